From an optimization exercise on the open Yosys and OpenROAD flow, aimed at small area; shortcuts taken in it are not production practice. RTL that was checked went through simulation tests only; none was proved equivalent to the original. Order is by start time. A run may have started before the one above it ended, and the first run may already hold edits. Some runs may be left out. An edit can pass the tests and still lose a function that they never use. The RTL of runs 3 and 4 was laid out without a check of its function. Power and IR drop assume default switching activity.

<file path="flow/design.v">
module DS18B20Z
(
	input				clk_in,			 
	input				rst_n_in,		 
	input				ow_i,			 
	output	reg			ow_o,			 
	output	reg			ow_oe,			 
	output	reg	[15:0]	data_out		 
);	
	wire				one_wire;
	assign one_wire = ow_i;
	localparam	IDLE	=	3'd0;
	localparam	MAIN	=	3'd1;
	localparam	INIT	=	3'd2;
	localparam	WRITE	=	3'd3;
	localparam	READ	=	3'd4;
	localparam	DELAY	=	3'd5;
	reg					clk_1mhz;
	reg		[2:0]		cnt_1mhz;
	always@(posedge clk_in or negedge rst_n_in) begin
		if(!rst_n_in) begin
			cnt_1mhz <= 3'd0;
			clk_1mhz <= 1'b0;
		end else if(cnt_1mhz >= 3'd5) begin
			cnt_1mhz <= 3'd0;
			clk_1mhz <= ~clk_1mhz;
		end else begin
			cnt_1mhz <= cnt_1mhz + 1'b1;
		end
	end
	wire				tick_1mhz;
	assign tick_1mhz = (cnt_1mhz >= 3'd5) && !clk_1mhz;
	reg		[3:0]		cnt_main;
	reg		[7:0]		data_wr;
	reg		[7:0]		data_wr_buffer;
	reg		[2:0]		cnt_init;
	reg		[19:0]		cnt_delay;
	reg		[19:0]		num_delay;
	reg		[5:0]		cnt_write;
	reg		[5:0]		cnt_read;
	reg		[15:0]		temperature;
	reg		[7:0]		temperature_buffer;
	reg		[2:0] 		state;
	reg		[2:0] 		state_back;
	always@(posedge clk_in or negedge rst_n_in) begin
		if(!rst_n_in) begin
			state <= IDLE;
			state_back <= IDLE;
			cnt_main <= 4'd0;
			cnt_init <= 3'd0;
			cnt_write <= 6'd0;
			cnt_read <= 6'd0;
			cnt_delay <= 20'd0;
			ow_oe <= 1'b0;
			ow_o <= 1'b0;
			temperature <= 16'h0;
			data_out <= 16'h0;
		end else if(tick_1mhz) begin
			case(state)
				IDLE:begin
						state <= MAIN;
						state_back <= MAIN;
						cnt_main <= 4'd0;
						cnt_init <= 3'd0;
						cnt_write <= 6'd0;
						cnt_read <= 6'd0;
						cnt_delay <= 20'd0;
						ow_oe <= 1'b0;
					end
				MAIN:begin
						if(cnt_main >= 4'd11) cnt_main <= 1'b0;
						else cnt_main <= cnt_main + 1'b1;
						case(cnt_main)
							4'd0: begin state <= INIT; end
							4'd1: begin data_wr <= 8'hcc;state <= WRITE; end
							4'd2: begin data_wr <= 8'h44;state <= WRITE; end
							4'd3: begin num_delay <= 20'd750000;state <= DELAY;state_back <= MAIN; end
							4'd4: begin state <= INIT; end
							4'd5: begin data_wr <= 8'hcc;state <= WRITE; end
							4'd6: begin data_wr <= 8'hbe;state <= WRITE; end
							4'd7: begin state <= READ; end
							4'd8: begin temperature[7:0] <= temperature_buffer; end
							4'd9: begin state <= READ; end
							4'd10: begin temperature[15:8] <= temperature_buffer; end
							4'd11: begin state <= IDLE;data_out <= temperature; end
							default: state <= IDLE;
						endcase
					end
				INIT:begin
						if(cnt_init >= 3'd6) cnt_init <= 1'b0;
						else cnt_init <= cnt_init + 1'b1;
						case(cnt_init)
							3'd0: begin ow_oe <= 1'b1; ow_o <= 1'b0; end
							3'd1: begin num_delay <= 20'd500;state <= DELAY;state_back <= INIT; end
							3'd2: begin ow_oe <= 1'b0; end
							3'd3: begin num_delay <= 20'd100;state <= DELAY;state_back <= INIT; end
							3'd4: begin if(one_wire) state <= IDLE; else state <= INIT; end
							3'd5: begin num_delay <= 20'd400;state <= DELAY;state_back <= INIT; end
							3'd6: begin state <= MAIN; end
							default: state <= IDLE;
						endcase
					end
				WRITE:begin
						if(cnt_write >= 6'd50) cnt_write <= 1'b0;
						else cnt_write <= cnt_write + 1'b1;
						case(cnt_write)
							6'd0: begin data_wr_buffer <= data_wr; end
							6'd1: begin ow_oe <= 1'b1; ow_o <= 1'b0; end
							6'd2: begin num_delay <= 20'd2;state <= DELAY;state_back <= WRITE; end
							6'd3: begin ow_oe <= 1'b1; ow_o <= data_wr_buffer[0]; end
							6'd4: begin num_delay <= 20'd80;state <= DELAY;state_back <= WRITE; end
							6'd5: begin ow_oe <= 1'b0; end
							6'd6: begin num_delay <= 20'd2;state <= DELAY;state_back <= WRITE; end
							6'd7: begin ow_oe <= 1'b1; ow_o <= 1'b0; end
							6'd8: begin num_delay <= 20'd2;state <= DELAY;state_back <= WRITE; end
							6'd9: begin ow_oe <= 1'b1; ow_o <= data_wr_buffer[1]; end
							6'd10: begin num_delay <= 20'd80;state <= DELAY;state_back <= WRITE; end
							6'd11: begin ow_oe <= 1'b0; end
							6'd12: begin num_delay <= 20'd2;state <= DELAY;state_back <= WRITE; end
							6'd13: begin ow_oe <= 1'b1; ow_o <= 1'b0; end
							6'd14: begin num_delay <= 20'd2;state <= DELAY;state_back <= WRITE; end
							6'd15: begin ow_oe <= 1'b1; ow_o <= data_wr_buffer[2]; end
							6'd16: begin num_delay <= 20'd80;state <= DELAY;state_back <= WRITE; end
							6'd17: begin ow_oe <= 1'b0; end
							6'd18: begin num_delay <= 20'd2;state <= DELAY;state_back <= WRITE; end
							6'd19: begin ow_oe <= 1'b1; ow_o <= 1'b0; end
							6'd20: begin num_delay <= 20'd2;state <= DELAY;state_back <= WRITE; end
							6'd21: begin ow_oe <= 1'b1; ow_o <= data_wr_buffer[3]; end
							6'd22: begin num_delay <= 20'd80;state <= DELAY;state_back <= WRITE; end
							6'd23: begin ow_oe <= 1'b0; end
							6'd24: begin num_delay <= 20'd2;state <= DELAY;state_back <= WRITE; end
							6'd25: begin ow_oe <= 1'b1; ow_o <= 1'b0; end
							6'd26: begin num_delay <= 20'd2;state <= DELAY;state_back <= WRITE; end
							6'd27: begin ow_oe <= 1'b1; ow_o <= data_wr_buffer[4]; end
							6'd28: begin num_delay <= 20'd80;state <= DELAY;state_back <= WRITE; end
							6'd29: begin ow_oe <= 1'b0; end
							6'd30: begin num_delay <= 20'd2;state <= DELAY;state_back <= WRITE; end
							6'd31: begin ow_oe <= 1'b1; ow_o <= 1'b0; end
							6'd32: begin num_delay <= 20'd2;state <= DELAY;state_back <= WRITE; end
							6'd33: begin ow_oe <= 1'b1; ow_o <= data_wr_buffer[5]; end
							6'd34: begin num_delay <= 20'd80;state <= DELAY;state_back <= WRITE; end
							6'd35: begin ow_oe <= 1'b0; end
							6'd36: begin num_delay <= 20'd2;state <= DELAY;state_back <= WRITE; end
							6'd37: begin ow_oe <= 1'b1; ow_o <= 1'b0; end
							6'd38: begin num_delay <= 20'd2;state <= DELAY;state_back <= WRITE; end
							6'd39: begin ow_oe <= 1'b1; ow_o <= data_wr_buffer[6]; end
							6'd40: begin num_delay <= 20'd80;state <= DELAY;state_back <= WRITE; end
							6'd41: begin ow_oe <= 1'b0; end
							6'd42: begin num_delay <= 20'd2;state <= DELAY;state_back <= WRITE; end
							6'd43: begin ow_oe <= 1'b1; ow_o <= 1'b0; end
							6'd44: begin num_delay <= 20'd2;state <= DELAY;state_back <= WRITE; end
							6'd45: begin ow_oe <= 1'b1; ow_o <= data_wr_buffer[7]; end
							6'd46: begin num_delay <= 20'd80;state <= DELAY;state_back <= WRITE; end
							6'd47: begin ow_oe <= 1'b0; end
							6'd48: begin num_delay <= 20'd2;state <= DELAY;state_back <= WRITE; end
							6'd49: begin num_delay <= 20'd80;state <= DELAY;state_back <= WRITE; end
							6'd50: begin state <= MAIN; end
							default: state <= IDLE;
						endcase
					end
				READ:begin
						if(cnt_read >= 6'd48) cnt_read <= 1'b0;
						else cnt_read <= cnt_read + 1'b1;
						case(cnt_read)
							6'd0: begin ow_oe <= 1'b1; ow_o <= 1'b0; end
							6'd1: begin num_delay <= 20'd2;state <= DELAY;state_back <= READ; end
							6'd2: begin ow_oe <= 1'b0; end
							6'd3: begin num_delay <= 20'd10;state <= DELAY;state_back <= READ; end
							6'd4: begin temperature_buffer[0] <= one_wire; end
							6'd5: begin num_delay <= 20'd55;state <= DELAY;state_back <= READ; end
							6'd6: begin ow_oe <= 1'b1; ow_o <= 1'b0; end
							6'd7: begin num_delay <= 20'd2;state <= DELAY;state_back <= READ; end
							6'd8: begin ow_oe <= 1'b0; end
							6'd9: begin num_delay <= 20'd10;state <= DELAY;state_back <= READ; end
							6'd10: begin temperature_buffer[1] <= one_wire; end
							6'd11: begin num_delay <= 20'd55;state <= DELAY;state_back <= READ; end
							6'd12: begin ow_oe <= 1'b1; ow_o <= 1'b0; end
							6'd13: begin num_delay <= 20'd2;state <= DELAY;state_back <= READ; end
							6'd14: begin ow_oe <= 1'b0; end
							6'd15: begin num_delay <= 20'd10;state <= DELAY;state_back <= READ; end
							6'd16: begin temperature_buffer[2] <= one_wire; end
							6'd17: begin num_delay <= 20'd55;state <= DELAY;state_back <= READ; end
							6'd18: begin ow_oe <= 1'b1; ow_o <= 1'b0; end
							6'd19: begin num_delay <= 20'd2;state <= DELAY;state_back <= READ; end
							6'd20: begin ow_oe <= 1'b0; end
							6'd21: begin num_delay <= 20'd10;state <= DELAY;state_back <= READ; end
							6'd22: begin temperature_buffer[3] <= one_wire; end
							6'd23: begin num_delay <= 20'd55;state <= DELAY;state_back <= READ; end
							6'd24: begin ow_oe <= 1'b1; ow_o <= 1'b0; end
							6'd25: begin num_delay <= 20'd2;state <= DELAY;state_back <= READ; end
							6'd26: begin ow_oe <= 1'b0; end
							6'd27: begin num_delay <= 20'd10;state <= DELAY;state_back <= READ; end
							6'd28: begin temperature_buffer[4] <= one_wire; end
							6'd29: begin num_delay <= 20'd55;state <= DELAY;state_back <= READ; end
							6'd30: begin ow_oe <= 1'b1; ow_o <= 1'b0; end
							6'd31: begin num_delay <= 20'd2;state <= DELAY;state_back <= READ; end
							6'd32: begin ow_oe <= 1'b0; end
							6'd33: begin num_delay <= 20'd10;state <= DELAY;state_back <= READ; end
							6'd34: begin temperature_buffer[5] <= one_wire; end
							6'd35: begin num_delay <= 20'd55;state <= DELAY;state_back <= READ; end
							6'd36: begin ow_oe <= 1'b1; ow_o <= 1'b0; end
							6'd37: begin num_delay <= 20'd2;state <= DELAY;state_back <= READ; end
							6'd38: begin ow_oe <= 1'b0; end
							6'd39: begin num_delay <= 20'd10;state <= DELAY;state_back <= READ; end
							6'd40: begin temperature_buffer[6] <= one_wire; end
							6'd41: begin num_delay <= 20'd55;state <= DELAY;state_back <= READ; end
							6'd42: begin ow_oe <= 1'b1; ow_o <= 1'b0; end
							6'd43: begin num_delay <= 20'd2;state <= DELAY;state_back <= READ; end
							6'd44: begin ow_oe <= 1'b0; end
							6'd45: begin num_delay <= 20'd10;state <= DELAY;state_back <= READ; end
							6'd46: begin temperature_buffer[7] <= one_wire; end
							6'd47: begin num_delay <= 20'd55;state <= DELAY;state_back <= READ; end
							6'd48: begin state <= MAIN; end
							default: state <= IDLE;
						endcase
					end
				DELAY:begin
						if(cnt_delay >= num_delay) begin
							cnt_delay <= 1'b0;
							state <= state_back; 
						end else cnt_delay <= cnt_delay + 1'b1;
					end
			endcase
		end
	end
endmodule
</file>
<file path="flow/run.sh">
#!/bin/bash
# synth_recipe.tcl (not shown) runs the flow's synth.tcl, then flattens the netlist and writes it again
# the make line also repeats each setting of config.mk as NAME=value (left out here)
make -C /OpenROAD-flow-scripts/flow DESIGN_CONFIG=/design/flow/config.mk WORK_HOME=/design/flow/orfs CLKGATE_MAP_FILE= SYNTH_SCRIPT=/design/flow/synth_recipe.tcl finish
</file>
<file path="flow/config.mk">
export PLATFORM = sky130hd
export DESIGN_NAME = DS18B20Z
export DESIGN_NICKNAME = DS18B20Z
export VERILOG_FILES = /design/flow/design.v
export SDC_FILE = /design/flow/constraint.sdc
export NUM_CORES = 4
export LEC_CHECK = 0
export CAP_MARGIN = 20
export CORE_MARGIN = 2
export CORE_UTILIZATION = 40
export SLEW_MARGIN = 20
</file>
<file path="flow/constraint.sdc">
create_clock -name core_clock -period 10.0 [get_ports {clk_in}]
set_input_delay 2.0000 -clock core_clock [delete_from_list [all_inputs] [get_ports {clk_in}]]
set_output_delay 2.0000 -clock core_clock [all_outputs]
set_load 0.01 [all_outputs]
</file>
==> results of run 1 <==
cell type report:
cell class | count | area, µm² | share of cell area (%)
Sequential cell | 106 | 2768 | 39.80
Inverter | 30 | 112.6 | 1.619
Clock buffer | 9 | 225.2 | 3.239
Timing Repair Buffer | 21 | 205.2 | 2.951
Tap cell | 216 | 270.3 | 3.886
Clock inverter | 7 | 67.56 | 0.9716
Multi-Input combinational cell | 480 | 3306 | 47.54
worst max path at each step:
stage	startpoint	end	slack, ns	cells after the start
2_1_floorplan	ow_i	state[1]	7.07	5
3_3_place_gp	rst_n_in	num_delay[17]	5.74	4
3_5_place_dp	rst_n_in	num_delay[17]	5.59	4
4_1_cts	rst_n_in	num_delay[0]	5.97	4
5_1_grt	rst_n_in	num_delay[17]	5.77	4
6_report	rst_n_in	num_delay[1]	6.06	4
critical path, cell delays in order:
cell      delay, ns
buf_4          0.47
buf_4          0.58
o311ai_0       0.24
nor2_1         0.60
sequential cells by signal, indices dropped and copies added, names as in the netlist, 3 cells and up:
name                cells
num_delay               9
cnt_read                6
cnt_main                4
cnt_write               6
data_out               16
cnt_delay              20
state_back              3
data_wr_buffer          3
cnt_1mhz                3
data_wr                 3
cnt_init                3
temperature_buffer      8
state                   3
temperature            16
cell families (layout without fill, tap and decap cells):
logic type	count (synthesis)	in the layout
AO/OA/AOI/OAI	136	136
XOR/XNOR	24	24
adder cells (fa/ha/maj)	39	39
buffers and inverters	66	67
flip-flops	106	106
multiplexers	40	40
AND/OR/NAND/NOR	241	241
stage by stage:
| stage | hold slack (ns) | std cells | utilization (%) | setup slack (ns) | instance area [µm²] |
|---|---|---|---|---|---|
| 2_1_floorplan | 0.4003 | 652 | - | 7.070 | 6360 |
| 3_3_place_gp | 0.4107 | 853 | 42.40 | 5.738 | 6661 |
| 3_5_place_dp | 0.4045 | 853 | 42.40 | 5.593 | 6661 |
| 4_1_cts | 0.4218 | 869 | 44.26 | 5.974 | 6954 |
| 5_1_grt | 0.4341 | 869 | 44.26 | 5.775 | 6954 |
| 6_report | 0.4206 | 869 | 44.26 | 6.064 | 6954 |
routing by layer:
| metal | part of all wire [%] | vias up |
|---|---|---|
| met3 | 3.8 | 20 |
| met1 | 48 | 2333 |
| met4 | 1.3 | 0 |
| li1 | - | 2345 |
| met2 | 47 | 119 |
| met5 | 0 | - |
cell usage in the layout (no fill, tap or decap), types with 5 or more instances in the layout:
cell type,n
ha_1,39
edfxtp_1,23
clkbuf_16,9
xor2_1,17
nand3b_1,5
mux2_2,34
nor4_1,8
nand3_1,29
inv_1,30
nor2_2,10
a21oi_1,26
xnor2_1,7
nand4_1,11
o21ai_0,45
o21ai_1,6
and3_1,10
nand2b_1,10
nand2_1,54
or3_1,5
nor3_1,19
nor2b_1,13
nor2_1,43
clkdlybuf4s50_1,19
dfrtp_1,83
o41ai_1,5
==> results.json, run 1 <==
{
  "grt.busiest_layer": "met2",
  "antenna_found_initial": 0,
  "min_period_ns": 3.936,
  "grt_max_degree": 48,
  "synth.top_cells.by_area": "dfrtp_1 (33%), edfxtp_1 (11%), ha_1 (7.7%)",
  "grt_usage_pct": 17.26,
  "async_flop_share_pct": 78.30,
  "clkTransAtPathRegs_ns": 0.07,
  "dieArea_um2": 16920,
  "ys_ff_latch": 106,
  "insertion_delay_ns": 0.35,
  "yosys.area_share.simple_pct": 20.01,
  "period_share_pct": 39.36,
  "grt.met2_usage_pct": 27.75,
  "vias": 4817,
  "final.setup.tns_ns": 0,
  "status": "complete, no violations",
  "hold_depth": 0,
  "cts_tree": "built",
  "synth_compound_area_share_pct": 13.99,
  "grt_pass1_vias": 4702,
  "yosys-top-cells-count": "dfrtp_1 (83), nand2_1 (54), o21ai_0 (45)",
  "critPathKind": "input port to flip-flop",
  "yosysTopAreaCell": "dfrtp_1",
  "cts.path.max_buffers": 2,
  "hold_viol_final": 0,
  "hold_path.class": "flip-flop to flip-flop",
  "start_util_pct": 40.48,
  "overflow": 0,
  "synth_most_common_cell": "dfrtp_1",
  "ios": 21,
  "synth_flop_cell": "dfrtp_1",
  "drt_iter0_drc": 436,
  "required_ns": 9.99,
  "n_antenna_cell": 0,
  "coreArea_um2": 15710,
  "grtUsageMet1_pct": 23.46,
  "reg2regPathDepth": 7,
  "hp-start": "data_wr[5]",
  "io_buffers": 20,
  "ant_nets": 0,
  "htreeDepth": 3,
  "synth_top_family_by_area": "simple AND/OR/NAND/NOR gates",
  "post_cts_buffers": 0,
  "fmax_mhz": 254.1,
  "ys_types": 73,
  "seq_area_frac_synth_pct": 43.52,
  "die_y_um": 130.1,
  "vias_per_cell": 5.543,
  "maxSlewViolCount": 0,
  "drc": 0,
  "grt_pass1_wl_um": 23250,
  "start_kind": "input port",
  "timing.rr.start": "cnt_1mhz[1]",
  "grt_setup_unrepaired": "false",
  "relSlewSlack_pct": 33.31,
  "worst_pin_slew_ns": 0.9927,
  "gp_congestion": 0.8863,
  "final_nets": 690,
  "synthMuxAreaShare_pct": 7.004,
  "firstDrtPassIters": 5,
  "std_cell_rows": 46,
  "yosys_warnings": 1,
  "cp-end-kind": "flip-flop",
  "wl_um": 13850,
  "grtUsageMet3_pct": 4.264,
  "crit_path_max_fanout": 47,
  "final_layout_size_suffix_gt1_share_pct": 11.18,
  "clock_sinks": 106,
  "synthAdderAreaFrac_pct": 7.673,
  "cap_violations": 0,
  "netlist_instances": 652,
  "syn_area_per_cell_um2": 9.754,
  "synthesis.nets": 694,
  "finClkSkew_ns": 0.007557,
  "synth_xor_area_share_pct": 3.305,
  "syn_area_um2": 6360,
  "cts_hold_buf": 0,
  "hpwl_um": 9822,
  "r2r_setup_slack_ns": 7.08,
  "area_growth_pct": 9.345,
  "finalSetupViolCount": 0,
  "whs_endpoint": "data_wr_buffer[5]",
  "cts_resized": 0,
  "rr_endpoint": "num_delay[1]",
  "fp.dieW_um": 130.1,
  "synth_edf_count": 23,
  "cts-root-buf": "clkbuf_16",
  "crit_arrival_ns": 3.92,
  "fill_cells": 1523,
  "cts_inserted_buffers": 9,
  "yosysTopAreaCellShare_pct": 32.66,
  "drt-wirelength-per-cell_um": 15.94
}
Power of run 1 is not shown: the default activity estimate is doubtful for this run.
==> run 2: changes to the inputs <==
==> flow/design.v (replaced) <==
module DS18B20Z
(
	input				clk_in,
	input				rst_n_in,
	input				ow_i,
	output	reg			ow_o,
	output	reg			ow_oe,
	output	reg	[15:0]	data_out
);
	reg		[2:0]	jc;
	reg				half;
	wire			j5 = jc[2] & ~jc[1];
	wire			tick = j5 & ~half;
	always @(posedge clk_in or negedge rst_n_in) begin
		if (!rst_n_in) begin
			jc <= 3'd0;
			half <= 1'b0;
		end else begin
			jc <= {jc[1:0], ~jc[2]};
			if (j5) half <= ~half;
		end
	end
	localparam PRE = 3'd0, INITA = 3'd1, INITB = 3'd2, WRITE = 3'd3, CONV = 3'd4, READ = 3'd5;
	reg		[15:0]	cnt;
	reg		[2:0]	ph;
	reg				grp;
	reg		[3:0]	bitn;
	reg		[15:0]	sr;
	function has;
		input [19:0] v;
		input [19:0] k;
		has = (v & k) == k;
	endfunction
	wire	[7:0]	wbyte = bitn[3] ? (grp ? 8'hbe : 8'h44) : 8'hcc;
	wire			wbit = wbyte[bitn[2:0]];
	wire			b7 = bitn[2:0] == 3'd7;
	wire			b15 = bitn == 4'd15;
	wire			sample = ph == READ && cnt[6:0] == 7'd17;
	always @(posedge clk_in) begin
		if (tick && sample) sr <= {ow_i, sr[15:1]};
	end
	reg				done;
	always @(*) begin
		case (ph)
			PRE:	done = has(cnt, 2);
			INITA:	done = has(cnt, 605);
			INITB:	done = has(cnt, 405);
			WRITE:	done = b15 ? has(cnt, 176) : b7 ? has(cnt, 177) : has(cnt, 92);
			CONV:	done = b15 ? has(cnt, 16'h31a2) : has(cnt, 16'hc000);
			default: done = b15 ? has(cnt, 77) : b7 ? has(cnt, 78) : has(cnt, 75);
		endcase
	end
	always @(posedge clk_in or negedge rst_n_in) begin
		if (!rst_n_in) begin
			cnt <= 16'd0;
			ph <= PRE;
			grp <= 1'b0;
			bitn <= 4'd0;
			ow_oe <= 1'b0;
			ow_o <= 1'b0;
			data_out <= 16'h0;
		end else if (tick) begin
			if (done) cnt <= 16'd0;
			else cnt <= cnt + 1'b1;
			if (ph == INITA && has(cnt, 502)) ow_oe <= 1'b0;
			if (ph == WRITE && has(cnt, 87)) ow_oe <= 1'b0;
			if (ph == READ && has(cnt, 4)) ow_oe <= 1'b0;
			if (ph == WRITE && has(cnt, 4)) ow_o <= wbit;
			if (done) begin
				case (ph)
					PRE: begin ph <= INITA; ow_oe <= 1'b1; ow_o <= 1'b0; end
					INITA: begin
						if (ow_i) begin ph <= PRE; grp <= 1'b0; end
						else ph <= INITB;
					end
					INITB: begin ph <= WRITE; ow_oe <= 1'b1; ow_o <= 1'b0; end
					WRITE: begin
						bitn <= bitn + 1'b1;
						if (b15 && !grp) ph <= CONV;
						else begin
							ow_oe <= 1'b1; ow_o <= 1'b0;
							if (b15) ph <= READ;
						end
					end
					CONV: begin
						bitn <= bitn + 1'b1;
						if (b15) begin ph <= INITA; grp <= 1'b1; ow_oe <= 1'b1; ow_o <= 1'b0; end
					end
					default: begin
						bitn <= bitn + 1'b1;
						if (b15) begin ph <= PRE; grp <= 1'b0; data_out <= sr; end
						else begin ow_oe <= 1'b1; ow_o <= 1'b0; end
					end
				endcase
			end
		end
	end
endmodule
==> run 2 against run 1 <==
  * Design area fell by 52%
  * Global-route usage fell by 1.7 points
  * First-iteration DRC count fell by 83%
  * Sequential cell count fell by 44
  * Via count fell by 60%
==> results.json, run 2 <==
{
  "final.setup.tns_ns": 0,
  "fp.dieW_um": 88.84,
  "gp_congestion": 0.8329,
  "ant_nets": 0,
  "layout_common_cells": "dfrtp_1 (46), nor2_1 (20), clkdlybuf4s50_1 (19)",
  "start_kind": "flip-flop",
  "syn_area_per_cell_um2": 11.80,
  "yosysTopAreaCell": "dfrtp_1",
  "worstPathBufferInverterCount": 1,
  "critPathSlowestCell": "clkdlybuf4s50_1",
  "final_nets": 272,
  "grt_pass1_vias": 1885,
  "crit_path_max_fanout": 2,
  "grt_max_degree": 47,
  "synthesis.nets": 252,
  "ys_types": 49,
  "cap_violations": 0,
  "drt-wirelength-per-cell_um": 14.61,
  "required_ns": 8.00,
  "cp_num_cells": 1,
  "status": "complete, no violations",
  "post_cts_buffers": 0,
  "endpoint": "data_out[15]",
  "io_buffers": 20,
  "grt_pass1_wl_um": 9252,
  "yosysTopAreaCellShare_pct": 39.98,
  "cp_cell_sequence": "clkdlybuf4s50_1",
  "async_flop_share_pct": 74.19,
  "hold_path.class": "flip-flop to flip-flop",
  "drc": 0,
  "timing.rr.start": "bitn[0]",
  "coreArea_um2": 6869,
  "synth_edf_count": 16,
  "netlist_instances": 244,
  "finClkSkew_ns": 0.007172,
  "clkTransAtPathRegs_ns": 0.08,
  "start_util_pct": 41.91,
  "yosys-top-cells-count": "dfrtp_1 (46), nor2_1 (20), edfxtp_1 (16), o21ai_0 (16), nand2_1 (15)",
  "finalSetupViolCount": 0,
  "r2r_setup_slack_ns": 7.23,
  "vias_per_cell": 5.227,
  "antenna_found_initial": 0,
  "final_layout_size_suffix_gt1_share_pct": 17.10,
  "hpwl_um": 3470,
  "reg_top3": "cnt x16, data_out x16, sr x16",
  "grt_setup_unrepaired": "false",
  "maxSlewViolCount": 0,
  "insertion_delay_ns": 0.34,
  "n_antenna_cell": 0,
  "cts_tree": "built",
  "firstDrtPassIters": 4,
  "vias": 1908,
  "yosys_warnings": 1,
  "critPathLaunch": "data_out[15]",
  "critPathKind": "flip-flop to output pin",
  "overflow": 0,
  "crit_arrival_ns": 1.25,
  "synth.top_cells.by_area": "dfrtp_1 (40%), edfxtp_1 (17%), mux2_4 (5.2%)",
  "period_share_pct": 32.49,
  "ys_ff_latch": 62,
  "critical-path-top-delay-family": "buffers and inverters",
  "synth_flop_cell": "dfrtp_1",
  "drt_iter0_drc": 76,
  "reg2regPathDepth": 8,
  "fmax_mhz": 307.8,
  "die_y_um": 88.84,
  "worst_pin_slew_ns": 0.7074,
  "hold_viol_final": 0,
  "fill_cells": 649,
  "min_period_ns": 3.249,
  "cts_resized": 0,
  "cp-end-kind": "output pin",
  "cts_inserted_buffers": 9,
  "cpPeakStageDelay_ns": 0.54,
  "seq_area_frac_synth_pct": 56.67,
  "mostFrequentLayoutCell": "dfrtp_1",
  "std_cell_rows": 30,
  "htreeDepth": 3,
  "syn_area_um2": 2879,
  "synth_most_common_cell": "dfrtp_1",
  "wl_um": 5331,
  "area_growth_pct": 16.25,
  "clock_sinks": 62,
  "cts_hold_buf": 0,
  "ios": 21,
  "cts-root-buf": "clkbuf_8",
  "rr_endpoint": "data_out[11]",
  "grt_usage_pct": 15.60,
  "cts.path.max_buffers": 2,
  "dieArea_um2": 7893,
  "relSlewSlack_pct": 52.48
}
## run 2: changes by cell type after synthesis, sizes merged, moves of 16 or more
| cell | previous run | this run |
|---|---|---|
| ha | 39 | 5 |
| dfrtp | 83 | 46 |
| mux2 | 36 | 19 |
| nor2 | 53 | 20 |
| o21ai | 51 | 16 |
| nand3 | 29 | 12 |
| a21oi | 26 | 10 |
| inv | 30 | 5 |
| nand2 | 55 | 15 |
## run 2: layout make-up
cell class                 instances  area, µm²  share of cell area, %
sequential                        62       1632                  48.75
multi-input combinational        165       1169                  34.92
timing repair buffer              21      205.2                  6.131
clock buffer                      11      162.7                  4.860
tap                               96      120.1                  3.589
clock inverter                     5      40.04                  1.196
inverter                           5      18.77                 0.5607
## run 2: cells by family after synthesis
| family | Yosys count | synth area share [%] |
|---|---|---|
| and+or+nand+nor | 85 | 15.99 |
| DFF | 62 | 56.67 |
| AOI/OAI and AO/OA | 45 | 10.08 |
| muxes | 20 | 9.083 |
| buffers and inverters | 17 | 2.955 |
| xor gates and xnor gates | 10 | 3.042 |
| adders and majority gates | 5 | 2.173 |
## run 2: metal layers
layer	part of all wire (%)	GRT usage, %	up-vias
met5	0	0	-
met4	2.1	6.887	0
met1	50	21.47	937
li1	-	-	924
met3	3.7	4.571	13
met2	44	22.86	34
## run 2: worst reg2reg max path, delay by kind of cell, from the launching register on
family,cells,cell delay (ns)
AOI/OAI and AO/OA,3,0.87
muxes,1,0.39
DFF,1,0.43
adders and majority gates,2,0.50
and+or+nand+nor,2,0.46
## run 2: through the flow
step | util [%] | cell area [µm²] | hold slack, ns | instances | worst slack (ns)
2_1_floorplan | - | 2879 | 0.3312 | 244 | 6.761
3_3_place_gp | 45.74 | 3142 | 0.3347 | 349 | 6.612
6_report | 48.73 | 3347 | 0.3456 | 365 | 6.751
3_5_place_dp | 45.74 | 3142 | 0.3418 | 349 | 6.578
4_1_cts | 48.69 | 3344 | 0.3487 | 365 | 6.735
5_1_grt | 48.73 | 3347 | 0.3501 | 365 | 6.702
## run 2: worst min path at each step
stage	start	end	slack [ns]	depth (start not counted)
floorplan	jc[0]	jc[1]	0.33	0
global route	jc[0]	jc[1]	0.35	0
detailed placement	jc[0]	jc[1]	0.34	0
CTS	jc[0]	jc[1]	0.35	0
global placement	jc[0]	jc[1]	0.33	0
finish	jc[0]	jc[1]	0.35	0
Power of run 2 is not shown: the default activity estimate is doubtful for this run.
==> run 3: changes to the inputs <==
--- a/flow/design.v
+++ b/flow/design.v
@@ -4,5 +4,5 @@
 	input				rst_n_in,
 	input				ow_i,
-	output	reg			ow_o,
+	output	wire		ow_o,
 	output	reg			ow_oe,
 	output	reg	[15:0]	data_out
@@ -40,4 +40,5 @@
 		if (tick && sample) sr <= {ow_i, sr[15:1]};
 	end
+	assign ow_o = wbit && cnt[6:0] > 7'd4;
 	reg				done;
 	always @(*) begin
@@ -58,5 +59,4 @@
 			bitn <= 4'd0;
 			ow_oe <= 1'b0;
-			ow_o <= 1'b0;
 			data_out <= 16'h0;
 		end else if (tick) begin
@@ -66,18 +66,17 @@
 			if (ph == WRITE && has(cnt, 87)) ow_oe <= 1'b0;
 			if (ph == READ && has(cnt, 4)) ow_oe <= 1'b0;
-			if (ph == WRITE && has(cnt, 4)) ow_o <= wbit;
 			if (done) begin
 				case (ph)
-					PRE: begin ph <= INITA; ow_oe <= 1'b1; ow_o <= 1'b0; end
+					PRE: begin ph <= INITA; ow_oe <= 1'b1; end
 					INITA: begin
 						if (ow_i) begin ph <= PRE; grp <= 1'b0; end
 						else ph <= INITB;
 					end
-					INITB: begin ph <= WRITE; ow_oe <= 1'b1; ow_o <= 1'b0; end
+					INITB: begin ph <= WRITE; ow_oe <= 1'b1; end
 					WRITE: begin
 						bitn <= bitn + 1'b1;
 						if (b15 && !grp) ph <= CONV;
 						else begin
-							ow_oe <= 1'b1; ow_o <= 1'b0;
+							ow_oe <= 1'b1;
 							if (b15) ph <= READ;
 						end
@@ -85,10 +84,10 @@
 					CONV: begin
 						bitn <= bitn + 1'b1;
-						if (b15) begin ph <= INITA; grp <= 1'b1; ow_oe <= 1'b1; ow_o <= 1'b0; end
+						if (b15) begin ph <= INITA; grp <= 1'b1; ow_oe <= 1'b1; end
 					end
 					default: begin
 						bitn <= bitn + 1'b1;
 						if (b15) begin ph <= PRE; grp <= 1'b0; data_out <= sr; end
-						else begin ow_oe <= 1'b1; ow_o <= 1'b0; end
+						else begin ow_oe <= 1'b1; end
 					end
 				endcase
==> run 3 against run 2 <==
  * Non-clock buffer count up 1
  * Register-to-register slack worse by 0.37 ns
  * Setup slack worse by 0.72 ns
  * Worst hold slack better by 0.015 ns
  * Synthesized cell count down 0.82%
  * Global-route usage up 0.44 points
  * Largest cell class unchanged
  * Critical path depth up 5
  * Still clean on timing, DRC and antenna
==> results.json, run 3 <==
{
  "htreeDepth": 3,
  "maxSlewViolCount": 0,
  "period_share_pct": 39.66,
  "final.setup.tns_ns": 0,
  "syn_area_um2": 2894,
  "drt_iter0_drc": 135,
  "cts_tree": "built",
  "start_util_pct": 40.55,
  "pre_cts_ws_ns": 6.405,
  "start_kind": "flip-flop",
  "fill_cells": 687,
  "vias_per_cell": 5.240,
  "synth_flop_cell": "dfrtp_1",
  "grt.busiest_layer": "met2",
  "worst_pin_slew_ns": 0.9691,
  "seqCellArea_um2": 1607,
  "yosysTopAreaCell": "dfrtp_1",
  "grtUsageMet1_pct": 21.02,
  "synth_edf_count": 16,
  "multi_input_area_um2": 1185,
  "wl_um": 5487,
  "finalSetupViolCount": 0,
  "crit_arrival_ns": 1.97,
  "dieArea_um2": 7932,
  "fin_ws_ns": 6.034,
  "gp_congestion": 0.8952,
  "r2r_setup_slack_ns": 6.86,
  "clock_sinks": 61,
  "yosysTopAreaCellShare_pct": 38.91,
  "async_flop_share_pct": 73.77,
  "synth_most_common_cell": "dfrtp_1",
  "grt_max_degree": 46,
  "min_period_ns": 3.966,
  "final_layout_size_suffix_gt1_share_pct": 14.23,
  "hold_path.class": "flip-flop to flip-flop",
  "grtUsageMet3_pct": 4.432,
  "cts-root-buf": "clkbuf_8",
  "synthesis.nets": 251,
  "required_ns": 8.00,
  "cap_violations": 0,
  "ant_nets": 0,
  "cts_inserted_buffers": 9,
  "clkTransAtPathRegs_ns": 0.07,
  "finClkSkew_ns": 0.01220,
  "mostFrequentLayoutCell": "dfrtp_1",
  "fmax_mhz": 252.2,
  "yosys_warnings": 1,
  "cts_hold_buf": 0,
  "firstDrtPassIters": 4,
  "hold_viol_final": 0,
  "grt_setup_unrepaired": "false",
  "netlist_instances": 242,
  "cts_resized": 0,
  "std_cell_rows": 31,
  "vias": 1918,
  "area_growth_pct": 16.21,
  "overflow": 0,
  "utilization_pct": 47.12,
  "status": "complete, no violations",
  "ys_ff_latch": 61,
  "grt_pass1_wl_um": 9328,
  "seq_area_frac_synth_pct": 55.51,
  "drc": 0,
  "grt_pass1_vias": 1897,
  "fp.dieW_um": 89.06,
  "n_antenna_cell": 0,
  "relSlewSlack_pct": 35.16,
  "syn_area_per_cell_um2": 11.96,
  "antenna_found_initial": 0,
  "final_nets": 271,
  "yosys-top-cells-count": "dfrtp_1 (45), nor2_1 (24), edfxtp_1 (16)",
  "hpwl_um": 3514,
  "drt-wirelength-per-cell_um": 14.99,
  "layout_common_cells": "dfrtp_1 (45), nor2_1 (24), clkdlybuf4s50_1 (19)",
  "synth.top_cells.by_area": "dfrtp_1 (39%), edfxtp_1 (17%), mux2_4 (5.2%)",
  "insertion_delay_ns": 0.35,
  "grt.met2_usage_pct": 23.61,
  "coreArea_um2": 7137,
  "cp-end-kind": "output pin",
  "ios": 21,
  "post_cts_buffers": 0,
  "cts.path.max_buffers": 2,
  "die_y_um": 89.06,
  "crit_path_max_fanout": 6,
  "ys_types": 48,
  "io_buffers": 20,
  "reg_top3": "cnt x16, data_out x16, sr x16",
  "grt_usage_pct": 16.04,
  "critPathKind": "flip-flop to output pin"
}
==> run 3: cell types whose count changed in the layout (fill, tap and decap cells not counted), sizes merged, moves of 3 or more <==
| cell | previous run | this run |
|---|---|---|
| nor2 | 20 | 24 |
| clkinvlp | 3 | 0 |
| nand2 | 15 | 10 |
| xor2 | 7 | 3 |
| inv | 6 | 11 |
| o21ai | 16 | 11 |
| xnor2 | 3 | 10 |
| nor3 | 11 | 7 |
==> run 3: critical path, cell delays in order (launching register included) <==
cell	delay, ns
dfrtp_1	0.44
inv_1	0.12
ha_1	0.22
inv_1	0.05
a21oi_1	0.06
a21oi_1	0.17
clkdlybuf4s50_1	0.55
==> run 3: cells by family after synthesis <==
logic type                 after synthesis  share of synthesized area, %
xor gates and xnor gates                13                         3.934
muxes                                   20                         9.079
DFF                                     61                         55.51
and+or+nand+nor                         86                         17.12
buffers and inverters                   21                         3.761
AOI/OAI and AO/OA                       35                         7.999
adders and majority gates                6                         2.594
==> run 3: cell type report <==
type	instances	area share, %
sequential	61	47.77
multi-input combinational	160	35.23
timing repair buffer	22	6.324
clock buffer	9	3.683
tap	99	3.683
clock inverter	7	2.418
inverter	8	0.8929
==> run 3: per-stage QoR <==
| step | instances | instance area (µm²) | hold slack (ns) |
|---|---|---|---|
| finish | 366 | 3363 | 0.3602 |
| CTS | 365 | 3353 | 0.3636 |
| global route | 366 | 3363 | 0.3671 |
| detailed placement | 349 | 3148 | 0.3435 |
| global placement | 349 | 3148 | 0.3429 |
| floorplan | 242 | 2894 | 0.3312 |
==> run 3: worst paths after layout <==
path	start	to	cells past startpoint
max reg2reg	bitn[0]	data_out[1]	8
max	cnt[0]	ow_o	6
min in group asynchronous	rst_n_in	data_out[12]	1
min reg2reg	jc[0]	jc[1]	0
min	jc[0]	jc[1]	0
max in group asynchronous	rst_n_in	cnt[14]	1
==> run 3: layer usage <==
layer | vias up | part of all wire, %
met5 | - | 0
met4 | 0 | 3.0
met3 | 18 | 3.4
met2 | 37 | 45
met1 | 943 | 48
li1 | 920 | -
Power of run 3 is not shown: the default activity estimate is doubtful for this run.
==> run 4: changes to the inputs <==
--- a/flow/design.v
+++ b/flow/design.v
@@ -22,5 +22,5 @@
 	end
 	localparam PRE = 3'd0, INITA = 3'd1, INITB = 3'd2, WRITE = 3'd3, CONV = 3'd4, READ = 3'd5;
-	reg		[15:0]	cnt;
+	reg		[10:0]	cnt;
 	reg		[2:0]	ph;
 	reg				grp;
@@ -37,9 +37,11 @@
 	wire			b15 = bitn == 4'd15;
 	wire			sample = ph == READ && cnt[6:0] == 7'd17;
+	reg				done;
+	wire			jend = ~sr[7] & sr[6];
 	always @(posedge clk_in) begin
-		if (tick && sample) sr <= {ow_i, sr[15:1]};
+		if (tick && (sample || done && (ph == WRITE || ph == CONV && b15)))
+			sr <= {ph == READ ? ow_i : ph == CONV ? ~sr[0] : 1'b0, sr[15:1]};
 	end
 	assign ow_o = wbit && cnt[6:0] > 7'd4;
-	reg				done;
 	always @(*) begin
 		case (ph)
@@ -48,5 +50,5 @@
 			INITB:	done = has(cnt, 405);
 			WRITE:	done = b15 ? has(cnt, 176) : b7 ? has(cnt, 177) : has(cnt, 92);
-			CONV:	done = b15 ? has(cnt, 16'h31a2) : has(cnt, 16'hc000);
+			CONV:	done = b15 && jend ? has(cnt, 96) : has(cnt, 1806);
 			default: done = b15 ? has(cnt, 77) : b7 ? has(cnt, 78) : has(cnt, 75);
 		endcase
@@ -54,5 +56,5 @@
 	always @(posedge clk_in or negedge rst_n_in) begin
 		if (!rst_n_in) begin
-			cnt <= 16'd0;
+			cnt <= 11'd0;
 			ph <= PRE;
 			grp <= 1'b0;
@@ -61,5 +63,5 @@
 			data_out <= 16'h0;
 		end else if (tick) begin
-			if (done) cnt <= 16'd0;
+			if (done) cnt <= 11'd0;
 			else cnt <= cnt + 1'b1;
 			if (ph == INITA && has(cnt, 502)) ow_oe <= 1'b0;
@@ -84,5 +86,5 @@
 					CONV: begin
 						bitn <= bitn + 1'b1;
-						if (b15) begin ph <= INITA; grp <= 1'b1; ow_oe <= 1'b1; end
+						if (b15 && jend) begin ph <= INITA; grp <= 1'b1; ow_oe <= 1'b1; end
 					end
 					default: begin
--- a/flow/config.mk
+++ b/flow/config.mk
@@ -9,3 +9,6 @@
 export CORE_MARGIN = 2
 export CORE_UTILIZATION = 40
+export CTS_BUF_LIST = sky130_fd_sc_hd__clkbuf_8
+export CTS_CLUSTER_DIAMETER = 200
+export CTS_CLUSTER_SIZE = 64
 export SLEW_MARGIN = 20
==> run 4 against run 3 <==
  * Still clean
  * Global-route usage shrank 0.48 points
  * Clock-buffer cell count down 4
  * First-iteration DRC count fell by 16%
  * Sequential share of layout area grew 0.25 points
  * Critical path type unchanged
  * Critical endpoint unchanged
  * Largest cell class unchanged
==> results.json, run 4 <==
{
  "cts-root-buf": "clkbuf_8",
  "start_kind": "flip-flop",
  "cts_resized": 0,
  "reg_top3": "data_out x16, sr x16, cnt x11",
  "drt-wirelength-per-cell_um": 16.21,
  "grt_usage_pct": 15.56,
  "std_cell_rows": 30,
  "ys_ff_latch": 56,
  "fill_cells": 615,
  "cts.path.max_buffers": 2,
  "ant_nets": 0,
  "critPathSlowestCell": "dfrtp_1",
  "ios": 21,
  "worstPathBufferInverterCount": 1,
  "post_cts_buffers": 0,
  "area_growth_pct": 11.74,
  "syn_area_per_cell_um2": 12.11,
  "final_layout_size_suffix_gt1_share_pct": 13.41,
  "endpoint": "ow_o",
  "seqCellArea_um2": 1481,
  "start_util_pct": 41.10,
  "grt_max_degree": 41,
  "cp_num_cells": 4,
  "synth_flop_cell": "dfrtp_1",
  "wl_um": 5283,
  "grt_pass1_vias": 1755,
  "clkTransAtPathRegs_ns": 0.10,
  "final_nets": 254,
  "synthesis.nets": 237,
  "final.setup.tns_ns": 0,
  "overflow": 0,
  "grt_setup_unrepaired": "false",
  "critPathKind": "flip-flop to output pin",
  "netlist_instances": 228,
  "yosys-top-cells-count": "dfrtp_1 (40), edfxtp_1 (16), a21oi_1 (14)",
  "mostFrequentLayoutCell": "dfrtp_1",
  "layout_common_cells": "dfrtp_1 (40), clkdlybuf4s50_1 (19), edfxtp_1 (16)",
  "fin_ws_ns": 5.977,
  "rr_endpoint": "data_out[4]",
  "cp-end-kind": "output pin",
  "hold_path.class": "flip-flop to flip-flop",
  "dieArea_um2": 7584,
  "maxSlewViolCount": 0,
  "status": "complete, no violations",
  "drc": 0,
  "coreArea_um2": 6719,
  "vias": 1820,
  "drt_iter0_drc": 113,
  "seq_area_frac_synth_pct": 53.65,
  "pre_cts_ws_ns": 6.322,
  "synth_edf_count": 16,
  "vias_per_cell": 5.583,
  "required_ns": 8.00,
  "relSlewSlack_pct": 39.18,
  "gp_congestion": 0.7913,
  "cts_hold_buf": 0,
  "hold_viol_final": 0,
  "clock_sinks": 56,
  "syn_area_um2": 2761,
  "die_y_um": 87.09,
  "worst_pin_slew_ns": 0.9123,
  "yosys_warnings": 1,
  "firstDrtPassIters": 4,
  "yosysTopAreaCellShare_pct": 36.25,
  "io_buffers": 20,
  "finClkSkew_ns": 0.004538,
  "cpPeakStageDelay_ns": 0.51,
  "synth_most_common_cell": "dfrtp_1",
  "cap_violations": 0,
  "antenna_found_initial": 0,
  "fmax_mhz": 248.6,
  "htreeDepth": 2,
  "async_flop_share_pct": 71.43,
  "reg2regPathDepth": 7,
  "r2r_setup_slack_ns": 6.93,
  "cts_tree": "built",
  "grt_pass1_wl_um": 9080,
  "crit_path_max_fanout": 12,
  "n_antenna_cell": 0,
  "critPathLaunch": "cnt[3]",
  "hpwl_um": 3512,
  "insertion_delay_ns": 0.31,
  "cp_cell_sequence": "or3_1 -> nor3_1 -> a21oi_1 -> clkdlybuf4s50_1",
  "ys_types": 52,
  "timing.rr.start": "bitn[0]",
  "critical-path-top-delay-family": "simple AND/OR/NAND/NOR gates",
  "fp.dieW_um": 87.09,
  "crit_arrival_ns": 2.02,
  "finalSetupViolCount": 0,
  "cts_inserted_buffers": 5,
  "min_period_ns": 4.023,
  "multi_input_area_um2": 1182,
  "synth.top_cells.by_area": "dfrtp_1 (36%), edfxtp_1 (17%), mux2_4 (5.4%)",
  "yosysTopAreaCell": "dfrtp_1",
  "period_share_pct": 40.23
}
[run 4: area by class of cell]
cell class / instances / share of cell area (%)
inverter: 8 / 0.9732
timing repair buffer: 21 / 6.569
sequential: 56 / 48.01
multi-input combinational: 153 / 38.32
tap: 80 / 3.244
clock inverter: 3 / 0.6488
clock buffer: 5 / 2.230
[run 4: how the worst min path moves through the flow]
stage               startpoint  slack (ns)  depth (start not counted)     to
finish                   jc[0]        0.36                          0  jc[1]
global route             jc[0]        0.38                          0  jc[1]
CTS                      jc[0]        0.36                          0  jc[1]
detailed placement       jc[0]        0.34                          0  jc[1]
global placement         jc[0]        0.33                          0  jc[1]
floorplan                jc[0]        0.33                          0  jc[1]
[run 4: logic make-up (layout without fill, tap and decap cells)]
group / after synthesis / after routing / synth area share [%]
buf+inv: 19 / 37 / 3.716
simple gates: 72 / 72 / 16.22
mux: 19 / 19 / 9.062
xor+xnor: 10 / 10 / 3.172
flops: 56 / 56 / 53.65
fa+ha+maj: 6 / 6 / 2.719
compound gates: 46 / 46 / 11.46
[run 4: per-stage QoR]
stage               hold slack [ns]  std cells  util, %  instance area, µm²
floorplan                    0.3312        228        -                2761
global placement             0.3339        318    44.60                2997
detailed placement           0.3372        318    44.60                2997
CTS                          0.3623        326    45.92                3085
global route                 0.3821        326    45.92                3085
finish                       0.3577        326    45.92                3085
[run 4: per-layer routing]
metal,vias to the layer above,share of wire (%),track usage [%]
met3,6,4.1,3.223
met2,47,46,22.83
met5,-,0,0
li1,871,-,-
met4,0,1.2,6.534
met1,896,49,22.34
Power of run 4 is not shown: the default activity estimate is doubtful for this run.
==> run 5: changes to the inputs <==
--- a/flow/design.v
+++ b/flow/design.v
@@ -21,5 +21,5 @@
 		end
 	end
-	localparam PRE = 3'd0, INITA = 3'd1, INITB = 3'd2, WRITE = 3'd3, CONV = 3'd4, READ = 3'd5;
+	localparam PRE = 3'd0, INITA = 3'd5, INITB = 3'd6, WRITE = 3'd2, CONV = 3'd7, READ = 3'd4;
 	reg		[10:0]	cnt;
 	reg		[2:0]	ph;
==> run 5 against run 4 <==
  * Highest routed layer unchanged
  * Critical path depth is 2 higher
  * Fmax about the same
  * Setup slack lost 0.0035 ns
  * Via count increased by 2.3%
  * Clock skew rose by 0.0099 ns
  * Core utilization fell by 0.30 points
  * First-iteration DRC count is 36% higher
  * Die area is 0.52% lower
  * Sequential share of layout area up 0.31 points
  * Worst hold slack got worse by 0.0016 ns
  * Global-route usage hardly changed
==> results.json, run 5 <==
{
  "layout_common_cells": "dfrtp_1 (40), nand2_1 (19), clkdlybuf4s50_1 (19)",
  "firstDrtPassIters": 5,
  "hold_viol_final": 0,
  "synth_most_common_cell": "dfrtp_1",
  "critPathKind": "flip-flop to output pin",
  "antenna_found_initial": 0,
  "synth_edf_count": 16,
  "min_period_ns": 4.027,
  "worst_pin_slew_ns": 0.9855,
  "yosysTopAreaCell": "dfrtp_1",
  "cts_resized": 0,
  "cap_violations": 0,
  "whs_endpoint": "jc[1]",
  "crit_arrival_ns": 2.03,
  "wl_um": 5400,
  "hpwl_um": 3612,
  "synth_flop_cell": "dfrtp_1",
  "drc": 0,
  "vias": 1861,
  "final.setup.tns_ns": 0,
  "clkTransAtPathRegs_ns": 0.10,
  "yosysTopAreaCellShare_pct": 36.45,
  "synthesis.nets": 247,
  "rr_endpoint": "sr[2]",
  "hold_depth": 0,
  "n_antenna_cell": 0,
  "std_cell_rows": 30,
  "fp.dieW_um": 86.86,
  "reg2regPathDepth": 7,
  "overflow": 0,
  "cts_tree": "built",
  "ys_ff_latch": 56,
  "async_flop_share_pct": 71.43,
  "finalSetupViolCount": 0,
  "die_y_um": 86.86,
  "htreeDepth": 2,
  "drt-wirelength-per-cell_um": 16.27,
  "syn_area_um2": 2746,
  "status": "complete, no violations",
  "fill_cells": 615,
  "grt_usage_pct": 15.55,
  "grt_pass1_vias": 1749,
  "ant_nets": 0,
  "finClkSkew_ns": 0.01443,
  "io_buffers": 20,
  "area_growth_pct": 11.62,
  "seq_area_frac_synth_pct": 53.94,
  "start_kind": "flip-flop",
  "hp-start": "jc[0]",
  "pre_cts_ws_ns": 6.341,
  "drt_iter0_drc": 154,
  "clock_sinks": 56,
  "utilization_pct": 45.62,
  "reg_top3": "data_out x16, sr x16, cnt x11",
  "ios": 21,
  "start_util_pct": 40.88,
  "post_cts_buffers": 0,
  "yosys_warnings": 1,
  "final_nets": 259,
  "timing.rr.start": "bitn[0]",
  "required_ns": 8.00,
  "dieArea_um2": 7545,
  "fin_ws_ns": 5.973,
  "ys_types": 50,
  "cts.path.max_buffers": 2,
  "fmax_mhz": 248.3,
  "timing.hold.ws_ns": 0.3561,
  "grt_max_degree": 41,
  "relSlewSlack_pct": 34.09,
  "mostFrequentLayoutCell": "dfrtp_1",
  "yosys-top-cells-count": "dfrtp_1 (40), nand2_1 (19), edfxtp_1 (16)",
  "hold_path.class": "flip-flop to flip-flop",
  "cts-root-buf": "clkbuf_8",
  "crit_path_max_fanout": 10,
  "cp-end-kind": "output pin",
  "maxSlewViolCount": 0,
  "final_layout_size_suffix_gt1_share_pct": 13.49,
  "insertion_delay_ns": 0.32,
  "coreArea_um2": 6719,
  "synth.top_cells.by_area": "dfrtp_1 (36%), edfxtp_1 (17%), mux2_4 (5.5%)",
  "r2r_setup_slack_ns": 6.62,
  "cts_hold_buf": 0,
  "syn_area_per_cell_um2": 11.49,
  "period_share_pct": 40.27,
  "gp_congestion": 0.8889,
  "netlist_instances": 239,
  "grt_setup_unrepaired": "false",
  "vias_per_cell": 5.605,
  "grt_pass1_wl_um": 9232,
  "cts_inserted_buffers": 5
}
==> run 5: changes by cell type after synthesis, moves of 4 or more <==
cell | before | now
o21ai_0 | 5 | 9
mux2_2 | 0 | 9
nand3_1 | 13 | 9
mux2_1 | 8 | 0
nand2_1 | 9 | 19
inv_1 | 6 | 10
==> run 5: per-stage QoR <==
step	std cells	area [µm²]
finish	332	3065
global route	332	3065
CTS	332	3065
detailed placement	324	2949
global placement	324	2949
floorplan	239	2746
==> run 5: cell families (layout without fill, tap and decap cells) <==
family / count (synthesis) / in the layout / synth area share (%)
compound gates: 51 / 51 / 12.30
xor+xnor: 7 / 7 / 2.232
fa+ha+maj: 5 / 5 / 2.278
buf+inv: 25 / 38 / 4.738
flops: 56 / 56 / 53.94
mux: 20 / 20 / 9.522
simple gates: 75 / 75 / 14.99
==> run 5: final cells by class <==
cell class	count	area (µm²)	area share [%]
Inverter	10	37.54	1.224
Clock buffer	5	68.82	2.245
Multi-Input combinational cell	158	1135	37.02
Sequential cell	56	1481	48.33
Tap cell	80	100.1	3.265
Clock inverter	3	47.55	1.551
Timing Repair Buffer	20	195.2	6.367
==> run 5: routing by layer <==
layer	up-vias	GRT usage (%)	part of all wire (%)
li1	894	-	-
met4	0	3.977	0.94
met3	6	3.223	6.1
met5	-	0	0
met2	62	23.18	45
met1	899	23.14	48
==> run 5: how the worst max path moves through the flow <==
stage | from | to | slack (ns) | cells past startpoint
after detailed placement | cnt[0] | ow_o | 6.34 | 6
after global routing | cnt[0] | ow_o | 5.80 | 6
after CTS | cnt[0] | ow_o | 5.96 | 6
final | cnt[0] | ow_o | 5.97 | 6
after global placement | cnt[0] | ow_o | 6.39 | 6
after floorplan | cnt[0] | ow_o | 6.88 | 6
==> run 5: critical path, stage by stage (launching register included) <==
cell and delay [ns]:
dfrtp_1 0.53, inv_1 0.11, ha_1 0.20, inv_1 0.05
a21oi_1 0.06, a22oi_1 0.19, clkdlybuf4s50_1 0.57
Power of run 5 is not shown: the default activity estimate is doubtful for this run.
==> run 6: changes to the inputs <==
--- a/flow/design.v
+++ b/flow/design.v
@@ -21,5 +21,5 @@
 		end
 	end
-	localparam PRE = 3'd0, INITA = 3'd5, INITB = 3'd6, WRITE = 3'd2, CONV = 3'd7, READ = 3'd4;
+	localparam PRE = 3'd0, INITA = 3'd4, INITB = 3'd7, WRITE = 3'd6, CONV = 3'd5, READ = 3'd2;
 	reg		[10:0]	cnt;
 	reg		[2:0]	ph;
==> flow/flow/run.sh (new file) <==
#!/bin/bash
# The standard layout, with single-drive buffers on the ports and a clock tree
# of clkbuf_8 without dummy loads.
set -euo pipefail
export BUFFER_PORTS_ARGS="-buffer_cell sky130_fd_sc_hd__buf_1"
export CTS_ARGS="-sink_clustering_enable -repair_clock_nets -dont_use_dummy_load -buf_list sky130_fd_sc_hd__clkbuf_8 -sink_clustering_size 64 -sink_clustering_max_diameter 200"
bash standard.sh > standard.log 2>&1
==> flow/standard.sh (new file) <==
#!/bin/bash
# synth_recipe.tcl (not shown) runs the flow's synth.tcl, then flattens the netlist and writes it again
# the make line also repeats each setting of config.mk as NAME=value (left out here)
make -C /OpenROAD-flow-scripts/flow DESIGN_CONFIG=/design/flow/config.mk WORK_HOME=/design/flow/orfs CLKGATE_MAP_FILE= SYNTH_SCRIPT=/design/flow/synth_recipe.tcl "${@:-finish}"
removed: flow/run.sh
==> run 6 against run 5 <==
  * Still clean on timing, DRC and antenna
  * Routed wire length shrank 7.4%
  * Final cell count shrank 3.6%
  * Register-to-register slack gained 0.34 ns
  * Sequential cell count is the same
  * Via count shrank 6.8%
  * Non-clock buffer count grew 1
  * Global-route usage shrank 0.43 points
  * First-iteration DRC count shrank 59%
  * Setup slack gained 0.52 ns
  * Worst hold slack gained 0.0015 ns
  * Design area shrank 7.6%
  * Area after synthesis shrank 3.8%
  * Critical endpoint unchanged
==> results.json, run 6 <==
{
  "drt_iter0_drc": 63,
  "finalSetupViolCount": 0,
  "ant_nets": 0,
  "async_flop_share_pct": 71.43,
  "yosysTopAreaCell": "dfrtp_1",
  "htreeDepth": 2,
  "start_util_pct": 41.38,
  "cap_violations": 0,
  "min_period_ns": 3.505,
  "grt_max_degree": 41,
  "syn_area_um2": 2643,
  "std_cell_rows": 29,
  "final_nets": 253,
  "antenna_found_initial": 0,
  "multi_input_area_um2": 1071,
  "hold_viol_final": 0,
  "grt_setup_unrepaired": "false",
  "vias": 1735,
  "netlist_instances": 229,
  "insertion_delay_ns": 0.31,
  "final_layout_size_suffix_gt1_share_pct": 12.35,
  "ys_ff_latch": 56,
  "fp.dieW_um": 85.28,
  "yosys-top-cells-count": "dfrtp_1 (40), nor2_1 (17), edfxtp_1 (16), mux2_2 (16), nand2_1 (16)",
  "seq_area_frac_synth_pct": 56.06,
  "cp-end-kind": "output pin",
  "coreArea_um2": 6386,
  "worst_pin_slew_ns": 0.9118,
  "cts-root-buf": "clkbuf_8",
  "fmax_mhz": 285.3,
  "cp_cell_sequence": "inv_1 -> ha_1 -> inv_1 -> a21oi_1 -> a21oi_1 -> buf_1",
  "synth_most_common_cell": "dfrtp_1",
  "cpPeakStageDelay_ns": 0.52,
  "finClkSkew_ns": 0.01977,
  "overflow": 0,
  "clkTransAtPathRegs_ns": 0.08,
  "firstDrtPassIters": 4,
  "grt_usage_pct": 15.11,
  "status": "complete, no violations",
  "crit_arrival_ns": 1.51,
  "ios": 21,
  "cts.path.max_buffers": 2,
  "mostFrequentLayoutCell": "dfrtp_1",
  "synth_flop_cell": "dfrtp_1",
  "post_cts_buffers": 0,
  "critPathKind": "flip-flop to output pin",
  "fill_cells": 609,
  "hold_path.class": "flip-flop to flip-flop",
  "ys_types": 46,
  "critPathSlowestCell": "dfrtp_1",
  "area_growth_pct": 7.150,
  "crit_path_max_fanout": 10,
  "drt-wirelength-per-cell_um": 15.63,
  "yosysTopAreaCellShare_pct": 37.88,
  "cts_inserted_buffers": 5,
  "worstPathBufferInverterCount": 3,
  "grt_pass1_vias": 1706,
  "final.setup.tns_ns": 0,
  "layout_common_cells": "dfrtp_1 (40), buf_1 (19), nor2_1 (17)",
  "yosys_warnings": 1,
  "maxSlewViolCount": 0,
  "relSlewSlack_pct": 39.21,
  "seqCellArea_um2": 1481,
  "io_buffers": 20,
  "reg_top3": "data_out x16, sr x16, cnt x11",
  "dieArea_um2": 7273,
  "drc": 0,
  "required_ns": 8.00,
  "grt_pass1_wl_um": 8666,
  "synth.top_cells.by_area": "dfrtp_1 (38%), edfxtp_1 (18%), mux2_2 (6.8%)",
  "cts_tree": "built",
  "synth_edf_count": 16,
  "clock_sinks": 56,
  "cts_resized": 0,
  "start_kind": "flip-flop",
  "n_antenna_cell": 0,
  "die_y_um": 85.28,
  "critical-path-top-delay-family": "flip-flops",
  "synthesis.nets": 237,
  "cts_hold_buf": 0,
  "period_share_pct": 35.05,
  "gp_congestion": 0.8471,
  "vias_per_cell": 5.422,
  "hpwl_um": 3266,
  "wl_um": 5003,
  "syn_area_per_cell_um2": 11.54
}
## run 6: cell types whose count changed after synthesis, moves of 3 or more
| cell | change |
|---|---|
| nor3_1 | -3 |
| a21oi_1 | -5 |
| a31oi_1 | +5 |
| mux2_2 | +7 |
| nand4_1 | -3 |
| mux2_4 | -9 |
| nand2_1 | -3 |
| nand3_1 | +3 |
| nor2_1 | +8 |
| o31ai_1 | -3 |
## run 6: cell families after synthesis
family / synth area share (%)
AOI/OAI and AO/OA: 10.56
xor gates and xnor gates: 2.983
adders and majority gates: 2.367
buffers and inverters: 3.409
DFF: 56.06
muxes: 8.996
and+or+nand+nor: 15.63
## run 6: worst paths after layout
path	from	endpoint	slack [ns]	cells after the start
max	cnt[0]	ow_o	6.49	6
min	jc[0]	jc[1]	0.36	0
max reg2reg	ph[0]	sr[8]	6.96	7
min reg2reg	jc[0]	jc[1]	0.36	0
max in group asynchronous	rst_n_in	data_out[3]	7.61	1
min in group asynchronous	rst_n_in	cnt[10]	1.82	1
## run 6: through the flow
| stage | cell area, µm² | hold slack, ns | std cells | worst slack [ns] | utilization (%) |
|---|---|---|---|---|---|
| 2_1_floorplan | 2643 | 0.3312 | 229 | 6.975 | - |
| 3_5_place_dp | 2763 | 0.3412 | 315 | 6.834 | 43.26 |
| 5_1_grt | 2831 | 0.3751 | 320 | 6.370 | 44.34 |
| 3_3_place_gp | 2763 | 0.3314 | 315 | 6.857 | 43.26 |
| 4_1_cts | 2831 | 0.3606 | 320 | 6.489 | 44.34 |
| 6_report | 2831 | 0.3576 | 320 | 6.495 | 44.34 |
## run 6: worst register-to-register path, delay by kind of cell, from the launching register on
| family | cells | cell delay (ns) |
|---|---|---|
| and+or+nand+nor | 2 | 0.55 |
| buffers and inverters | 1 | 0.26 |
| DFF | 1 | 0.75 |
| AOI/OAI and AO/OA | 4 | 1.18 |
## run 6: layout make-up
cell class,instances,share of cell area (%)
repair buffers,21,2.961
multi-input cells,153,37.83
clock buffers,5,2.430
flip-flops and latches,56,52.32
inverters,8,1.061
well taps,77,3.403
## run 6: per-layer routing
metal | GRT usage, % | vias up | part of all wire (%)
li1 | - | 853 | -
met1 | 22.28 | 837 | 50
met2 | 22.16 | 39 | 44
met3 | 3.210 | 6 | 3.9
met4 | 5.051 | 0 | 1.3
met5 | 0 | - | 0
Power of run 6 is not shown: the default activity estimate is doubtful for this run.
==> run 7: changes to the inputs <==
==> flow/run.sh (new file) <==
#!/bin/bash
# synth_recipe.tcl (not shown) runs the flow's synth.tcl, then flattens the netlist and writes it again
# the make line also repeats each setting of config.mk as NAME=value (left out here)
make -C /OpenROAD-flow-scripts/flow DESIGN_CONFIG=/design/flow/config.mk WORK_HOME=/design/flow/orfs CLKGATE_MAP_FILE= SYNTH_SCRIPT=/design/flow/synth_recipe.tcl finish
removed: flow/flow/run.sh
removed: flow/standard.sh
==> run 7 against run 6 <==
  * Still clean
  * Design area is 5.2% higher
  * Critical path depth unchanged
  * Sequential cell count did not move
  * Worst hold slack better by 0.018 ns
  * Sequential share of layout area down 2.6 points
  * Routed wire length is 0.56% lower
  * Setup slack got worse by 0.43 ns
  * Clock skew fell by 0.0047 ns
  * Register-to-register slack got worse by 0.07 ns
==> results.json, run 7 <==
{
  "synth_edf_count": 16,
  "vias": 1742,
  "cts_tree": "built",
  "hold_viol_final": 0,
  "yosysTopAreaCellShare_pct": 37.88,
  "io_buffers": 20,
  "yosysTopAreaCell": "dfrtp_1",
  "cts_inserted_buffers": 5,
  "drt_iter0_drc": 158,
  "critPathKind": "flip-flop to output pin",
  "antenna_found_initial": 0,
  "cts.path.max_buffers": 2,
  "netlist_instances": 229,
  "finClkSkew_ns": 0.01502,
  "timing.hold.ws_ns": 0.3755,
  "synth_most_common_cell": "dfrtp_1",
  "start_kind": "flip-flop",
  "dieArea_um2": 7273,
  "cts_resized": 0,
  "finalSetupViolCount": 0,
  "ios": 21,
  "firstDrtPassIters": 4,
  "cp-end-kind": "output pin",
  "cp_cell_sequence": "inv_1 -> ha_1 -> inv_1 -> a21oi_1 -> a21oi_1 -> clkdlybuf4s50_1",
  "drt-wirelength-per-cell_um": 15.40,
  "fp.dieW_um": 85.28,
  "fmax_mhz": 254.3,
  "hold_path.class": "flip-flop to flip-flop",
  "crit_path_max_fanout": 10,
  "async_flop_share_pct": 71.43,
  "n_antenna_cell": 0,
  "clock_sinks": 56,
  "cts-root-buf": "clkbuf_8",
  "die_y_um": 85.28,
  "insertion_delay_ns": 0.32,
  "hpwl_um": 3275,
  "min_period_ns": 3.932,
  "grt_usage_pct": 14.63,
  "area_growth_pct": 12.69,
  "syn_area_um2": 2643,
  "period_share_pct": 39.32,
  "grt_pass1_vias": 1656,
  "htreeDepth": 2,
  "yosys_warnings": 1,
  "fill_cells": 585,
  "clkTransAtPathRegs_ns": 0.11,
  "drc": 0,
  "post_cts_buffers": 0,
  "fin_ws_ns": 6.068,
  "mostFrequentLayoutCell": "dfrtp_1",
  "start_util_pct": 41.38,
  "vias_per_cell": 5.393,
  "seq_area_frac_synth_pct": 56.06,
  "ys_types": 46,
  "grt_max_degree": 41,
  "synth_flop_cell": "dfrtp_1",
  "fin_cells": 323,
  "cts_hold_buf": 0,
  "relSlewSlack_pct": 40.72,
  "critPathSlowestCell": "clkdlybuf4s50_1",
  "layout_common_cells": "dfrtp_1 (40), clkdlybuf4s50_1 (19), nor2_1 (17)",
  "ys_ff_latch": 56,
  "maxSlewViolCount": 0,
  "overflow": 0,
  "cpPeakStageDelay_ns": 0.55,
  "reg_top3": "data_out x16, sr x16, cnt x11",
  "place_inst": 315,
  "grt_pass1_wl_um": 8355,
  "synthesis.nets": 237,
  "yosys-top-cells-count": "dfrtp_1 (40), nor2_1 (17), edfxtp_1 (16), mux2_2 (16), nand2_1 (16)",
  "grt_setup_unrepaired": "false",
  "worst_pin_slew_ns": 0.8892,
  "ant_nets": 0,
  "final_layout_size_suffix_gt1_share_pct": 13.41,
  "gp_congestion": 0.8335,
  "final_nets": 253,
  "std_cell_rows": 29,
  "pre_cts_ws_ns": 6.440,
  "cap_violations": 0,
  "synth.top_cells.by_area": "dfrtp_1 (38%), edfxtp_1 (18%), mux2_2 (6.8%)",
  "coreArea_um2": 6386,
  "syn_area_per_cell_um2": 11.54,
  "required_ns": 8.00,
  "crit_arrival_ns": 1.93,
  "final.setup.tns_ns": 0,
  "wl_um": 4975,
  "status": "complete, no violations"
}
## run 7: cell counts after synthesis
Identical to the previous run, type by type.
## run 7: area by class of cell
cell class                 count  area (µm²)  share of cell area, %
tap                           77       96.34                  3.235
timing repair buffer          21       202.7                  6.807
inverter                       8       30.03                  1.008
sequential                    56        1481                  49.75
clock buffer                   5       68.82                  2.311
clock inverter                 3       27.53                 0.9244
multi-input combinational    153        1071                  35.97
## run 7: metrics by stage
stage / util [%] / cell area [µm²]
finish: 46.63 / 2978
global route: 46.63 / 2978
CTS: 46.63 / 2978
detailed placement: 45.12 / 2882
global placement: 45.12 / 2882
floorplan: - / 2643
## run 7: logic make-up (layout without fill, tap and decap cells)
group / after synthesis / count (layout) / synth area share (%)
buf+inv: 20 / 37 / 3.409
fa+ha+maj: 5 / 5 / 2.367
mux: 21 / 21 / 8.996
compound gates: 42 / 42 / 10.56
xor+xnor: 9 / 9 / 2.983
flops: 56 / 56 / 56.06
simple gates: 76 / 76 / 15.63
## run 7: final timing paths
path / start / endpoint / slack [ns] / cells past startpoint
worst max-delay path: cnt[0] / ow_o / 6.07 / 6
min in group asynchronous: rst_n_in / bitn[0] / 1.79 / 1
worst min-delay path: jc[0] / jc[1] / 0.38 / 0
max in group asynchronous: rst_n_in / data_out[4] / 7.65 / 1
worst min register to register: jc[0] / jc[1] / 0.38 / 0
worst max register to register: ph[0] / sr[6] / 6.89 / 7
## run 7: per-layer routing
| metal | global-route usage (%) | part of all wire, % | routed length [µm] |
|---|---|---|---|
| met5 | 0 | 0 | 0 |
| met4 | 5.628 | 1.1 | 56 |
| met3 | 2.432 | 3.4 | 171 |
| met2 | 21.66 | 46 | 2287 |
| met1 | 21.55 | 49 | 2459 |
## run 7: critical path, delay by kind of cell (launching register included)
family | cells | cell delay [ns]
adder cells (fa/ha/maj) | 1 | 0.20
buffers and inverters | 3 | 0.68
flip-flops | 1 | 0.52
AO/OA/AOI/OAI | 2 | 0.21
Power of run 7 is not shown: the default activity estimate is doubtful for this run.
==> run 8: changes to the inputs <==
==> flow/flow/run.sh (new file) <==
#!/bin/bash
# Own layout flow: the standard synthesis; its combinational logic mapped
# again by ABC for area, with every register instance kept as it is and the
# result proven equivalent (else the standard netlist is kept); then the
# standard layout, with buf_1 port buffers and a clkbuf_8 clock tree without
# dummy loads. Each tool's output goes to a log file in this folder.
set -euo pipefail
W=$(pwd)
R=$W/orfs/results/$FLOW_PLATFORM/DS18B20Z/base
LIB=$FLOW_HOME/platforms/$FLOW_PLATFORM/lib/sky130_fd_sc_hd__tt_025C_1v80.lib
export BUFFER_PORTS_ARGS="-buffer_cell sky130_fd_sc_hd__buf_1"
export CTS_ARGS="-sink_clustering_enable -repair_clock_nets -dont_use_dummy_load -buf_list sky130_fd_sc_hd__clkbuf_8 -sink_clustering_size 64 -sink_clustering_max_diameter 200"

bash standard.sh synth > synth.log 2>&1
cp "$R/1_2_yosys.v" "$W/std.v"

# cells the platform keeps out of use (low-power and probe cells)
DU=$(grep -o 'cell *( *"\?sky130_fd_sc_hd__\(lpflow\|probe\)[a-z0-9_]*' "$LIB" \
	| sed 's/.*(\s*"\?//; s/^/-dont_use /' | tr '\n' ' ')
sed "s|@LIB@|$LIB|g; s|@DU@|$DU|" flow/remap.ys > remap.ys
sed "s|@LIB@|$LIB|g" flow/equiv.ys > equiv.ys
if yosys -l remap.log -s remap.ys > /dev/null 2>&1 &&
	yosys -l equiv.log -s equiv.ys > /dev/null 2>&1; then
	cp "$W/remapped.v" "$R/1_2_yosys.v"
	rm -f "$R/1_synth.odb" "$R/1_synth.sdc"
	echo "remapped netlist used" > remap_result.txt
else
	echo "standard netlist kept" > remap_result.txt
fi

bash standard.sh > layout.log 2>&1
==> flow/flow/equiv.ys (new file) <==
read_liberty -ignore_miss_func @LIB@
read_verilog std.v
rename DS18B20Z gold
read_verilog remapped.v
rename DS18B20Z gate
flatten gold gate
opt_clean
async2sync
equiv_make gold gate equiv
equiv_simple
equiv_induct
equiv_status -assert equiv
==> flow/flow/remap.ys (new file) <==
read_liberty -ignore_miss_func @LIB@
blackbox sky130_fd_sc_hd__df* sky130_fd_sc_hd__edf* sky130_fd_sc_hd__sdf* sky130_fd_sc_hd__dl* sky130_fd_sc_hd__sed*
read_verilog std.v
hierarchy -top DS18B20Z
flatten
opt_clean
abc -liberty @LIB@ @DU@ -script +strash;dc2;dch,-f;amap;strash;dc2;dch,-f;amap
opt_clean -purge
tee -o remap_stat.txt stat -liberty @LIB@
write_verilog -noattr -nohex -nodec remapped.v
==> flow/standard.sh (new file) <==
#!/bin/bash
# synth_recipe.tcl (not shown) runs the flow's synth.tcl, then flattens the netlist and writes it again
# the make line also repeats each setting of config.mk as NAME=value (left out here)
make -C /OpenROAD-flow-scripts/flow DESIGN_CONFIG=/design/flow/config.mk WORK_HOME=/design/flow/orfs CLKGATE_MAP_FILE= SYNTH_SCRIPT=/design/flow/synth_recipe.tcl "${@:-finish}"
removed: flow/run.sh
==> run 8 against run 7 <==
  * Critical path type unchanged
  * Largest cell class unchanged
  * Register-to-register slack gained 0.07 ns
  * Design area shrank 4.9%
  * Synthesized cell count is the same
==> results.json, run 8 <==
{
  "yosys-top-cells-count": "dfrtp_1 (40), nor2_1 (17), edfxtp_1 (16), mux2_2 (16), nand2_1 (16)",
  "cts_hold_buf": 0,
  "synth_flop_cell": "dfrtp_1",
  "clkTransAtPathRegs_ns": 0.08,
  "fmax_mhz": 285.3,
  "drt-wirelength-per-cell_um": 15.63,
  "overflow": 0,
  "coreArea_um2": 6386,
  "insertion_delay_ns": 0.31,
  "synth.top_cells.by_area": "dfrtp_1 (38%), edfxtp_1 (18%), mux2_2 (6.8%)",
  "post_cts_buffers": 0,
  "worst_pin_slew_ns": 0.9118,
  "layout_common_cells": "dfrtp_1 (40), buf_1 (19), nor2_1 (17)",
  "grt.met2_usage_pct": 22.16,
  "gp_congestion": 0.8471,
  "start_kind": "flip-flop",
  "io_buffers": 20,
  "std_cell_rows": 29,
  "ios": 21,
  "critical-path-top-delay-family": "flip-flops",
  "clock_sinks": 56,
  "final_layout_size_suffix_gt1_share_pct": 12.35,
  "cpPeakStageDelay_ns": 0.52,
  "grtUsageMet3_pct": 3.210,
  "netlist_instances": 229,
  "final.setup.tns_ns": 0,
  "required_ns": 8.00,
  "vias": 1735,
  "firstDrtPassIters": 4,
  "grt_max_degree": 41,
  "fill_cells": 609,
  "grtUsageMet1_pct": 22.28,
  "crit_path_max_fanout": 10,
  "die_y_um": 85.28,
  "syn_area_per_cell_um2": 11.54,
  "hold_path.class": "flip-flop to flip-flop",
  "ys_types": 46,
  "dieArea_um2": 7273,
  "critPathSlowestCell": "dfrtp_1",
  "cts_resized": 0,
  "async_flop_share_pct": 71.43,
  "yosysTopAreaCellShare_pct": 37.88,
  "cp_cell_sequence": "inv_1 -> ha_1 -> inv_1 -> a21oi_1 -> a21oi_1 -> buf_1",
  "cts_tree": "built",
  "n_antenna_cell": 0,
  "cap_violations": 0,
  "cp-end-kind": "output pin",
  "hpwl_um": 3266,
  "grt_setup_unrepaired": "false",
  "mostFrequentLayoutCell": "dfrtp_1",
  "r2r_setup_slack_ns": 6.96,
  "ys_ff_latch": 56,
  "finClkSkew_ns": 0.01977,
  "area_growth_pct": 7.150,
  "vias_per_cell": 5.422,
  "synth_edf_count": 16,
  "synth_most_common_cell": "dfrtp_1",
  "hold_viol_final": 0,
  "antenna_found_initial": 0,
  "finalSetupViolCount": 0,
  "ant_nets": 0,
  "critPathKind": "flip-flop to output pin",
  "status": "complete, no violations",
  "cts.path.max_buffers": 2,
  "seqCellArea_um2": 1481,
  "min_period_ns": 3.505,
  "start_util_pct": 41.38,
  "grt_pass1_wl_um": 8666,
  "reg_top3": "data_out x16, sr x16, cnt x11",
  "cts-root-buf": "clkbuf_8",
  "grt.busiest_layer": "met1",
  "htreeDepth": 2,
  "relSlewSlack_pct": 39.21,
  "grt_usage_pct": 15.11,
  "drc": 0,
  "worstPathBufferInverterCount": 3,
  "period_share_pct": 35.05,
  "maxSlewViolCount": 0,
  "final_nets": 253,
  "seq_area_frac_synth_pct": 56.06,
  "grt_pass1_vias": 1706,
  "syn_area_um2": 2643,
  "wl_um": 5003,
  "crit_arrival_ns": 1.51,
  "fp.dieW_um": 85.28,
  "multi_input_area_um2": 1071,
  "cts_inserted_buffers": 5,
  "drt_iter0_drc": 63,
  "yosys_warnings": 1,
  "synthesis.nets": 237,
  "yosysTopAreaCell": "dfrtp_1"
}
==> run 8: cell types whose count changed in the layout (fill, tap and decap cells not counted) <==
cell,previous run,this run
clkinv_4,1,0
buf_1,0,19
clkinvlp_4,1,0
clkdlybuf4s50_1,19,0
inv_8,1,0
==> run 8: path summary, 6_finish.rpt <==
kind / startpoint / endpoint / depth (start not counted)
worst max-delay path: cnt[0] / ow_o / 6
worst min-delay path: jc[0] / jc[1] / 0
worst max register to register: ph[0] / sr[8] / 7
worst min register to register: jc[0] / jc[1] / 0
max in group asynchronous: rst_n_in / data_out[3] / 1
min in group asynchronous: rst_n_in / cnt[10] / 1
==> run 8: cell families (layout without fill, tap and decap cells) <==
logic type | after synthesis | count (layout) | share of synthesized area [%]
AND/OR/NAND/NOR | 76 | 76 | 15.63
AO/OA/AOI/OAI | 42 | 42 | 10.56
multiplexers | 21 | 21 | 8.996
XOR/XNOR | 9 | 9 | 2.983
flip-flops | 56 | 56 | 56.06
adder cells (fa/ha/maj) | 5 | 5 | 2.367
buffers and inverters | 20 | 34 | 3.409
==> run 8: area by class of cell <==
cell class | count | area share [%]
tap | 77 | 3.403
inverter | 8 | 1.061
timing repair buffer | 21 | 2.961
multi-input combinational | 153 | 37.83
clock buffer | 5 | 2.430
sequential | 56 | 52.32
==> run 8: through the flow <==
step	util [%]	worst slack, ns	area, µm²	hold slack (ns)	instances
floorplan	-	6.975	2643	0.3312	229
global placement	43.26	6.857	2763	0.3314	315
detailed placement	43.26	6.834	2763	0.3412	315
CTS	44.34	6.489	2831	0.3606	320
global route	44.34	6.370	2831	0.3751	320
finish	44.34	6.495	2831	0.3576	320
==> run 8: routing by layer <==
metal | routed length (µm) | vias up
li1 | - | 853
met1 | 2526 | 837
met2 | 2216 | 39
met3 | 194 | 6
met4 | 66 | 0
met5 | 0 | -
Power of run 8 is not shown: the default activity estimate is doubtful for this run.
==> run 9: changes to the inputs <==
--- a/flow/flow/equiv.ys
+++ b/flow/flow/equiv.ys
@@ -4,4 +4,5 @@
 read_verilog remapped.v
 rename DS18B20Z gate
+rename -hide gold/c:_*_ gold/w:_*_ gate/c:_*_ gate/w:_*_
 flatten gold gate
 opt_clean
==> run 9 against run 8 <==
  * Fmax is 3.6% lower
  * Clock-buffer cell count is the same
  * Global-route usage increased by 2.1 points
  * Highest routed layer unchanged
  * Final cell count up 0.63%
  * Setup slack lost 0.13 ns
  * Via count increased by 1.7%
==> results.json, run 9 <==
{
  "fmax_mhz": 275.1,
  "insertion_delay_ns": 0.31,
  "fin_cells": 322,
  "grtUsageMet1_pct": 25.17,
  "cts_tree": "built",
  "drc": 0,
  "mostFrequentLayoutCell": "nor2_1",
  "dieArea_um2": 6480,
  "coreArea_um2": 5574,
  "critPathSlowestCell": "or3_1",
  "grt.met2_usage_pct": 24.83,
  "die_y_um": 80.50,
  "min_period_ns": 3.635,
  "drt-wirelength-per-cell_um": 15.29,
  "required_ns": 8.00,
  "crit_path_max_fanout": 6,
  "ios": 21,
  "grt_setup_unrepaired": "false",
  "pre_cts_ws_ns": 6.629,
  "hold_path.class": "flip-flop to flip-flop",
  "vias": 1764,
  "reg_top3": "data_out x16, sr x16, cnt x11",
  "multi_input_area_um2": 765.7,
  "cts_hold_buf": 0,
  "vias_per_cell": 5.478,
  "seqCellArea_um2": 1481,
  "crit_arrival_ns": 1.64,
  "grtUsageMet3_pct": 3.820,
  "fill_cells": 517,
  "grt_max_degree": 41,
  "grt_pass1_wl_um": 8328,
  "cts-root-buf": "clkbuf_8",
  "htreeDepth": 2,
  "period_share_pct": 36.35,
  "cts_inserted_buffers": 5,
  "critPathKind": "flip-flop to output pin",
  "std_cell_rows": 27,
  "antenna_found_initial": 0,
  "status": "complete, no violations",
  "post_cts_buffers": 0,
  "start_util_pct": 42.00,
  "final_layout_size_suffix_gt1_share_pct": 3.600,
  "drt_iter0_drc": 223,
  "finalSetupViolCount": 0,
  "grt_usage_pct": 17.17,
  "ant_nets": 0,
  "wl_um": 4924,
  "fp.dieW_um": 80.50,
  "cp-end-kind": "output pin",
  "synthesis.nets": 226,
  "clkTransAtPathRegs_ns": 0.08,
  "io_buffers": 20,
  "layout_common_cells": "nor2_1 (42), dfrtp_1 (40), clkinv_1 (30)",
  "cp_cell_sequence": "or3_1 -> nor3_1 -> a21oi_1 -> buf_1",
  "start_kind": "flip-flop",
  "netlist_instances": 223,
  "final.setup.tns_ns": 0,
  "n_antenna_cell": 0,
  "finClkSkew_ns": 0.01820,
  "hold_viol_final": 0,
  "cap_violations": 0,
  "syn_area_um2": 2341,
  "grt_pass1_vias": 1673,
  "firstDrtPassIters": 5,
  "relSlewSlack_pct": 40.17,
  "cpPeakStageDelay_ns": 0.47,
  "clock_sinks": 56,
  "final_nets": 255,
  "maxSlewViolCount": 0,
  "cts_resized": 0,
  "gp_congestion": 0.9203,
  "place_inst": 317,
  "fin_ws_ns": 6.365,
  "cts.path.max_buffers": 2,
  "yosys_warnings": 1,
  "grt.busiest_layer": "met1",
  "overflow": 0,
  "worst_pin_slew_ns": 0.8974,
  "area_growth_pct": 11.49,
  "syn_area_per_cell_um2": 10.50,
  "hpwl_um": 3448
}
==> run 9: cell types whose count changed in the layout (fill, tap and decap cells not counted), sizes merged, moves of 6 or more <==
cell	before	now
xor2	6	0
mux2	19	0
a22o	1	15
inv	8	0
nand3	13	1
clkinv	0	30
a21oi	8	15
nor2	17	42
==> run 9: layout make-up <==
class                      count  area share (%)
timing repair buffer          22           3.500
clock buffer                   5           2.637
inverter                      30           4.314
multi-input combinational    137           29.34
sequential                    56           56.76
tap                           72           3.452
==> run 9: worst paths after layout <==
path                       startpoint           end  slack, ns  cells past startpoint
setup / recovery               cnt[3]          ow_o       6.36                      4
hold / removal                  jc[0]         jc[1]       0.36                      0
setup reg to reg              bitn[2]       bitn[2]       6.59                     17
hold reg to reg                 jc[0]         jc[1]       0.36                      0
max in group asynchronous    rst_n_in       bitn[3]       7.62                      1
min in group asynchronous    rst_n_in  data_out[13]       1.79                      1
==> run 9: critical path, delay by kind of cell, from the launching register on <==
kind	cells	cell delay, ns
AO/OA/AOI/OAI	1	0.10
buffers and inverters	1	0.13
flip-flops	1	0.46
AND/OR/NAND/NOR	2	0.64
==> run 9: per-stage QoR <==
stage | hold WS (ns) | utilization (%) | cell area, µm²
after floorplan | 0.3312 | - | 2341
after global placement | 0.3374 | 45.39 | 2530
after detailed placement | 0.3443 | 45.59 | 2541
after CTS | 0.3624 | 46.82 | 2610
after global routing | 0.3752 | 46.82 | 2610
final | 0.3594 | 46.82 | 2610
==> run 9: routing by layer <==
layer	vias to the layer above	part of all wire, %
li1	858	-
met1	835	47
met2	58	45
met3	13	5.2
met4	0	2.2
met5	-	0
Power of run 9 is not shown: the default activity estimate is doubtful for this run.
==> run 10: changes to the inputs <==
--- a/flow/flow/run.sh
+++ b/flow/flow/run.sh
@@ -10,5 +10,5 @@
 LIB=$FLOW_HOME/platforms/$FLOW_PLATFORM/lib/sky130_fd_sc_hd__tt_025C_1v80.lib
 export BUFFER_PORTS_ARGS="-buffer_cell sky130_fd_sc_hd__buf_1"
-export CTS_ARGS="-sink_clustering_enable -repair_clock_nets -dont_use_dummy_load -buf_list sky130_fd_sc_hd__clkbuf_8 -sink_clustering_size 64 -sink_clustering_max_diameter 200"
+export CTS_ARGS="-sink_clustering_enable -repair_clock_nets -dont_use_dummy_load -buf_list sky130_fd_sc_hd__clkbuf_8 -sink_clustering_size 30 -sink_clustering_max_diameter 500 -sink_clustering_levels 1"
 
 bash standard.sh synth > synth.log 2>&1
==> run 10 against run 9 <==
  * Core utilization is the same
  * First-iteration DRC count stayed put
  * Fmax did not move
  * Sequential share of layout area unchanged
  * Final cell count unchanged
  * Register-to-register slack barely moved
  * Critical path depth stayed put
  * Critical endpoint unchanged
==> results.json, run 10 <==
{
  "status": "complete, no violations",
  "final.setup.tns_ns": 0,
  "overflow": 0,
  "grt_setup_unrepaired": "false",
  "io_buffers": 20,
  "cap_violations": 0,
  "wl_met1_um": 2330,
  "period_share_pct": 36.35,
  "critPathKind": "flip-flop to output pin",
  "drt_iter0_drc": 223,
  "wl_met2_um": 2226,
  "grt_max_degree": 41,
  "finalSetupViolCount": 0,
  "cts-root-buf": "clkbuf_8",
  "die_y_um": 80.50,
  "ant_nets": 0,
  "cts_tree": "built",
  "final_nets": 255,
  "grt_pass1_vias": 1673,
  "crit_arrival_ns": 1.64,
  "grt_pass1_wl_um": 8328,
  "netlist_instances": 223,
  "n_antenna_cell": 0,
  "top_layer": "met4",
  "utilization_pct": 46.82,
  "coreArea_um2": 5574,
  "hold_viol_final": 0,
  "post_cts_buffers": 0,
  "vias_per_cell": 5.478,
  "dieArea_um2": 6480,
  "cts_resized": 0,
  "wl_um": 4924,
  "rr_endpoint": "bitn[2]",
  "min_period_ns": 3.635,
  "cpPeakStageDelay_ns": 0.47,
  "fmax_mhz": 275.1,
  "firstDrtPassIters": 5,
  "hpwl_um": 3448,
  "std_cell_rows": 27,
  "crit_path_max_fanout": 6,
  "area_growth_pct": 11.49,
  "hold_path.class": "flip-flop to flip-flop",
  "hp-start": "jc[0]",
  "gp_congestion": 0.9203,
  "grt_usage_pct": 17.17,
  "reg_top3": "data_out x16, sr x16, cnt x11",
  "hold_depth": 0,
  "reg2regPathDepth": 17,
  "htreeDepth": 2,
  "worst_pin_slew_ns": 0.8974,
  "clkTransAtPathRegs_ns": 0.08,
  "cp-end-kind": "output pin",
  "synthesis.nets": 226,
  "mostFrequentLayoutCell": "nor2_1",
  "cts.path.max_buffers": 2,
  "finClkSkew_ns": 0.01820,
  "required_ns": 8.00,
  "maxSlewViolCount": 0,
  "clock_sinks": 56,
  "r2r_setup_slack_ns": 6.59,
  "whs_endpoint": "jc[1]",
  "layout_common_cells": "nor2_1 (42), dfrtp_1 (40), clkinv_1 (30)",
  "relSlewSlack_pct": 40.17,
  "final_layout_size_suffix_gt1_share_pct": 3.600,
  "drt-wirelength-per-cell_um": 15.29,
  "timing.hold.ws_ns": 0.3594,
  "vias": 1764,
  "fp.dieW_um": 80.50,
  "cts_hold_buf": 0,
  "timing.rr.start": "bitn[2]",
  "antenna_found_initial": 0,
  "ios": 21,
  "wl_met3_um": 258,
  "worstPathBufferInverterCount": 1,
  "start_kind": "flip-flop",
  "drc": 0,
  "syn_area_per_cell_um2": 10.50,
  "critPathSlowestCell": "or3_1",
  "cp_num_cells": 4,
  "start_util_pct": 42.00,
  "cts_inserted_buffers": 5,
  "critical-path-top-delay-family": "simple AND/OR/NAND/NOR gates",
  "cp_cell_sequence": "or3_1 -> nor3_1 -> a21oi_1 -> buf_1",
  "syn_area_um2": 2341,
  "yosys_warnings": 1,
  "insertion_delay_ns": 0.31
}
[run 10: routing by layer]
| metal | global-route usage (%) | vias up |
|---|---|---|
| met5 | 0 | - |
| met4 | 6.441 | 0 |
| met3 | 3.820 | 13 |
| met2 | 24.83 | 58 |
| met1 | 25.17 | 835 |
| li1 | - | 858 |
[run 10: final cells by class]
| class | instances | area [µm²] |
|---|---|---|
| tap | 72 | 90.09 |
| inverter | 30 | 112.6 |
| sequential | 56 | 1481 |
| multi-input combinational | 137 | 765.7 |
| fill | 517 | 2964 |
| timing repair buffer | 22 | 91.34 |
| clock buffer | 5 | 68.82 |
[run 10: stage by stage]
stage | instance area [µm²] | std cells | worst slack (ns)
6_report | 2610 | 322 | 6.365
3_5_place_dp | 2541 | 317 | 6.629
3_3_place_gp | 2530 | 317 | 6.565
2_1_floorplan | 2341 | 223 | 6.011
4_1_cts | 2610 | 322 | 6.367
5_1_grt | 2610 | 322 | 6.135
[run 10: worst max-delay path by stage]
stage / from / endpoint
detailed placement: bitn[2] / sr[0]
global placement: bitn[2] / sr[0]
floorplan: bitn[0] / sr[0]
global route: bitn[1] / bitn[2]
CTS: cnt[3] / ow_o
finish: cnt[3] / ow_o
Power of run 10 is not shown: the default activity estimate is doubtful for this run.
==> run 11: changes to the inputs <==
--- a/flow/flow/run.sh
+++ b/flow/flow/run.sh
@@ -10,5 +10,5 @@
 LIB=$FLOW_HOME/platforms/$FLOW_PLATFORM/lib/sky130_fd_sc_hd__tt_025C_1v80.lib
 export BUFFER_PORTS_ARGS="-buffer_cell sky130_fd_sc_hd__buf_1"
-export CTS_ARGS="-sink_clustering_enable -repair_clock_nets -dont_use_dummy_load -buf_list sky130_fd_sc_hd__clkbuf_8 -sink_clustering_size 30 -sink_clustering_max_diameter 500 -sink_clustering_levels 1"
+export CTS_ARGS="-sink_clustering_enable -repair_clock_nets -dont_use_dummy_load -buf_list sky130_fd_sc_hd__clkbuf_16 -sink_clustering_size 64 -sink_clustering_max_diameter 500"
 
 bash standard.sh synth > synth.log 2>&1
==> run 11 against run 10 <==
  * Critical endpoint unchanged
  * Worst hold slack got worse by 0.0059 ns
  * Critical path type unchanged
  * Non-clock buffer count unchanged
  * Core utilization increased by 1.0 points
  * Sequential cell count unchanged
==> results.json, run 11 <==
{
  "critPathKind": "flip-flop to output pin",
  "vias_per_cell": 5.615,
  "insertion_delay_ns": 0.29,
  "fill_cells": 509,
  "reg_top3": "data_out x16, sr x16, cnt x11",
  "drt-wirelength-per-cell_um": 15.39,
  "hpwl_um": 3448,
  "drt_iter0_drc": 224,
  "top_layer": "met4",
  "finalSetupViolCount": 0,
  "synthesis.nets": 226,
  "seqCellArea_um2": 1481,
  "crit_arrival_ns": 1.59,
  "grt_max_degree": 41,
  "finClkSkew_ns": 0.01165,
  "critPathSlowestCell": "or3_1",
  "grt_setup_unrepaired": "false",
  "dieArea_um2": 6480,
  "status": "complete, no violations",
  "n_antenna_cell": 0,
  "utilization_pct": 47.83,
  "cp-end-kind": "output pin",
  "critical-path-top-delay-family": "simple AND/OR/NAND/NOR gates",
  "overflow": 0,
  "wl_met2_um": 2265,
  "final_layout_size_suffix_gt1_share_pct": 3.600,
  "clkTransAtPathRegs_ns": 0.06,
  "final.setup.tns_ns": 0,
  "ios": 21,
  "cp_cell_sequence": "or3_1 -> nor3_1 -> a21oi_1 -> buf_1",
  "hold_path.class": "flip-flop to flip-flop",
  "firstDrtPassIters": 4,
  "wl_met1_um": 2347,
  "wl_met3_um": 228,
  "min_period_ns": 3.593,
  "gp_congestion": 0.9203,
  "multi_input_area_um2": 765.7,
  "worst_pin_slew_ns": 0.8914,
  "worstPathBufferInverterCount": 1,
  "grt_pass1_wl_um": 8383,
  "final_nets": 255,
  "cpPeakStageDelay_ns": 0.47,
  "coreArea_um2": 5574,
  "start_util_pct": 42.00,
  "cts.path.max_buffers": 2,
  "die_y_um": 80.50,
  "yosys_warnings": 1,
  "period_share_pct": 35.93,
  "mostFrequentLayoutCell": "nor2_1",
  "wl_um": 4956,
  "grt_usage_pct": 17.39,
  "htreeDepth": 2,
  "layout_common_cells": "nor2_1 (42), dfrtp_1 (40), clkinv_1 (30)",
  "cts_inserted_buffers": 5,
  "cts_hold_buf": 0,
  "std_cell_rows": 27,
  "start_kind": "flip-flop",
  "syn_area_um2": 2341,
  "clock_sinks": 56,
  "fp.dieW_um": 80.50,
  "fin_ws_ns": 6.407,
  "cap_violations": 0,
  "cts-root-buf": "clkbuf_16",
  "syn_area_per_cell_um2": 10.50,
  "cts_tree": "built",
  "area_growth_pct": 13.90,
  "io_buffers": 20,
  "ant_nets": 0,
  "maxSlewViolCount": 0,
  "vias": 1808,
  "crit_path_max_fanout": 6,
  "post_cts_buffers": 0,
  "cts_resized": 0,
  "grt_pass1_vias": 1657,
  "fmax_mhz": 278.3,
  "drc": 0,
  "antenna_found_initial": 0,
  "relSlewSlack_pct": 40.57,
  "timing.hold.ws_ns": 0.3535,
  "netlist_instances": 223,
  "pre_cts_ws_ns": 6.629,
  "required_ns": 8.00,
  "hold_viol_final": 0
}
==> run 11: changes by cell type in the layout (fill, tap and decap cells not counted) <==
cell       previous run  this run
clkbuf_16             0         5
clkbuf_8              5         0
==> run 11: layout make-up <==
| class | count | share of cell area [%] |
|---|---|---|
| clock buffers | 5 | 4.693 |
| multi-input cells | 137 | 28.72 |
| inverters | 30 | 4.223 |
| flip-flops and latches | 56 | 55.56 |
| well taps | 72 | 3.379 |
| repair buffers | 22 | 3.426 |
==> run 11: worst register-to-register path: stages, from the launching register on <==
cell	delay (ns)
dfrtp_1	0.38
clkinv_1	0.10
nor3_1	0.39
clkinv_1	0.19
nor2_1	0.24
clkinv_1	0.15
or3_1	0.44
nor3_1	0.17
a2111oi_0	0.10
a21oi_1	0.25
clkinv_1	0.21
o32ai_4	0.47
==> run 11: per-stage QoR <==
| stage | cells | cell area [µm²] |
|---|---|---|
| floorplan | 223 | 2341 |
| global placement | 317 | 2530 |
| detailed placement | 317 | 2541 |
| CTS | 322 | 2666 |
| global route | 322 | 2666 |
| finish | 322 | 2666 |
==> run 11: layer usage <==
metal,GRT usage (%),vias up
li1,-,859
met1,25.75,874
met2,24.92,61
met3,3.933,14
met4,6.271,0
met5,0,-
==> run 11: final timing paths <==
| kind | from | to | slack, ns | cells after the start |
|---|---|---|---|---|
| max in group asynchronous | rst_n_in | bitn[2] | 7.60 | 1 |
| min in group asynchronous | rst_n_in | data_out[13] | 1.83 | 1 |
| hold / removal | jc[0] | jc[1] | 0.35 | 0 |
| hold reg to reg | jc[0] | jc[1] | 0.35 | 0 |
| setup reg to reg | bitn[2] | sr[9] | 6.56 | 11 |
| setup / recovery | cnt[3] | ow_o | 6.41 | 4 |
Power of run 11 is not shown: the default activity estimate is doubtful for this run.
==> run 12: changes to the inputs <==
--- a/flow/flow/run.sh
+++ b/flow/flow/run.sh
@@ -10,5 +10,5 @@
 LIB=$FLOW_HOME/platforms/$FLOW_PLATFORM/lib/sky130_fd_sc_hd__tt_025C_1v80.lib
 export BUFFER_PORTS_ARGS="-buffer_cell sky130_fd_sc_hd__buf_1"
-export CTS_ARGS="-sink_clustering_enable -repair_clock_nets -dont_use_dummy_load -buf_list sky130_fd_sc_hd__clkbuf_16 -sink_clustering_size 64 -sink_clustering_max_diameter 500"
+export CTS_ARGS="-repair_clock_nets -dont_use_dummy_load -buf_list sky130_fd_sc_hd__clkbuf_16"
 
 bash standard.sh synth > synth.log 2>&1
==> run 12 against run 11 <==
  * Core utilization did not move
  * Still clean on timing, DRC and antenna
  * Setup slack did not move
  * Critical path type unchanged
  * Design area is the same
==> results.json, run 12 <==
{
  "status": "complete, no violations",
  "crit_path_max_fanout": 6,
  "overflow": 0,
  "std_cell_rows": 27,
  "cpPeakStageDelay_ns": 0.47,
  "cts.path.max_buffers": 2,
  "min_period_ns": 3.593,
  "cap_violations": 0,
  "hold_viol_final": 0,
  "clkTransAtPathRegs_ns": 0.06,
  "vias_per_cell": 5.615,
  "ant_nets": 0,
  "cts_inserted_buffers": 5,
  "io_buffers": 20,
  "required_ns": 8.00,
  "area_growth_pct": 13.90,
  "insertion_delay_ns": 0.29,
  "hp-start": "jc[0]",
  "final_nets": 255,
  "grt_setup_unrepaired": "false",
  "drc": 0,
  "critPathSlowestCell": "or3_1",
  "drt-wirelength-per-cell_um": 15.39,
  "fp.dieW_um": 80.50,
  "hold_depth": 0,
  "syn_area_per_cell_um2": 10.50,
  "crit_arrival_ns": 1.59,
  "maxSlewViolCount": 0,
  "reg_top3": "data_out x16, sr x16, cnt x11",
  "clock_sinks": 56,
  "htreeDepth": 2,
  "die_y_um": 80.50,
  "final.setup.tns_ns": 0,
  "grt_pass1_wl_um": 8383,
  "ios": 21,
  "dieArea_um2": 6480,
  "final_layout_size_suffix_gt1_share_pct": 3.600,
  "coreArea_um2": 5574,
  "grt_usage_pct": 17.39,
  "relSlewSlack_pct": 40.57,
  "grt_pass1_vias": 1657,
  "netlist_instances": 223,
  "yosys_warnings": 1,
  "n_antenna_cell": 0,
  "rr_endpoint": "sr[9]",
  "vias": 1808,
  "cp_cell_sequence": "or3_1 -> nor3_1 -> a21oi_1 -> buf_1",
  "worst_pin_slew_ns": 0.8914,
  "wl_um": 4956,
  "start_util_pct": 42.00,
  "mostFrequentLayoutCell": "nor2_1",
  "cts_tree": "built",
  "hold_path.class": "flip-flop to flip-flop",
  "critPathKind": "flip-flop to output pin",
  "grt_max_degree": 41,
  "whs_endpoint": "jc[1]",
  "finClkSkew_ns": 0.01165,
  "start_kind": "flip-flop",
  "layout_common_cells": "nor2_1 (42), dfrtp_1 (40), clkinv_1 (30)",
  "cp-end-kind": "output pin",
  "finalSetupViolCount": 0,
  "timing.rr.start": "bitn[2]",
  "post_cts_buffers": 0,
  "drt_iter0_drc": 224,
  "reg2regPathDepth": 11,
  "firstDrtPassIters": 4,
  "cts_hold_buf": 0,
  "fmax_mhz": 278.3,
  "period_share_pct": 35.93,
  "hpwl_um": 3448,
  "antenna_found_initial": 0,
  "r2r_setup_slack_ns": 6.56,
  "cts-root-buf": "clkbuf_16",
  "syn_area_um2": 2341,
  "synthesis.nets": 226,
  "cts_resized": 0,
  "gp_congestion": 0.9203
}
==> run 12: area by class of cell <==
type	instances	area (µm²)
Inverter	30	112.6
Sequential cell	56	1481
Multi-Input combinational cell	137	765.7
Clock buffer	5	125.1
Tap cell	72	90.09
Timing Repair Buffer	22	91.34
Fill cell	509	2908
==> run 12: worst max path at each step <==
stage               endpoint  startpoint  slack, ns  depth (start not counted)
global placement       sr[0]     bitn[2]       6.57                         11
finish                  ow_o      cnt[3]       6.41                          4
floorplan              sr[0]     bitn[0]       6.01                         11
CTS                     ow_o      cnt[3]       6.39                          4
global route         bitn[2]     bitn[1]       6.15                         17
detailed placement     sr[0]     bitn[2]       6.63                         11
==> run 12: through the flow <==
stage / area, µm² / instances / worst slack, ns / utilization (%) / hold slack, ns
finish: 2666 / 322 / 6.407 / 47.83 / 0.3535
global route: 2666 / 322 / 6.147 / 47.83 / 0.3685
CTS: 2666 / 322 / 6.392 / 47.83 / 0.3564
detailed placement: 2541 / 317 / 6.629 / 45.59 / 0.3443
global placement: 2530 / 317 / 6.565 / 45.39 / 0.3374
floorplan: 2341 / 223 / 6.011 / - / 0.3312
==> run 12: metal layers <==
metal | share of wire, % | track usage [%]
met3 | 4.6 | 3.933
met4 | 2.3 | 6.271
met5 | 0 | 0
met2 | 46 | 24.92
met1 | 47 | 25.75
==> run 12: critical path: cells and delay by family, from the launching register on <==
kind,cells,cell delay (ns)
and+or+nand+nor,2,0.64
DFF,1,0.44
buffers and inverters,1,0.13
AOI/OAI and AO/OA,1,0.09
Power of run 12 is not shown: the default activity estimate is doubtful for this run.
==> run 13: changes to the inputs <==
--- a/flow/design.v
+++ b/flow/design.v
@@ -5,5 +5,5 @@
 	input				ow_i,
 	output	wire		ow_o,
-	output	reg			ow_oe,
+	output	wire		ow_oe,
 	output	reg	[15:0]	data_out
 );
@@ -38,4 +38,6 @@
 	wire			sample = ph == READ && cnt[6:0] == 7'd17;
 	reg				done;
+	assign ow_oe = (ph == INITA && cnt < 11'd503) || (ph == WRITE && cnt < 11'd88) ||
+		(ph == READ && cnt < 11'd5);
 	wire			jend = ~sr[7] & sr[6];
 	always @(posedge clk_in) begin
@@ -60,25 +62,20 @@
 			grp <= 1'b0;
 			bitn <= 4'd0;
-			ow_oe <= 1'b0;
 			data_out <= 16'h0;
 		end else if (tick) begin
 			if (done) cnt <= 11'd0;
 			else cnt <= cnt + 1'b1;
-			if (ph == INITA && has(cnt, 502)) ow_oe <= 1'b0;
-			if (ph == WRITE && has(cnt, 87)) ow_oe <= 1'b0;
-			if (ph == READ && has(cnt, 4)) ow_oe <= 1'b0;
 			if (done) begin
 				case (ph)
-					PRE: begin ph <= INITA; ow_oe <= 1'b1; end
+					PRE: begin ph <= INITA; end
 					INITA: begin
 						if (ow_i) begin ph <= PRE; grp <= 1'b0; end
 						else ph <= INITB;
 					end
-					INITB: begin ph <= WRITE; ow_oe <= 1'b1; end
+					INITB: begin ph <= WRITE; end
 					WRITE: begin
 						bitn <= bitn + 1'b1;
 						if (b15 && !grp) ph <= CONV;
 						else begin
-							ow_oe <= 1'b1;
 							if (b15) ph <= READ;
 						end
@@ -86,10 +83,10 @@
 					CONV: begin
 						bitn <= bitn + 1'b1;
-						if (b15 && jend) begin ph <= INITA; grp <= 1'b1; ow_oe <= 1'b1; end
+						if (b15 && jend) begin ph <= INITA; grp <= 1'b1; end
 					end
 					default: begin
 						bitn <= bitn + 1'b1;
 						if (b15) begin ph <= PRE; grp <= 1'b0; data_out <= sr; end
-						else begin ow_oe <= 1'b1; end
+						else begin end
 					end
 				endcase
--- a/flow/flow/run.sh
+++ b/flow/flow/run.sh
@@ -10,5 +10,5 @@
 LIB=$FLOW_HOME/platforms/$FLOW_PLATFORM/lib/sky130_fd_sc_hd__tt_025C_1v80.lib
 export BUFFER_PORTS_ARGS="-buffer_cell sky130_fd_sc_hd__buf_1"
-export CTS_ARGS="-repair_clock_nets -dont_use_dummy_load -buf_list sky130_fd_sc_hd__clkbuf_16"
+export CTS_ARGS="-sink_clustering_enable -repair_clock_nets -dont_use_dummy_load -buf_list sky130_fd_sc_hd__clkbuf_8 -sink_clustering_size 64 -sink_clustering_max_diameter 200"
 
 bash standard.sh synth > synth.log 2>&1
==> run 13 against run 12 <==
  * Clock skew grew 0.023 ns
  * Sequential share of layout area is 1.3 points higher
  * Clock-buffer cell count unchanged
  * Largest cell class unchanged
==> results.json, run 13 <==
{
  "ant_nets": 0,
  "grt_setup_unrepaired": "false",
  "mostFrequentLayoutCell": "dfrtp_1",
  "critical-path-top-delay-family": "compound AO/OA/AOI/OAI gates",
  "syn_area_um2": 2297,
  "cts_tree": "built",
  "std_cell_rows": 27,
  "relSlewSlack_pct": 41.65,
  "fp.dieW_um": 79.78,
  "worst_pin_slew_ns": 0.8753,
  "overflow": 0,
  "grt_pass1_wl_um": 7776,
  "crit_top_cell": "clkinv_1",
  "vias": 1696,
  "drc": 0,
  "status": "complete, no violations",
  "cts_inserted_buffers": 5,
  "crit_path_max_fanout": 8,
  "syn_area_per_cell_um2": 10.68,
  "cts-root-buf": "clkbuf_8",
  "reg_top3": "data_out x16, sr x16, cnt x11",
  "start_kind": "flip-flop",
  "drt_iter0_drc": 168,
  "grt_pass1_vias": 1624,
  "antenna_found_initial": 0,
  "worstPathBufferInverterCount": 3,
  "crit_arrival_ns": 2.07,
  "cpPeakStageDelay_ns": 0.43,
  "min_period_ns": 4.067,
  "critPathKind": "flip-flop to output pin",
  "clkTransAtPathRegs_ns": 0.11,
  "period_share_pct": 40.67,
  "post_cts_buffers": 0,
  "gp_congestion": 0.9328,
  "wl_um": 4341,
  "firstDrtPassIters": 4,
  "r2r_setup_slack_ns": 6.06,
  "htreeDepth": 2,
  "netlist_instances": 215,
  "cp_cell_sequence": "clkinv_1 -> nor2_1 -> clkinv_1 -> a2111o_1 -> o22ai_1 -> o211a_1 -> buf_1",
  "grt_max_degree": 40,
  "dieArea_um2": 6365,
  "grt_usage_pct": 15.80,
  "critPathSlowestCell": "dfrtp_1",
  "layout_common_cells": "dfrtp_1 (39), nor2_1 (34), clkinv_1 (30)",
  "final.setup.tns_ns": 0,
  "coreArea_um2": 5540,
  "start_util_pct": 41.46,
  "n_antenna_cell": 0,
  "fin_area_um2": 2561,
  "hold_path.class": "flip-flop to flip-flop",
  "io_buffers": 20,
  "drt-wirelength-per-cell_um": 13.78,
  "maxSlewViolCount": 0,
  "cap_violations": 0,
  "hpwl_um": 3103,
  "required_ns": 8.00,
  "fmax_mhz": 245.9,
  "cp-end-kind": "output pin",
  "place_area_um2": 2492,
  "vias_per_cell": 5.384,
  "hold_viol_final": 0,
  "die_y_um": 79.78,
  "cts_hold_buf": 0,
  "clock_sinks": 55,
  "yosys_warnings": 1,
  "final_nets": 248,
  "finalSetupViolCount": 0,
  "area_growth_pct": 11.49,
  "synthesis.nets": 218,
  "finClkSkew_ns": 0.03500,
  "fill_cells": 534,
  "cts_resized": 0,
  "insertion_delay_ns": 0.32,
  "final_layout_size_suffix_gt1_share_pct": 4.115,
  "cts.path.max_buffers": 2,
  "ios": 21
}
==> run 13: layer usage <==
metal / track usage [%] / vias to the layer above / share of wire, %
li1: - / 833 / -
met1: 23.60 / 810 / 51
met2: 22.27 / 42 / 43
met3: 3.394 / 11 / 3.8
met4: 6.610 / 0 / 2.2
met5: 0 / - / 0
==> run 13: area by class of cell <==
class | count | area [µm²] | share of cell area (%)
flip-flops and latches | 55 | 1456 | 56.86
multi-input cells | 130 | 734.5 | 28.68
inverters | 30 | 112.6 | 4.397
repair buffers | 23 | 98.84 | 3.859
well taps | 72 | 90.09 | 3.517
clock buffers | 5 | 68.82 | 2.687
==> run 13: worst paths after layout <==
path,start,cells after the start,endpoint
max,ph[1],7,ow_oe
min,jc[0],0,jc[1]
min reg2reg,jc[0],0,jc[1]
max in group asynchronous,rst_n_in,1,bitn[1]
min in group asynchronous,rst_n_in,1,data_out[7]
max reg2reg,bitn[2],15,data_out[9]
==> run 13: through the flow <==
step                util [%]  hold slack [ns]  worst slack, ns  instances
finish                 46.23           0.3614            5.933        315
global route           46.23           0.3837            5.498        315
CTS                    46.23           0.3677            5.919        315
detailed placement     44.99           0.3372            6.071        310
global placement       44.99           0.3335            6.185        310
floorplan                  -           0.3312            4.746        215
Power of run 13 is not shown: the default activity estimate is doubtful for this run.
==> run 14: changes to the inputs <==
--- a/flow/config.mk
+++ b/flow/config.mk
@@ -6,9 +6,9 @@
 export NUM_CORES = 4
 export LEC_CHECK = 0
-export CAP_MARGIN = 20
+export CAP_MARGIN = 0
 export CORE_MARGIN = 2
-export CORE_UTILIZATION = 40
+export CORE_UTILIZATION = 60
 export CTS_BUF_LIST = sky130_fd_sc_hd__clkbuf_8
 export CTS_CLUSTER_DIAMETER = 200
 export CTS_CLUSTER_SIZE = 64
-export SLEW_MARGIN = 20
+export SLEW_MARGIN = 0
==> run 14 against run 13 <==
  * Clock skew decreased by 0.021 ns
  * Still clean
  * Critical path depth increased by 8
  * Critical endpoint is now data_out[7]
  * Via count grew 2.5%
  * Largest cell class unchanged
==> results.json, run 14 <==
{
  "insertion_delay_ns": 0.30,
  "die_y_um": 65.88,
  "crit_path_max_fanout": 18,
  "period_share_pct": 49.07,
  "netlist_instances": 215,
  "htreeDepth": 2,
  "crit_top_cell": "clkinv_1",
  "wl_um": 4485,
  "dieArea_um2": 4340,
  "min_period_ns": 4.907,
  "status": "complete, no violations",
  "cp-end-kind": "flip-flop",
  "hold_path.class": "flip-flop to flip-flop",
  "cts_hold_buf": 0,
  "fmax_mhz": 203.8,
  "ios": 21,
  "fin_ws_ns": 5.093,
  "ant_nets": 0,
  "area_growth_pct": 9.858,
  "maxSlewViolCount": 0,
  "final_nets": 247,
  "start_util_pct": 62.75,
  "hpwl_um": 3265,
  "antenna_found_initial": 0,
  "clock_sinks": 55,
  "syn_area_per_cell_um2": 10.68,
  "yosys_warnings": 1,
  "cp_cell_sequence": "clkinv_1 -> nor3_1 -> clkinv_1 -> nor2_1 -> clkinv_1 -> or3_1 -> a21oi_1 -> o21ai_0 -> a31o_1 -> a31oi_1 -> clkinv_1 -> nor4_2 -> buf_4 -> clkinv_1 -> a22o_1",
  "reg2regPathDepth": 15,
  "worst_pin_slew_ns": 1.091,
  "firstDrtPassIters": 4,
  "critical-path-top-delay-family": "compound AO/OA/AOI/OAI gates",
  "io_buffers": 20,
  "clkTransAtPathRegs_ns": 0.08,
  "reg_top3": "data_out x16, sr x16, cnt x11",
  "std_cell_rows": 22,
  "mostFrequentLayoutCell": "dfrtp_1",
  "finClkSkew_ns": 0.01389,
  "grt_setup_unrepaired": "false",
  "cts_inserted_buffers": 5,
  "synthesis.nets": 218,
  "finalSetupViolCount": 0,
  "grt_max_degree": 40,
  "hold_viol_final": 0,
  "cpPeakStageDelay_ns": 0.80,
  "drt-wirelength-per-cell_um": 15.47,
  "final.setup.tns_ns": 0,
  "final_layout_size_suffix_gt1_share_pct": 3.719,
  "coreArea_um2": 3661,
  "drc": 0,
  "worstPathBufferInverterCount": 6,
  "cap_violations": 0,
  "gp_congestion": 0.9559,
  "utilization_pct": 68.93,
  "vias": 1739,
  "fp.dieW_um": 65.88,
  "cp_num_cells": 15,
  "hold_depth": 0,
  "start_kind": "flip-flop",
  "cts-root-buf": "clkbuf_8",
  "crit_arrival_ns": 5.09,
  "cts.path.max_buffers": 2,
  "relSlewSlack_pct": 26.94,
  "overflow": 0,
  "cts_resized": 0,
  "vias_per_cell": 5.997,
  "grt_pass1_vias": 1656,
  "layout_common_cells": "dfrtp_1 (39), nor2_1 (34), clkinv_1 (30)",
  "fill_cells": 268,
  "pre_cts_ws_ns": 5.147,
  "n_antenna_cell": 0,
  "grt_usage_pct": 23.75,
  "timing.hold.ws_ns": 0.3579,
  "drt_iter0_drc": 202,
  "grt_pass1_wl_um": 7596,
  "critPathSlowestCell": "a31oi_1",
  "syn_area_um2": 2297,
  "post_cts_buffers": 0,
  "required_ns": 10.18,
  "cts_tree": "built",
  "critPathKind": "flip-flop to flip-flop"
}
-- run 14: worst paths after layout --
path | startpoint | to | slack, ns
max in group asynchronous | rst_n_in | ph[2] | 7.59
hold / removal | jc[0] | jc[1] | 0.36
setup / recovery | bitn[2] | data_out[7] | 5.09
min in group asynchronous | rst_n_in | data_out[12] | 1.82
hold reg to reg | jc[0] | jc[1] | 0.36
setup reg to reg | bitn[2] | data_out[7] | 5.09
-- run 14: cell type report --
| type | count | area (µm²) | area share [%] |
|---|---|---|---|
| clock buffer | 5 | 68.82 | 2.727 |
| tap | 48 | 60.06 | 2.380 |
| sequential | 55 | 1456 | 57.71 |
| multi-input combinational | 130 | 734.5 | 29.10 |
| timing repair buffer | 22 | 91.34 | 3.619 |
| inverter | 30 | 112.6 | 4.462 |
-- run 14: through the flow --
stage / std cells / area [µm²]
3_3_place_gp: 285 / 2455
2_1_floorplan: 215 / 2297
5_1_grt: 290 / 2524
3_5_place_dp: 285 / 2455
4_1_cts: 290 / 2524
6_report: 290 / 2524
-- run 14: routing by layer --
metal  GRT usage, %  wire length (µm)
met2          38.51              2224
met5              0                 0
met4          11.72               142
met1          29.19              1856
met3          6.644               261
Power of run 14 is not shown: the default activity estimate is doubtful for this run.
==> run 15: changes to the inputs <==
--- a/flow/config.mk
+++ b/flow/config.mk
@@ -8,7 +8,8 @@
 export CAP_MARGIN = 0
 export CORE_MARGIN = 2
-export CORE_UTILIZATION = 60
+export CORE_UTILIZATION = 40
 export CTS_BUF_LIST = sky130_fd_sc_hd__clkbuf_8
 export CTS_CLUSTER_DIAMETER = 200
 export CTS_CLUSTER_SIZE = 64
+export GPL_TIMING_DRIVEN = 0
 export SLEW_MARGIN = 0
==> run 15 against run 14 <==
  * Routed wire length up 2.4%
  * Setup slack worse by 0.28 ns
  * Die area up 47%
  * Core utilization down 23 points
  * Highest routed layer unchanged
==> results.json, run 15 <==
{
  "post_cts_buffers": 0,
  "grt_pass1_wl_um": 7755,
  "hold_path.class": "flip-flop to flip-flop",
  "cts_resized": 0,
  "cts.path.max_buffers": 2,
  "vias_per_cell": 5.318,
  "netlist_instances": 215,
  "fmax_mhz": 192.9,
  "status": "complete, no violations",
  "gp_congestion": 0.8601,
  "final_nets": 247,
  "start_kind": "flip-flop",
  "multi_input_area_um2": 734.5,
  "wl_um": 4591,
  "worstPathBufferInverterCount": 5,
  "r2r_setup_slack_ns": 4.82,
  "critPathKind": "flip-flop to flip-flop",
  "overflow": 0,
  "area_growth_pct": 11.33,
  "die_y_um": 79.78,
  "utilization_pct": 46.16,
  "cp_num_cells": 14,
  "fill_cells": 542,
  "pre_cts_ws_ns": 4.751,
  "insertion_delay_ns": 0.31,
  "grt_max_degree": 40,
  "io_buffers": 20,
  "grt_pass1_vias": 1587,
  "endpoint": "data_out[0]",
  "rr_endpoint": "data_out[0]",
  "period_share_pct": 51.84,
  "hpwl_um": 3231,
  "coreArea_um2": 5540,
  "cts_tree": "built",
  "reg2regPathDepth": 14,
  "cpPeakStageDelay_ns": 0.87,
  "cp_cell_sequence": "clkinv_1 -> nor3_1 -> clkinv_1 -> nor2_1 -> clkinv_1 -> or3_1 -> a21oi_1 -> o21ai_0 -> a31o_1 -> a31oi_1 -> clkinv_1 -> nor4_2 -> clkinv_1 -> a22o_1",
  "reg_top3": "data_out x16, sr x16, cnt x11",
  "n_antenna_cell": 0,
  "syn_area_per_cell_um2": 10.68,
  "cts_inserted_buffers": 5,
  "critical-path-top-delay-family": "compound AO/OA/AOI/OAI gates",
  "clkTransAtPathRegs_ns": 0.09,
  "hold_viol_final": 0,
  "worst_pin_slew_ns": 1.173,
  "layout_common_cells": "dfrtp_1 (39), nor2_1 (34), clkinv_1 (30)",
  "start_util_pct": 41.46,
  "min_period_ns": 5.184,
  "cts_hold_buf": 0,
  "timing.rr.start": "bitn[0]",
  "critPathSlowestCell": "a31oi_1",
  "drc": 0,
  "crit_arrival_ns": 5.38,
  "grt_usage_pct": 15.89,
  "ant_nets": 0,
  "finClkSkew_ns": 0.03149,
  "finalSetupViolCount": 0,
  "mostFrequentLayoutCell": "dfrtp_1",
  "cap_violations": 0,
  "crit_top_cell": "clkinv_1",
  "firstDrtPassIters": 4,
  "syn_area_um2": 2297,
  "final.setup.tns_ns": 0,
  "crit_path_max_fanout": 18,
  "timing.hold.ws_ns": 0.3521,
  "hp-start": "jc[0]",
  "drt_iter0_drc": 135,
  "cts-root-buf": "clkbuf_8",
  "synthesis.nets": 218,
  "dieArea_um2": 6365,
  "final_layout_size_suffix_gt1_share_pct": 3.719,
  "fin_ws_ns": 4.816,
  "required_ns": 10.20,
  "cp-end-kind": "flip-flop",
  "antenna_found_initial": 0,
  "grt_setup_unrepaired": "false",
  "maxSlewViolCount": 0,
  "relSlewSlack_pct": 21.42,
  "seqCellArea_um2": 1456,
  "drt-wirelength-per-cell_um": 14.62,
  "htreeDepth": 2,
  "ios": 21,
  "clock_sinks": 55,
  "fp.dieW_um": 79.78,
  "vias": 1670,
  "critPathLaunch": "bitn[0]",
  "std_cell_rows": 27,
  "yosys_warnings": 1
}
[run 15: cell types whose count changed in the layout (fill, tap and decap cells not counted), sizes merged]
cell / delta
clkbuf: -1
buf: +1
[run 15: worst min path at each step]
stage | end | slack (ns) | cells after the start
CTS | jc[1] | 0.36 | 0
finish | jc[1] | 0.35 | 0
global placement | jc[1] | 0.34 | 0
global route | jc[1] | 0.37 | 0
floorplan | jc[1] | 0.33 | 0
detailed placement | jc[1] | 0.35 | 0
[run 15: layer usage]
layer	up-vias	routed length, µm	global-route usage [%]
li1	838	-	-
met1	792	2295	23.19
met2	35	2096	23.19
met3	5	142	4.186
met4	0	56	5.085
met5	-	0	0
[run 15: cell type report]
cell class / instances / share of cell area, %
timing repair buffer: 22 / 3.718
sequential: 55 / 56.95
tap: 72 / 3.523
multi-input combinational: 130 / 28.72
inverter: 30 / 4.403
clock buffer: 5 / 2.691
[run 15: metrics by stage]
| step | instances | instance area, µm² |
|---|---|---|
| finish | 314 | 2557 |
| global route | 314 | 2557 |
| CTS | 314 | 2557 |
| detailed placement | 309 | 2489 |
| global placement | 307 | 2462 |
| floorplan | 215 | 2297 |
Power of run 15 is not shown: the default activity estimate is doubtful for this run.
==> run 16: changes to the inputs <==
--- a/flow/flow/run.sh
+++ b/flow/flow/run.sh
@@ -18,14 +18,27 @@
 DU=$(grep -o 'cell *( *"\?sky130_fd_sc_hd__\(lpflow\|probe\)[a-z0-9_]*' "$LIB" \
 	| sed 's/.*(\s*"\?//; s/^/-dont_use /' | tr '\n' ' ')
-sed "s|@LIB@|$LIB|g; s|@DU@|$DU|" flow/remap.ys > remap.ys
-sed "s|@LIB@|$LIB|g" flow/equiv.ys > equiv.ys
-if yosys -l remap.log -s remap.ys > /dev/null 2>&1 &&
-	yosys -l equiv.log -s equiv.ys > /dev/null 2>&1; then
-	cp "$W/remapped.v" "$R/1_2_yosys.v"
-	rm -f "$R/1_synth.odb" "$R/1_synth.sdc"
-	echo "remapped netlist used" > remap_result.txt
-else
-	echo "standard netlist kept" > remap_result.txt
-fi
+# a few ABC scripts; the smallest result that is proven equivalent is used
+SCRIPTS=(
+	"+strash;dc2;dch,-f;amap;strash;dc2;dch,-f;amap"
+	"+strash;balance;rewrite;refactor;resub;rewrite,-z;dc2;dch,-f;amap;strash;dc2;dch,-f;amap"
+	"+strash;dc2;dc2;dc2;dch,-f;amap;strash;dch,-f;amap;strash;dch,-f;amap"
+)
+echo "standard netlist kept" > remap_result.txt
+for N in 0 1 2; do
+	sed "s|@LIB@|$LIB|g; s|@DU@|$DU|; s|@SCRIPT@|${SCRIPTS[$N]}|; s|@N@|$N|g" flow/remap.ys > remap_$N.ys
+	yosys -l remap_$N.log -s remap_$N.ys > /dev/null 2>&1 || true
+done
+for N in $(for N in 0 1 2; do
+		[[ -f remap_stat_$N.txt ]] && echo "$(awk '/Chip area/ {print $NF}' remap_stat_$N.txt) $N"
+	done | sort -n | awk '{print $2}'); do
+	cp "remapped_$N.v" remapped.v
+	sed "s|@LIB@|$LIB|g" flow/equiv.ys > equiv.ys
+	if yosys -l equiv_$N.log -s equiv.ys > /dev/null 2>&1; then
+		cp "$W/remapped.v" "$R/1_2_yosys.v"
+		rm -f "$R/1_synth.odb" "$R/1_synth.sdc"
+		echo "remapped netlist $N used" > remap_result.txt
+		break
+	fi
+done
 
 bash standard.sh > layout.log 2>&1
==> flow/flow/remap.ys (replaced) <==
read_liberty -ignore_miss_func @LIB@
blackbox sky130_fd_sc_hd__df* sky130_fd_sc_hd__edf* sky130_fd_sc_hd__sdf* sky130_fd_sc_hd__dl* sky130_fd_sc_hd__sed*
read_verilog std.v
hierarchy -top DS18B20Z
flatten
opt_clean
abc -liberty @LIB@ @DU@ -script @SCRIPT@
opt_clean -purge
tee -o remap_stat_@N@.txt stat -liberty @LIB@
write_verilog -noattr -nohex -nodec remapped_@N@.v
--- a/flow/config.mk
+++ b/flow/config.mk
@@ -6,5 +6,5 @@
 export NUM_CORES = 4
 export LEC_CHECK = 0
-export CAP_MARGIN = 0
+export CAP_MARGIN = 20
 export CORE_MARGIN = 2
 export CORE_UTILIZATION = 40
@@ -12,4 +12,3 @@
 export CTS_CLUSTER_DIAMETER = 200
 export CTS_CLUSTER_SIZE = 64
-export GPL_TIMING_DRIVEN = 0
-export SLEW_MARGIN = 0
+export SLEW_MARGIN = 20
==> run 16 against run 15 <==
  * Final cell count stayed put
  * Highest routed layer unchanged
  * Non-clock buffer count stayed put
  * Critical path depth is 6 lower
  * Clock-buffer cell count stayed put
  * Design area is 0.98% lower
  * Area after synthesis is 0.65% lower
  * Global-route usage is 0.40 points higher
  * Register-to-register slack better by 1.6 ns
  * Still clean on timing, DRC and antenna
  * Worst hold slack worse by 0.011 ns
  * Sequential cell count stayed put
==> results.json, run 16 <==
{
  "status": "complete, no violations",
  "fmax_mhz": 249.0,
  "cts_hold_buf": 0,
  "reg_top3": "data_out x16, sr x16, cnt x11",
  "cts.path.max_buffers": 2,
  "vias_per_cell": 5.417,
  "period_share_pct": 40.16,
  "hold_path.class": "flip-flop to flip-flop",
  "fp.dieW_um": 79.54,
  "finClkSkew_ns": 0.03493,
  "required_ns": 8.00,
  "drt_iter0_drc": 105,
  "mostFrequentLayoutCell": "dfrtp_1",
  "worstPathBufferInverterCount": 2,
  "crit_path_max_fanout": 5,
  "hold_depth": 0,
  "hpwl_um": 3280,
  "worst_pin_slew_ns": 0.8827,
  "relSlewSlack_pct": 41.15,
  "ant_nets": 0,
  "insertion_delay_ns": 0.31,
  "grt_usage_pct": 16.29,
  "cp_cell_sequence": "clkinv_1 -> nand3_1 -> nor4_1 -> a31o_1 -> nand3_1 -> o32a_1 -> nor3_1 -> buf_1",
  "utilization_pct": 45.99,
  "wl_um": 4619,
  "critical-path-top-delay-family": "simple AND/OR/NAND/NOR gates",
  "finalSetupViolCount": 0,
  "cap_violations": 0,
  "gp_congestion": 0.8544,
  "critPathKind": "flip-flop to output pin",
  "fin_cells": 314,
  "crit_arrival_ns": 2.02,
  "firstDrtPassIters": 4,
  "ios": 21,
  "final_layout_size_suffix_gt1_share_pct": 3.306,
  "cpPeakStageDelay_ns": 0.43,
  "die_y_um": 79.54,
  "hold_viol_final": 0,
  "cts_inserted_buffers": 5,
  "fill_cells": 541,
  "final.setup.tns_ns": 0,
  "grt_pass1_wl_um": 7907,
  "post_cts_buffers": 0,
  "dieArea_um2": 6326,
  "io_buffers": 20,
  "place_inst": 309,
  "min_period_ns": 4.016,
  "clkTransAtPathRegs_ns": 0.11,
  "cp_num_cells": 8,
  "synthesis.nets": 218,
  "htreeDepth": 2,
  "start_util_pct": 41.45,
  "syn_area_per_cell_um2": 10.61,
  "grt_max_degree": 40,
  "coreArea_um2": 5507,
  "clock_sinks": 55,
  "drc": 0,
  "cts-root-buf": "clkbuf_8",
  "cts_resized": 0,
  "maxSlewViolCount": 0,
  "layout_common_cells": "dfrtp_1 (39), nor2_1 (37), clkinv_1 (29)",
  "grt_pass1_vias": 1633,
  "cp-end-kind": "output pin",
  "yosys_warnings": 1,
  "vias": 1701,
  "area_growth_pct": 10.96,
  "syn_area_um2": 2282,
  "std_cell_rows": 27,
  "start_kind": "flip-flop",
  "drt-wirelength-per-cell_um": 14.71,
  "antenna_found_initial": 0,
  "critPathSlowestCell": "dfrtp_1",
  "netlist_instances": 215,
  "crit_top_cell": "nand3_1",
  "reg2regPathDepth": 12,
  "overflow": 0,
  "cts_tree": "built",
  "n_antenna_cell": 0,
  "grt_setup_unrepaired": "false",
  "final_nets": 247
}
==> run 16: cell type report <==
class | instances | area, µm² | area share (%)
Sequential cell | 55 | 1456 | 57.51
Inverter | 29 | 108.9 | 4.298
Tap cell | 72 | 90.09 | 3.557
Timing Repair Buffer | 22 | 91.34 | 3.607
Multi-Input combinational cell | 131 | 716.9 | 28.31
Clock buffer | 5 | 68.82 | 2.717
==> run 16: stage by stage <==
| stage | cell area (µm²) | hold WS [ns] | worst slack, ns |
|---|---|---|---|
| 2_1_floorplan | 2282 | 0.3312 | 6.515 |
| 3_3_place_gp | 2464 | 0.3334 | 6.353 |
| 3_5_place_dp | 2464 | 0.3466 | 6.305 |
| 4_1_cts | 2532 | 0.3497 | 5.978 |
| 5_1_grt | 2532 | 0.3587 | 5.786 |
| 6_report | 2532 | 0.3414 | 5.984 |
==> run 16: routing by layer <==
metal	track usage (%)	share of wire, %
met1	24.31	50
met2	23.19	44
met3	3.394	4.5
met4	6.207	1.9
met5	0	0
==> run 16: final timing paths <==
check | startpoint | endpoint | slack (ns)
worst min-delay path | jc[1] | jc[2] | 0.34
worst max-delay path | cnt[6] | ow_oe | 5.98
min in group asynchronous | rst_n_in | data_out[8] | 1.79
max in group asynchronous | rst_n_in | bitn[3] | 7.61
worst min register to register | jc[1] | jc[2] | 0.34
worst max register to register | bitn[2] | data_out[15] | 6.40
==> run 16: worst reg2reg max path, delay by kind of cell, from the launching register on <==
| kind | cells | cell delay (ns) |
|---|---|---|
| buffers and inverters | 2 | 0.86 |
| AO/OA/AOI/OAI | 5 | 0.86 |
| flip-flops | 1 | 0.40 |
| AND/OR/NAND/NOR | 5 | 1.37 |
Power of run 16 is not shown: the default activity estimate is doubtful for this run.
==> run 17: changes to the inputs <==
--- a/flow/config.mk
+++ b/flow/config.mk
@@ -6,9 +6,9 @@
 export NUM_CORES = 4
 export LEC_CHECK = 0
-export CAP_MARGIN = 20
+export CAP_MARGIN = 0
 export CORE_MARGIN = 2
-export CORE_UTILIZATION = 40
+export CORE_UTILIZATION = 60
 export CTS_BUF_LIST = sky130_fd_sc_hd__clkbuf_8
 export CTS_CLUSTER_DIAMETER = 200
 export CTS_CLUSTER_SIZE = 64
-export SLEW_MARGIN = 20
+export SLEW_MARGIN = 0
==> run 17 against run 16 <==
  * Clock skew fell by 0.015 ns
  * Routed wire length down 2.1%
  * Critical path type unchanged
  * Synthesized cell count did not move
  * Critical path depth did not move
  * Global-route usage grew 7.6 points
  * Design area decreased by 1.2%
  * Clock-buffer cell count unchanged
  * Still clean on timing, DRC and antenna
  * Area after synthesis is the same
  * Worst hold slack improved by 0.032 ns
  * Fmax up 0.42%
==> results.json, run 17 <==
{
  "clock_sinks": 55,
  "final_nets": 247,
  "ios": 21,
  "vias": 1728,
  "fill_cells": 286,
  "period_share_pct": 39.99,
  "n_antenna_cell": 0,
  "cts_inserted_buffers": 5,
  "start_kind": "flip-flop",
  "crit_arrival_ns": 2.00,
  "cts_tree": "built",
  "relSlewSlack_pct": 35.99,
  "netlist_instances": 215,
  "post_cts_buffers": 0,
  "clkTransAtPathRegs_ns": 0.08,
  "drt_iter0_drc": 164,
  "synthesis.nets": 218,
  "timing.rr.start": "bitn[3]",
  "gp_congestion": 1.026,
  "cts.path.max_buffers": 2,
  "area_growth_pct": 9.649,
  "finClkSkew_ns": 0.02034,
  "place_inst": 285,
  "grt_pass1_vias": 1682,
  "vias_per_cell": 5.959,
  "reg_top3": "data_out x16, sr x16, cnt x11",
  "multi_input_area_um2": 716.9,
  "grt_usage_pct": 23.94,
  "hold_viol_final": 0,
  "antenna_found_initial": 0,
  "cap_violations": 0,
  "crit_path_max_fanout": 6,
  "grt_max_degree": 40,
  "insertion_delay_ns": 0.30,
  "coreArea_um2": 3661,
  "syn_area_um2": 2282,
  "min_period_ns": 3.999,
  "fp.dieW_um": 65.68,
  "io_buffers": 20,
  "fin_cells": 290,
  "hpwl_um": 3252,
  "hp-start": "jc[0]",
  "std_cell_rows": 22,
  "hold_depth": 0,
  "grt_setup_unrepaired": "false",
  "ant_nets": 0,
  "maxSlewViolCount": 0,
  "reg2regPathDepth": 12,
  "whs_endpoint": "jc[1]",
  "final.setup.tns_ns": 0,
  "syn_area_per_cell_um2": 10.61,
  "yosys_warnings": 1,
  "status": "complete, no violations",
  "firstDrtPassIters": 5,
  "fmax_mhz": 250.0,
  "hold_path.class": "flip-flop to flip-flop",
  "cts_hold_buf": 0,
  "drc": 0,
  "seqCellArea_um2": 1456,
  "rr_endpoint": "data_out[9]",
  "overflow": 0,
  "r2r_setup_slack_ns": 6.52,
  "finalSetupViolCount": 0,
  "final_layout_size_suffix_gt1_share_pct": 3.306,
  "cts-root-buf": "clkbuf_8",
  "grt_pass1_wl_um": 7707,
  "required_ns": 8.00,
  "worst_pin_slew_ns": 0.9602,
  "cp-end-kind": "output pin",
  "dieArea_um2": 4313,
  "wl_um": 4524,
  "cts_resized": 0,
  "htreeDepth": 2,
  "critPathKind": "flip-flop to output pin",
  "layout_common_cells": "dfrtp_1 (39), nor2_1 (37), clkinv_1 (29)",
  "drt-wirelength-per-cell_um": 15.60,
  "start_util_pct": 62.34,
  "mostFrequentLayoutCell": "dfrtp_1",
  "die_y_um": 65.68
}
-- run 17: changes by cell type in the layout (fill, tap and decap cells not counted), sizes merged --
cell    before  now
buf         22   21
clkbuf       5    6
-- run 17: cell type report --
class | instances | area share (%)
flip-flops and latches | 55 | 58.20
multi-input cells | 131 | 28.65
inverters | 29 | 4.350
repair buffers | 22 | 3.650
clock buffers | 5 | 2.750
well taps | 48 | 2.400
-- run 17: worst max path at each step --
stage               startpoint  endpoint
floorplan               cnt[6]     ow_oe
finish                  cnt[3]     ow_oe
CTS                     cnt[3]     ow_oe
global route            cnt[3]     ow_oe
detailed placement      cnt[3]     ow_oe
global placement        cnt[6]     ow_oe
-- run 17: stage by stage --
step                      setup slack (ns)  util (%)  hold WS, ns  area [µm²]
final                                6.001     68.35       0.3736        2502
after global routing                 5.838     68.35       0.3786        2502
after CTS                            5.988     68.35       0.3791        2502
after detailed placement             6.327     66.47       0.3483        2434
after global placement               6.361     66.47       0.3407        2434
after floorplan                      6.515         -       0.3312        2282
-- run 17: layer usage --
metal / vias to the layer above / wire [µm] / global-route usage, %
li1: 826 / - / -
met1: 837 / 2002 / 30.68
met2: 56 / 2219 / 39.27
met3: 9 / 220 / 5.822
met4: 0 / 82 / 9.375
met5: - / 0 / 0
-- run 17: critical path: stages, from the launching register on --
cell and delay (ns):
dfrtp_1 0.44, clkinv_1 0.09, nand3_1 0.09, nor4_1 0.37
a31o_1 0.15, nand3_1 0.07, o32a_1 0.18, nor3_1 0.17
buf_1 0.17
Power of run 17 is not shown: the default activity estimate is doubtful for this run.
==> run 18: changes to the inputs <==
--- a/flow/flow/run.sh
+++ b/flow/flow/run.sh
@@ -10,5 +10,5 @@
 LIB=$FLOW_HOME/platforms/$FLOW_PLATFORM/lib/sky130_fd_sc_hd__tt_025C_1v80.lib
 export BUFFER_PORTS_ARGS="-buffer_cell sky130_fd_sc_hd__buf_1"
-export CTS_ARGS="-sink_clustering_enable -repair_clock_nets -dont_use_dummy_load -buf_list sky130_fd_sc_hd__clkbuf_8 -sink_clustering_size 64 -sink_clustering_max_diameter 200"
+export CTS_ARGS="-sink_clustering_enable -repair_clock_nets -dont_use_dummy_load -root_buf sky130_fd_sc_hd__clkbuf_16 -buf_list sky130_fd_sc_hd__clkbuf_16 -sink_clustering_size 100 -sink_clustering_max_diameter 1000"
 
 bash standard.sh synth > synth.log 2>&1
--- a/flow/config.mk
+++ b/flow/config.mk
@@ -6,9 +6,9 @@
 export NUM_CORES = 4
 export LEC_CHECK = 0
-export CAP_MARGIN = 0
+export CAP_MARGIN = 20
 export CORE_MARGIN = 2
-export CORE_UTILIZATION = 60
+export CORE_UTILIZATION = 40
 export CTS_BUF_LIST = sky130_fd_sc_hd__clkbuf_8
 export CTS_CLUSTER_DIAMETER = 200
 export CTS_CLUSTER_SIZE = 64
-export SLEW_MARGIN = 0
+export SLEW_MARGIN = 20
==> run 18 against run 17 <==
  * Still clean
  * Area after synthesis did not move
  * Critical path depth stayed put
  * Non-clock buffer count did not move
  * Via count down 2.2%
  * Clock skew up 0.0033 ns
  * Global-route usage is 7.6 points lower
  * Register-to-register slack lost 0.12 ns
  * Sequential share of layout area shrank 1.9 points
  * Routed wire length grew 2.6%
  * Critical path type unchanged
  * Highest routed layer unchanged
==> results.json, run 18 <==
{
  "start_util_pct": 41.45,
  "htreeDepth": 2,
  "clkTransAtPathRegs_ns": 0.08,
  "grt_pass1_wl_um": 7935,
  "min_period_ns": 3.993,
  "drt-wirelength-per-cell_um": 14.78,
  "critPathKind": "flip-flop to output pin",
  "vias": 1690,
  "worst_pin_slew_ns": 0.8861,
  "n_antenna_cell": 0,
  "drt_iter0_drc": 115,
  "drc": 0,
  "cap_violations": 0,
  "status": "complete, no violations",
  "cts_tree": "built",
  "critical-path-top-delay-family": "simple AND/OR/NAND/NOR gates",
  "fin_area_um2": 2589,
  "required_ns": 8.00,
  "timing.hold.ws_ns": 0.3510,
  "crit_top_cell": "nand3_1",
  "mostFrequentLayoutCell": "dfrtp_1",
  "dieArea_um2": 6326,
  "hold_viol_final": 0,
  "fp.dieW_um": 79.54,
  "area_growth_pct": 13.43,
  "grt_pass1_vias": 1616,
  "cts-root-buf": "clkbuf_16",
  "crit_path_max_fanout": 5,
  "grt_setup_unrepaired": "false",
  "antenna_found_initial": 0,
  "firstDrtPassIters": 4,
  "cpPeakStageDelay_ns": 0.42,
  "layout_common_cells": "dfrtp_1 (39), nor2_1 (37), clkinv_1 (29)",
  "grt_max_degree": 40,
  "maxSlewViolCount": 0,
  "fmax_mhz": 250.5,
  "crit_arrival_ns": 1.99,
  "cp-end-kind": "output pin",
  "cts_hold_buf": 0,
  "hold_path.class": "flip-flop to flip-flop",
  "ant_nets": 0,
  "period_share_pct": 39.93,
  "finalSetupViolCount": 0,
  "post_cts_buffers": 0,
  "worstPathBufferInverterCount": 2,
  "vias_per_cell": 5.382,
  "netlist_instances": 215,
  "cts_inserted_buffers": 5,
  "final_nets": 247,
  "place_area_um2": 2464,
  "utilization_pct": 47.01,
  "coreArea_um2": 5507,
  "std_cell_rows": 27,
  "hpwl_um": 3280,
  "synthesis.nets": 218,
  "overflow": 0,
  "syn_area_um2": 2282,
  "yosys_warnings": 1,
  "final_layout_size_suffix_gt1_share_pct": 3.306,
  "insertion_delay_ns": 0.30,
  "gp_congestion": 0.8544,
  "die_y_um": 79.54,
  "ios": 21,
  "cts_resized": 0,
  "start_kind": "flip-flop",
  "grt_usage_pct": 16.36,
  "io_buffers": 20,
  "finClkSkew_ns": 0.02359,
  "reg_top3": "data_out x16, sr x16, cnt x11",
  "critPathSlowestCell": "dfrtp_1",
  "wl_um": 4641,
  "relSlewSlack_pct": 40.93,
  "cp_cell_sequence": "clkinv_1 -> nand3_1 -> nor4_1 -> a31o_1 -> nand3_1 -> o32a_1 -> nor3_1 -> buf_1",
  "final.setup.tns_ns": 0,
  "cts.path.max_buffers": 2,
  "clock_sinks": 55,
  "syn_area_per_cell_um2": 10.61
}
[run 18: cell types whose count changed in the layout (fill, tap and decap cells not counted)]
cell       before  now
clkbuf_8        5    0
clkbuf_16       0    5
buf_2           0    1
clkbuf_2        1    0
[run 18: worst register-to-register path, delay by kind of cell (launching register included)]
| kind | cells | cell delay [ns] |
|---|---|---|
| simple gates | 5 | 1.36 |
| buf+inv | 2 | 0.87 |
| compound gates | 5 | 0.87 |
| flops | 1 | 0.39 |
[run 18: final timing paths]
check / from / endpoint / slack, ns / depth (start not counted)
worst min-delay path: jc[1] / jc[2] / 0.35 / 0
worst min register to register: jc[1] / jc[2] / 0.35 / 0
min in group asynchronous: rst_n_in / data_out[8] / 1.82 / 1
max in group asynchronous: rst_n_in / bitn[3] / 7.59 / 1
worst max register to register: bitn[2] / data_out[15] / 6.40 / 12
worst max-delay path: cnt[6] / ow_oe / 6.01 / 8
[run 18: stage by stage]
stage               instances  setup slack (ns)
floorplan                 215             6.515
global placement          309             6.353
detailed placement        309             6.305
CTS                       314             5.995
global route              314             5.810
finish                    314             6.007
[run 18: layout make-up]
cell class | count | area, µm²
Timing Repair Buffer | 22 | 91.34
Sequential cell | 55 | 1456
Tap cell | 72 | 90.09
Inverter | 29 | 108.9
Fill cell | 536 | 2918
Multi-Input combinational cell | 131 | 716.9
Clock buffer | 5 | 125.1
[run 18: per-layer routing]
metal	routed length (µm)	part of all wire [%]	global-route usage [%]	vias up
li1	-	-	-	827
met1	2380	51	24.91	816
met3	211	4.5	3.733	4
met4	54	1.2	5.172	0
met2	1995	43	23.03	43
met5	0	0	0	-
Power of run 18 is not shown: the default activity estimate is doubtful for this run.
==> run 19: changes to the inputs <==
--- a/flow/flow/run.sh
+++ b/flow/flow/run.sh
@@ -10,5 +10,5 @@
 LIB=$FLOW_HOME/platforms/$FLOW_PLATFORM/lib/sky130_fd_sc_hd__tt_025C_1v80.lib
 export BUFFER_PORTS_ARGS="-buffer_cell sky130_fd_sc_hd__buf_1"
-export CTS_ARGS="-sink_clustering_enable -repair_clock_nets -dont_use_dummy_load -root_buf sky130_fd_sc_hd__clkbuf_16 -buf_list sky130_fd_sc_hd__clkbuf_16 -sink_clustering_size 100 -sink_clustering_max_diameter 1000"
+export CTS_ARGS="-sink_clustering_enable -repair_clock_nets -dont_use_dummy_load -buf_list sky130_fd_sc_hd__clkbuf_8 -sink_clustering_size 100 -sink_clustering_max_diameter 1000"
 
 bash standard.sh synth > synth.log 2>&1
==> run 19 against run 18 <==
  * Routed wire length decreased by 0.47%
  * Core utilization fell by 1.0 points
  * Clock skew is 0.011 ns higher
  * Area after synthesis stayed put
  * Critical path depth unchanged
  * Sequential share of layout area grew 1.3 points
  * Via count grew 0.65%
  * Die area is the same
  * Highest routed layer unchanged
  * Synthesized cell count did not move
  * Fmax shrank 0.59%
==> results.json, run 19 <==
{
  "syn_area_um2": 2282,
  "start_util_pct": 41.45,
  "vias_per_cell": 5.417,
  "start_kind": "flip-flop",
  "reg2regPathDepth": 12,
  "whs_endpoint": "jc[2]",
  "grt_usage_pct": 16.29,
  "cts_resized": 0,
  "final.setup.tns_ns": 0,
  "htreeDepth": 2,
  "status": "complete, no violations",
  "clock_sinks": 55,
  "finClkSkew_ns": 0.03493,
  "relSlewSlack_pct": 41.15,
  "syn_area_per_cell_um2": 10.61,
  "post_cts_buffers": 0,
  "clkTransAtPathRegs_ns": 0.11,
  "cts_tree": "built",
  "dieArea_um2": 6326,
  "coreArea_um2": 5507,
  "area_growth_pct": 10.96,
  "seqCellArea_um2": 1456,
  "hold_path.class": "flip-flop to flip-flop",
  "min_period_ns": 4.016,
  "fmax_mhz": 249.0,
  "reg_top3": "data_out x16, sr x16, cnt x11",
  "drt-wirelength-per-cell_um": 14.71,
  "ant_nets": 0,
  "synthesis.nets": 218,
  "maxSlewViolCount": 0,
  "grt_max_degree": 40,
  "period_share_pct": 40.16,
  "netlist_instances": 215,
  "layout_common_cells": "dfrtp_1 (39), nor2_1 (37), clkinv_1 (29)",
  "die_y_um": 79.54,
  "drt_iter0_drc": 105,
  "drc": 0,
  "io_buffers": 20,
  "yosys_warnings": 1,
  "worst_pin_slew_ns": 0.8827,
  "ios": 21,
  "crit_path_max_fanout": 5,
  "std_cell_rows": 27,
  "mostFrequentLayoutCell": "dfrtp_1",
  "hp-start": "jc[1]",
  "cts.path.max_buffers": 2,
  "cp-end-kind": "output pin",
  "grt_pass1_vias": 1633,
  "hpwl_um": 3280,
  "final_layout_size_suffix_gt1_share_pct": 3.306,
  "final_nets": 247,
  "crit_arrival_ns": 2.02,
  "cap_violations": 0,
  "firstDrtPassIters": 4,
  "required_ns": 8.00,
  "n_antenna_cell": 0,
  "rr_endpoint": "data_out[15]",
  "timing.rr.start": "bitn[2]",
  "gp_congestion": 0.8544,
  "vias": 1701,
  "wl_um": 4619,
  "hold_depth": 0,
  "multi_input_area_um2": 716.9,
  "grt_pass1_wl_um": 7907,
  "fill_cells": 541,
  "critPathKind": "flip-flop to output pin",
  "cts_hold_buf": 0,
  "hold_viol_final": 0,
  "insertion_delay_ns": 0.31,
  "cts-root-buf": "clkbuf_8",
  "antenna_found_initial": 0,
  "overflow": 0,
  "cts_inserted_buffers": 5,
  "finalSetupViolCount": 0,
  "r2r_setup_slack_ns": 6.40,
  "fp.dieW_um": 79.54,
  "grt_setup_unrepaired": "false"
}
[run 19: changes by cell type in the layout (fill, tap and decap cells not counted)]
cell,before,now
clkbuf_16,5,0
clkbuf_8,0,5
[run 19: worst max path at each step]
stage | cells past startpoint | end | startpoint | slack (ns)
4_1_cts | 8 | ow_oe | cnt[6] | 5.98
5_1_grt | 8 | ow_oe | cnt[6] | 5.79
6_report | 8 | ow_oe | cnt[6] | 5.98
2_1_floorplan | 7 | ow_oe | cnt[6] | 6.52
3_5_place_dp | 8 | ow_oe | cnt[6] | 6.30
3_3_place_gp | 12 | data_out[14] | bitn[2] | 6.35
[run 19: critical path, cell delays in order (launching register included)]
cell	delay [ns]
dfrtp_1	0.43
clkinv_1	0.09
nand3_1	0.10
nor4_1	0.37
a31o_1	0.15
nand3_1	0.07
o32a_1	0.18
nor3_1	0.17
buf_1	0.17
[run 19: per-layer routing]
layer | global-route usage, % | share of wire (%)
met1 | 24.31 | 50
met2 | 23.19 | 44
met3 | 3.394 | 4.5
met4 | 6.207 | 1.9
met5 | 0 | 0
[run 19: cell type report]
| type | count | area share [%] |
|---|---|---|
| tap | 72 | 3.557 |
| sequential | 55 | 57.51 |
| timing repair buffer | 22 | 3.607 |
| inverter | 29 | 4.298 |
| clock buffer | 5 | 2.717 |
| multi-input combinational | 131 | 28.31 |
[run 19: through the flow]
stage | instance area (µm²) | cells | util, % | setup slack [ns] | hold slack, ns
floorplan | 2282 | 215 | - | 6.515 | 0.3312
global placement | 2464 | 309 | 44.74 | 6.353 | 0.3334
detailed placement | 2464 | 309 | 44.74 | 6.305 | 0.3466
CTS | 2532 | 314 | 45.99 | 5.978 | 0.3497
global route | 2532 | 314 | 45.99 | 5.786 | 0.3587
finish | 2532 | 314 | 45.99 | 5.984 | 0.3414
Power of run 19 is not shown: the default activity estimate is doubtful for this run.
==> run 20: changes to the inputs <==
--- a/flow/design.v
+++ b/flow/design.v
@@ -22,5 +22,5 @@
 	end
 	localparam PRE = 3'd0, INITA = 3'd4, INITB = 3'd7, WRITE = 3'd6, CONV = 3'd5, READ = 3'd2;
-	reg		[10:0]	cnt;
+	reg		[9:0]	cnt;
 	reg		[2:0]	ph;
 	reg				grp;
@@ -38,7 +38,7 @@
 	wire			sample = ph == READ && cnt[6:0] == 7'd17;
 	reg				done;
-	assign ow_oe = (ph == INITA && cnt < 11'd503) || (ph == WRITE && cnt < 11'd88) ||
-		(ph == READ && cnt < 11'd5);
-	wire			jend = ~sr[7] & sr[6];
+	assign ow_oe = (ph == INITA && cnt < 10'd503) || (ph == WRITE && cnt < 10'd88) ||
+		(ph == READ && cnt < 10'd5);
+	wire			jend = ~sr[4] & sr[3];
 	always @(posedge clk_in) begin
 		if (tick && (sample || done && (ph == WRITE || ph == CONV && b15)))
@@ -52,5 +52,5 @@
 			INITB:	done = has(cnt, 405);
 			WRITE:	done = b15 ? has(cnt, 176) : b7 ? has(cnt, 177) : has(cnt, 92);
-			CONV:	done = b15 && jend ? has(cnt, 96) : has(cnt, 1806);
+			CONV:	done = b15 && jend && grp ? has(cnt, 226) : has(cnt, 768);
 			default: done = b15 ? has(cnt, 77) : b7 ? has(cnt, 78) : has(cnt, 75);
 		endcase
@@ -58,5 +58,5 @@
 	always @(posedge clk_in or negedge rst_n_in) begin
 		if (!rst_n_in) begin
-			cnt <= 11'd0;
+			cnt <= 10'd0;
 			ph <= PRE;
 			grp <= 1'b0;
@@ -64,5 +64,5 @@
 			data_out <= 16'h0;
 		end else if (tick) begin
-			if (done) cnt <= 11'd0;
+			if (done) cnt <= 10'd0;
 			else cnt <= cnt + 1'b1;
 			if (done) begin
@@ -83,5 +83,5 @@
 					CONV: begin
 						bitn <= bitn + 1'b1;
-						if (b15 && jend) begin ph <= INITA; grp <= 1'b1; end
+						if (b15 && jend) begin grp <= 1'b1; if (grp) ph <= INITA; end
 					end
 					default: begin
--- a/flow/flow/run.sh
+++ b/flow/flow/run.sh
@@ -10,5 +10,5 @@
 LIB=$FLOW_HOME/platforms/$FLOW_PLATFORM/lib/sky130_fd_sc_hd__tt_025C_1v80.lib
 export BUFFER_PORTS_ARGS="-buffer_cell sky130_fd_sc_hd__buf_1"
-export CTS_ARGS="-sink_clustering_enable -repair_clock_nets -dont_use_dummy_load -buf_list sky130_fd_sc_hd__clkbuf_8 -sink_clustering_size 100 -sink_clustering_max_diameter 1000"
+export CTS_ARGS="-sink_clustering_enable -repair_clock_nets -dont_use_dummy_load -buf_list sky130_fd_sc_hd__clkbuf_8 -sink_clustering_size 64 -sink_clustering_max_diameter 200"
 
 bash standard.sh synth > synth.log 2>&1
==> run 20 against run 19 <==
  * Core utilization down 0.22 points
  * Routed wire length is 0.48% higher
  * Sequential share of layout area down 0.37 points
  * Global-route usage shrank 0.44 points
  * Clock skew down 0.0073 ns
  * Design area is 1.1% lower
  * Largest cell class unchanged
  * Sequential cell count shrank 1
  * Clock-buffer cell count is the same
==> results.json, run 20 <==
{
  "status": "complete, no violations",
  "vias": 1686,
  "maxSlewViolCount": 0,
  "grt_pass1_wl_um": 7790,
  "vias_per_cell": 5.352,
  "post_cts_buffers": 0,
  "cts-root-buf": "clkbuf_8",
  "grt_setup_unrepaired": "false",
  "grt_max_degree": 39,
  "coreArea_um2": 5473,
  "final_nets": 248,
  "std_cell_rows": 27,
  "critPathLaunch": "ph[2]",
  "cts.path.max_buffers": 2,
  "cts_tree": "built",
  "timing.rr.start": "ph[2]",
  "drt_iter0_drc": 119,
  "clkTransAtPathRegs_ns": 0.09,
  "syn_area_per_cell_um2": 10.38,
  "start_util_pct": 41.15,
  "cts_resized": 0,
  "htreeDepth": 2,
  "r2r_setup_slack_ns": 5.27,
  "hold_path.class": "flip-flop to flip-flop",
  "crit_arrival_ns": 4.96,
  "mostFrequentLayoutCell": "nor2_1",
  "firstDrtPassIters": 4,
  "drt-wirelength-per-cell_um": 14.73,
  "dieArea_um2": 6247,
  "antenna_found_initial": 0,
  "cp-end-kind": "flip-flop",
  "required_ns": 10.23,
  "period_share_pct": 47.30,
  "final_layout_size_suffix_gt1_share_pct": 3.704,
  "clock_sinks": 54,
  "syn_area_um2": 2252,
  "wl_um": 4641,
  "overflow": 0,
  "ios": 21,
  "critPathKind": "flip-flop to flip-flop",
  "relSlewSlack_pct": 42.14,
  "ant_nets": 0,
  "fp.dieW_um": 79.04,
  "area_growth_pct": 11.22,
  "layout_common_cells": "nor2_1 (40), dfrtp_1 (38), clkinv_1 (32)",
  "cap_violations": 0,
  "hold_viol_final": 0,
  "synthesis.nets": 220,
  "final.setup.tns_ns": 0,
  "start_kind": "flip-flop",
  "min_period_ns": 4.730,
  "rr_endpoint": "grp",
  "finalSetupViolCount": 0,
  "netlist_instances": 217,
  "finClkSkew_ns": 0.02764,
  "insertion_delay_ns": 0.31,
  "die_y_um": 79.04,
  "n_antenna_cell": 0,
  "yosys_warnings": 1,
  "hpwl_um": 3329,
  "fmax_mhz": 211.4,
  "cts_inserted_buffers": 5,
  "crit_path_max_fanout": 18,
  "worst_pin_slew_ns": 0.8680,
  "grt_usage_pct": 15.85,
  "reg2regPathDepth": 19,
  "endpoint": "grp",
  "gp_congestion": 0.8864,
  "grt_pass1_vias": 1620,
  "drc": 0,
  "io_buffers": 20,
  "cts_hold_buf": 0,
  "reg_top3": "data_out x16, sr x16, cnt x10"
}
## run 20: worst min path at each step
stage | start | endpoint | slack, ns | cells after the start
finish | jc[0] | jc[1] | 0.35 | 0
global route | jc[0] | jc[1] | 0.36 | 0
CTS | jc[0] | jc[1] | 0.36 | 0
detailed placement | jc[0] | jc[1] | 0.34 | 0
global placement | jc[0] | jc[1] | 0.33 | 0
floorplan | jc[0] | jc[1] | 0.33 | 0
## run 20: per-stage QoR
step	setup WS [ns]	hold WS [ns]	cell area (µm²)	util, %	std cells
finish	5.270	0.3545	2505	45.77	315
detailed placement	4.827	0.3371	2434	44.47	310
CTS	4.813	0.3562	2502	45.72	315
global route	4.614	0.3636	2505	45.77	315
global placement	5.075	0.3345	2434	44.47	310
floorplan	6.106	0.3312	2252	-	217
## run 20: per-layer routing
| metal | part of all wire [%] | track usage [%] | up-vias |
|---|---|---|---|
| li1 | - | - | 821 |
| met1 | 49 | 21.45 | 818 |
| met2 | 46 | 25.85 | 40 |
| met3 | 3.9 | 3.636 | 7 |
| met4 | 1.0 | 4.138 | 0 |
| met5 | 0 | 0 | - |
## run 20: critical path, cell delays in order (launching register included)
cell and delay [ns]:
dfrtp_1 0.39, clkinv_1 0.20, nor2_1 0.20, clkinv_1 0.16, nor2_1 0.15, nand2_1 0.06, o21ai_0 0.15, a21oi_1 0.09
nor2_1 0.09, nor3_1 0.08, or2_0 0.26, nor2_1 0.60, clkinv_1 0.30, nor2_1 0.25, clkinv_1 0.13, nor2_2 0.54
clkinv_1 0.61, nand2_1 0.22, a21oi_1 0.06, a21oi_1 0.14
## run 20: area by class of cell
cell class / instances / area (µm²)
fillers: 535 / 2968
flip-flops and latches: 54 / 1431
multi-input cells: 131 / 710.7
inverters: 32 / 120.1
well taps: 72 / 90.09
repair buffers: 21 / 83.83
clock buffers: 5 / 68.82
Power of run 20 is not shown: the default activity estimate is doubtful for this run.
==> run 21: changes to the inputs <==
--- a/flow/design.v
+++ b/flow/design.v
@@ -21,6 +21,7 @@
 		end
 	end
-	localparam PRE = 3'd0, INITA = 3'd4, INITB = 3'd7, WRITE = 3'd6, CONV = 3'd5, READ = 3'd2;
-	reg		[9:0]	cnt;
+	localparam PRE = 3'd0, INITA = 3'd4, INITA2 = 3'd1, INITB = 3'd7, WRITE = 3'd6, CONV = 3'd5,
+		CONV2 = 3'd3, READ = 3'd2;
+	reg		[8:0]	cnt;
 	reg		[2:0]	ph;
 	reg				grp;
@@ -38,10 +39,9 @@
 	wire			sample = ph == READ && cnt[6:0] == 7'd17;
 	reg				done;
-	assign ow_oe = (ph == INITA && cnt < 10'd503) || (ph == WRITE && cnt < 10'd88) ||
-		(ph == READ && cnt < 10'd5);
-	wire			jend = ~sr[4] & sr[3];
+	assign ow_oe = ph == INITA || (ph == WRITE && cnt < 9'd88) || (ph == READ && cnt < 9'd5);
+	wire			jend = ~sr[3] & sr[2];
 	always @(posedge clk_in) begin
-		if (tick && (sample || done && (ph == WRITE || ph == CONV && b15)))
-			sr <= {ph == READ ? ow_i : ph == CONV ? ~sr[0] : 1'b0, sr[15:1]};
+		if (tick && (sample || done && (ph == WRITE || (ph == CONV || ph == CONV2) && b15)))
+			sr <= {ph == READ ? ow_i : ph == CONV || ph == CONV2 ? ~sr[0] : 1'b0, sr[15:1]};
 	end
 	assign ow_o = wbit && cnt[6:0] > 7'd4;
@@ -49,8 +49,10 @@
 		case (ph)
 			PRE:	done = has(cnt, 2);
-			INITA:	done = has(cnt, 605);
+			INITA:	done = has(cnt, 502);
+			INITA2:	done = has(cnt, 102);
 			INITB:	done = has(cnt, 405);
 			WRITE:	done = b15 ? has(cnt, 176) : b7 ? has(cnt, 177) : has(cnt, 92);
-			CONV:	done = b15 && jend && grp ? has(cnt, 226) : has(cnt, 768);
+			CONV:	done = has(cnt, 498);
+			CONV2:	done = b15 && jend ? has(cnt, 4) : has(cnt, 498);
 			default: done = b15 ? has(cnt, 77) : b7 ? has(cnt, 78) : has(cnt, 75);
 		endcase
@@ -58,5 +60,5 @@
 	always @(posedge clk_in or negedge rst_n_in) begin
 		if (!rst_n_in) begin
-			cnt <= 10'd0;
+			cnt <= 9'd0;
 			ph <= PRE;
 			grp <= 1'b0;
@@ -64,10 +66,11 @@
 			data_out <= 16'h0;
 		end else if (tick) begin
-			if (done) cnt <= 10'd0;
+			if (done) cnt <= 9'd0;
 			else cnt <= cnt + 1'b1;
 			if (done) begin
 				case (ph)
 					PRE: begin ph <= INITA; end
-					INITA: begin
+					INITA: begin ph <= INITA2; end
+					INITA2: begin
 						if (ow_i) begin ph <= PRE; grp <= 1'b0; end
 						else ph <= INITB;
@@ -83,5 +86,9 @@
 					CONV: begin
 						bitn <= bitn + 1'b1;
-						if (b15 && jend) begin grp <= 1'b1; if (grp) ph <= INITA; end
+						if (b15 && jend) begin grp <= 1'b1; if (grp) ph <= CONV2; end
+					end
+					CONV2: begin
+						bitn <= bitn + 1'b1;
+						if (b15 && jend) ph <= INITA;
 					end
 					default: begin
==> run 21 against run 20 <==
  * Die area down 1.6%
  * Register-to-register slack gained 0.47 ns
  * Via count fell by 2.9%
  * Global-route usage grew 0.28 points
  * Non-clock buffer count is 1 higher
  * Area after synthesis fell by 1.7%
==> results.json, run 21 <==
{
  "hold_viol_final": 0,
  "p_switching_uw": 66.84,
  "critical-path-top-delay-family": "simple AND/OR/NAND/NOR gates",
  "htreeDepth": 2,
  "netlist_instances": 207,
  "cts_tree": "built",
  "grt_pass1_wl_um": 7652,
  "reg2regPathDepth": 15,
  "clkTransAtPathRegs_ns": 0.08,
  "p_int_uw": 268.7,
  "mostFrequentLayoutCell": "dfrtp_1",
  "final_nets": 239,
  "worst_pin_slew_ns": 0.9229,
  "pwr_density_cell_nw_per_um2": 135.7,
  "insertion_delay_ns": 0.31,
  "yosys_warnings": 1,
  "cp_cell_sequence": "clkinv_1 -> nor3_1 -> clkinv_1 -> nor2_1 -> clkinv_1 -> nor3_1 -> a21oi_1 -> o32ai_1 -> o21ai_0 -> nor2_1 -> clkinv_1 -> nor2_1 -> buf_4 -> clkinv_1 -> a22o_1",
  "fmax_mhz": 234.8,
  "power.leakage_uw": 0.0009107,
  "firstDrtPassIters": 5,
  "post_cts_buffers": 0,
  "hold_path.class": "flip-flop to flip-flop",
  "rr_endpoint": "data_out[4]",
  "cap_violations": 0,
  "final_layout_size_suffix_gt1_share_pct": 3.846,
  "overflow": 0,
  "ir_drop_mv": 0.05705,
  "pwr-share-clk_pct": 31.8,
  "critPathSlowestCell": "nor2_1",
  "drc": 0,
  "cts.path.max_buffers": 2,
  "start_kind": "flip-flop",
  "std_cell_rows": 27,
  "whs_endpoint": "jc[1]",
  "maxSlewViolCount": 0,
  "r2r_setup_slack_ns": 5.74,
  "required_ns": 10.18,
  "finClkSkew_ns": 0.02959,
  "multi_input_area_um2": 703.2,
  "synthesis.nets": 210,
  "crit_top_cell": "clkinv_1",
  "status": "complete, no violations",
  "cts_hold_buf": 0,
  "cp-end-kind": "flip-flop",
  "crit_arrival_ns": 4.44,
  "hp-start": "jc[0]",
  "fp.dieW_um": 78.41,
  "syn_area_um2": 2215,
  "hold_depth": 0,
  "layout_common_cells": "dfrtp_1 (37), nor2_1 (31), clkinv_1 (30)",
  "hpwl_um": 3174,
  "syn_area_per_cell_um2": 10.70,
  "antenna_found_initial": 0,
  "ios": 21,
  "area_growth_pct": 11.64,
  "start_util_pct": 40.72,
  "clock_sinks": 53,
  "pre_cts_ws_ns": 5.715,
  "combPwrFrac_pct": 1.9,
  "finalSetupViolCount": 0,
  "timing.rr.start": "bitn[1]",
  "dieArea_um2": 6148,
  "cts_inserted_buffers": 5,
  "min_period_ns": 4.259,
  "grt_setup_unrepaired": "false",
  "grt_pass1_vias": 1597,
  "grt_max_degree": 38,
  "reg_top3": "data_out x16, sr x16, cnt x9",
  "cpPeakStageDelay_ns": 0.53,
  "fin_ws_ns": 5.741,
  "period_share_pct": 42.59,
  "cts-root-buf": "clkbuf_8",
  "swShare_pct": 19.92,
  "critPathKind": "flip-flop to flip-flop",
  "io_buffers": 20,
  "seqCellArea_um2": 1406,
  "ant_nets": 0,
  "drt-wirelength-per-cell_um": 14.40,
  "die_y_um": 78.41,
  "n_antenna_cell": 0,
  "vias": 1637,
  "worstPathBufferInverterCount": 6,
  "fill_cells": 541,
  "gp_congestion": 0.9757,
  "grt_usage_pct": 16.13,
  "power_frac_seq_pct": 66.3,
  "crit_path_max_fanout": 17,
  "final.setup.tns_ns": 0,
  "vias_per_cell": 5.350,
  "cts_resized": 0,
  "coreArea_um2": 5439,
  "wl_um": 4407,
  "relSlewSlack_pct": 38.47,
  "drt_iter0_drc": 117
}
run 21: cell count changes in the layout (fill, tap and decap cells not counted), sizes merged, moves of 3 or more:
| cell | previous run | this run |
|---|---|---|
| o21ai | 9 | 12 |
| nand3 | 5 | 1 |
| nor2 | 41 | 31 |
| o22ai | 2 | 5 |
| nor3 | 6 | 9 |
run 21: worst register-to-register path, cell delays in order (launching register included):
cell	delay, ns
dfrtp_1	0.37
clkinv_1	0.13
nor3_1	0.34
clkinv_1	0.19
nor2_1	0.27
clkinv_1	0.16
nor3_1	0.37
a21oi_1	0.13
o32ai_1	0.13
o21ai_0	0.15
nor2_1	0.53
clkinv_1	0.28
nor2_1	0.15
buf_4	0.22
clkinv_1	0.40
a22o_1	0.35
run 21: cell type report:
cell class | instances | area share (%)
flip-flops and latches | 53 | 56.88
clock buffers | 5 | 2.783
multi-input cells | 124 | 28.44
repair buffers | 22 | 3.694
well taps | 72 | 3.644
inverters | 30 | 4.555
run 21: how the worst max path moves through the flow:
stage            start  slack [ns]           to  depth (start not counted)
2_1_floorplan  bitn[1]        6.06  data_out[0]                         14
5_1_grt        bitn[1]        5.14  data_out[4]                         15
3_3_place_gp   bitn[1]        5.92  data_out[4]                         15
3_5_place_dp   bitn[1]        5.71  data_out[4]                         15
6_report       bitn[1]        5.74  data_out[4]                         15
4_1_cts        bitn[1]        5.72  data_out[4]                         15
run 21: power by group through the flow:
stage / registers [µW] / logic, µW / clock network (µW)
after floorplan: 227 / 2.47 / 0
after CTS: 222 / 6.58 / 110
final: 223 / 6.36 / 107
after detailed placement: 227 / 6.56 / 0
after global routing: 223 / 7.49 / 120
after global placement: 227 / 6.48 / 0
run 21: layer usage:
| metal | share of wire (%) | global-route usage (%) | routed length [µm] |
|---|---|---|---|
| met1 | 49 | 22.42 | 2168 |
| met2 | 46 | 24.83 | 2022 |
| met3 | 3.5 | 4.138 | 153 |
| met4 | 1.4 | 5.263 | 63 |
| met5 | 0 | 0 | 0 |
run 21: per-stage QoR:
stage	std cells	area (µm²)	util, %	total power, µW	hold slack, ns
finish	306	2472	45.46	335.5	0.3527
global route	306	2472	45.46	349.6	0.3728
CTS	306	2472	45.46	339.5	0.3552
detailed placement	301	2404	44.19	233.5	0.3364
global placement	301	2404	44.19	233.5	0.3347
floorplan	207	2215	-	229.4	0.3312

[port drivers added, routing unchanged]
Ports are ideal in the flow. The routed layouts listed here were re-timed in OpenROAD. Step 1 (the two cells are an assumption about what drives the block):
set clk [get_ports {clk_in}]
set_driving_cell -lib_cell sky130_fd_sc_hd__clkbuf_16 $clk
set_driving_cell -lib_cell sky130_fd_sc_hd__buf_2 [delete_from_list [all_inputs] $clk]
Step 2 also shifts input and output timing later by t, the mid clock arrival at the registers, as if the neighbouring blocks saw the same clock. a / b / c = no drivers / after step 1 / after step 2; a / b = the first two.
run	t, ns	setup slack, ns	clock arrival spread, ns	slew at the worst register clock pin (ns)	pins driven straight from the clock port
run 1	0.394	6.064 / 6.080 / 5.686	0.009 / 0.008	0.08 / 0.08	1
run 2	0.362	6.751 / 6.722 / 6.573	0.007 / 0.007	0.08 / 0.08	1
run 3	0.376	6.034 / 6.004 / 6.380	0.012 / 0.012	0.08 / 0.08	1
run 4	0.338	5.977 / 5.945 / 6.283	0.005 / 0.004	0.10 / 0.10	1
run 5	0.342	5.973 / 5.944 / 6.286	0.015 / 0.015	0.11 / 0.11	1
run 6	0.333	6.495 / 6.466 / 6.799	0.021 / 0.020	0.11 / 0.11	1
run 7	0.339	6.068 / 6.040 / 6.379	0.015 / 0.015	0.11 / 0.11	1
run 8	0.333	6.495 / 6.466 / 6.799	0.021 / 0.020	0.11 / 0.11	1
run 9	0.334	6.365 / 6.336 / 6.590	0.018 / 0.018	0.10 / 0.10	1
run 10	0.334	6.365 / 6.336 / 6.590	0.018 / 0.018	0.10 / 0.10	1
run 11	0.315	6.407 / 6.374 / 6.562	0.012 / 0.012	0.07 / 0.07	1
run 12	0.315	6.407 / 6.374 / 6.562	0.012 / 0.012	0.07 / 0.07	1
run 13	0.326	5.933 / 5.905 / 6.059	0.035 / 0.035	0.11 / 0.11	1
run 14	0.324	5.093 / 5.093 / 5.093	0.014 / 0.014	0.09 / 0.09	1
run 15	0.327	4.816 / 4.816 / 4.816	0.032 / 0.032	0.11 / 0.11	1
run 16	0.328	5.984 / 5.953 / 6.281	0.035 / 0.035	0.11 / 0.11	1
run 17	0.317	6.001 / 5.974 / 6.291	0.020 / 0.020	0.09 / 0.09	1
run 18	0.319	6.007 / 5.973 / 6.292	0.023 / 0.024	0.08 / 0.08	1
run 19	0.328	5.984 / 5.953 / 6.281	0.035 / 0.035	0.11 / 0.11	1
run 20	0.326	5.270 / 5.270 / 5.270	0.027 / 0.027	0.11 / 0.11	1
run 21	0.328	5.741 / 5.741 / 5.741	0.030 / 0.030	0.10 / 0.10	1
After both steps setup and hold are still met in every run listed. For run 1, which loses most, drivers alone change the setup slack by +0.016 ns; drivers and shift together by -0.378 ns.
